Source: an optimization exercise on an open RTL-to-GDS flow (aim: small area). Production flows keep margins and buffers that such runs may drop. Where RTL was checked, it was by simulation tests only, not by an equivalence proof against the original. Order is by start time. A run may have started before the one above it ended, and the first run may already hold edits. The series may have gaps, and a smaller design here may also do less where the tests do not look. Only the layout flow was run in runs 1, 2 and 4 to 8; the RTL was not checked for function there. Power is estimated from default activity; no workload was simulated.

## design/flow/run.sh

```bash
#!/bin/bash
# synth_recipe.tcl (not shown) runs the flow's synth.tcl, then flattens the netlist and writes it again
# the make line also repeats each setting of config.mk as NAME=value (left out here)
make -C /OpenROAD-flow-scripts/flow DESIGN_CONFIG=/design/flow/config.mk WORK_HOME=/design/flow/orfs CLKGATE_MAP_FILE= SYNTH_SCRIPT=/design/flow/synth_recipe.tcl finish
```

## design/flow/constraint.sdc

```tcl
create_clock -name core_clock -period 6.734 [get_ports {clk}]
set_input_delay 1.3468 -clock core_clock [delete_from_list [all_inputs] [get_ports {clk}]]
set_output_delay 1.3468 -clock core_clock [all_outputs]
set_load 0.01 [all_outputs]
```

## design/flow/design.v

```verilog
module dark_channel(
	input	clk,
	input	nrst,
	input	[7:0]	r,
	input	[7:0]	g,
	input	[7:0]	b,
	input	hsync,
	input	vsync,
	input	en,
	input frame_done_flag,
	output	[7:0]	dark,
	output	o_hsync,
	output	o_vsync,
	output	o_en,
	output reg[7:0] max_of_dark
);
reg	[7:0]	r_r,g_r,b_r;
always@(posedge clk or negedge nrst)begin
	if(!nrst)begin
		r_r	<=	8'd0;
		g_r	<=	8'd0;
		b_r	<=	8'd0;
	end
	else begin
		r_r	<=	r;
		g_r	<=	g;
		b_r	<=	b;
	end
end
reg	[7:0]	min_rg;
always@(posedge clk or negedge nrst)begin
	if(!nrst)
		min_rg	<=	8'd0;
	else begin
		min_rg	<=	(r <= g)	?	r:g;
	end
end
reg [7:0]	min_rgb;
always@(posedge clk or negedge nrst)begin
	if(!nrst)
		min_rgb	<=	8'd0;
	else
		min_rgb	<=	(min_rg	<=	b_r)	?	min_rg: b_r;
end
assign dark = min_rgb;
reg hsync_r,vsync_r,en_r,hsync_rr,vsync_rr,en_rr;
always@(posedge clk or negedge nrst)begin
	if(!nrst)begin
		hsync_r	<=	1'b0;
		vsync_r	<=	1'b0;
		en_r	<=	1'b0;
		hsync_rr	<=	1'b0;
		vsync_rr	<=	1'b0;
		en_rr	<=	1'b0;
	end
	else begin
		hsync_r	<=	hsync;
		vsync_r	<=	vsync;
		en_r	<=	en;
		hsync_rr	<=	hsync_r;
		vsync_rr	<=	vsync_r;
		en_rr	<=	en_r;
	end
end
assign o_hsync	=	hsync_rr;
assign o_vsync	=	vsync_rr;
assign o_en	=	en_rr;
always@(posedge clk or negedge nrst)begin
  if(!nrst)
    max_of_dark <=  8'd0;
  else if(frame_done_flag == 1'b1)
    max_of_dark <=  8'd0;
  else if(max_of_dark < min_rgb)
    max_of_dark <=  min_rgb;
  else
    max_of_dark <=  max_of_dark;
end
endmodule
module image_absorbance(
	input	clk,
	input	nrst,
	input	hsync,
	input	vsync,
	input	en,
	input	[7:0]	in_data,
	output	o_hsync,
	output	o_vsync,
	output	o_en,
	output	[7:0]	out_data
);
localparam [15:0]	defog_factor = 16'd167;    
localparam [15:0]	global_average_factor = 16'd26;
reg	[15:0]	t1,t2;
always@(posedge clk or negedge nrst)begin
	if(!nrst)begin
		t1	<=	16'd0;
		t2	<=	16'd0;
	end
	else begin
		t1	<=	16'd255 - ((defog_factor * in_data )>> 8);
		t2	<=	global_average_factor; 
	end
end
assign out_data	=	(t1 >= t2)	?	t1[7:0]:t2[7:0] ;
reg hsync_r,vsync_r,en_r;
always@(posedge clk or negedge nrst)begin
	if(!nrst)begin
		hsync_r	<=	1'b0;
		vsync_r	<=	1'b0;
		en_r	<=	1'b0;
	end
	else begin
		hsync_r	<=	hsync;
		vsync_r	<=	vsync;
		en_r	<=	en;
	end
end
assign o_hsync	=	hsync_r;
assign o_vsync	=	vsync_r;
assign o_en		=	en_r;
endmodule
module divider_for_defog(
	input	[7:0]	t2,
	input	[11:0]	dividend,
	input	clk,
	input	nrst,
	output	[7:0]	quotient
);
reg	[8:0]	step1,step2,step3,step4,step5,step6,step7,step8;
reg	[7:0]	results1,results2,results3,results4,results5,results6,results7,results8;
reg	[7:0]	t2_r1,t2_r2,t2_r3,t2_r4,t2_r5,t2_r6,t2_r7,t2_r8;
always@(posedge clk or negedge nrst)begin
	if(!nrst)	begin
		step1	<=	8'd0;
		results1	<=	8'd0;
		t2_r1	<=	8'd0;
	end
	else if(t2	>=	8'd128)begin
		step1	<=	(dividend[11:4]	>=	t2)	?	(dividend[11:4]	-	t2)	:	dividend[11:4];
		results1	<=	(dividend[11:4]	>=	t2)	?	1'b1	:	1'b0;
		t2_r1	<=	t2;
	end
	else if(t2	>=	8'd64)begin
		step1	<=	(dividend[11:5]	>=	t2)	?	(dividend[11:5]	-	t2)	:	dividend[11:5];
		results1	<=	(dividend[11:5]	>=	t2)	?	1'b1	:	1'b0;
		t2_r1	<=	t2;
	end
	else if(t2	>=	8'd32)begin
		step1	<=	(dividend[11:6]	>=	t2)	?	(dividend[11:6]	-	t2)	:	dividend[11:6];
		results1	<=	(dividend[11:6]	>=	t2)	?	1'b1	:	1'b0;
		t2_r1	<=	t2;		
	end
	else begin
		step1	<=	(dividend[11:7]	>=	t2)	?	(dividend[11:7]	-	t2)	:	dividend[11:7];
		results1	<=	(dividend[11:7]	>=	t2)	?	1'b1	:	1'b0;
		t2_r1	<=	t2;		
	end
end
always@(posedge clk or negedge nrst)begin
	if(!nrst)	begin
		step2	<=	8'd0;
		results2	<=	8'd0;
		t2_r2	<=	8'd0;
	end
	else if(t2_r1	>=	8'd128)begin
		step2	<=	({step1,dividend[3]}	>=	t2_r1)	?	({step1,dividend[3]}	-	t2_r1)	:	{step1,dividend[3]};
		results2	<=	({step1,dividend[3]}	>=	t2_r1)	?	(results1 << 1)+1'b1	:	(results1 << 1)+1'b0;
		t2_r2	<=	t2_r1;
	end
	else if(t2_r1	>=	8'd64)begin
		step2	<=	({step1,dividend[4]}	>=	t2_r1)	?	({step1,dividend[4]}	-	t2_r1)	:	{step1,dividend[4]};
		results2	<=	({step1,dividend[4]}	>=	t2_r1)	?	(results1 << 1)+1'b1	:	(results1 << 1)+1'b0;
		t2_r2	<=	t2_r1;
	end
	else if(t2_r1	>=	8'd32)begin
		step2	<=	({step1,dividend[5]}	>=	t2_r1)	?	({step1,dividend[5]}	-	t2_r1)	:	{step1,dividend[5]};
		results2	<=	({step1,dividend[5]}	>=	t2_r1)	?	(results1 << 1)+1'b1	:	(results1 << 1)+1'b0;
		t2_r2	<=	t2_r1;	
	end
	else begin
		step2	<=	({step1,dividend[6]}	>=	t2_r1)	?	({step1,dividend[6]}	-	t2_r1)	:	{step1,dividend[6]};
		results2	<=	({step1,dividend[6]}	>=	t2_r1)	?	(results1 << 1)+1'b1	:	(results1 << 1)+1'b0;
		t2_r2	<=	t2_r1;	
	end
end
always@(posedge clk or negedge nrst)begin
	if(!nrst)	begin
		step3	<=	8'd0;
		results3	<=	8'd0;
		t2_r3	<=	8'd0;
	end
	else if(t2_r2	>=	8'd128)begin
		step3	<=	({step2,dividend[2]}	>=	t2_r2)	?	({step2,dividend[2]}	-	t2_r2)	:	{step2,dividend[2]};
		results3	<=	({step2,dividend[2]}	>=	t2_r2)	?	(results2 << 1)+1'b1	:	(results2 << 1)+1'b0;
		t2_r3	<=	t2_r2;
	end
	else if(t2_r2	>=	8'd64)begin
		step3	<=	({step2,dividend[3]}	>=	t2_r2)	?	({step2,dividend[3]}	-	t2_r2)	:	{step2,dividend[3]};
		results3	<=	({step2,dividend[3]}	>=	t2_r2)	?	(results2 << 1)+1'b1	:	(results2 << 1)+1'b0;
		t2_r3	<=	t2_r2;
	end
	else if(t2_r2	>=	8'd32)begin
		step3	<=	({step2,dividend[4]}	>=	t2_r2)	?	({step2,dividend[4]}	-	t2_r2)	:	{step2,dividend[4]};
		results3	<=	({step2,dividend[4]}	>=	t2_r2)	?	(results2 << 1)+1'b1	:	(results2 << 1)+1'b0;
		t2_r3	<=	t2_r2;
	end
	else begin
		step3	<=	({step2,dividend[5]}	>=	t2_r2)	?	({step2,dividend[5]}	-	t2_r2)	:	{step2,dividend[5]};
		results3	<=	({step2,dividend[5]}	>=	t2_r2)	?	(results2 << 1)+1'b1	:	(results2 << 1)+1'b0;
		t2_r3	<=	t2_r2;
	end
end
always@(posedge clk or negedge nrst)begin
	if(!nrst)	begin
		step4	<=	8'd0;
		results4	<=	8'd0;
		t2_r4	<=	8'd0;
	end
	else if(t2_r3	>=	8'd128)begin
		step4	<=	({step3,dividend[1]}	>=	t2_r3)	?	({step3,dividend[1]}	-	t2_r3)	:	{step3,dividend[1]};
		results4	<=	({step3,dividend[1]}	>=	t2_r3)	?	(results3 << 1)+1'b1	:	(results3 << 1)+1'b0;
		t2_r4	<=	t2_r3;
	end
	else if(t2_r3	>=	8'd64)begin
		step4	<=	({step3,dividend[2]}	>=	t2_r3)	?	({step3,dividend[2]}	-	t2_r3)	:	{step3,dividend[2]};
		results4	<=	({step3,dividend[2]}	>=	t2_r3)	?	(results3 << 1)+1'b1	:	(results3 << 1)+1'b0;
		t2_r4	<=	t2_r3;
	end
	else if(t2_r3	>=	8'd32)begin
		step4	<=	({step3,dividend[3]}	>=	t2_r3)	?	({step3,dividend[3]}	-	t2_r3)	:	{step3,dividend[3]};
		results4	<=	({step3,dividend[3]}	>=	t2_r3)	?	(results3 << 1)+1'b1	:	(results3 << 1)+1'b0;
		t2_r4	<=	t2_r3;
	end
	else begin
		step4	<=	({step3,dividend[4]}	>=	t2_r3)	?	({step3,dividend[4]}	-	t2_r3)	:	{step3,dividend[4]};
		results4	<=	({step3,dividend[4]}	>=	t2_r3)	?	(results3 << 1)+1'b1	:	(results3 << 1)+1'b0;
		t2_r4	<=	t2_r3;
	end
end
always@(posedge clk or negedge nrst)begin
	if(!nrst)	begin
		step5	<=	8'd0;
		results5	<=	8'd0;
		t2_r5	<=	8'd0;
	end
	else if(t2_r4	>=	8'd128)begin
		step5	<=	({step4,dividend[0]}	>=	t2_r4)	?	({step4,dividend[0]}	-	t2_r4)	:	{step4,dividend[0]};
		results5	<=	({step4,dividend[0]}	>=	t2_r4)	?	(results4 << 1)+1'b1	:	(results4 << 1)+1'b0;
		t2_r5	<=	t2_r4;
	end
	else if(t2_r4	>=	8'd64)begin
		step5	<=	({step4,dividend[1]}	>=	t2_r4)	?	({step4,dividend[1]}	-	t2_r4)	:	{step4,dividend[1]};
		results5	<=	({step4,dividend[1]}	>=	t2_r4)	?	(results4 << 1)+1'b1	:	(results4 << 1)+1'b0;
		t2_r5	<=	t2_r4;
	end
	else if(t2_r4	>=	8'd32)begin
		step5	<=	({step4,dividend[2]}	>=	t2_r4)	?	({step4,dividend[2]}	-	t2_r4)	:	{step4,dividend[2]};
		results5	<=	({step4,dividend[2]}	>=	t2_r4)	?	(results4 << 1)+1'b1	:	(results4 << 1)+1'b0;
		t2_r5	<=	t2_r4;
	end
	else begin
		step5	<=	({step4,dividend[3]}	>=	t2_r4)	?	({step4,dividend[3]}	-	t2_r4)	:	{step4,dividend[3]};
		results5	<=	({step4,dividend[3]}	>=	t2_r4)	?	(results4 << 1)+1'b1	:	(results4 << 1)+1'b0;
		t2_r5	<=	t2_r4;
	end
end
always@(posedge clk or negedge nrst)begin
	if(!nrst)	begin
		step6	<=	8'd0;
		results6	<=	8'd0;
		t2_r6	<=	8'd0;
	end
	else if(t2_r5	>=	8'd128)begin
		step6	<=	9'd0;
		results6	<=	results5;
		t2_r6	<=	t2_r5;
	end
	else if(t2_r5	>=	8'd64)begin
		step6	<=	({step5,dividend[0]}	>=	t2_r5)	?	({step5,dividend[0]}	-	t2_r5)	:	{step5,dividend[0]};
		results6	<=	({step5,dividend[0]}	>=	t2_r5)	?	(results5 << 1)+1'b1	:	(results5 << 1)+1'b0;
		t2_r6	<=	t2_r5;
	end
	else if(t2_r5	>=	8'd32)begin
		step6	<=	({step5,dividend[1]}	>=	t2_r5)	?	({step5,dividend[1]}	-	t2_r5)	:	{step5,dividend[1]};
		results6	<=	({step5,dividend[1]}	>=	t2_r5)	?	(results5 << 1)+1'b1	:	(results5 << 1)+1'b0;
		t2_r6	<=	t2_r5;
	end
	else begin
		step6	<=	({step5,dividend[2]}	>=	t2_r5)	?	({step5,dividend[2]}	-	t2_r5)	:	{step5,dividend[2]};
		results6	<=	({step5,dividend[2]}	>=	t2_r5)	?	(results5 << 1)+1'b1	:	(results5 << 1)+1'b0;
		t2_r6	<=	t2_r5;
	end
end
always@(posedge clk or negedge nrst)begin
	if(!nrst)	begin
		step7	<=	8'd0;
		results7	<=	8'd0;
		t2_r7	<=	8'd0;
	end
	else if(t2_r6	>=	8'd128)begin
		step7	<=	9'd0;
		results7	<=	results6;
		t2_r7	<=	t2_r6;
	end
	else if(t2_r6	>=	8'd64)begin
		step7	<=	9'd0;
		results7	<=	results6;
		t2_r7	<=	t2_r6;
	end
	else if(t2_r6	>=	8'd32)begin
		step7	<=	({step6,dividend[0]}	>=	t2_r6)	?	({step6,dividend[0]}	-	t2_r6)	:	{step6,dividend[0]};
		results7	<=	({step6,dividend[0]}	>=	t2_r6)	?	(results6 << 1)+1'b1	:	(results6 << 1)+1'b0;
		t2_r7	<=	t2_r6;
	end
	else begin
		step7	<=	({step6,dividend[1]}	>=	t2_r6)	?	({step6,dividend[1]}	-	t2_r6)	:	{step6,dividend[1]};
		results7	<=	({step6,dividend[1]}	>=	t2_r6)	?	(results6 << 1)+1'b1	:	(results6 << 1)+1'b0;
		t2_r7	<=	t2_r6;
	end
end
always@(posedge clk or negedge nrst)begin
	if(!nrst)	begin
		step8	<=	8'd0;
		results8	<=	8'd0;
		t2_r8	<=	8'd0;
	end
	else if(t2_r7	>=	8'd128)begin
		step8	<=	9'd0;
		results8	<=	results7;
		t2_r8	<=	t2_r7;
	end
	else if(t2_r7	>=	8'd64)begin
		step8	<=	9'd0;
		results8	<=	results7;
		t2_r8	<=	t2_r7;
	end
	else if(t2_r7	>=	8'd32)begin
		step8	<=	9'd0;
		results8	<=	results7;
		t2_r8	<=	t2_r7;
	end
	else begin
		step8	<=	({step7,dividend[0]}	>=	t2_r7)	?	({step7,dividend[0]}	-	t2_r7)	:	{step7,dividend[0]};
		results8	<=	({step7,dividend[0]}	>=	t2_r7)	?	(results7 << 1)+1'b1	:	(results7 << 1)+1'b0;
		t2_r8	<=	t2_r7;
	end
end
assign	quotient	=	results8;
endmodule
module	defogged_image(
	input	clk,
	input	nrst,
	input	hsync,
	input	vsync,
	input	en,
	input	[7:0]	r,
	input	[7:0]	g,	
	input	[7:0]	b,
	input	[7:0]	t2,
	input	[7:0]	max_of_dark,
	output	[7:0]	defogged_r,
	output	[7:0]	defogged_g,
	output	[7:0]	defogged_b,
	output	o_hsync,
	output	o_vsync,
	output	o_en
);
wire [7:0]  quotient;
divider_for_defog u4(
	.t2(t2),
	.dividend(12'd4080),
	.clk(clk),
	.nrst(nrst),
	.quotient(quotient)
);
reg [7:0] r_r1,r_r2,r_r3,r_r4,r_r5,r_r6,r_r7,r_r8;
reg [7:0] g_r1,g_r2,g_r3,g_r4,g_r5,g_r6,g_r7,g_r8;
reg [7:0] b_r1,b_r2,b_r3,b_r4,b_r5,b_r6,b_r7,b_r8;
always@(posedge clk or negedge nrst)begin
  if(!nrst)begin
    r_r1  <=  8'd0;
    r_r2  <=  8'd0;
    r_r3  <=  8'd0;
    r_r4  <=  8'd0;
    r_r5  <=  8'd0;
    r_r6  <=  8'd0;
    r_r7  <=  8'd0;
    r_r8  <=  8'd0;
    g_r1  <=  8'd0;
    g_r2  <=  8'd0;
    g_r3  <=  8'd0;
    g_r4  <=  8'd0;
    g_r5  <=  8'd0;
    g_r6  <=  8'd0;
    g_r7  <=  8'd0;
    g_r8  <=  8'd0;
    b_r1  <=  8'd0;
    b_r2  <=  8'd0;
    b_r3  <=  8'd0;
    b_r4  <=  8'd0;
    b_r5  <=  8'd0;
    b_r6  <=  8'd0;
    b_r7  <=  8'd0;
    b_r8  <=  8'd0;
  end
  else begin
    r_r1  <=  r;
    r_r2  <=  r_r1;
    r_r3  <=  r_r2;
    r_r4  <=  r_r3;
    r_r5  <=  r_r4;
    r_r6  <=  r_r5;
    r_r7  <=  r_r6;
    r_r8  <=  r_r7;
    g_r1  <=  g;
    g_r2  <=  g_r1;
    g_r3  <=  g_r2;
    g_r4  <=  g_r3;
    g_r5  <=  g_r4;
    g_r6  <=  g_r5;
    g_r7  <=  g_r6;
    g_r8  <=  g_r7;   
    b_r1  <=  b;
    b_r2  <=  b_r1;
    b_r3  <=  b_r2;
    b_r4  <=  b_r3;
    b_r5  <=  b_r4;
    b_r6  <=  b_r5;
    b_r7  <=  b_r6;
    b_r8  <=  b_r7;
  end
end       
reg	[15:0]	out_r,out_g,out_b;
always@(posedge clk or negedge nrst)begin     
	if(!nrst)begin
		out_r	<=	16'd0;
		out_g	<=	16'd0;
		out_b	<=	16'd0;
	end
	else begin
		out_r	<=	((max_of_dark - r_r8) * quotient);
		out_g	<=	((max_of_dark - g_r8) * quotient);
		out_b	<=	((max_of_dark - b_r8) * quotient);
	end
end
assign defogged_r	=	({4'h0,max_of_dark} >= out_r[15:4]) ? (max_of_dark - out_r[11:4]) : 8'd0;
assign defogged_g	=	({4'h0,max_of_dark} >= out_g[15:4]) ? (max_of_dark - out_g[11:4]) : 8'd0;
assign defogged_b	=	({4'h0,max_of_dark} >= out_b[15:4]) ? (max_of_dark - out_b[11:4]) : 8'd0;
reg hsync_r0,vsync_r0,en_r0,hsync_r1,vsync_r1,en_r1,hsync_r2,vsync_r2,en_r2,hsync_r3,vsync_r3,en_r3;
reg hsync_r4,vsync_r4,en_r4,hsync_r5,vsync_r5,en_r5,hsync_r6,vsync_r6,en_r6,hsync_r7,vsync_r7,en_r7;
reg hsync_r8,vsync_r8,en_r8;
always@(posedge clk or negedge nrst)begin
	if(!nrst)begin
		hsync_r0	<=	1'b0;
		vsync_r0	<=	1'b0;
		en_r0	<=	1'b0;
		hsync_r1	<=	1'b0;
		vsync_r1	<=	1'b0;
		en_r1	<=	1'b0;
		hsync_r2	<=	1'b0;
		vsync_r2	<=	1'b0;
		en_r2	<=	1'b0;
		hsync_r3	<=	1'b0;
		vsync_r3	<=	1'b0;
		en_r3	<=	1'b0;
		hsync_r4	<=	1'b0;
		vsync_r4	<=	1'b0;
		en_r4	<=	1'b0;
		hsync_r5	<=	1'b0;
		vsync_r5	<=	1'b0;
		en_r5	<=	1'b0;
		hsync_r6	<=	1'b0;
		vsync_r6	<=	1'b0;
		en_r6	<=	1'b0;
		hsync_r7	<=	1'b0;
		vsync_r7	<=	1'b0;
		en_r7	<=	1'b0;
		hsync_r8	<=	1'b0;
		vsync_r8	<=	1'b0;
		en_r8	<=	1'b0;		
	end
	else begin
		hsync_r0	<=	hsync;
		vsync_r0	<=	vsync;
		en_r0	<=	en;
		hsync_r1	<=	hsync_r0;
		vsync_r1	<=	vsync_r0;
		en_r1	<=	en_r0;
		hsync_r2	<=	hsync_r1;
		vsync_r2	<=	vsync_r1;
		en_r2	<=	en_r1;
		hsync_r3	<=	hsync_r2;
		vsync_r3	<=	vsync_r2;
		en_r3	<=	en_r2;
		hsync_r4	<=	hsync_r3;
		vsync_r4	<=	vsync_r3;
		en_r4	<=	en_r3;
		hsync_r5	<=	hsync_r4;
		vsync_r5	<=	vsync_r4;
		en_r5	<=	en_r4;
		hsync_r6	<=	hsync_r5;
		vsync_r6	<=	vsync_r5;
		en_r6	<=	en_r5;
		hsync_r7	<=	hsync_r6;
		vsync_r7	<=	vsync_r6;
		en_r7	<=	en_r6;
		hsync_r8	<=	hsync_r7;
		vsync_r8	<=	vsync_r7;
		en_r8	<=	en_r7;				
	end
end
assign	o_hsync	=	hsync_r8;
assign	o_vsync	=	vsync_r8;
assign	o_en	=	en_r8;
endmodule
module rgb_buffer(
	input	clk,
	input	nrst,
	input	[7:0]	r,
	input	[7:0]	g,
	input	[7:0]	b,
	output	[7:0]	r_out,
	output	[7:0]	g_out,
	output	[7:0]	b_out
);
reg [7:0] r_d1,r_d2,r_d3;
reg [7:0] g_d1,g_d2,g_d3;
reg [7:0] b_d1,b_d2,b_d3;
always@(posedge clk or negedge nrst)begin
	if(!nrst)begin
		r_d1 <= 8'd0; r_d2 <= 8'd0; r_d3 <= 8'd0;
		g_d1 <= 8'd0; g_d2 <= 8'd0; g_d3 <= 8'd0;
		b_d1 <= 8'd0; b_d2 <= 8'd0; b_d3 <= 8'd0;
	end
	else begin
		r_d1 <= r; r_d2 <= r_d1; r_d3 <= r_d2;
		g_d1 <= g; g_d2 <= g_d1; g_d3 <= g_d2;
		b_d1 <= b; b_d2 <= b_d1; b_d3 <= b_d2;
	end
end
assign r_out = r_d3;
assign g_out = g_d3;
assign b_out = b_d3;
endmodule
module defog_top(
	input	clk,
	input	nrst,
	input	[7:0]	r,
	input	[7:0]	g,
	input	[7:0]	b,
	input	hsync,
	input	vsync,
	input	en,
	input	frame_done_flag,
	input	[7:0]	atmos,
	output	[7:0]	defogged_r,
	output	[7:0]	defogged_g,
	output	[7:0]	defogged_b,
	output	o_hsync,
	output	o_vsync,
	output	o_en,
	output	[7:0]	max_of_dark
);
wire [7:0] dark_value;
wire d_hsync,d_vsync,d_en;
dark_channel u0(
	.clk(clk),
	.nrst(nrst),
	.r(r),
	.g(g),
	.b(b),
	.hsync(hsync),
	.vsync(vsync),
	.en(en),
	.frame_done_flag(frame_done_flag),
	.dark(dark_value),
	.o_hsync(d_hsync),
	.o_vsync(d_vsync),
	.o_en(d_en),
	.max_of_dark(max_of_dark)
);
wire a_hsync,a_vsync,a_en;
wire [7:0] aimg;
image_absorbance u1(
	.clk(clk),
	.nrst(nrst),
	.hsync(d_hsync),
	.vsync(d_vsync),
	.en(d_en),
	.in_data(dark_value),
	.o_hsync(a_hsync),
	.o_vsync(a_vsync),
	.o_en(a_en),
	.out_data(aimg)
);
wire [7:0] r_delayed,g_delayed,b_delayed;
rgb_buffer u2(
	.clk(clk),
	.nrst(nrst),
	.r(r),
	.g(g),
	.b(b),
	.r_out(r_delayed),
	.g_out(g_delayed),
	.b_out(b_delayed)
);
defogged_image u3(
	.clk(clk),
	.nrst(nrst),
	.hsync(a_hsync),
	.vsync(a_vsync),
	.en(a_en),
	.r(r_delayed),
	.g(g_delayed),
	.b(b_delayed),
	.t2(aimg),
	.max_of_dark(atmos),
	.defogged_r(defogged_r),
	.defogged_g(defogged_g),
	.defogged_b(defogged_b),
	.o_hsync(o_hsync),
	.o_vsync(o_vsync),
	.o_en(o_en)
);
endmodule
```

## design/flow/config.mk

```make
export PLATFORM = sky130hd
export DESIGN_NAME = defog_top
export DESIGN_NICKNAME = defog_top
export VERILOG_FILES = /design/flow/design.v
export SDC_FILE = /design/flow/constraint.sdc
export NUM_CORES = 4
export LEC_CHECK = 0
export CAP_MARGIN = 20
export CORE_MARGIN = 2
export CORE_UTILIZATION = 40
export PLACE_DENSITY = 0.6
export SLEW_MARGIN = 20
```

==> results of run 1 <==
final timing paths:
check	to	cells after the start	slack, ns
max	u3.out_g[15]	20	0.34
max reg2reg	u3.out_r[12]	21	0.88
min in group asynchronous	u0.min_rg[1]	1	0.78
min	u3.r_r7[1]	0	0.34
min reg2reg	u3.r_r7[1]	0	0.34
max in group asynchronous	u3.u4.step7[2]	2	4.36
Yosys cell counts, types with 43 or more instances:
master	count	area [sq um]
clkbuf_1	44	165
dfrtp_1	524	13100
ha_1	243	3040
a21oi_1	106	531
inv_1	427	1600
nor2b_1	70	438
nor3_1	43	215
xnor2_1	85	744
fa_1	197	3940
nand2b_1	67	419
nor2_1	90	338
nand2_1	147	552
o21ai_0	94	470
and2_1	97	607
timing repair:
item | in CTS | in global routing
setup buffers | 0 | 5
resized for setup | 2 | 44
endpoints found under the setup margin | 5 | 17
pin swaps | 0 | 11
layout make-up:
cell class	count	area share
multi-input cells	1693	0.429
flip-flops and latches	524	0.370
repair buffers	274	0.0644
inverters	427	0.0453
clock buffers	77	0.0446
well taps	969	0.0342
clock inverters	28	0.0124
metal layers:
layer	share of wire	GRT usage	vias to the layer above	wire, um
met5	0	0	-	0
met4	0.023	0.0424	0	1360
met1	0.45	0.208	9611	27000
li1	-	-	9367	-
met2	0.50	0.283	298	30000
met3	0.032	0.0240	97	1950
stage by stage:
step / area (sq um) / worst slack (ns)
3_3_place_gp: 33200 / -0.595
5_1_grt: 35500 / 0.112
2_1_floorplan: 30000 / -0.0380
3_5_place_dp: 33300 / -0.747
6_report: 35500 / 0.339
4_1_cts: 35300 / 0.0136
worst register-to-register path, cell delays in order (launching register included):
cell,delay [ns]
dfrtp_1,0.38
inv_1,0.06
ha_1,0.26
nor2b_1,0.13
o21ai_1,0.15
a21boi_1,0.11
o21a_1,0.19
buf_4,0.15
o41ai_4,0.40
buf_4,0.18
mux2_2,0.35
fa_1,0.51
fa_1,0.44
fa_1,0.51
fa_1,0.55
inv_1,0.04
ha_1,0.28
and3_1,0.19
a221oi_4,0.07
buf_4,0.15
and4b_1,0.18
or4b_1,0.47
cells by family after synthesis:
logic type      synth area share
compound gates            0.0918
mux                       0.0262
xor+xnor                  0.0360
fa+ha+maj                  0.233
buf+inv                   0.0598
other cells             0.000125
flops                      0.438
simple gates               0.115
==> flow_summary.toml, run 1 <==
[outcome]
status = "no timing/DRC/antenna violations"

[logic_synthesis]
ys_ff_latch = 524
avgSynthCellArea_sq_um = 11.1
synthCells = 2692
synth-edff-count = 0
synth-main-ff-cell = "dfrtp_1"
syn_nets = 3170
syn-cell-area_sq_mm = 0.0299
synth.distinct_cells = 78
synth-seq-area-share = 0.438
ys_warn_count = 5
synthArstFlopShare = 1.00

[timing]
period_share = 0.950
final-hold-violation-count = 0
tightest_slew_ns = 1.05
rsz0062_at_grt = "no"
slew_violations = 0
skew_ns = 0.0767
max_slew_margin = 0.300
holdWs_ns = 0.340
max_clock_freq_mhz = 156
tns_ns = 0
report.final.setup_viol = 0
post-route-min-period_ns = 6.40

[drt]
drt-vias-per-instance = 4.85
drt_iter0_markers = 937
drc = 0
drt_pre_antenna_iters = 6
totalWireLength_um = 60300
wl_per_cell_um = 15.1
vias = 19373
ant_nets = 0

[die]
dieArea_sq_mm = 0.0771
num_rows = 100
io_pins = 73
dieWidth_um = 278
die_h_um = 278
core_area_sq_mm = 0.0743
start_util = 0.403

[critical_path]
path_delay_family = "adder cells"
cp_slowest_cell = "fa_1"
required_ns = 7.21
critPathMaxFanout = 6
worst-path-buf-inv = 7
cp-startpoint = "atmos[1]"
cp.arrival_ns = 6.87
crit_chain = "clkbuf_2 > buf_6 > buf_4 > fa_2 > a21o_1 > a221o_1 > o41ai_4 > buf_4 > buf_4 > and2_1 > inv_1 > fa_1 > fa_1 > fa_1 > fa_1 > inv_1 > ha_1 > or4_1 > o22ai_1 > xnor2_1"
cpMostUsedCell = "fa_1"
max_stage_delay_ns = 0.58
r2r_start = "u3.r_r8[1]"
crit_type = "primary input to flop"
cp-start-kind = "primary input"
end_kind = "flop"

[clock_network]
cts_tree = "built"
clock_sinks = 524
postCtsHoldBufs = 0
cts_buffer_depth = 3
cts_root_buffer = "clkbuf_16"
cts_buffers = 56
clk_latency_ns = 0.63
cts.clk_slew.worst_paths_ns = 0.07
htreeDepth = 2

[global_route]
grt_pass1_wl_um = 103000
grt_pass1_vias = 20805
grt_overflow = 0
grt_max_degree = 184
antenna_found_initial = 0
grt_usage = 0.161

[job]
cap_viol_max_count = 0

[layout]
layout_common_cells = "dfrtp_1 (524), inv_1 (425), ha_1 (239)"
layout_commonest_cell = "dfrtp_1"
seq_area_sq_mm = 0.0131
drive_gt1_frac = 0.131
nFillCells = 6696
syn2layout_area_growth_pct = 18.4
multi_input_area_sq_mm = 0.0152
post-route-util = 0.477
antenna_cells = 0
reg_top3 = "u3.out_b: 12 flops, u3.out_g: 12 flops, u3.out_r: 12 flops"
final_nets = 3454
stdcell_count = 3992

[placement]
port-buffer-count = 72
hpwl_um = 45500
place.gp.congestion = 0.876
placed_cells = 3882

[min_path]
hold_path.class = "flop to flop"
min_from = "u3.r_r6[1]"
Power of run 1 is left out: the tool's default activity adds up to more than one toggle a clock period on the data nets, which glitch-free logic cannot reach.
==> inputs of run 2 (changes only) <==
==> design/flow/design.v (replaced) <==
module defog_channel(
	input	[7:0]	c,
	input	[7:0]	a,
	input	[4:0]	qd,
	output	[7:0]	out
);
wire [8:0] e = {1'b0, a} - {1'b0, c};
wire [12:0] prod = e[7:0] * qd;
wire [9:0] v = {2'b00, c} - {1'b0, prod[12:4]};
assign out = (e[8] | v[9]) ? 8'd0 : v[7:0];
endmodule
module defog_top(
	input	clk,
	input	nrst,
	input	[7:0]	r,
	input	[7:0]	g,
	input	[7:0]	b,
	input	hsync,
	input	vsync,
	input	en,
	input	frame_done_flag,
	input	[7:0]	atmos,
	output	[7:0]	defogged_r,
	output	[7:0]	defogged_g,
	output	[7:0]	defogged_b,
	output	o_hsync,
	output	o_vsync,
	output	o_en,
	output	reg [7:0]	max_of_dark
);
reg [3:0] cnt;
wire cnt_done = cnt[3] & cnt[2];
always @(posedge clk or negedge nrst) begin
	if (!nrst)
		cnt <= 4'd0;
	else if (!cnt_done)
		cnt <= cnt + 4'd1;
end
wire p2_valid = cnt[3] | cnt[2] | cnt[1];
reg [23:0] p1, p2;
always @(posedge clk) begin
	p1 <= {r, g, b};
	p2 <= p1;
end
wire [7:0] r2 = p2[23:16];
wire [7:0] g2 = p2[15:8];
wire [7:0] b2 = p2[7:0];
wire [7:0] min_rg = (r2 <= g2) ? r2 : g2;
wire [7:0] dark = (min_rg <= b2) ? min_rg : b2;
always @(posedge clk or negedge nrst) begin
	if (!nrst)
		max_of_dark <= 8'd0;
	else if (frame_done_flag)
		max_of_dark <= 8'd0;
	else if (p2_valid && dark > max_of_dark)
		max_of_dark <= dark;
end
reg [4:0] qd;
always @(*) begin
	case (dark)
		8'd0: qd = 5'd0;
		8'd1: qd = 5'd0;
		8'd2: qd = 5'd0;
		8'd3: qd = 5'd0;
		8'd4: qd = 5'd0;
		8'd5: qd = 5'd0;
		8'd6: qd = 5'd0;
		8'd7: qd = 5'd0;
		8'd8: qd = 5'd0;
		8'd9: qd = 5'd0;
		8'd10: qd = 5'd0;
		8'd11: qd = 5'd0;
		8'd12: qd = 5'd0;
		8'd13: qd = 5'd0;
		8'd14: qd = 5'd0;
		8'd15: qd = 5'd0;
		8'd16: qd = 5'd0;
		8'd17: qd = 5'd0;
		8'd18: qd = 5'd0;
		8'd19: qd = 5'd0;
		8'd20: qd = 5'd0;
		8'd21: qd = 5'd0;
		8'd22: qd = 5'd0;
		8'd23: qd = 5'd1;
		8'd24: qd = 5'd1;
		8'd25: qd = 5'd1;
		8'd26: qd = 5'd1;
		8'd27: qd = 5'd1;
		8'd28: qd = 5'd1;
		8'd29: qd = 5'd1;
		8'd30: qd = 5'd1;
		8'd31: qd = 5'd1;
		8'd32: qd = 5'd1;
		8'd33: qd = 5'd1;
		8'd34: qd = 5'd1;
		8'd35: qd = 5'd1;
		8'd36: qd = 5'd1;
		8'd37: qd = 5'd1;
		8'd38: qd = 5'd1;
		8'd39: qd = 5'd1;
		8'd40: qd = 5'd1;
		8'd41: qd = 5'd1;
		8'd42: qd = 5'd1;
		8'd43: qd = 5'd1;
		8'd44: qd = 5'd1;
		8'd45: qd = 5'd2;
		8'd46: qd = 5'd2;
		8'd47: qd = 5'd2;
		8'd48: qd = 5'd2;
		8'd49: qd = 5'd2;
		8'd50: qd = 5'd2;
		8'd51: qd = 5'd2;
		8'd52: qd = 5'd2;
		8'd53: qd = 5'd2;
		8'd54: qd = 5'd2;
		8'd55: qd = 5'd2;
		8'd56: qd = 5'd2;
		8'd57: qd = 5'd2;
		8'd58: qd = 5'd2;
		8'd59: qd = 5'd2;
		8'd60: qd = 5'd2;
		8'd61: qd = 5'd2;
		8'd62: qd = 5'd2;
		8'd63: qd = 5'd3;
		8'd64: qd = 5'd3;
		8'd65: qd = 5'd3;
		8'd66: qd = 5'd3;
		8'd67: qd = 5'd3;
		8'd68: qd = 5'd3;
		8'd69: qd = 5'd3;
		8'd70: qd = 5'd3;
		8'd71: qd = 5'd3;
		8'd72: qd = 5'd3;
		8'd73: qd = 5'd3;
		8'd74: qd = 5'd3;
		8'd75: qd = 5'd3;
		8'd76: qd = 5'd3;
		8'd77: qd = 5'd3;
		8'd78: qd = 5'd3;
		8'd79: qd = 5'd4;
		8'd80: qd = 5'd4;
		8'd81: qd = 5'd4;
		8'd82: qd = 5'd4;
		8'd83: qd = 5'd4;
		8'd84: qd = 5'd4;
		8'd85: qd = 5'd4;
		8'd86: qd = 5'd4;
		8'd87: qd = 5'd4;
		8'd88: qd = 5'd4;
		8'd89: qd = 5'd4;
		8'd90: qd = 5'd4;
		8'd91: qd = 5'd4;
		8'd92: qd = 5'd4;
		8'd93: qd = 5'd4;
		8'd94: qd = 5'd5;
		8'd95: qd = 5'd5;
		8'd96: qd = 5'd5;
		8'd97: qd = 5'd5;
		8'd98: qd = 5'd5;
		8'd99: qd = 5'd5;
		8'd100: qd = 5'd5;
		8'd101: qd = 5'd5;
		8'd102: qd = 5'd5;
		8'd103: qd = 5'd5;
		8'd104: qd = 5'd5;
		8'd105: qd = 5'd5;
		8'd106: qd = 5'd5;
		8'd107: qd = 5'd5;
		8'd108: qd = 5'd6;
		8'd109: qd = 5'd6;
		8'd110: qd = 5'd6;
		8'd111: qd = 5'd6;
		8'd112: qd = 5'd6;
		8'd113: qd = 5'd6;
		8'd114: qd = 5'd6;
		8'd115: qd = 5'd6;
		8'd116: qd = 5'd6;
		8'd117: qd = 5'd6;
		8'd118: qd = 5'd6;
		8'd119: qd = 5'd6;
		8'd120: qd = 5'd7;
		8'd121: qd = 5'd7;
		8'd122: qd = 5'd7;
		8'd123: qd = 5'd7;
		8'd124: qd = 5'd7;
		8'd125: qd = 5'd7;
		8'd126: qd = 5'd7;
		8'd127: qd = 5'd7;
		8'd128: qd = 5'd7;
		8'd129: qd = 5'd7;
		8'd130: qd = 5'd7;
		8'd131: qd = 5'd8;
		8'd132: qd = 5'd8;
		8'd133: qd = 5'd8;
		8'd134: qd = 5'd8;
		8'd135: qd = 5'd8;
		8'd136: qd = 5'd8;
		8'd137: qd = 5'd8;
		8'd138: qd = 5'd8;
		8'd139: qd = 5'd8;
		8'd140: qd = 5'd8;
		8'd141: qd = 5'd8;
		8'd142: qd = 5'd9;
		8'd143: qd = 5'd9;
		8'd144: qd = 5'd9;
		8'd145: qd = 5'd9;
		8'd146: qd = 5'd9;
		8'd147: qd = 5'd9;
		8'd148: qd = 5'd9;
		8'd149: qd = 5'd9;
		8'd150: qd = 5'd9;
		8'd151: qd = 5'd9;
		8'd152: qd = 5'd10;
		8'd153: qd = 5'd10;
		8'd154: qd = 5'd10;
		8'd155: qd = 5'd10;
		8'd156: qd = 5'd10;
		8'd157: qd = 5'd10;
		8'd158: qd = 5'd10;
		8'd159: qd = 5'd10;
		8'd160: qd = 5'd11;
		8'd161: qd = 5'd11;
		8'd162: qd = 5'd11;
		8'd163: qd = 5'd11;
		8'd164: qd = 5'd11;
		8'd165: qd = 5'd11;
		8'd166: qd = 5'd11;
		8'd167: qd = 5'd11;
		8'd168: qd = 5'd11;
		8'd169: qd = 5'd12;
		8'd170: qd = 5'd12;
		8'd171: qd = 5'd12;
		8'd172: qd = 5'd12;
		8'd173: qd = 5'd12;
		8'd174: qd = 5'd12;
		8'd175: qd = 5'd12;
		8'd176: qd = 5'd12;
		8'd177: qd = 5'd13;
		8'd178: qd = 5'd13;
		8'd179: qd = 5'd13;
		8'd180: qd = 5'd13;
		8'd181: qd = 5'd13;
		8'd182: qd = 5'd13;
		8'd183: qd = 5'd14;
		8'd184: qd = 5'd14;
		8'd185: qd = 5'd14;
		8'd186: qd = 5'd14;
		8'd187: qd = 5'd14;
		8'd188: qd = 5'd14;
		8'd189: qd = 5'd14;
		8'd190: qd = 5'd14;
		8'd191: qd = 5'd15;
		8'd192: qd = 5'd15;
		8'd193: qd = 5'd15;
		8'd194: qd = 5'd15;
		8'd195: qd = 5'd15;
		8'd196: qd = 5'd15;
		8'd197: qd = 5'd16;
		8'd198: qd = 5'd16;
		8'd199: qd = 5'd16;
		8'd200: qd = 5'd16;
		8'd201: qd = 5'd16;
		8'd202: qd = 5'd16;
		8'd203: qd = 5'd17;
		8'd204: qd = 5'd17;
		8'd205: qd = 5'd17;
		8'd206: qd = 5'd17;
		8'd207: qd = 5'd18;
		8'd208: qd = 5'd18;
		8'd209: qd = 5'd18;
		8'd210: qd = 5'd18;
		8'd211: qd = 5'd18;
		8'd212: qd = 5'd18;
		8'd213: qd = 5'd18;
		8'd214: qd = 5'd19;
		8'd215: qd = 5'd19;
		8'd216: qd = 5'd19;
		8'd217: qd = 5'd19;
		8'd218: qd = 5'd20;
		8'd219: qd = 5'd20;
		8'd220: qd = 5'd20;
		8'd221: qd = 5'd20;
		8'd222: qd = 5'd20;
		8'd223: qd = 5'd21;
		8'd224: qd = 5'd21;
		8'd225: qd = 5'd21;
		8'd226: qd = 5'd21;
		8'd227: qd = 5'd22;
		8'd228: qd = 5'd22;
		8'd229: qd = 5'd22;
		8'd230: qd = 5'd22;
		8'd231: qd = 5'd22;
		8'd232: qd = 5'd23;
		8'd233: qd = 5'd23;
		8'd234: qd = 5'd23;
		8'd235: qd = 5'd24;
		8'd236: qd = 5'd24;
		8'd237: qd = 5'd24;
		8'd238: qd = 5'd24;
		8'd239: qd = 5'd24;
		8'd240: qd = 5'd25;
		8'd241: qd = 5'd25;
		8'd242: qd = 5'd25;
		8'd243: qd = 5'd26;
		8'd244: qd = 5'd26;
		8'd245: qd = 5'd26;
		8'd246: qd = 5'd26;
		8'd247: qd = 5'd27;
		8'd248: qd = 5'd27;
		8'd249: qd = 5'd27;
		8'd250: qd = 5'd28;
		8'd251: qd = 5'd28;
		8'd252: qd = 5'd28;
		8'd253: qd = 5'd29;
		8'd254: qd = 5'd29;
		8'd255: qd = 5'd29;
		default: qd = 5'd0;
	endcase
end
wire [23:0] res;
defog_channel ur(.c(r2), .a(atmos), .qd(qd), .out(res[23:16]));
defog_channel ug(.c(g2), .a(atmos), .qd(qd), .out(res[15:8]));
defog_channel ub(.c(b2), .a(atmos), .qd(qd), .out(res[7:0]));
reg [23:0] d3, d4, d5, d6, d7, d8, d9, d10, d11, d12;
always @(posedge clk) begin
	d3 <= res;
	d4 <= d3;
	d5 <= d4;
	d6 <= d5;
	d7 <= d6;
	d8 <= d7;
	d9 <= d8;
	d10 <= d9;
	d11 <= d10;
	d12 <= d11;
end
assign defogged_r = d12[23:16];
assign defogged_g = d12[15:8];
assign defogged_b = d12[7:0];
reg [2:0] s1, s2, s3, s4, s5, s6, s7, s8, s9, s10, s11, s12;
always @(posedge clk) begin
	s1 <= {hsync, vsync, en};
	s2 <= s1;
	s3 <= s2;
	s4 <= s3;
	s5 <= s4;
	s6 <= s5;
	s7 <= s6;
	s8 <= s7;
	s9 <= s8;
	s10 <= s9;
	s11 <= s10;
	s12 <= s11;
end
assign {o_hsync, o_vsync, o_en} = s12 & {3{cnt_done}};
endmodule
==> flow_summary.toml, run 2 <==
[clock_network]
cts_buffer_depth = 3
htreeDepth = 2
clk_latency_ns = 0.53
cts_buffers = 34
clock_sinks = 336
cts_tree = "built"
postCtsHoldBufs = 0
cts_root_buffer = "clkbuf_16"
cts.clk_slew.worst_paths_ns = 0.06

[critical_path]
path_depth = 45
cp_slowest_cell = "fa_1"
cp-start-kind = "flop"
r2r_end = "d3[19]"
max_stage_delay_ns = 0.55
cp.arrival_ns = 9.02
r2r_cells = 45
required_ns = 7.14
crit_type = "flop to flop"
worst-path-buf-inv = 9
cp-startpoint = "p2[9]"
end_kind = "flop"
rrSetupSlack_ns = -1.88
r2r_start = "p2[9]"
critPathMaxFanout = 8
crit_end = "d3[19]"
path_delay_family = "compound AO/OA/AOI/OAI gates"

[layout]
antenna_cells = 0
multi_input_area_sq_mm = 0.00696
postLayoutCellArea_sq_mm = 0.0188
seq_area_sq_mm = 0.00679
final_nets = 1820
stdcell_count = 2065
layout_commonest_cell = "dfxtp_1"
syn2layout_area_growth_pct = 36.9
layout_common_cells = "dfxtp_1 (318), buf_4 (257), ha_1 (117)"
drive_gt1_frac = 0.305
nFillCells = 2932

[global_route]
grt_overflow = 0
grt_pass1_wl_um = 48900
antenna_found_initial = 2
grt_max_degree = 17
grt_usage = 0.171
grt_pass1_vias = 9901

[timing]
period_share = 1.28
holdWs_ns = 0.316
max_slew_margin = 0.458
max_clock_freq_mhz = 116
skew_ns = 0.0292
final-hold-violation-count = 0
worst_slack_ns = -1.88
slew_violations = 0
report.final.setup_viol = 24
rsz0062_at_grt = "yes"
tightest_slew_ns = 0.814
post-route-min-period_ns = 8.62

[logic_synthesis]
synth-seq-area-share = 0.494
synth-main-ff-cell = "dfxtp_1"
avgSynthCellArea_sq_um = 11.1
synth-edff-count = 0
syn-cell-area_sq_mm = 0.0137
ys_warn_count = 1
ys_top_cells_by_area = "dfxtp_1 (47%), ha_1 (12%), fa_1 (8.3%)"
ys_ff_latch = 336
yosysMostFrequentCell = "dfxtp_1"
yosysTopAreaCellShare = 0.472
synthArstFlopShare = 0.0357
synth.distinct_cells = 80
syn_nets = 1461
synth_largest_area_cell = "dfxtp_1"
synthCells = 1234
synth_commonest_cells = "dfxtp_1 (324), ha_1 (132), inv_1 (126)"

[drt]
drc = 0
totalWireLength_um = 29400
wl_per_cell_um = 14.3
drt_iter0_markers = 450
vias = 9610
drt-vias-per-instance = 4.65
drt_pre_antenna_iters = 5
ant_nets = 0

[placement]
place.gp.congestion = 0.886
place_ws_ns = -2.33
hpwl_um = 22600
port-buffer-count = 72
place_area_sq_mm = 0.0169
placed_cells = 1968

[job]
cap_viol_max_count = 0

[die]
dieArea_sq_mm = 0.0358
num_rows = 67
core_area_sq_mm = 0.0337
dieWidth_um = 189
die_h_um = 189
io_pins = 73
start_util = 0.408

[outcome]
status = "complete, but fails checks"
violations = "setup timing"

[min_path]
hold_path.class = "flop to flop"
run 2: cell types whose count changed in the layout (fill, tap and decap cells not counted), sizes merged, moves of 53 or more:
cell   previous run  this run
inv             429       135
nand2           147        42
dfxtp             0       324
fa              197        57
dfrtp           524        12
buf             203       273
nor2b            70        17
and2             97         5
a21oi           106        49
ha              243       132
o21ai           102        36
run 2: worst min path at each step:
stage / start / end / slack [ns] / depth (start not counted)
after floorplan: p1[17] / p2[17] / 0.31 / 0
after global placement: d11[2] / d12[2] / 0.31 / 0
after detailed placement: d11[12] / d12[12] / 0.31 / 0
after CTS: s8[0] / s9[0] / 0.32 / 0
after global routing: d11[5] / d12[5] / 0.32 / 0
final: s8[0] / s9[0] / 0.32 / 0
run 2: cells by family (layout without fill, tap and decap cells):
kind of cell	Yosys count	after routing	synth area share
compound gates	213	213	0.112
xor+xnor	55	55	0.0351
fa+ha+maj	190	190	0.204
buf+inv	152	535	0.0446
flops	336	336	0.494
mux	10	10	0.00811
simple gates	278	278	0.102
run 2: per-layer routing:
layer | vias up | GRT usage | part of all wire
li1 | 4844 | - | -
met1 | 4537 | 0.228 | 0.47
met2 | 171 | 0.281 | 0.46
met3 | 56 | 0.0280 | 0.039
met4 | 2 | 0.0608 | 0.027
met5 | - | 0 | 0.00044
run 2: layout make-up:
cell class,instances,share of cell area
Multi-Input combinational cell,746,0.370
Sequential cell,336,0.361
Timing Repair Buffer,345,0.152
Clock buffer,44,0.0505
Tap cell,448,0.0298
Inverter,130,0.0261
Clock inverter,16,0.00958
run 2: through the flow:
stage	setup TNS (ns)	util
4_1_cts	-43.43	0.553
5_1_grt	-52.57	0.558
3_3_place_gp	-48.33	0.502
2_1_floorplan	-35.69	-
3_5_place_dp	-50.45	0.502
6_report	-43.13	0.558
run 2: timing repair:
action                     CTS  global route
setup endpoints to repair   24            24
cloned                       1             0
pin swaps                   67            29
gates resized for setup     80            27
setup buffers               29             7
Power of run 2 is not shown: the default activity estimate is doubtful for this run.
==> inputs of run 3 (changes only) <==
--- a/design/flow/design.v
+++ b/design/flow/design.v
@@ -1,13 +1,13 @@
 module defog_channel(
-	input	[7:0]	c,
+	input	[7:0]	e,
 	input	[7:0]	a,
 	input	[4:0]	qd,
 	output	[7:0]	out
 );
-wire [8:0] e = {1'b0, a} - {1'b0, c};
-wire [12:0] prod = e[7:0] * qd;
-wire [9:0] v = {2'b00, c} - {1'b0, prod[12:4]};
-assign out = (e[8] | v[9]) ? 8'd0 : v[7:0];
+wire [12:0] prod = e * qd;
+wire [9:0] y = {2'b00, e} + {1'b0, prod[12:4]};
+wire [10:0] v = {3'b000, a} - {1'b0, y};
+assign out = v[10] ? 8'd0 : v[7:0];
 endmodule
 module defog_top(
 	input	clk,
@@ -55,6 +55,13 @@
 	else if (p2_valid && dark > max_of_dark)
 		max_of_dark <= dark;
 end
+function [7:0] defog_diff(input [7:0] a, input [7:0] c);
+	reg [8:0] d;
+	begin
+		d = {1'b0, a} - {1'b0, c};
+		defog_diff = d[7:0] | {8{d[8]}};
+	end
+endfunction
 reg [4:0] qd;
 always @(*) begin
 	case (dark)
@@ -317,14 +324,19 @@
 		default: qd = 5'd0;
 	endcase
 end
+reg [4:0] qd3;
+reg [23:0] e3;
+always @(posedge clk) begin
+	qd3 <= qd;
+	e3 <= {defog_diff(atmos, r2), defog_diff(atmos, g2), defog_diff(atmos, b2)};
+end
 wire [23:0] res;
-defog_channel ur(.c(r2), .a(atmos), .qd(qd), .out(res[23:16]));
-defog_channel ug(.c(g2), .a(atmos), .qd(qd), .out(res[15:8]));
-defog_channel ub(.c(b2), .a(atmos), .qd(qd), .out(res[7:0]));
-reg [23:0] d3, d4, d5, d6, d7, d8, d9, d10, d11, d12;
+defog_channel ur(.e(e3[23:16]), .a(atmos), .qd(qd3), .out(res[23:16]));
+defog_channel ug(.e(e3[15:8]), .a(atmos), .qd(qd3), .out(res[15:8]));
+defog_channel ub(.e(e3[7:0]), .a(atmos), .qd(qd3), .out(res[7:0]));
+reg [23:0] d4, d5, d6, d7, d8, d9, d10, d11, d12;
 always @(posedge clk) begin
-	d3 <= res;
-	d4 <= d3;
+	d4 <= res;
 	d5 <= d4;
 	d6 <= d5;
 	d7 <= d6;
==> flow_summary.toml, run 3 <==
[global_route]
grt_pass1_vias = 8782
grt_overflow = 0
grt_usage = 0.150
grt_pass1_wl_um = 43400
antenna_found_initial = 0
grt_max_degree = 20

[clock_network]
cts.clk_slew.worst_paths_ns = 0.06
cts_tree = "built"
cts_buffer_depth = 3
clock_sinks = 341
postCtsHoldBufs = 0
clk_latency_ns = 0.52
cts_setup_buffers = 0
cts_root_buffer = "clkbuf_16"
htreeDepth = 2
cts_buffers = 35
post_cts_resized = 0

[timing]
rsz0062_at_grt = "no"
post-route-min-period_ns = 5.96
final-hold-violation-count = 0
tightest_slew_ns = 0.726
skew_ns = 0.0150
max_slew_margin = 0.502
max_clock_freq_mhz = 168
slew_violations = 0
report.final.setup_viol = 0
tns_ns = 0
period_share = 0.885

[die]
num_rows = 69
dieArea_sq_mm = 0.0370
die_h_um = 192
core_area_sq_mm = 0.0353
dieWidth_um = 192
io_pins = 73
start_util = 0.402

[logic_synthesis]
synth-main-ff-cell = "dfxtp_1"
ys_warn_count = 1
yosysMostFrequentCell = "dfxtp_1"
ys_top_cells_by_area = "dfxtp_1 (46%), ha_1 (12%), fa_1 (11%)"
ys_ff_latch = 341
synthCells = 1296
syn-cell-area_sq_mm = 0.0142
synth-edff-count = 0
syn_nets = 1544
synth.distinct_cells = 66
synth-seq-area-share = 0.485
synth_largest_area_cell = "dfxtp_1"
synth_commonest_cells = "dfxtp_1 (329), inv_1 (180), ha_1 (132)"
avgSynthCellArea_sq_um = 11.0
yosysTopAreaCellShare = 0.464
synthArstFlopShare = 0.0352

[critical_path]
cp-start-kind = "flop"
r2r_start = "p2[9]"
required_ns = 7.13
end_kind = "flop"
crit_type = "flop to flop"
r2r_end = "max_of_dark[2]"
r2r_cells = 19
critPathMaxFanout = 15
cp.arrival_ns = 6.35
rrSetupSlack_ns = 0.78

[drt]
drt_pre_antenna_iters = 4
totalWireLength_um = 26200
drt-vias-per-instance = 4.61
vias = 8675
drt_iter0_markers = 307
ant_nets = 0
drc = 0
wl_per_cell_um = 13.9

[layout]
antenna_cells = 0
seq_area_sq_mm = 0.00689
multi_input_area_sq_mm = 0.00653
layout_commonest_cell = "dfxtp_1"
final_nets = 1643
nFillCells = 3296
syn2layout_area_growth_pct = 17.1
layout_common_cells = "dfxtp_1 (329), inv_1 (180), ha_1 (132)"
drive_gt1_frac = 0.0627

[min_path]
hold_path.class = "flop to flop"
min_from = "d10[23]"
hold_end = "d11[23]"
holdPathStages = 0

[placement]
hpwl_um = 19900
place.gp.congestion = 0.803
port-buffer-count = 72

[outcome]
status = "no timing/DRC/antenna violations"

[job]
cap_viol_max_count = 0
-- run 3: changes by cell type in the layout (fill, tap and decap cells not counted), sizes merged, moves of 13 or more --
cell and delta:
mux2i +13, inv +51, nand2 +46, fa +21
buf -262, a211oi -15, nor3 +13, and2 +59
or2 -14, a21o -18, nor2 -87
-- run 3: critical path: stages (launching register included) --
cell and delay [ns]:
dfxtp_1 0.44, inv_1 0.09, ha_1 0.29, nor2b_1 0.13, o211a_1 0.22, o31ai_2 0.46
o21ai_0 0.22, nand2_1 0.11, ha_1 0.24, and3_4 0.19, a221o_1 0.38, a22oi_4 0.40
mux2i_1 0.69, inv_1 0.29, ha_1 0.36, o21ai_0 0.08, nand2b_1 0.14, o41ai_4 0.75
mux2i_1 0.27, nor2_1 0.05
-- run 3: metal layers --
metal | share of wire | vias to the layer above | track usage
met1 | 0.44 | 4050 | 0.177
met5 | 0 | - | 0
met2 | 0.48 | 172 | 0.265
met4 | 0.037 | 0 | 0.0658
met3 | 0.040 | 58 | 0.0302
li1 | - | 4395 | -
-- run 3: cell families after synthesis --
logic type | after synthesis | share of synthesized area
XOR/XNOR | 53 | 0.0327
flip-flops | 341 | 0.485
multiplexers | 15 | 0.0109
AND/OR/NAND/NOR | 286 | 0.103
adder cells (fa/ha/maj) | 212 | 0.228
buffers and inverters | 205 | 0.0554
AO/OA/AOI/OAI | 184 | 0.0852
-- run 3: stage by stage --
step	util	std cells	hold slack, ns	area (sq um)	worst slack, ns
after floorplan	-	1296	0.310	14200	1.16
after global placement	0.439	1819	0.310	15500	0.848
after detailed placement	0.439	1819	0.312	15500	0.795
after CTS	0.471	1881	0.321	16600	0.774
after global routing	0.471	1881	0.327	16600	0.391
final	0.471	1881	0.323	16600	0.778
-- run 3: cell type report --
cell class              count  share of cell area
clock inverters            10             0.00677
clock buffers              52              0.0625
inverters                 184              0.0415
repair buffers             83              0.0483
multi-input cells         750               0.393
well taps                 461              0.0347
flip-flops and latches    341               0.414
-- run 3: worst max path at each step --
| stage | startpoint | end | slack [ns] |
|---|---|---|---|
| 2_1_floorplan | qd3[4] | d4[2] | 1.16 |
| 3_3_place_gp | p2[9] | max_of_dark[7] | 0.85 |
| 3_5_place_dp | p2[9] | max_of_dark[2] | 0.80 |
| 4_1_cts | p2[9] | max_of_dark[2] | 0.77 |
| 5_1_grt | p2[9] | max_of_dark[6] | 0.39 |
| 6_report | p2[9] | max_of_dark[2] | 0.78 |
Power of run 3 is left out: the tool's default activity adds up to more than one toggle a clock period on the data nets, which glitch-free logic cannot reach.
==> inputs of run 4 (changes only) <==
--- a/design/flow/design.v
+++ b/design/flow/design.v
@@ -1,13 +1,123 @@
 module defog_channel(
-	input	[7:0]	e,
-	input	[7:0]	a,
-	input	[4:0]	qd,
+	input	[7:0]	f,
+	input	[4:0]	qdn,
+	input	[7:0]	an,
+	input	z,
 	output	[7:0]	out
 );
-wire [12:0] prod = e * qd;
-wire [9:0] y = {2'b00, e} + {1'b0, prod[12:4]};
-wire [10:0] v = {3'b000, a} - {1'b0, y};
-assign out = v[10] ? 8'd0 : v[7:0];
+wire [7:0] e = ~f;
+wire [7:0] pp0 = ~(f | {8{qdn[0]}});
+wire [7:0] pp1 = ~(f | {8{qdn[1]}});
+wire [7:0] pp2 = ~(f | {8{qdn[2]}});
+wire [7:0] pp3 = ~(f | {8{qdn[3]}});
+wire [7:0] pp4 = ~(f | {8{qdn[4]}});
+wire t_1, t_2;
+defog_fa t_fa2(.a(pp0[2]), .b(pp1[1]), .ci(pp2[0]), .s(t_1), .co(t_2));
+wire t_3, t_4;
+defog_fa t_fa4(.a(pp0[3]), .b(pp1[2]), .ci(pp2[1]), .s(t_3), .co(t_4));
+wire t_5, t_6;
+defog_fa t_fa6(.a(pp3[0]), .b(t_2), .ci(t_3), .s(t_5), .co(t_6));
+wire t_7, t_8;
+defog_fa t_fa8(.a(e[0]), .b(pp0[4]), .ci(pp1[3]), .s(t_7), .co(t_8));
+wire t_9, t_10;
+defog_fa t_fa10(.a(pp2[2]), .b(pp3[1]), .ci(pp4[0]), .s(t_9), .co(t_10));
+wire t_11, t_12;
+defog_fa t_fa12(.a(an[0]), .b(t_4), .ci(t_7), .s(t_11), .co(t_12));
+wire t_13, t_14;
+defog_fa t_fa14(.a(t_9), .b(t_11), .ci(t_6), .s(t_13), .co(t_14));
+wire t_15, t_16;
+defog_fa t_fa16(.a(e[1]), .b(pp0[5]), .ci(pp1[4]), .s(t_15), .co(t_16));
+wire t_17, t_18;
+defog_fa t_fa18(.a(pp2[3]), .b(pp3[2]), .ci(pp4[1]), .s(t_17), .co(t_18));
+wire t_19, t_20;
+defog_fa t_fa20(.a(an[1]), .b(t_10), .ci(t_15), .s(t_19), .co(t_20));
+wire t_21, t_22;
+defog_fa t_fa22(.a(t_17), .b(t_8), .ci(t_12), .s(t_21), .co(t_22));
+wire t_23, t_24;
+defog_fa t_fa24(.a(t_19), .b(t_14), .ci(t_21), .s(t_23), .co(t_24));
+wire t_25, t_26;
+defog_fa t_fa26(.a(e[2]), .b(pp0[6]), .ci(pp1[5]), .s(t_25), .co(t_26));
+wire t_27, t_28;
+defog_fa t_fa28(.a(pp2[4]), .b(pp3[3]), .ci(pp4[2]), .s(t_27), .co(t_28));
+wire t_29, t_30;
+defog_fa t_fa30(.a(an[2]), .b(t_16), .ci(t_18), .s(t_29), .co(t_30));
+wire t_31, t_32;
+defog_fa t_fa32(.a(t_25), .b(t_27), .ci(t_20), .s(t_31), .co(t_32));
+wire t_33, t_34;
+defog_fa t_fa34(.a(t_29), .b(t_22), .ci(t_31), .s(t_33), .co(t_34));
+wire t_35, t_36;
+defog_fa t_fa36(.a(e[3]), .b(pp0[7]), .ci(pp1[6]), .s(t_35), .co(t_36));
+wire t_37, t_38;
+defog_fa t_fa38(.a(pp2[5]), .b(pp3[4]), .ci(pp4[3]), .s(t_37), .co(t_38));
+wire t_39, t_40;
+defog_fa t_fa40(.a(an[3]), .b(t_26), .ci(t_28), .s(t_39), .co(t_40));
+wire t_41, t_42;
+defog_fa t_fa42(.a(t_35), .b(t_37), .ci(t_30), .s(t_41), .co(t_42));
+wire t_43, t_44;
+defog_fa t_fa44(.a(t_39), .b(t_32), .ci(t_41), .s(t_43), .co(t_44));
+wire t_45, t_46;
+defog_fa t_fa46(.a(e[4]), .b(pp1[7]), .ci(pp2[6]), .s(t_45), .co(t_46));
+wire t_47, t_48;
+defog_fa t_fa48(.a(pp3[5]), .b(pp4[4]), .ci(an[4]), .s(t_47), .co(t_48));
+wire t_49, t_50;
+defog_fa t_fa50(.a(t_36), .b(t_38), .ci(t_45), .s(t_49), .co(t_50));
+wire t_51, t_52;
+defog_fa t_fa52(.a(t_40), .b(t_47), .ci(t_49), .s(t_51), .co(t_52));
+wire t_53, t_54;
+defog_fa t_fa54(.a(t_42), .b(t_51), .ci(t_44), .s(t_53), .co(t_54));
+wire t_55, t_56;
+defog_fa t_fa56(.a(e[5]), .b(pp2[7]), .ci(pp3[6]), .s(t_55), .co(t_56));
+wire t_57, t_58;
+defog_fa t_fa58(.a(pp4[5]), .b(an[5]), .ci(t_46), .s(t_57), .co(t_58));
+wire t_59, t_60;
+defog_fa t_fa60(.a(t_55), .b(t_48), .ci(t_50), .s(t_59), .co(t_60));
+wire t_61, t_62;
+defog_fa t_fa62(.a(t_57), .b(t_52), .ci(t_59), .s(t_61), .co(t_62));
+wire t_63, t_64;
+defog_fa t_fa64(.a(e[6]), .b(pp3[7]), .ci(pp4[6]), .s(t_63), .co(t_64));
+wire t_65, t_66;
+defog_fa t_fa66(.a(an[6]), .b(t_56), .ci(t_63), .s(t_65), .co(t_66));
+wire t_67, t_68;
+defog_fa t_fa68(.a(t_58), .b(t_65), .ci(t_60), .s(t_67), .co(t_68));
+wire t_69, t_70;
+defog_fa t_fa70(.a(e[7]), .b(pp4[7]), .ci(an[7]), .s(t_69), .co(t_70));
+wire t_71, t_72;
+defog_fa t_fa72(.a(t_64), .b(t_66), .ci(t_69), .s(t_71), .co(t_72));
+wire t_73, t_74;
+defog_ha t_ha74(.a(pp0[1]), .b(pp1[0]), .s(t_73), .co(t_74));
+wire t_75, t_76;
+defog_ha t_ha76(.a(t_1), .b(t_74), .s(t_75), .co(t_76));
+wire t_77, t_78;
+defog_ha t_ha78(.a(t_5), .b(t_76), .s(t_77), .co(t_78));
+wire t_79, t_80;
+defog_ha t_ha80(.a(t_13), .b(t_78), .s(t_79), .co(t_80));
+wire t_81, t_82;
+defog_ha t_ha82(.a(t_23), .b(t_80), .s(t_81), .co(t_82));
+wire t_83, t_84;
+defog_fa t_fa84(.a(t_24), .b(t_33), .ci(t_82), .s(t_83), .co(t_84));
+wire t_85, t_86;
+defog_fa t_fa86(.a(t_34), .b(t_43), .ci(t_84), .s(t_85), .co(t_86));
+wire t_87, t_88;
+defog_ha t_ha88(.a(t_53), .b(t_86), .s(t_87), .co(t_88));
+wire t_89, t_90;
+defog_fa t_fa90(.a(t_61), .b(t_54), .ci(t_88), .s(t_89), .co(t_90));
+wire t_91, t_92;
+defog_fa t_fa92(.a(t_62), .b(t_67), .ci(t_90), .s(t_91), .co(t_92));
+wire t_93, t_94;
+defog_fa t_fa94(.a(t_71), .b(t_68), .ci(t_92), .s(t_93), .co(t_94));
+wire t_95, t_96;
+defog_fa t_fa96(.a(t_70), .b(t_72), .ci(t_94), .s(t_95), .co(t_96));
+wire [9:0] w = {t_96, t_95, t_93, t_91, t_89, t_87, t_85, t_83, t_81, t_79};
+wire zero = w[9] | w[8] | z;
+assign out = ~(w[7:0] | {8{zero}});
+endmodule
+module defog_fa(input a, input b, input ci, output s, output co);
+assign s = a ^ b ^ ci;
+assign co = (a & b) | (a & ci) | (b & ci);
+endmodule
+module defog_ha(input a, input b, output s, output co);
+assign s = a ^ b;
+assign co = a & b;
 endmodule
 module defog_top(
 	input	clk,
@@ -55,13 +165,6 @@
 	else if (p2_valid && dark > max_of_dark)
 		max_of_dark <= dark;
 end
-function [7:0] defog_diff(input [7:0] a, input [7:0] c);
-	reg [8:0] d;
-	begin
-		d = {1'b0, a} - {1'b0, c};
-		defog_diff = d[7:0] | {8{d[8]}};
-	end
-endfunction
 reg [4:0] qd;
 always @(*) begin
 	case (dark)
@@ -324,16 +427,24 @@
 		default: qd = 5'd0;
 	endcase
 end
-reg [4:0] qd3;
-reg [23:0] e3;
+wire [7:0] an = ~atmos;
+wire [7:0] fr, fg, fb;
+wire zr, zg, zb;
+defog_sub sr(.an(an), .c(r2), .f(fr), .z(zr));
+defog_sub sg(.an(an), .c(g2), .f(fg), .z(zg));
+defog_sub sb(.an(an), .c(b2), .f(fb), .z(zb));
+reg [4:0] qdn3;
+reg [23:0] f3;
+reg [2:0] z3;
 always @(posedge clk) begin
-	qd3 <= qd;
-	e3 <= {defog_diff(atmos, r2), defog_diff(atmos, g2), defog_diff(atmos, b2)};
+	qdn3 <= ~qd;
+	f3 <= {fr, fg, fb};
+	z3 <= {zr, zg, zb};
 end
 wire [23:0] res;
-defog_channel ur(.e(e3[23:16]), .a(atmos), .qd(qd3), .out(res[23:16]));
-defog_channel ug(.e(e3[15:8]), .a(atmos), .qd(qd3), .out(res[15:8]));
-defog_channel ub(.e(e3[7:0]), .a(atmos), .qd(qd3), .out(res[7:0]));
+defog_channel ur(.f(f3[23:16]), .qdn(qdn3), .an(an), .z(z3[2]), .out(res[23:16]));
+defog_channel ug(.f(f3[15:8]), .qdn(qdn3), .an(an), .z(z3[1]), .out(res[15:8]));
+defog_channel ub(.f(f3[7:0]), .qdn(qdn3), .an(an), .z(z3[0]), .out(res[7:0]));
 reg [23:0] d4, d5, d6, d7, d8, d9, d10, d11, d12;
 always @(posedge clk) begin
 	d4 <= res;
@@ -366,3 +477,17 @@
 end
 assign {o_hsync, o_vsync, o_en} = s12 & {3{cnt_done}};
 endmodule
+module defog_sub(
+	input	[7:0]	an,
+	input	[7:0]	c,
+	output	[7:0]	f,
+	output	z
+);
+wire [8:0] cy;
+defog_ha h0(.a(an[0]), .b(c[0]), .s(f[0]), .co(cy[1]));
+genvar i;
+generate for (i = 1; i < 8; i = i + 1) begin : gsub
+	defog_fa fa(.a(an[i]), .b(c[i]), .ci(cy[i]), .s(f[i]), .co(cy[i+1]));
+end endgenerate
+assign z = cy[8];
+endmodule
--- a/design/flow/config.mk
+++ b/design/flow/config.mk
@@ -5,6 +5,7 @@
 export SDC_FILE = /design/flow/constraint.sdc
 export NUM_CORES = 4
 export LEC_CHECK = 0
+export ABC_AREA = 1
 export CAP_MARGIN = 20
 export CORE_MARGIN = 2
 export CORE_UTILIZATION = 40
==> flow_summary.toml, run 4 <==
[outcome]
status = "no timing/DRC/antenna violations"

[logic_synthesis]
synth_largest_area_cell = "dfxtp_1"
synthCells = 1147
synth-edff-count = 0
synth_commonest_cells = "dfxtp_1 (332), inv_1 (221), fa_1 (141)"
synth.distinct_cells = 42
ys_ff_latch = 344
ys_top_cells_by_area = "dfxtp_1 (51%), fa_1 (22%), inv_1 (6.4%)"
syn-cell-area_sq_mm = 0.0130
synth_mux_area_frac = 0.000868
synth-seq-area-share = 0.535
synth-main-ff-cell = "dfxtp_1"
synth_xor_area_frac = 0.00338
synthAdderAreaFrac = 0.256
synth-compound-area-share = 0.0254
synth-simple-area-share = 0.106
yosysTopAreaCellShare = 0.512
synth_top_family_by_area = "adder cells"
synthArstFlopShare = 0.0349
syn_nets = 1366
yosysMostFrequentCell = "dfxtp_1"
ys_warn_count = 1
avgSynthCellArea_sq_um = 11.3

[clock_network]
htreeDepth = 2
cts.clk_slew.worst_paths_ns = 0.06
cts_buffer_depth = 3
cts_tree = "built"
clk_latency_ns = 0.51
clock_sinks = 344
cts_root_buffer = "clkbuf_16"
cts_buffers = 36

[die]
dieArea_sq_mm = 0.0339
io_pins = 73
num_rows = 65
die_h_um = 184
core_area_sq_mm = 0.0317
start_util = 0.409
dieWidth_um = 184

[placement]
place.gp.congestion = 0.854
port-buffer-count = 72
hpwl_um = 16100
placed_cells = 1619

[job]
cap_viol_max_count = 0

[drt]
ant_nets = 0
vias = 7282
drt_iter0_markers = 272
drt-vias-per-instance = 4.32
wl_per_cell_um = 12.5
drt_pre_antenna_iters = 4
drc = 0
totalWireLength_um = 21100

[critical_path]
critPathMaxFanout = 8
crit_type = "primary input to flop"
cp_slowest_cell = "clkdlybuf4s50_1"
path_delay_family = "adder cells"
cpMostUsedCell = "fa_1"
crit_chain = "clkdlybuf4s50_1 > fa_1 > fa_1 > fa_1 > inv_1 > ha_1 > fa_1 > inv_1 > fa_1 > inv_1 > ha_1 > inv_1 > fa_1 > fa_1 > fa_1 > inv_1 > fa_1 > or3_1 > nor2_1"
end_kind = "flop"
max_stage_delay_ns = 0.54
cp-start-kind = "primary input"
worst-path-buf-inv = 6
cp.arrival_ns = 6.88
required_ns = 7.18

[layout]
post-route-util = 0.489
drive_gt1_frac = 0.0966
layout_commonest_cell = "dfxtp_1"
stdcell_count = 1685
antenna_cells = 0
nFillCells = 2829
layout_common_cells = "dfxtp_1 (331), inv_1 (221), fa_1 (141)"
final_nets = 1474
syn2layout_area_growth_pct = 19.7

[timing]
post-route-min-period_ns = 6.44
final-hold-violation-count = 0
skew_ns = 0.0145
slew_violations = 0
period_share = 0.956
report.final.setup_viol = 0
max_clock_freq_mhz = 155
tightest_slew_ns = 0.770
holdWs_ns = 0.317
max_slew_margin = 0.486
rsz0062_at_grt = "no"

[global_route]
grt_pass1_wl_um = 35500
grt_usage = 0.133
grt_max_degree = 19
grt_overflow = 0
antenna_found_initial = 0
grt_pass1_vias = 7383

[min_path]
hold_path.class = "flop to flop"
run 4: cell types whose count changed in the layout (fill, tap and decap cells not counted), moves of 27 or more:
cell | previous run | this run
a21oi_1 | 52 | 18
and2_1 | 64 | 0
fa_1 | 78 | 141
ha_1 | 132 | 40
inv_1 | 180 | 221
nand2_1 | 88 | 121
nor2_1 | 30 | 118
o21ai_0 | 41 | 13
xnor2_1 | 31 | 4
run 4: what timing repair did:
action / in CTS / in global routing
setup buffers: 0 / 0
endpoints found under the setup margin: 0 / 2
gates resized for setup: 0 / 1
hold buffers: 0 / 0
run 4: final cells by class:
class | count | area, sq um | area share
Inverter | 228 | 858 | 0.0553
Clock buffer | 48 | 1020 | 0.0655
Timing Repair Buffer | 88 | 841 | 0.0542
Sequential cell | 344 | 6950 | 0.448
Multi-Input combinational cell | 557 | 5090 | 0.328
Clock inverter | 18 | 269 | 0.0173
Tap cell | 402 | 503 | 0.0324
run 4: per-stage QoR:
step / cell area (sq um) / TNS, ns / setup WS, ns
2_1_floorplan: 13000 / 0 / 0.458
5_1_grt: 15500 / 0 / 0.00133
3_5_place_dp: 14200 / -5.02 / -0.281
3_3_place_gp: 14200 / -2.35 / -0.186
6_report: 15500 / 0 / 0.299
4_1_cts: 15500 / 0 / 0.265
run 4: cells by family after synthesis:
logic type / after synthesis
flip-flops: 344
XOR/XNOR: 5
buffers and inverters: 246
AO/OA/AOI/OAI: 55
AND/OR/NAND/NOR: 315
multiplexers: 1
adder cells (fa/ha/maj): 181
run 4: worst paths after layout:
kind,from,end,slack (ns),cells past startpoint
worst max register to register,qdn3[0],d4[15],0.40,21
max in group asynchronous,nrst,max_of_dark[6],5.17,1
worst min-delay path,d6[1],d7[1],0.32,0
min in group asynchronous,nrst,cnt[0],1.19,1
worst max-delay path,atmos[0],d4[15],0.30,19
worst min register to register,d6[1],d7[1],0.32,0
run 4: routing by layer:
layer | routed length [um] | up-vias | global-route usage
met3 | 1060 | 52 | 0.0291
li1 | - | 3621 | -
met1 | 9520 | 3453 | 0.169
met2 | 9930 | 156 | 0.222
met5 | 0 | - | 0
met4 | 642 | 0 | 0.0547
Power of run 4 is not shown: the default activity estimate is doubtful for this run.
==> inputs of run 5 (changes only) <==
--- a/design/flow/config.mk
+++ b/design/flow/config.mk
@@ -5,7 +5,6 @@
 export SDC_FILE = /design/flow/constraint.sdc
 export NUM_CORES = 4
 export LEC_CHECK = 0
-export ABC_AREA = 1
 export CAP_MARGIN = 20
 export CORE_MARGIN = 2
 export CORE_UTILIZATION = 40
==> flow_summary.toml, run 5 <==
[outcome]
status = "no timing/DRC/antenna violations"

[logic_synthesis]
synth-edff-count = 0
avgSynthCellArea_sq_um = 12.1
syn_nets = 1301
synth-main-ff-cell = "dfxtp_1"
synthCells = 1082
ys_warn_count = 1
yosysMostFrequentCell = "dfxtp_1"
synth_commonest_cells = "dfxtp_1 (332), inv_1 (186), fa_1 (141)"
synth.distinct_cells = 70
ys_top_cells_by_area = "dfxtp_1 (51%), fa_1 (21%), inv_1 (5.3%)"
ys_ff_latch = 344
syn-cell-area_sq_mm = 0.0131
synth_largest_area_cell = "dfxtp_1"
synth-seq-area-share = 0.529
yosysTopAreaCellShare = 0.506
synthArstFlopShare = 0.0349

[placement]
placed_cells = 1590
place_area_sq_mm = 0.0144
hpwl_um = 15800
place.gp.congestion = 0.838
port-buffer-count = 72

[critical_path]
cpMostUsedCell = "fa_1"
r2r_cells = 22
cp-start-kind = "primary input"
end_kind = "flop"
critPathMaxFanout = 4
worst-path-buf-inv = 6
cp_slowest_cell = "fa_1"
max_stage_delay_ns = 0.54
cp-startpoint = "atmos[0]"
crit_chain = "clkdlybuf4s50_1 > fa_1 > fa_1 > fa_1 > inv_1 > ha_1 > fa_1 > inv_1 > fa_1 > inv_1 > ha_1 > inv_1 > fa_1 > fa_1 > fa_1 > inv_1 > fa_1 > or3_1 > nor2_1"
rrSetupSlack_ns = 0.48
required_ns = 7.17
r2r_start = "qdn3[1]"
path_depth = 19
crit_end = "d4[12]"
r2r_end = "d4[12]"
crit_type = "primary input to flop"
cp.arrival_ns = 6.81
path_delay_family = "adder cells"

[clock_network]
cts_buffers = 36
cts.clk_slew.worst_paths_ns = 0.06
cts_setup_buffers = 0
post_cts_resized = 0
cts_root_buffer = "clkbuf_16"
cts_tree = "built"
postCtsHoldBufs = 0
htreeDepth = 2
clk_latency_ns = 0.52
cts_buffer_depth = 3
clock_sinks = 344

[drt]
totalWireLength_um = 21400
drt-vias-per-instance = 4.40
drt_pre_antenna_iters = 5
drt_iter0_markers = 332
vias = 7294
drc = 0
wl_per_cell_um = 12.9
ant_nets = 0

[power_and_ir_drop]
leakage_uw = 0.00701
powerDensity_mw_per_mm2 = 514
ir_worst_vdd_mv = 0.237

[die]
start_util = 0.405
core_area_sq_mm = 0.0325
io_pins = 73
num_rows = 66
dieWidth_um = 185
die_h_um = 185
dieArea_sq_mm = 0.0343

[timing]
final-hold-violation-count = 0
report.final.setup_viol = 0
tightest_slew_ns = 0.618
slew_violations = 0
period_share = 0.947
skew_ns = 0.0180
rsz0062_at_grt = "no"
post-route-min-period_ns = 6.37
max_clock_freq_mhz = 157
max_slew_margin = 0.587
holdWs_ns = 0.317

[layout]
final_nets = 1405
postLayoutCellArea_sq_mm = 0.0157
antenna_cells = 0
multi_input_area_sq_mm = 0.00538
seq_area_sq_mm = 0.00695
layout_common_cells = "dfxtp_1 (332), inv_1 (186), fa_1 (141)"
layout_commonest_cell = "dfxtp_1"
drive_gt1_frac = 0.114
nFillCells = 2925
stdcell_count = 1656
syn2layout_area_growth_pct = 19.2
post-route-util = 0.483

[global_route]
grt_pass1_wl_um = 36400
grt_pass1_vias = 7496
grt_max_degree = 25
grt_overflow = 0
grt_usage = 0.134
antenna_found_initial = 0

[min_path]
hold_path.class = "flop to flop"
min_from = "d5[10]"

[job]
cap_viol_max_count = 0
run 5: changes by cell type after synthesis, sizes merged, moves of 8 or more:
cell	before	now
nor2	121	108
or2	12	40
nand2	137	21
a21o	1	9
mux2i	0	10
inv	227	191
nand3	32	13
and2	0	15
run 5: worst min path at each step:
| stage | slack [ns] | cells after the start | end |
|---|---|---|---|
| after global placement | 0.31 | 0 | d11[23] |
| final | 0.32 | 0 | d6[10] |
| after detailed placement | 0.31 | 0 | d10[11] |
| after global routing | 0.32 | 0 | d6[10] |
| after CTS | 0.32 | 0 | d6[10] |
| after floorplan | 0.31 | 0 | d10[0] |
run 5: logic make-up after synthesis:
logic type / share of synthesized area
adders and majority gates: 0.253
buffers and inverters: 0.0618
AOI/OAI and AO/OA: 0.0539
and+or+nand+nor: 0.0880
xor gates and xnor gates: 0.00467
muxes: 0.0102
DFF: 0.529
run 5: cell type report:
cell class                 count  area share
inverter                     191      0.0458
sequential                   344       0.443
clock inverter                15      0.0117
tap                          442      0.0353
clock buffer                  51      0.0676
timing repair buffer          86      0.0527
multi-input combinational    527       0.344
run 5: per-layer routing:
metal / global-route usage / share of wire / vias to the layer above / routed length, um
li1: - / - / 3548 / -
met1: 0.172 / 0.45 / 3510 / 9620
met2: 0.223 / 0.47 / 185 / 10100
met3: 0.0271 / 0.055 / 51 / 1180
met4: 0.0486 / 0.025 / 0 / 530
met5: 0 / 0 / - / 0
run 5: metrics by stage:
stage               setup TNS [ns]  total power (uW)  worst slack, ns
global placement            -0.420              6110          -0.0668
floorplan                        0              5260            0.537
CTS                              0              8250            0.328
global route                     0              9020           0.0729
finish                           0              8060            0.360
detailed placement           -2.05              6210           -0.185
run 5: where the power goes:
group | total, uW | switching, uW | internal, uW
sequential | 2600 | 169 | 2430
combinational | 3470 | 1900 | 1570
clock | 1990 | 765 | 1220
total | 8060 | 2840 | 5220
run 5: worst register-to-register path: stages, from the launching register on:
cell     delay [ns]
dfxtp_1        0.43
buf_4          0.25
or2_2          0.32
fa_1           0.46
inv_1          0.09
fa_1           0.16
inv_1          0.05
fa_1           0.52
inv_1          0.05
fa_1           0.57
fa_1           0.18
inv_1          0.06
fa_1           0.42
inv_1          0.07
ha_1           0.13
inv_1          0.05
fa_1           0.44
fa_1           0.46
fa_1           0.43
inv_1          0.09
fa_1           0.40
or3_1          0.44
nor2_1         0.11
==> inputs of run 6 (changes only) <==
==> design/flow/config.mk (replaced) <==
export PLATFORM = sky130hd
export DESIGN_NAME = defog_top
export DESIGN_NICKNAME = defog_top
export VERILOG_FILES = /design/flow/design.v
export SDC_FILE = /design/flow/constraint.sdc
export NUM_CORES = 4
export LEC_CHECK = 0
export ABC_AREA = 1
export CAP_MARGIN = 20
export CORE_MARGIN = 2
export CORE_UTILIZATION = 70
export PLACE_DENSITY = 0.8
export SLEW_MARGIN = 20
==> flow_summary.toml, run 6 <==
[outcome]
status = "no timing/DRC/antenna violations"

[global_route]
use_met2 = 0.484
grt_overflow = 0
grt_busiest_layer = "met2"
grt_usage = 0.273
grt_max_degree = 19
use_met3 = 0.0609
gr-usage-met1 = 0.308
antenna_found_initial = 0
grt_pass1_vias = 8809
grt_pass1_wl_um = 41700

[drt]
totalWireLength_um = 25300
vias = 7915
ant_nets = 0
drt_pre_antenna_iters = 19
wl_per_cell_um = 16.8
drt_iter0_markers = 594
drt-vias-per-instance = 5.26
drc = 0

[placement]
place.gp.congestion = 0.947
port-buffer-count = 72
hpwl_um = 16500
place_area_sq_mm = 0.0140
place_ws_ns = -0.272

[timing]
report.final.setup_viol = 0
final-hold-violation-count = 0
rsz0062_at_grt = "no"
tightest_slew_ns = 0.690
max_slew_margin = 0.534
skew_ns = 0.0145
post-route-min-period_ns = 6.44
slew_violations = 0
worst_slack_ns = 0.295
holdWs_ns = 0.320
max_clock_freq_mhz = 155
period_share = 0.956

[layout]
drive_gt1_frac = 0.0940
nFillCells = 906
antenna_cells = 0
syn2layout_area_growth_pct = 17.1
seq_area_sq_mm = 0.00695
post-route-util = 0.840
postLayoutCellArea_sq_mm = 0.0152
multi_input_area_sq_mm = 0.00510
layout_commonest_cell = "dfxtp_1"
final_nets = 1470
layout_common_cells = "dfxtp_1 (330), inv_1 (221), fa_1 (141)"

[logic_synthesis]
avgSynthCellArea_sq_um = 11.3
yosysTopAreaCellShare = 0.512
ys_top_cells_by_area = "dfxtp_1 (51%), fa_1 (22%), inv_1 (6.4%)"
synthCells = 1147
synth-seq-area-share = 0.535
ys_warn_count = 1
synth.distinct_cells = 42
ys_ff_latch = 344
synth_largest_area_cell = "dfxtp_1"
synthArstFlopShare = 0.0349
syn-cell-area_sq_mm = 0.0130
yosysMostFrequentCell = "dfxtp_1"
synth-main-ff-cell = "dfxtp_1"
synth_commonest_cells = "dfxtp_1 (332), inv_1 (221), fa_1 (141)"
synth-edff-count = 0
syn_nets = 1366

[clock_network]
clock_sinks = 344
cts_buffers = 34
cts_buffer_depth = 3
cts_setup_buffers = 0
cts.clk_slew.worst_paths_ns = 0.07
cts_root_buffer = "clkbuf_16"
clk_latency_ns = 0.51
cts_tree = "built"
htreeDepth = 2

[die]
start_util = 0.717
die_h_um = 140
io_pins = 73
dieArea_sq_mm = 0.0196
num_rows = 49
dieWidth_um = 140
core_area_sq_mm = 0.0181

[critical_path]
required_ns = 7.17
crit_type = "flop to flop"
cp-start-kind = "flop"
end_kind = "flop"
critPathMaxFanout = 9
cp.arrival_ns = 6.87

[min_path]
hold_path.class = "flop to flop"

[job]
cap_viol_max_count = 0
[run 6: cell types whose count changed in the layout (fill, tap and decap cells not counted), moves of 8 or more]
cell | previous run | this run
inv_1 | 186 | 221
or2_2 | 40 | 11
nand2_1 | 19 | 121
a21o_1 | 9 | 1
and2_1 | 15 | 0
mux2i_1 | 10 | 0
nand2_2 | 2 | 13
nor2_1 | 106 | 118
nand3_1 | 13 | 29
[run 6: kinds of logic (layout without fill, tap and decap cells)]
family          after synthesis  in the layout  synth area share
buf+inv                     246            375            0.0724
mux                           1              1          0.000868
xor+xnor                      5              5           0.00338
fa+ha+maj                   181            181             0.256
flops                       344            344             0.535
compound gates               55             55            0.0254
simple gates                315            315             0.106
[run 6: routing by layer]
layer / share of wire / wire, um / vias up
li1: - / - / 3614
met1: 0.36 / 9190 / 3789
met2: 0.51 / 13000 / 389
met3: 0.069 / 1740 / 123
met4: 0.054 / 1360 / 0
met5: 0 / 0 / -
[run 6: path summary, 6_finish.rpt]
check	from	cells past startpoint	slack, ns	end
max	qdn3[1]	22	0.30	d4[3]
min in group asynchronous	nrst	1	1.22	cnt[1]
min	d7[23]	0	0.32	d8[23]
max in group asynchronous	nrst	1	5.12	max_of_dark[2]
max reg2reg	qdn3[1]	22	0.30	d4[3]
min reg2reg	d7[23]	0	0.32	d8[23]
[run 6: worst max-delay path, stage by stage, from the launching register on]
cell,delay [ns]
dfxtp_2,0.48
buf_4,0.25
nor2_1,0.09
fa_1,0.41
inv_1,0.09
fa_1,0.44
fa_1,0.44
fa_1,0.46
inv_1,0.07
ha_1,0.18
fa_1,0.18
inv_1,0.05
fa_1,0.43
inv_1,0.10
ha_1,0.18
inv_1,0.07
fa_1,0.46
fa_1,0.46
fa_1,0.43
inv_1,0.09
fa_1,0.39
or3_4,0.43
nor2_1,0.17
[run 6: final cells by class]
class | instances | area share
Tap cell | 229 | 0.0189
Sequential cell | 344 | 0.457
Inverter | 228 | 0.0565
Clock inverter | 18 | 0.0166
Multi-Input combinational cell | 557 | 0.335
Timing Repair Buffer | 86 | 0.0545
Clock buffer | 43 | 0.0609
[run 6: timing repair]
action | in CTS | in global routing
hold buffers | 0 | 0
resized for setup | 0 | 5
endpoints found under the setup margin | 0 | 24
[run 6: metrics by stage]
stage	TNS, ns	instances
2_1_floorplan	0	1147
3_3_place_gp	-2.39	1444
3_5_place_dp	-5.06	1444
4_1_cts	0	1505
5_1_grt	0	1505
6_report	0	1505
Power of run 6 is not shown: the default activity estimate is doubtful for this run.
==> inputs of run 7 (changes only) <==
--- a/design/flow/config.mk
+++ b/design/flow/config.mk
@@ -9,5 +9,8 @@
 export CAP_MARGIN = 20
 export CORE_MARGIN = 2
 export CORE_UTILIZATION = 70
+export CTS_BUF_LIST = sky130_fd_sc_hd__clkbuf_8
+export CTS_CLUSTER_DIAMETER = 60
+export CTS_CLUSTER_SIZE = 20
 export PLACE_DENSITY = 0.8
 export SLEW_MARGIN = 20
==> flow_summary.toml, run 7 <==
[outcome]
status = "no timing/DRC/antenna violations"

[logic_synthesis]
ys_ff_latch = 344
ys_top_cells_by_area = "dfxtp_1 (51%), fa_1 (22%), inv_1 (6.4%)"
synth-seq-area-share = 0.535
avgSynthCellArea_sq_um = 11.3
syn_nets = 1366
synth_largest_area_cell = "dfxtp_1"
synth-edff-count = 0
yosysMostFrequentCell = "dfxtp_1"
syn-cell-area_sq_mm = 0.0130
synth.distinct_cells = 42
ys_warn_count = 1
synth_commonest_cells = "dfxtp_1 (332), inv_1 (221), fa_1 (141)"
synth-main-ff-cell = "dfxtp_1"
yosysTopAreaCellShare = 0.512
synthCells = 1147
synthArstFlopShare = 0.0349

[drt]
wl_per_cell_um = 14.6
vias = 7427
drt_iter0_markers = 488
ant_nets = 0
drt-vias-per-instance = 5.03
drt_pre_antenna_iters = 20
totalWireLength_um = 21600
drc = 0

[timing]
final-hold-violation-count = 0
period_share = 0.959
post-route-min-period_ns = 6.46
slew_violations = 0
tightest_slew_ns = 0.699
report.final.setup_viol = 0
rsz0062_at_grt = "no"
worst_slack_ns = 0.275
skew_ns = 0.0204
max_clock_freq_mhz = 155
max_slew_margin = 0.528

[critical_path]
cp_slowest_cell = "fa_1"
required_ns = 7.21
crit_chain = "clkdlybuf4s50_1 > fa_1 > fa_1 > fa_1 > inv_1 > ha_1 > fa_1 > inv_1 > fa_1 > inv_1 > ha_1 > inv_1 > fa_1 > fa_1 > fa_1 > inv_1 > fa_1 > or3_1 > nor2_1"
end_kind = "flop"
max_stage_delay_ns = 0.56
path_delay_family = "adder cells"
cp.arrival_ns = 6.94
worst-path-buf-inv = 6
critPathMaxFanout = 8
cpMostUsedCell = "fa_1"
rrSetupSlack_ns = 0.42
r2r_cells = 21
path_depth = 19
cp-start-kind = "primary input"
crit_type = "primary input to flop"

[die]
io_pins = 73
die_h_um = 140
start_util = 0.717
num_rows = 49
dieWidth_um = 140
dieArea_sq_mm = 0.0196
core_area_sq_mm = 0.0181

[clock_network]
clk_latency_ns = 0.56
cts_buffer_depth = 3
cts.clk_slew.worst_paths_ns = 0.12
cts_root_buffer = "clkbuf_8"
cts_buffers = 22
cts_tree = "built"
clock_sinks = 344
htreeDepth = 1
cts_setup_buffers = 0

[placement]
hpwl_um = 16500
place_ws_ns = -0.272
port-buffer-count = 72
place_area_sq_mm = 0.0140
place.gp.congestion = 0.947
placed_cells = 1444

[global_route]
grt_pass1_vias = 8081
antenna_found_initial = 0
grt_max_degree = 22
grt_pass1_wl_um = 36800
grt_overflow = 0
grt_usage = 0.236

[min_path]
hold_path.class = "flop to flop"
holdPathStages = 0

[layout]
drive_gt1_frac = 0.0730
layout_common_cells = "dfxtp_1 (331), inv_1 (224), fa_1 (141)"
layout_commonest_cell = "dfxtp_1"
post-route-util = 0.797
syn2layout_area_growth_pct = 11.2
antenna_cells = 0
postLayoutCellArea_sq_mm = 0.0144
stdcell_count = 1476
final_nets = 1458

[job]
cap_viol_max_count = 0
-- run 7: cell count changes in the layout (fill, tap and decap cells not counted), sizes merged --
cell,before,now
clkbuf,43,22
clkinv,10,4
inv,227,232
clkinvlp,4,0
bufinv,5,2
clkdlybuf4s50,71,72
dlymetal6s2s,1,0
-- run 7: worst paths after layout --
check / startpoint / end
max reg2reg: qdn3[0] / d4[3]
max: atmos[0] / d4[3]
min reg2reg: s6[0] / s7[0]
min in group asynchronous: nrst / cnt[3]
min: s6[0] / s7[0]
max in group asynchronous: nrst / max_of_dark[2]
-- run 7: metal layers --
| metal | global-route usage | wire [um] |
|---|---|---|
| met1 | 0.280 | 8570 |
| met2 | 0.427 | 11100 |
| met3 | 0.0451 | 1270 |
| met4 | 0.0957 | 731 |
| met5 | 0 | 0 |
-- run 7: through the flow --
step	setup TNS, ns	hold WS, ns
2_1_floorplan	0	0.310
3_3_place_gp	-2.39	0.309
3_5_place_dp	-5.06	0.312
4_1_cts	0	0.329
5_1_grt	0	0.327
6_report	0	0.330
-- run 7: kinds of logic (layout without fill, tap and decap cells) --
group                    count (synthesis)  count (layout)  share of synthesized area
multiplexers                             1               1                   0.000868
buffers and inverters                  246             346                     0.0724
flip-flops                             344             344                      0.535
XOR/XNOR                                 5               5                    0.00338
AO/OA/AOI/OAI                           55              55                     0.0254
AND/OR/NAND/NOR                        315             315                      0.106
adder cells (fa/ha/maj)                181             181                      0.256
-- run 7: repair_timing --
item	CTS	global route
hold buffers	0	0
resized for setup	0	1
endpoints found under the setup margin	0	2
-- run 7: layout make-up --
type	count	area [sq um]
fill	1063	3660
timing repair buffer	86	826
clock inverter	10	115
sequential	344	6950
multi-input combinational	557	5090
clock buffer	22	303
inverter	228	858
tap	229	287
Power of run 7 is not shown: the default activity estimate is doubtful for this run.
==> inputs of run 8 (changes only) <==
--- a/design/flow/config.mk
+++ b/design/flow/config.mk
@@ -9,8 +9,8 @@
 export CAP_MARGIN = 20
 export CORE_MARGIN = 2
 export CORE_UTILIZATION = 70
-export CTS_BUF_LIST = sky130_fd_sc_hd__clkbuf_8
-export CTS_CLUSTER_DIAMETER = 60
-export CTS_CLUSTER_SIZE = 20
+export CTS_BUF_LIST = sky130_fd_sc_hd__clkbuf_16
+export CTS_CLUSTER_DIAMETER = 80
+export CTS_CLUSTER_SIZE = 30
 export PLACE_DENSITY = 0.8
 export SLEW_MARGIN = 20
==> flow_summary.toml, run 8 <==
[layout]
post-route-util = 0.798
layout_commonest_cell = "dfxtp_1"
stdcell_count = 1464
syn2layout_area_growth_pct = 11.2
final_nets = 1451
antenna_cells = 0
nFillCells = 1059
layout_common_cells = "dfxtp_1 (331), inv_1 (223), fa_1 (141)"
drive_gt1_frac = 0.0664

[global_route]
grt_usage = 0.242
grt_pass1_wl_um = 37500
grt_max_degree = 32
antenna_found_initial = 0
grt_overflow = 0
grt_pass1_vias = 8114

[clock_network]
cts_tree = "built"
cts_root_buffer = "clkbuf_16"
clock_sinks = 344
cts_buffers = 15
clk_latency_ns = 0.51
postCtsHoldBufs = 0
cts_buffer_depth = 3
cts.clk_slew.worst_paths_ns = 0.10
htreeDepth = 1

[die]
die_h_um = 140
core_area_sq_mm = 0.0181
io_pins = 73
num_rows = 49
start_util = 0.717
dieArea_sq_mm = 0.0196
dieWidth_um = 140

[placement]
place.gp.congestion = 0.947
hpwl_um = 16500
place_ws_ns = -0.272
port-buffer-count = 72
placed_cells = 1444

[min_path]
hold_path.class = "flop to flop"
hold_end = "d8[16]"
min_from = "d7[16]"
holdPathStages = 0

[drt]
ant_nets = 0
vias = 7495
drt_iter0_markers = 441
drt-vias-per-instance = 5.12
totalWireLength_um = 22000
drc = 0
wl_per_cell_um = 15.0
drt_pre_antenna_iters = 20

[logic_synthesis]
syn-cell-area_sq_mm = 0.0130
avgSynthCellArea_sq_um = 11.3
syn_nets = 1366
synth-main-ff-cell = "dfxtp_1"
yosysMostFrequentCell = "dfxtp_1"
yosysTopAreaCellShare = 0.512
synth.distinct_cells = 42
synth-edff-count = 0
synth_commonest_cells = "dfxtp_1 (332), inv_1 (221), fa_1 (141)"
ys_ff_latch = 344
synthCells = 1147
synthArstFlopShare = 0.0349
ys_warn_count = 1
ys_top_cells_by_area = "dfxtp_1 (51%), fa_1 (22%), inv_1 (6.4%)"
synth_largest_area_cell = "dfxtp_1"
synth-seq-area-share = 0.535

[timing]
rsz0062_at_grt = "no"
skew_ns = 0.0109
worst_slack_ns = 0.216
slew_violations = 0
post-route-min-period_ns = 6.52
final-hold-violation-count = 0
period_share = 0.968
report.final.setup_viol = 0
max_slew_margin = 0.552
tns_ns = 0
max_clock_freq_mhz = 153
tightest_slew_ns = 0.664

[critical_path]
critPathMaxFanout = 8
r2r_end = "d4[6]"
r2r_cells = 21
cp.arrival_ns = 6.96
required_ns = 7.17
rrSetupSlack_ns = 0.40
crit_type = "primary input to flop"
end_kind = "flop"
cp-start-kind = "primary input"
r2r_start = "qdn3[0]"

[job]
cap_viol_max_count = 0

[outcome]
status = "no timing/DRC/antenna violations"
run 8: cells by family after synthesis:
family,Yosys count,share of synthesized area
compound gates,55,0.0254
xor+xnor,5,0.00338
simple gates,315,0.106
mux,1,0.000868
fa+ha+maj,181,0.256
flops,344,0.535
buf+inv,246,0.0724
run 8: per-layer routing:
metal / vias up / part of all wire / GRT usage
met1: 3616 / 0.39 / 0.285
met2: 253 / 0.51 / 0.434
met5: - / 0 / 0
met4: 0 / 0.045 / 0.112
met3: 73 / 0.058 / 0.0427
li1: 3553 / - / -
run 8: cell type report:
| cell class | instances | area (sq um) | share of cell area |
|---|---|---|---|
| Clock buffer | 15 | 375 | 0.0260 |
| Clock inverter | 5 | 36.3 | 0.00252 |
| Inverter | 228 | 858 | 0.0595 |
| Multi-Input combinational cell | 557 | 5100 | 0.353 |
| Sequential cell | 344 | 6950 | 0.482 |
| Tap cell | 229 | 287 | 0.0199 |
| Timing Repair Buffer | 86 | 826 | 0.0572 |
run 8: worst max path at each step:
stage	from	cells past startpoint	endpoint	slack, ns
after floorplan	atmos[1]	20	d4[10]	0.46
after global routing	atmos[0]	21	d4[14]	0.05
final	atmos[0]	19	d4[6]	0.22
after global placement	atmos[0]	19	d4[10]	-0.18
after detailed placement	atmos[0]	19	d4[2]	-0.27
after CTS	atmos[0]	19	d4[6]	0.16
run 8: repair_timing:
action / CTS / global route
gates resized for setup: 0 / 3
setup buffers: 0 / 0
setup endpoints to repair: 0 / 15
run 8: worst max-delay path, stage by stage:
cell and delay (ns):
clkdlybuf4s50_1 0.53, fa_1 0.56, fa_1 0.44, fa_1 0.46, inv_1 0.07, ha_1 0.18, fa_1 0.18, inv_1 0.06
fa_1 0.43, inv_1 0.09, ha_1 0.15, inv_1 0.06, fa_1 0.46, fa_1 0.46, fa_1 0.43, inv_1 0.09
fa_1 0.40, or3_4 0.43, nor2_1 0.14
run 8: stage by stage:
step                      hold WS, ns  instance area (sq um)
final                           0.332                  14400
after global routing            0.340                  14400
after CTS                       0.335                  14400
after detailed placement        0.312                  14000
after global placement          0.309                  14000
after floorplan                 0.310                  13000
Power of run 8 is not shown: the default activity estimate is doubtful for this run.
==> inputs of run 9 (changes only) <==
--- a/design/flow/design.v
+++ b/design/flow/design.v
@@ -155,14 +155,30 @@
 wire [7:0] r2 = p2[23:16];
 wire [7:0] g2 = p2[15:8];
 wire [7:0] b2 = p2[7:0];
-wire [7:0] min_rg = (r2 <= g2) ? r2 : g2;
-wire [7:0] dark = (min_rg <= b2) ? min_rg : b2;
+wire [8:0] ar, ag, ab;
+wire [7:0] dark;
+assign ar[8] = 1'b1;
+assign ag[8] = 1'b1;
+assign ab[8] = 1'b1;
+genvar k;
+generate for (k = 7; k >= 0; k = k - 1) begin : gmin
+	assign dark[k] = ~((ar[k+1] & ~r2[k]) | (ag[k+1] & ~g2[k]) | (ab[k+1] & ~b2[k]));
+	assign ar[k] = ar[k+1] & ~(r2[k] & ~dark[k]);
+	assign ag[k] = ag[k+1] & ~(g2[k] & ~dark[k]);
+	assign ab[k] = ab[k+1] & ~(b2[k] & ~dark[k]);
+end endgenerate
+wire [8:0] gt;
+assign gt[0] = 1'b0;
+generate for (k = 0; k < 8; k = k + 1) begin : ggt
+	assign gt[k+1] = (dark[k] & ~max_of_dark[k]) | (dark[k] & gt[k]) | (~max_of_dark[k] & gt[k]);
+end endgenerate
+wire dark_gt = gt[8];
 always @(posedge clk or negedge nrst) begin
 	if (!nrst)
 		max_of_dark <= 8'd0;
 	else if (frame_done_flag)
 		max_of_dark <= 8'd0;
-	else if (p2_valid && dark > max_of_dark)
+	else if (p2_valid && dark_gt)
 		max_of_dark <= dark;
 end
 reg [4:0] qd;
==> flow_summary.toml, run 9 <==
[outcome]
status = "no timing/DRC/antenna violations"

[timing]
post-route-min-period_ns = 6.18
final-hold-violation-count = 0
tightest_slew_ns = 0.589
rsz0062_at_grt = "no"
period_share = 0.918
worst_slack_ns = 0.552
max_clock_freq_mhz = 162
max_slew_margin = 0.606
slew_violations = 0
tns_ns = 0
skew_ns = 0.0229
report.final.setup_viol = 0

[logic_synthesis]
synth-edff-count = 0
ys_ff_latch = 344
ys_top_cells_by_area = "dfxtp_1 (53%), fa_1 (23%), inv_1 (5.6%)"
synth.distinct_cells = 45
ys_warn_count = 1
avgSynthCellArea_sq_um = 11.7
yosysMostFrequentCell = "dfxtp_1"
synth-main-ff-cell = "dfxtp_1"
yosysTopAreaCellShare = 0.532
synth_largest_area_cell = "dfxtp_1"
syn_nets = 1261
synthArstFlopShare = 0.0349
synth_commonest_cells = "dfxtp_1 (332), inv_1 (188), fa_1 (141)"
syn-cell-area_sq_mm = 0.0125
synthCells = 1066
synth-seq-area-share = 0.556

[power_and_ir_drop]
combPwrFrac = 0.350
pwr-share-seq = 0.458
power.net_switching_uw = 1910
pwr-share-clk = 0.193
netSwitchingFraction = 0.336
ir_worst_vdd_mv = 0.367
p_int_uw = 3760
leakage_uw = 0.00651
powerDensity_mw_per_mm2 = 405

[critical_path]
crit_chain = "inv_1 > buf_4 > nand2_1 > fa_1 > fa_1 > inv_1 > fa_1 > fa_1 > ha_1 > fa_1 > fa_1 > ha_1 > inv_1 > fa_1 > fa_1 > fa_1 > inv_1 > fa_1 > or3_1 > nor2_1"
cp_slowest_cell = "dfxtp_1"
r2r_start = "qdn3[0]"
path_depth = 20
cpMostUsedCell = "fa_1"
critPathMaxFanout = 11
rrSetupSlack_ns = 0.55
max_stage_delay_ns = 0.66
cp.arrival_ns = 6.62
path_delay_family = "adder cells"
crit_end = "d4[17]"
cp-start-kind = "flop"
end_kind = "flop"
required_ns = 7.17
r2r_cells = 20
crit_type = "flop to flop"
worst-path-buf-inv = 5
cp-startpoint = "qdn3[0]"
r2r_end = "d4[17]"

[drt]
drc = 0
vias = 7047
drt_iter0_markers = 491
ant_nets = 0
wl_per_cell_um = 16.1
totalWireLength_um = 22200
drt-vias-per-instance = 5.10
drt_pre_antenna_iters = 7

[layout]
antenna_cells = 0
nFillCells = 995
drive_gt1_frac = 0.0691
post-route-util = 0.807
layout_common_cells = "dfxtp_1 (332), inv_1 (190), fa_1 (141)"
stdcell_count = 1383
postLayoutCellArea_sq_mm = 0.0140
final_nets = 1346
syn2layout_area_growth_pct = 12.0
layout_commonest_cell = "dfxtp_1"

[job]
cap_viol_max_count = 0

[clock_network]
cts_buffer_depth = 3
post_cts_resized = 0
postCtsHoldBufs = 0
clk_latency_ns = 0.51
cts_root_buffer = "clkbuf_16"
clock_sinks = 344
cts_setup_buffers = 0
cts.clk_slew.worst_paths_ns = 0.11
htreeDepth = 1
cts_buffers = 16
cts_tree = "built"

[die]
core_area_sq_mm = 0.0174
num_rows = 48
dieWidth_um = 138
io_pins = 73
dieArea_sq_mm = 0.0189
die_h_um = 138
start_util = 0.720

[global_route]
grt_overflow = 0
antenna_found_initial = 0
grt_max_degree = 32
grt_usage = 0.252
grt_pass1_wl_um = 36600
grt_pass1_vias = 7423

[placement]
place.gp.congestion = 0.869
hpwl_um = 16100
place_area_sq_mm = 0.0135
place_ws_ns = 0.0408
port-buffer-count = 72
placed_cells = 1358

[min_path]
hold_path.class = "flop to flop"
==> run 9: power groups by stage <==
| stage | registers [uW] | logic (uW) | clock network, uW |
|---|---|---|---|
| detailed placement | 2640 | 1910 | 0 |
| global route | 2630 | 2310 | 1190 |
| floorplan | 2590 | 1370 | 0 |
| global placement | 2610 | 1780 | 0 |
| finish | 2600 | 1980 | 1090 |
| CTS | 2600 | 2000 | 1120 |
==> run 9: through the flow <==
stage                     power [uW]  hold WS [ns]
after CTS                       5720         0.320
after global routing            6130         0.323
after floorplan                 3960         0.310
final                           5670         0.318
after global placement          4390         0.309
after detailed placement        4550         0.312
==> run 9: how the worst min path moves through the flow <==
stage / endpoint / startpoint / slack [ns] / cells after the start
after global routing: d9[6] / d8[6] / 0.32 / 0
after floorplan: d10[0] / d9[0] / 0.31 / 0
final: d8[7] / d7[7] / 0.32 / 0
after global placement: s5[1] / s4[1] / 0.31 / 0
after detailed placement: d11[16] / d10[16] / 0.31 / 0
after CTS: d8[7] / d7[7] / 0.32 / 0
==> run 9: layout make-up <==
class	count	area (sq um)	area share
repair buffers	84	811	0.0579
clock inverters	8	66.3	0.00473
clock buffers	17	425	0.0304
inverters	192	721	0.0514
well taps	225	282	0.0201
flip-flops and latches	344	6950	0.496
multi-input cells	513	4760	0.340
==> run 9: metal layers <==
metal  wire length, um  vias to the layer above  share of wire  track usage
li1                  -                     3331              -            -
met1              8990                     3437           0.40        0.323
met2             11600                      231           0.52        0.458
met3              1140                       48          0.051       0.0313
met4               514                        0          0.023       0.0619
met5                 0                        -              0            0
==> run 9: kinds of logic after synthesis <==
family | after synthesis | share of synthesized area
flops | 344 | 0.556
simple gates | 306 | 0.111
buf+inv | 209 | 0.0639
fa+ha+maj | 157 | 0.242
compound gates | 45 | 0.0242
xor+xnor | 5 | 0.00350
==> inputs of run 10 (changes only) <==
==> design/flow/flow/run.sh (new file) <==
#!/bin/bash
# The standard layout (standard.sh, unchanged synthesis), with two settings:
# - port buffers: every input and output port still gets its own buffer,
#   but the small sky130_fd_sc_hd__buf_1 instead of the default choice;
# - clock tree: sink clustering into fewer, larger clusters, no dummy loads.
set -euo pipefail
export BUFFER_PORTS_ARGS="-buffer_cell sky130_fd_sc_hd__buf_1"
export CTS_ARGS="-sink_clustering_enable -repair_clock_nets -sink_clustering_size 30 -sink_clustering_max_diameter 80 -buf_list sky130_fd_sc_hd__clkbuf_16 -dont_use_dummy_load"
bash standard.sh > standard.log 2>&1
==> design/flow/standard.sh (new file) <==
#!/bin/bash
# synth_recipe.tcl (not shown) runs the flow's synth.tcl, then flattens the netlist and writes it again
# the make line also repeats each setting of config.mk as NAME=value (left out here)
make -C /OpenROAD-flow-scripts/flow DESIGN_CONFIG=/design/flow/config.mk WORK_HOME=/design/flow/orfs CLKGATE_MAP_FILE= SYNTH_SCRIPT=/design/flow/synth_recipe.tcl "${@:-finish}"
--- a/design/flow/config.mk
+++ b/design/flow/config.mk
@@ -9,8 +9,5 @@
 export CAP_MARGIN = 20
 export CORE_MARGIN = 2
 export CORE_UTILIZATION = 70
-export CTS_BUF_LIST = sky130_fd_sc_hd__clkbuf_16
-export CTS_CLUSTER_DIAMETER = 80
-export CTS_CLUSTER_SIZE = 30
 export PLACE_DENSITY = 0.8
 export SLEW_MARGIN = 20
removed: design/flow/run.sh
==> flow_summary.toml, run 10 <==
[layout]
syn2layout_area_growth_pct = 7.40
drive_gt1_frac = 0.0603
antenna_cells = 0
layout_common_cells = "dfxtp_1 (332), inv_1 (188), fa_1 (141)"
multi_input_area_sq_mm = 0.00476
layout_commonest_cell = "dfxtp_1"
seq_area_sq_mm = 0.00695
post-route-util = 0.774
nFillCells = 1102
final_nets = 1341

[logic_synthesis]
syn_nets = 1261
synthAdderAreaFrac = 0.242
synth_xor_area_frac = 0.00350
ys_top_cells_by_area = "dfxtp_1 (53%), fa_1 (23%), inv_1 (5.6%)"
synth_largest_area_cell = "dfxtp_1"
synth-seq-area-share = 0.556
yosysTopAreaCellShare = 0.532
ys_ff_latch = 344
yosysMostFrequentCell = "dfxtp_1"
synthArstFlopShare = 0.0349
avgSynthCellArea_sq_um = 11.7
ys_warn_count = 1
synth_commonest_cells = "dfxtp_1 (332), inv_1 (188), fa_1 (141)"
synth_top_family_by_area = "adder cells"
synth-edff-count = 0
synth.distinct_cells = 45
syn-cell-area_sq_mm = 0.0125
synthCells = 1066
synth-main-ff-cell = "dfxtp_1"
synth_mux_area_frac = 0
synth-simple-area-share = 0.111
synth-compound-area-share = 0.0242

[clock_network]
cts_setup_buffers = 0
cts_buffer_depth = 3
clock_sinks = 344
cts_tree = "built"
cts_root_buffer = "clkbuf_16"
cts.clk_slew.worst_paths_ns = 0.11
clk_latency_ns = 0.50
postCtsHoldBufs = 0
cts_buffers = 16
post_cts_resized = 0
htreeDepth = 1

[drt]
routed.top_layer = "met4"
totalWireLength_um = 20100
drt_pre_antenna_iters = 5
ant_nets = 0
drt-vias-per-instance = 5.08
drt_iter0_markers = 354
drc = 0
vias = 6958
wl_met1_um = 8280
wl_met2_um = 10200
wl_met3_um = 1090
wl_per_cell_um = 14.7

[die]
dieWidth_um = 138
die_h_um = 138
start_util = 0.720
core_area_sq_mm = 0.0174
io_pins = 73
dieArea_sq_mm = 0.0189
num_rows = 48

[timing]
tightest_slew_ns = 0.738
max_slew_margin = 0.508
skew_ns = 0.0338
holdWs_ns = 0.308
rsz0062_at_grt = "no"
slew_violations = 0
period_share = 0.923
tns_ns = 0
final-hold-violation-count = 0
max_clock_freq_mhz = 161
report.final.setup_viol = 0
post-route-min-period_ns = 6.22

[global_route]
antenna_found_initial = 0
grt_overflow = 0
grt_pass1_wl_um = 33200
grt_pass1_vias = 7069
grt_max_degree = 31
grt_usage = 0.227

[critical_path]
path_delay_family = "adder cells"
required_ns = 7.14
cp-start-kind = "flop"
critPathMaxFanout = 11
worst-path-buf-inv = 5
crit_type = "flop to flop"
crit_chain = "inv_1 > buf_4 > nand2_1 > fa_1 > fa_1 > inv_1 > fa_1 > fa_1 > ha_1 > fa_1 > fa_1 > ha_1 > inv_1 > fa_1 > fa_1 > fa_1 > inv_1 > fa_1 > or3_1 > nor2_1"
cp.arrival_ns = 6.62
cpMostUsedCell = "fa_1"
cp_slowest_cell = "dfxtp_1"
end_kind = "flop"
max_stage_delay_ns = 0.63
r2r_cells = 20
path_depth = 20

[min_path]
hold_path.class = "flop to flop"
holdPathStages = 0

[outcome]
status = "no timing/DRC/antenna violations"

[placement]
hpwl_um = 15300
port-buffer-count = 72
place.gp.congestion = 0.894

[job]
cap_viol_max_count = 0

[power_and_ir_drop]
ir_worst_vdd_mv = 0.297
powerDensity_mw_per_mm2 = 407
leakage_uw = 0.00625
run 10: cells by family (layout without fill, tap and decap cells):
kind of cell,after synthesis,count (layout)
flip-flops,344,344
AND/OR/NAND/NOR,306,306
buffers and inverters,209,287
adder cells (fa/ha/maj),157,157
AO/OA/AOI/OAI,45,45
XOR/XNOR,5,5
run 10: final timing paths:
check,slack (ns),startpoint,to
max in group asynchronous,5.37,nrst,max_of_dark[7]
min in group asynchronous,0.87,nrst,cnt[0]
max reg2reg,0.52,qdn3[0],d4[18]
min reg2reg,0.31,p1[13],p2[13]
max,0.52,qdn3[0],d4[18]
min,0.31,p1[13],p2[13]
run 10: layout make-up:
cell class              count  share of cell area
flip-flops and latches    344               0.517
clock buffers              16              0.0298
multi-input cells         513               0.354
inverters                 192              0.0537
repair buffers             79              0.0240
well taps                 225              0.0210
run 10: per-layer routing:
layer  global-route usage  vias up
met5                    0        -
met4               0.0785        0
met3               0.0313       41
met2                0.397      222
met1                0.293     3389
li1                     -     3306
run 10: per-stage QoR:
| stage | power, uW | cell area (sq um) | setup slack [ns] | std cells |
|---|---|---|---|---|
| 2_1_floorplan | 3960 | 12500 | 0.771 | 1066 |
| 6_report | 5460 | 13400 | 0.517 | 1369 |
| 3_3_place_gp | 4370 | 13000 | 0.412 | 1353 |
| 3_5_place_dp | 4520 | 13000 | 0.232 | 1353 |
| 4_1_cts | 5520 | 13400 | 0.531 | 1369 |
| 5_1_grt | 5950 | 13400 | 0.274 | 1369 |
run 10: where the power goes:
part           internal [uW]  switching [uW]
Sequential              2430             152
Combinational            783            1110
Clock                    429             563
Total                   3640            1820
==> inputs of run 11 (changes only) <==
==> design/flow/flow/run.sh (replaced) <==
#!/bin/bash
# The standard layout (standard.sh, with its synthesis unchanged), with:
# - full-adder polarity: after synthesis, flow/fapol.py flips full-adder
#   cells (FA is self-dual) to need fewer inverters; registers untouched;
# - port buffers: every input and output port still gets its own buffer,
#   the small sky130_fd_sc_hd__buf_1 instead of the default choice;
# - clock tree: sinks clustered into fewer, larger clusters, no dummy loads.
set -euo pipefail
export BUFFER_PORTS_ARGS="-buffer_cell sky130_fd_sc_hd__buf_1"
export CTS_ARGS="-sink_clustering_enable -repair_clock_nets -sink_clustering_size 30 -sink_clustering_max_diameter 80 -buf_list sky130_fd_sc_hd__clkbuf_16 -dont_use_dummy_load"
bash standard.sh synth > synth.log 2>&1
R=orfs/results/${FLOW_PLATFORM}/defog_top/base
cp $R/1_2_yosys.v yosys_netlist.v
if python3 flow/fapol.py yosys_netlist.v fapol_netlist.v > fapol.log 2>&1; then
  cp fapol_netlist.v $R/1_2_yosys.v
  touch $R/1_2_yosys.v
fi
bash standard.sh > layout.log 2>&1
==> design/flow/flow/fapol.py (new file) <==
#!/usr/bin/env python3
"""Re-assigns the polarity of full-adder cells in a flat gate-level netlist
(written by Yosys) to cut inverters.  A full adder is self-dual:
FA(~a, ~b, ~c) = (~sum, ~cout), so each FA may be "flipped" (all inputs and
both outputs complemented) without changing the function.  All inverter
cells are taken out, the flips are chosen greedily to need the fewest
inverters, and one inverter is put back for each signal that is needed in
the polarity its driver does not give.

usage: fapol.py IN.v OUT.v
"""
import re, sys
from collections import defaultdict

src = open(sys.argv[1]).read()
m = re.search(r"^module\s+(\w+)", src, re.M)
# split into header (module ... up to first cell), cells, footer
cell_re = re.compile(r"^(\s*)(sky130_fd_sc_hd__\w+)\s+(\S+)\s*\((.*?)\);\s*$", re.S | re.M)
pin_re = re.compile(r"\.(\w+)\(([^()]*)\)")
OUT = {"X", "Y", "Q", "Q_N", "SUM", "COUT", "HI", "LO"}

cells = []  # [type, name, {pin: net}, span]
for mm in cell_re.finditer(src):
    pins = {p: n.strip() for p, n in pin_re.findall(mm.group(4))}
    cells.append([mm.group(2), mm.group(3), pins, mm.span()])

def is_inv(t):
    return re.fullmatch(r"sky130_fd_sc_hd__(inv|clkinv)_\d+", t) is not None

def is_fa(t):
    return re.fullmatch(r"sky130_fd_sc_hd__fa_\d+", t) is not None

# inverter graph: net -> (root, pol)
inv_of = {}  # output net -> input net
for t, n, p, _ in cells:
    if is_inv(t):
        inv_of[p["Y"]] = p["A"]

def root(net):
    pol = 0
    seen = 0
    while net in inv_of:
        net = inv_of[net]
        pol ^= 1
        seen += 1
        if seen > 100:
            raise SystemExit("inverter loop")
    return net, pol

# nets that must stay as they are: ports (outputs) and anything named like a clock
port_nets = set()
for mm in re.finditer(r"^\s*(input|output|inout)\s+(\[[^\]]*\]\s*)?([^;]+);", src, re.M):
    for nm in mm.group(3).split(","):
        port_nets.add(nm.strip())
outputs = set()
for mm in re.finditer(r"^\s*output\s+(\[[^\]]*\]\s*)?([^;]+);", src, re.M):
    for nm in mm.group(2).split(","):
        outputs.add(nm.strip())

# consumers: list of (cellidx, pin, root, pol)
cons = []
fa_idx = []
for i, (t, n, p, _) in enumerate(cells):
    if is_inv(t):
        continue
    if is_fa(t):
        fa_idx.append(i)
    for pin, net in p.items():
        if pin in OUT:
            continue
        r, pol = root(net)
        cons.append((i, pin, r, pol))
# output ports that are driven through inverters count as consumers too
assigns = re.findall(r"^\s*assign\s+(.+?)\s*=\s*(.+?)\s*;", src, re.M)
if any(re.search(r"\S", a[1]) for a in assigns):
    pass
port_cons = []
for net in outputs:
    if net in inv_of:
        r, pol = root(net)
        port_cons.append((net, r, pol))

# which cell drives each root net, and via which pin
drv = {}
for i, (t, n, p, _) in enumerate(cells):
    if is_inv(t):
        continue
    for pin, net in p.items():
        if pin in OUT:
            drv[net] = (i, pin)

flip = defaultdict(int)  # cell index -> 0/1

def need_sets():
    need = defaultdict(set)  # root -> set of physical polarities needed
    for i, pin, r, pol in cons:
        need[r].add(pol ^ flip[i] if is_fa(cells[i][0]) else pol)
    for net, r, pol in port_cons:
        need[r].add(pol)
    return need

def produced(r):
    d = drv.get(r)
    if d is None:
        return 0
    return flip[d[0]]

def cost():
    need = need_sets()
    c = 0
    for r, s in need.items():
        pr = produced(r)
        if (pr ^ 1) in s:
            c += 1
    return c

fa_roots = {}
root_users = defaultdict(list)
for k, (i, pin, r, pol) in enumerate(cons):
    root_users[r].append(k)
for i in fa_idx:
    rs = set()
    for pin, net in cells[i][2].items():
        if pin in OUT:
            rs.add(net)
        else:
            rs.add(root(net)[0])
    fa_roots[i] = rs

port_by_root = defaultdict(list)
for net, r, pol in port_cons:
    port_by_root[r].append(pol)

def root_cost(r):
    s = set()
    for k in root_users[r]:
        i, pin, _, pol = cons[k]
        s.add(pol ^ flip[i] if is_fa(cells[i][0]) else pol)
    for pol in port_by_root[r]:
        s.add(pol)
    return 1 if (produced(r) ^ 1) in s else 0

def local(i):
    return sum(root_cost(r) for r in fa_roots[i])

for i in list(fa_idx):
    if any(net in port_nets for pin, net in cells[i][2].items() if pin in OUT):
        fa_idx.remove(i)
before = cost()
changed = True
it = 0
while changed and it < 50:
    changed = False
    it += 1
    for i in fa_idx:
        c0 = local(i)
        flip[i] ^= 1
        c1 = local(i)
        if c1 < c0:
            changed = True
        else:
            flip[i] ^= 1
import random
random.seed(1)
best = cost(); bestflip = dict(flip)
T = 1.0
for step in range(20000):
    i = random.choice(fa_idx)
    c0 = local(i)
    flip[i] ^= 1
    c1 = local(i)
    d = c1 - c0
    if d <= 0 or random.random() < pow(2.718, -d / T):
        pass
    else:
        flip[i] ^= 1
    T = max(0.05, T * 0.9997)
    if step % 500 == 0:
        c = cost()
        if c < best:
            best = c; bestflip = dict(flip)
c = cost()
if c < best:
    best = c; bestflip = dict(flip)
flip.clear(); flip.update(bestflip)
changed = True
while changed:
    changed = False
    for i in fa_idx:
        c0 = local(i)
        flip[i] ^= 1
        c1 = local(i)
        if c1 < c0:
            changed = True
        else:
            flip[i] ^= 1
after = cost()
n_inv_before = sum(1 for c in cells if is_inv(c[0]))
sys.stderr.write("fapol: %d inverters in; polarity cost %d -> %d; %d of %d full adders flipped\n"
                 % (n_inv_before, before, after, sum(flip[i] for i in fa_idx), len(fa_idx)))

# rebuild: every root r gets net r with produced polarity; if the other polarity
# is needed, one inverter drives net "r_fapoln" (or reuse an existing output port name)
need = need_sets()
newname = {}
extra = []
k = 0
def esc(net):
    return net
def inv_net(r):
    return newname[r]
for r, s in need.items():
    pr = produced(r)
    if (pr ^ 1) in s:
        k += 1
        nn = "fapol_n%d" % k
        newname[r] = nn
        extra.append((r, nn))

# physical net for (root, wanted polarity)
def phys(r, want):
    return r if produced(r) == want else newname[r]

# output ports driven through inverters: keep the port name as the net of the
# wanted polarity, via a buffer-free route: we drive the port with an inverter
# or assign statement
out_lines = []
pieces = []
last = 0
for i, (t, n, p, span) in enumerate(cells):
    pieces.append(src[last:span[0]])
    last = span[1]
    if is_inv(t):
        continue
    newp = {}
    for pin, net in p.items():
        if pin in OUT:
            newp[pin] = net
        else:
            r, pol = root(net)
            want = pol ^ flip[i] if is_fa(t) else pol
            newp[pin] = phys(r, want)
    indent = re.match(r"\s*", src[span[0]:span[1]]).group(0)
    pins = ",\n".join("%s    .%s(%s)" % (indent, pin, net + (" " if net.startswith("\\") else "")) for pin, net in newp.items())
    pieces.append("%s%s %s (\n%s);" % (indent, t, n, pins))
pieces.append(src[last:])
body = "".join(pieces)
# declarations and new inverters before endmodule
add = []
for r, nn in extra:
    add.append("  wire %s;" % nn)
for j, (r, nn) in enumerate(extra):
    if produced(r) == 0:
        add.append("  sky130_fd_sc_hd__inv_1 fapol_inv%d (\n    .A(%s),\n    .Y(%s));" % (j, r + (" " if r.startswith("\\") else ""), nn))
    else:
        add.append("  sky130_fd_sc_hd__inv_1 fapol_inv%d (\n    .A(%s),\n    .Y(%s));" % (j, r + (" " if r.startswith("\\") else ""), nn))
# output ports that were driven by inverters: now drive them from the right polarity
for net, r, pol in port_cons:
    pn = phys(r, pol)
    add.append("  assign %s = %s;" % (net, pn + (" " if pn.startswith("\\") else "")))
idx = body.rindex("endmodule")
body = body[:idx] + "\n".join(add) + "\n" + body[idx:]
open(sys.argv[2], "w").write(body)
==> flow_summary.toml, run 11 <==
[outcome]
status = "no timing/DRC/antenna violations"

[job]
cap_viol_max_count = 0

[timing]
slew_violations = 0
skew_ns = 0.0537
max_slew_margin = 0.535
final-hold-violation-count = 0
post-route-min-period_ns = 6.49
report.final.setup_viol = 0
max_clock_freq_mhz = 154
tightest_slew_ns = 0.698
worst_slack_ns = 0.240
rsz0062_at_grt = "no"
period_share = 0.964

[placement]
place.gp.congestion = 0.877
placed_cells = 1280
place_area_sq_mm = 0.0128
port-buffer-count = 72
place_ws_ns = -0.335
hpwl_um = 15600

[die]
die_h_um = 136
start_util = 0.711
dieArea_sq_mm = 0.0185
num_rows = 48
io_pins = 73
core_area_sq_mm = 0.0172
dieWidth_um = 136

[critical_path]
rrSetupSlack_ns = 0.24
r2r_start = "qdn3[1]"
max_stage_delay_ns = 0.54
required_ns = 7.17
r2r_cells = 16
cp-start-kind = "flop"
critPathMaxFanout = 8
cp_slowest_cell = "fa_1"
crit_chain = "or2_2 > fa_1 > inv_1 > fa_1 > fa_1 > fa_1 > ha_1 > fa_1 > fa_1 > ha_1 > fa_2 > fa_2 > fa_1 > fa_1 > or3_4 > nor2_1"
cp-startpoint = "qdn3[1]"
crit_type = "flop to flop"
end_kind = "flop"
worst-path-buf-inv = 1
cp.arrival_ns = 6.93
r2r_end = "d4[4]"
cpMostUsedCell = "fa_1"
path_delay_family = "adder cells"

[clock_network]
cts_setup_buffers = 0
clk_latency_ns = 0.52
cts_tree = "built"
cts_buffer_depth = 3
cts_buffers = 16
post_cts_resized = 0
htreeDepth = 1
clock_sinks = 344
cts.clk_slew.worst_paths_ns = 0.11
cts_root_buffer = "clkbuf_16"
postCtsHoldBufs = 0

[power_and_ir_drop]
ir_worst_vdd_mv = 0.245
leakage_uw = 0.00608
total_power_uw = 5590
powerDensity_mw_per_mm2 = 424

[drt]
drc = 0
totalWireLength_um = 23900
drt_pre_antenna_iters = 7
vias = 6992
drt-vias-per-instance = 5.40
wl_per_cell_um = 18.4
ant_nets = 0
drt_iter0_markers = 506

[global_route]
antenna_found_initial = 0
grt_max_degree = 31
grt_overflow = 0
grt_pass1_vias = 7453
grt_pass1_wl_um = 37900
grt_usage = 0.272

[min_path]
hold_end = "d7[14]"
min_from = "d6[14]"
hold_path.class = "flop to flop"
holdPathStages = 0

[logic_synthesis]
synthCells = 987
avgSynthCellArea_sq_um = 12.4
syn_nets = 1182
ys_warn_count = 1
syn-cell-area_sq_mm = 0.0122

[layout]
layout_common_cells = "dfxtp_1 (332), fa_1 (139), nor2_1 (114)"
syn2layout_area_growth_pct = 8.04
drive_gt1_frac = 0.0691
post-route-util = 0.768
antenna_cells = 0
layout_commonest_cell = "dfxtp_1"
final_nets = 1268
postLayoutCellArea_sq_mm = 0.0132
stdcell_count = 1296
nFillCells = 1002
[run 11: cell count changes in the layout (fill, tap and decap cells not counted), sizes merged]
cell / change
buf: +6
inv: -79
[run 11: worst max path at each step]
stage / depth (start not counted) / endpoint / slack, ns
finish: 16 / d4[4] / 0.24
global placement: 15 / d4[0] / -0.17
global route: 16 / d4[4] / 0.04
CTS: 16 / d4[4] / 0.03
floorplan: 15 / d4[0] / 0.06
detailed placement: 15 / d4[0] / -0.33
[run 11: area by class of cell]
class                   count  area [sq um]  area share
multi-input cells         513          4770       0.362
repair buffers             85           368      0.0279
flip-flops and latches    344          6950       0.527
clock buffers              16           400      0.0304
inverters                 113           424      0.0322
well taps                 225           282      0.0213
[run 11: metrics by stage]
| stage | TNS [ns] | hold WS, ns |
|---|---|---|
| 3_3_place_gp | -1.32 | 0.310 |
| 2_1_floorplan | 0 | 0.310 |
| 3_5_place_dp | -2.70 | 0.312 |
| 4_1_cts | 0 | 0.313 |
| 6_report | 0 | 0.314 |
| 5_1_grt | 0 | 0.321 |
[run 11: worst register-to-register path: stages (launching register included)]
cell,delay (ns)
dfxtp_1,0.32
or2_2,0.32
fa_1,0.54
inv_1,0.09
fa_1,0.43
fa_1,0.53
fa_1,0.50
ha_1,0.22
fa_1,0.46
fa_1,0.44
ha_1,0.25
fa_2,0.43
fa_2,0.41
fa_1,0.47
fa_1,0.48
or3_4,0.43
nor2_1,0.12
[run 11: metal layers]
metal  GRT usage  share of wire  vias up
met2       0.478           0.51      306
met4       0.135          0.054        0
met1       0.325           0.37     3416
met5           0              0        -
met3      0.0451          0.061      108
li1            -              -     3162
[run 11: power by group]
part	total, uW	switching (uW)	internal, uW
logic	1980	1140	833
registers	2600	164	2430
clock network	1020	587	429
total	5590	1890	3700
==> inputs of run 12 (changes only) <==
==> design/flow/flow/run.sh (replaced) <==
#!/bin/bash
# The standard layout (standard.sh, with its synthesis unchanged), with:
# - after synthesis, the netlist between the registers is improved for area;
#   registers keep their instances, names and cell types:
#   1. flow/fapol.py flips full-adder cells (FA is self-dual) to need fewer
#      inverters,
#   2. flow/resyn.sh re-maps the gates between registers and adders with ABC
#      for area;
# - port buffers: every input and output port still gets its own buffer,
#   the small sky130_fd_sc_hd__buf_1 instead of the default choice;
# - clock tree: sinks clustered into fewer, larger clusters, no dummy loads.
# Each tool's output goes to a log of its own in this folder.
set -euo pipefail
export BUFFER_PORTS_ARGS="-buffer_cell sky130_fd_sc_hd__buf_1"
export CTS_ARGS="-sink_clustering_enable -repair_clock_nets -sink_clustering_size 30 -sink_clustering_max_diameter 80 -buf_list sky130_fd_sc_hd__clkbuf_16 -dont_use_dummy_load"
bash standard.sh synth > synth.log 2>&1
R=orfs/results/${FLOW_PLATFORM}/defog_top/base
cp $R/1_2_yosys.v yosys_netlist.v
cp yosys_netlist.v net_in.v
if python3 flow/fapol.py net_in.v fapol_netlist.v > fapol.log 2>&1; then
  cp fapol_netlist.v net_in.v
fi
if bash flow/resyn.sh net_in.v resyn_netlist.v > resyn.log 2>&1; then
  cp resyn_netlist.v net_in.v
fi
cp net_in.v $R/1_2_yosys.v
touch $R/1_2_yosys.v
bash standard.sh > layout.log 2>&1
==> design/flow/flow/resyn.abc (new file) <==
strash
dch -f
map -a
mfs2
strash
dch -f
map -a
topo
==> design/flow/flow/resyn.sh (new file) <==
#!/bin/bash
# Re-maps the combinational logic of a synthesized netlist for area with ABC.
# Flip-flops, full/half adders and tie cells are kept as they are (same
# instances, same names); only the gates between them are re-mapped.
# usage: resyn.sh IN.v OUT.v
set -euo pipefail
IN=$1; OUT=$2
HERE=$(cd "$(dirname "$0")" && pwd)
LIB=$FLOW_HOME/platforms/$FLOW_PLATFORM/lib/sky130_fd_sc_hd__tt_025C_1v80.lib
YOSYS=$FLOW_HOME/../tools/install/yosys/bin/yosys
DU=""
for c in $(sed -n '/DONT_USE_CELLS += /,/^$/p' $FLOW_HOME/platforms/$FLOW_PLATFORM/config.mk | tr -d '\\' | tr ' ' '\n' | grep sky130); do
  DU="$DU -dont_use $c"
done
cat > resyn.ys <<EOY
read_liberty -ignore_miss_func $LIB
read_verilog $IN
hierarchy -top $FLOW_TOP
setattr -mod -set keep_hierarchy 1 sky130_fd_sc_hd__fa_* sky130_fd_sc_hd__ha_* sky130_fd_sc_hd__df* sky130_fd_sc_hd__conb*
flatten
opt_clean -purge
select -module $FLOW_TOP
abc -liberty $LIB -script $HERE/resyn.abc $DU -dont_use sky130_fd_sc_hd__clk* -dont_use sky130_fd_sc_hd__dly*
select -clear
opt_clean -purge
rename -hide w:*.*
splitnets
opt_clean -purge
tee -o resyn_stat.txt stat -liberty $LIB $FLOW_TOP
select $FLOW_TOP
write_verilog -noattr -selected $OUT
EOY
$YOSYS -q -l resyn_yosys.log resyn.ys
==> flow_summary.toml, run 12 <==
[outcome]
status = "no timing/DRC/antenna violations"

[timing]
max_slew_margin = 0.588
max_clock_freq_mhz = 155
slew_violations = 0
report.final.setup_viol = 0
final-hold-violation-count = 0
post-route-min-period_ns = 6.45
rsz0062_at_grt = "no"
worst_slack_ns = 0.288
tightest_slew_ns = 0.617
period_share = 0.957
holdWs_ns = 0.291
skew_ns = 0.0353

[logic_synthesis]
syn_nets = 1115
synthCells = 920
ys_warn_count = 1
avgSynthCellArea_sq_um = 12.8
syn-cell-area_sq_mm = 0.0118

[min_path]
hold_end = "d6[12]"
min_from = "d5[12]"
holdPathStages = 0
hold_path.class = "flop to flop"

[drt]
drt_pre_antenna_iters = 5
ant_nets = 0
drt_iter0_markers = 455
wl_per_cell_um = 16.2
totalWireLength_um = 20200
drt-vias-per-instance = 5.24
drc = 0
vias = 6521

[critical_path]
required_ns = 7.13
crit_chain = "or2_2 > fa_1 > inv_1 > fa_1 > fa_1 > fa_1 > ha_1 > fa_1 > fa_1 > ha_1 > fa_1 > fa_1 > fa_1 > fa_1 > or3_4 > nor2_1"
cpMostUsedCell = "fa_1"
cp_slowest_cell = "fa_1"
max_stage_delay_ns = 0.52
path_delay_family = "adder cells"
r2r_cells = 16
r2r_end = "d4[5]"
crit_type = "flop to flop"
r2r_start = "f3[3]"
end_kind = "flop"
critPathMaxFanout = 8
cp.arrival_ns = 6.85
worst-path-buf-inv = 1
cp-start-kind = "flop"
rrSetupSlack_ns = 0.29

[placement]
place_ws_ns = -0.247
hpwl_um = 14600
place.gp.congestion = 0.916
port-buffer-count = 72

[clock_network]
cts_tree = "built"
cts_setup_buffers = 0
htreeDepth = 1
cts_root_buffer = "clkbuf_16"
clk_latency_ns = 0.49
cts_buffer_depth = 3
post_cts_resized = 0
cts_buffers = 15
clock_sinks = 344
postCtsHoldBufs = 0
cts.clk_slew.worst_paths_ns = 0.11

[global_route]
grt_pass1_vias = 6771
grt_max_degree = 31
grt_pass1_wl_um = 32900
grt_overflow = 0
antenna_found_initial = 0
grt_usage = 0.239

[power_and_ir_drop]
powerDensity_mw_per_mm2 = 407
leakage_uw = 0.00576
ir_worst_vdd_mv = 0.255

[layout]
final_nets = 1221
layout_commonest_cell = "dfxtp_1"
drive_gt1_frac = 0.0420
syn2layout_area_growth_pct = 8.94
layout_common_cells = "dfxtp_1 (332), nor2_1 (147), fa_1 (141)"
antenna_cells = 0

[die]
die_h_um = 134
io_pins = 73
dieWidth_um = 134
core_area_sq_mm = 0.0165
start_util = 0.714
num_rows = 47
dieArea_sq_mm = 0.0179

[job]
cap_viol_max_count = 0
[run 12: how the worst max path moves through the flow]
| stage | startpoint | end | slack (ns) | depth (start not counted) |
|---|---|---|---|---|
| 2_1_floorplan | atmos[0] | d4[0] | 0.07 | 14 |
| 3_3_place_gp | atmos[0] | d4[7] | -0.16 | 15 |
| 3_5_place_dp | atmos[0] | d4[7] | -0.25 | 15 |
| 4_1_cts | f3[3] | d4[5] | 0.09 | 16 |
| 5_1_grt | p2[23] | max_of_dark[5] | 0.04 | 37 |
| 6_report | f3[3] | d4[5] | 0.29 | 16 |
[run 12: layout make-up]
type / count / area [sq um]
Inverter: 115 / 432
Tap cell: 220 / 275
Clock buffer: 15 / 375
Multi-Input combinational cell: 461 / 4420
Sequential cell: 344 / 6950
Timing Repair Buffer: 89 / 398
Fill cell: 1015 / 3670
[run 12: power by group]
part           total [uW]  switching (uW)  internal (uW)
clock                 960             557            403
combinational        1690             955            730
sequential           2580             148           2430
[run 12: worst register-to-register path, cell delays in order, from the launching register on]
cell and delay (ns):
dfxtp_1 0.33, or2_2 0.31, fa_1 0.51, inv_1 0.06, fa_1 0.42, fa_1 0.52
fa_1 0.48, ha_1 0.22, fa_1 0.48, fa_1 0.44, ha_1 0.23, fa_1 0.46
fa_1 0.46, fa_1 0.46, fa_1 0.43, or3_4 0.44, nor2_1 0.11
[run 12: stage by stage]
| step | instance area, sq um | total power, uW | setup TNS [ns] | util | cells |
|---|---|---|---|---|---|
| global placement | 12500 | 4160 | -1.21 | 0.755 | 1229 |
| global route | 12800 | 5640 | 0 | 0.778 | 1244 |
| detailed placement | 12500 | 4300 | -2.05 | 0.755 | 1229 |
| CTS | 12800 | 5280 | 0 | 0.777 | 1244 |
| finish | 12800 | 5230 | 0 | 0.778 | 1244 |
| floorplan | 11800 | 3820 | 0 | - | 920 |
[run 12: per-layer routing]
layer / part of all wire / track usage / vias up
met1: 0.39 / 0.304 / 3174
met3: 0.059 / 0.0401 / 72
li1: - / - / 3025
met5: 0 / 0 / -
met4: 0.039 / 0.0916 / 0
met2: 0.51 / 0.415 / 250
==> inputs of run 13 (changes only) <==
--- a/design/flow/flow/run.sh
+++ b/design/flow/flow/run.sh
@@ -12,7 +12,7 @@
 # Each tool's output goes to a log of its own in this folder.
 set -euo pipefail
 export BUFFER_PORTS_ARGS="-buffer_cell sky130_fd_sc_hd__buf_1"
-export CTS_ARGS="-sink_clustering_enable -repair_clock_nets -sink_clustering_size 30 -sink_clustering_max_diameter 80 -buf_list sky130_fd_sc_hd__clkbuf_16 -dont_use_dummy_load"
+export CTS_ARGS="-sink_clustering_enable -repair_clock_nets -sink_clustering_size 20 -sink_clustering_max_diameter 60 -buf_list sky130_fd_sc_hd__clkbuf_8 -dont_use_dummy_load"
 bash standard.sh synth > synth.log 2>&1
 R=orfs/results/${FLOW_PLATFORM}/defog_top/base
 cp $R/1_2_yosys.v yosys_netlist.v
==> flow_summary.toml, run 13 <==
[critical_path]
critPathMaxFanout = 8
path_delay_family = "adder cells"
crit_type = "flop to flop"
cpMostUsedCell = "fa_1"
cp_slowest_cell = "fa_1"
worst-path-buf-inv = 1
required_ns = 7.19
max_stage_delay_ns = 0.52
cp-start-kind = "flop"
cp.arrival_ns = 6.85
crit_chain = "or2_2 > fa_1 > inv_1 > fa_1 > fa_1 > fa_1 > ha_1 > fa_1 > fa_1 > ha_1 > fa_1 > fa_1 > fa_1 > fa_1 > or3_4 > nor2_1"
end_kind = "flop"

[clock_network]
postCtsHoldBufs = 0
cts_root_buffer = "clkbuf_8"
cts_buffer_depth = 3
cts_buffers = 22
cts.clk_slew.worst_paths_ns = 0.11
cts_tree = "built"
clk_latency_ns = 0.55
htreeDepth = 1
clock_sinks = 344

[drt]
vias = 6494
drc = 0
drt_pre_antenna_iters = 5
totalWireLength_um = 19300
drt_iter0_markers = 347
drt-vias-per-instance = 5.19
ant_nets = 0
wl_per_cell_um = 15.4

[job]
cap_viol_max_count = 0

[placement]
place.gp.congestion = 0.916
hpwl_um = 14600
port-buffer-count = 72
placed_cells = 1229
place_area_sq_mm = 0.0125

[power_and_ir_drop]
powerDensity_mw_per_mm2 = 398
leakage_uw = 0.00573
combPwrFrac = 0.329
netSwitchingFraction = 0.320
pwr-share-seq = 0.506
power.net_switching_uw = 1630
p_int_uw = 3460
pwr-share-clk = 0.165
ir_worst_vdd_mv = 0.228

[timing]
tightest_slew_ns = 0.626
report.final.setup_viol = 0
rsz0062_at_grt = "no"
max_clock_freq_mhz = 156
post-route-min-period_ns = 6.39
period_share = 0.949
final-hold-violation-count = 0
skew_ns = 0.0477
slew_violations = 0
max_slew_margin = 0.583

[min_path]
hold_path.class = "flop to flop"

[die]
start_util = 0.714
die_h_um = 134
dieWidth_um = 134
io_pins = 73
core_area_sq_mm = 0.0165
num_rows = 47
dieArea_sq_mm = 0.0179

[layout]
layout_common_cells = "dfxtp_1 (332), nor2_1 (147), fa_1 (141)"
antenna_cells = 0
nFillCells = 1052
final_nets = 1228
syn2layout_area_growth_pct = 8.33
drive_gt1_frac = 0.0485
postLayoutCellArea_sq_mm = 0.0128
layout_commonest_cell = "dfxtp_1"
stdcell_count = 1251

[logic_synthesis]
synthCells = 920
avgSynthCellArea_sq_um = 12.8
syn_nets = 1115
ys_warn_count = 1
syn-cell-area_sq_mm = 0.0118

[global_route]
grt_max_degree = 21
grt_usage = 0.229
antenna_found_initial = 0
grt_pass1_wl_um = 31900
grt_overflow = 0
grt_pass1_vias = 6763

[outcome]
status = "no timing/DRC/antenna violations"
-- run 13: changes by cell type in the layout (fill, tap and decap cells not counted), sizes merged --
| cell | before | now |
|---|---|---|
| clkbuf | 15 | 22 |
-- run 13: per-stage QoR --
step / setup WS [ns] / total power (uW) / utilization / setup TNS, ns / hold slack [ns]
detailed placement: -0.247 / 4300 / 0.755 / -2.05 / 0.312
global route: 0.0698 / 5510 / 0.773 / 0 / 0.298
CTS: 0.150 / 5150 / 0.773 / 0 / 0.301
finish: 0.342 / 5080 / 0.773 / 0 / 0.289
floorplan: 0.0664 / 3820 / - / 0 / 0.310
global placement: -0.156 / 4160 / 0.755 / -1.21 / 0.309
-- run 13: power groups by stage --
stage / Sequential, uW / Clock [uW] / Combinational, uW
after floorplan: 2600 / 0 / 1210
after global placement: 2600 / 0 / 1560
after detailed placement: 2630 / 0 / 1680
after CTS: 2580 / 873 / 1700
after global routing: 2610 / 948 / 1950
final: 2570 / 838 / 1670
-- run 13: worst paths after layout --
check | slack [ns] | cells after the start | to | from
max | 0.34 | 16 | d4[1] | f3[3]
min | 0.29 | 0 | p2[22] | p1[22]
max reg2reg | 0.34 | 16 | d4[1] | f3[3]
min reg2reg | 0.29 | 0 | p2[22] | p1[22]
max in group asynchronous | 5.56 | 1 | max_of_dark[3] | nrst
min in group asynchronous | 0.77 | 1 | cnt[0] | nrst
-- run 13: timing repair --
action,4_1_cts,5_1_grt
endpoints found under the setup margin,0,12
setup buffers,0,0
resized for setup,0,3
-- run 13: final cells by class --
type | count | area (sq um) | share of cell area
clock buffers | 22 | 303 | 0.0237
inverters | 115 | 432 | 0.0338
multi-input cells | 461 | 4420 | 0.346
flip-flops and latches | 344 | 6950 | 0.544
well taps | 220 | 275 | 0.0215
repair buffers | 89 | 398 | 0.0311
-- run 13: metal layers --
metal  wire (um)  track usage  vias up
li1            -            -     3039
met1        7610        0.283     3162
met2        9830        0.398      234
met3        1180       0.0420       59
met4         702       0.0975        0
met5           0            0        -
==> inputs of run 14 (changes only) <==
--- a/design/flow/config.mk
+++ b/design/flow/config.mk
@@ -9,5 +9,6 @@
 export CAP_MARGIN = 20
 export CORE_MARGIN = 2
 export CORE_UTILIZATION = 70
+export GPL_TIMING_DRIVEN = 0
 export PLACE_DENSITY = 0.8
 export SLEW_MARGIN = 20
==> flow_summary.toml, run 14 <==
[critical_path]
critPathMaxFanout = 12
cp_slowest_cell = "or3_2"
max_stage_delay_ns = 0.58
end_kind = "flop"
r2r_start = "qdn3[0]"
r2r_cells = 18
cp.arrival_ns = 6.90
crit_type = "flop to flop"
cpMostUsedCell = "fa_1"
rrSetupSlack_ns = 0.29
required_ns = 7.19
cp-start-kind = "flop"
r2r_end = "d4[15]"
crit_chain = "clkinvlp_4 > buf_4 > nand2_1 > fa_1 > inv_1 > fa_1 > fa_1 > fa_1 > ha_1 > fa_1 > fa_1 > ha_1 > fa_1 > fa_1 > fa_1 > fa_1 > or3_2 > nor2_1"

[power_and_ir_drop]
powerDensity_mw_per_mm2 = 400
pwr-share-seq = 0.509
leakage_uw = 0.00566
p_int_uw = 3450
power.net_switching_uw = 1640
ir_worst_vdd_mv = 0.298
combPwrFrac = 0.328
netSwitchingFraction = 0.322
pwr-share-clk = 0.163

[drt]
totalWireLength_um = 18100
drt_iter0_markers = 323
drt-vias-per-instance = 5.16
drt_pre_antenna_iters = 5
drc = 0
vias = 6380
wl_per_cell_um = 14.6
ant_nets = 0

[placement]
place.gp.congestion = 0.852
hpwl_um = 13300
port-buffer-count = 72
place_ws_ns = -0.396

[timing]
tightest_slew_ns = 0.654
max_clock_freq_mhz = 155
worst_slack_ns = 0.295
max_slew_margin = 0.564
tns_ns = 0
final-hold-violation-count = 0
post-route-min-period_ns = 6.44
report.final.setup_viol = 0
period_share = 0.956
slew_violations = 0
skew_ns = 0.0308

[die]
io_pins = 73
core_area_sq_mm = 0.0165
num_rows = 47
dieWidth_um = 134
dieArea_sq_mm = 0.0179
start_util = 0.714
die_h_um = 134

[clock_network]
postCtsHoldBufs = 0
cts_root_buffer = "clkbuf_8"
clock_sinks = 344
clk_latency_ns = 0.55
cts_buffers = 21
htreeDepth = 1
cts_tree = "built"
cts.clk_slew.worst_paths_ns = 0.11
cts_buffer_depth = 3

[min_path]
hold_end = "d11[6]"
min_from = "d10[6]"
holdPathStages = 0
hold_path.class = "flop to flop"

[logic_synthesis]
syn-cell-area_sq_mm = 0.0118
syn_nets = 1115
avgSynthCellArea_sq_um = 12.8
synthCells = 920
ys_warn_count = 1

[job]
cap_viol_max_count = 0

[layout]
final_nets = 1214
layout_common_cells = "dfxtp_1 (326), nor2_1 (147), fa_1 (139)"
drive_gt1_frac = 0.0462
layout_commonest_cell = "dfxtp_1"
syn2layout_area_growth_pct = 7.75
nFillCells = 1061
antenna_cells = 0

[global_route]
antenna_found_initial = 0
grt_pass1_wl_um = 30000
grt_usage = 0.212
grt_pass1_vias = 6459
grt_overflow = 0
grt_max_degree = 28

[outcome]
status = "no timing/DRC/antenna violations"
[run 14: timing repair]
action,in CTS,in global routing
setup endpoints to repair,18,35
setup buffers,1,3
resized for setup,6,11
pin swaps,0,2
[run 14: metrics by stage]
step | cell area [sq um] | instances | utilization | total power, uW | hold WS, ns
4_1_cts | 12700 | 1234 | 0.766 | 5110 | 0.320
6_report | 12700 | 1237 | 0.769 | 5090 | 0.322
3_5_place_dp | 12300 | 1212 | 0.747 | 4260 | 0.312
2_1_floorplan | 11800 | 920 | - | 3820 | 0.310
3_3_place_gp | 12300 | 1212 | 0.747 | 4160 | 0.310
5_1_grt | 12700 | 1237 | 0.769 | 5510 | 0.334
[run 14: critical path: cells and delay by family (launching register included)]
family / cells / cell delay, ns
adders and majority gates: 12 / 4.56
and+or+nand+nor: 3 / 0.88
DFF: 1 / 0.47
buffers and inverters: 3 / 0.42
[run 14: worst max-delay path by stage]
stage	from	end	slack [ns]	cells after the start
floorplan	atmos[0]	d4[0]	0.07	14
global placement	atmos[0]	d4[7]	-0.36	15
detailed placement	atmos[0]	d4[1]	-0.40	15
CTS	p2[23]	max_of_dark[5]	0.04	39
global route	p2[15]	max_of_dark[0]	-0.01	39
finish	qdn3[0]	d4[15]	0.29	18
[run 14: power groups by stage]
stage	Sequential (uW)	Combinational, uW	Clock, uW
global placement	2620	1550	0
global route	2630	1950	931
floorplan	2600	1210	0
finish	2590	1670	830
detailed placement	2640	1620	0
CTS	2590	1650	862
[run 14: routing by layer]
metal / part of all wire / up-vias / GRT usage
li1: - / 3005 / -
met1: 0.40 / 3129 / 0.273
met2: 0.51 / 201 / 0.363
met3: 0.055 / 45 / 0.0336
met4: 0.034 / 0 / 0.0881
met5: 0 / - / 0
[run 14: cell type report]
type                    instances  area (sq um)  share of cell area
clock buffers                  21           289              0.0227
multi-input cells             461          4450               0.350
flip-flops and latches        344          6960               0.548
well taps                     220           275              0.0217
repair buffers                 76           300              0.0236
inverters                     115           435              0.0343
==> inputs of run 15 (changes only) <==
--- a/design/flow/design.v
+++ b/design/flow/design.v
@@ -5,12 +5,12 @@
 	input	z,
 	output	[7:0]	out
 );
-wire [7:0] e = ~f;
-wire [7:0] pp0 = ~(f | {8{qdn[0]}});
-wire [7:0] pp1 = ~(f | {8{qdn[1]}});
-wire [7:0] pp2 = ~(f | {8{qdn[2]}});
-wire [7:0] pp3 = ~(f | {8{qdn[3]}});
-wire [7:0] pp4 = ~(f | {8{qdn[4]}});
+wire [7:0] e = f;
+wire [7:0] pp0 = e & {8{~qdn[0]}};
+wire [7:0] pp1 = e & {8{~qdn[1]}};
+wire [7:0] pp2 = e & {8{~qdn[2]}};
+wire [7:0] pp3 = e & {8{~qdn[3]}};
+wire [7:0] pp4 = e & {8{~qdn[4]}};
 wire t_1, t_2;
 defog_fa t_fa2(.a(pp0[2]), .b(pp1[1]), .ci(pp2[0]), .s(t_1), .co(t_2));
 wire t_3, t_4;
@@ -105,10 +105,8 @@
 defog_fa t_fa92(.a(t_62), .b(t_67), .ci(t_90), .s(t_91), .co(t_92));
 wire t_93, t_94;
 defog_fa t_fa94(.a(t_71), .b(t_68), .ci(t_92), .s(t_93), .co(t_94));
-wire t_95, t_96;
-defog_fa t_fa96(.a(t_70), .b(t_72), .ci(t_94), .s(t_95), .co(t_96));
-wire [9:0] w = {t_96, t_95, t_93, t_91, t_89, t_87, t_85, t_83, t_81, t_79};
-wire zero = w[9] | w[8] | z;
+wire [7:0] w = {t_93, t_91, t_89, t_87, t_85, t_83, t_81, t_79};
+wire zero = t_70 | t_72 | t_94 | z;
 assign out = ~(w[7:0] | {8{zero}});
 endmodule
 module defog_fa(input a, input b, input ci, output s, output co);
@@ -454,7 +452,7 @@
 reg [2:0] z3;
 always @(posedge clk) begin
 	qdn3 <= ~qd;
-	f3 <= {fr, fg, fb};
+	f3 <= ~{fr, fg, fb};
 	z3 <= {zr, zg, zb};
 end
 wire [23:0] res;
--- a/design/flow/flow/run.sh
+++ b/design/flow/flow/run.sh
@@ -12,7 +12,7 @@
 # Each tool's output goes to a log of its own in this folder.
 set -euo pipefail
 export BUFFER_PORTS_ARGS="-buffer_cell sky130_fd_sc_hd__buf_1"
-export CTS_ARGS="-sink_clustering_enable -repair_clock_nets -sink_clustering_size 20 -sink_clustering_max_diameter 60 -buf_list sky130_fd_sc_hd__clkbuf_8 -dont_use_dummy_load"
+export CTS_ARGS="-sink_clustering_enable -repair_clock_nets -sink_clustering_size 18 -sink_clustering_max_diameter 50 -buf_list sky130_fd_sc_hd__clkbuf_8 -dont_use_dummy_load"
 bash standard.sh synth > synth.log 2>&1
 R=orfs/results/${FLOW_PLATFORM}/defog_top/base
 cp $R/1_2_yosys.v yosys_netlist.v
--- a/design/flow/flow/fapol.py
+++ b/design/flow/flow/fapol.py
@@ -29,6 +29,13 @@
 
 def is_fa(t):
     return re.fullmatch(r"sky130_fd_sc_hd__fa_\d+", t) is not None
+
+def is_fixed(t):
+    # cells whose pins have a fixed polarity: registers, half adders, tie cells
+    return re.fullmatch(r"sky130_fd_sc_hd__(df\w*|ha_\d+|conb_\d+|s?dl\w*)", t) is not None
+
+def is_logic(t):
+    return not (is_fa(t) or is_fixed(t) or is_inv(t))
 
 # inverter graph: net -> (root, pol)
 inv_of = {}  # output net -> input net
@@ -106,13 +113,7 @@
     return flip[d[0]]
 
 def cost():
-    need = need_sets()
-    c = 0
-    for r, s in need.items():
-        pr = produced(r)
-        if (pr ^ 1) in s:
-            c += 1
-    return c
+    return sum(root_cost(r) for r in set(root_users) | set(port_by_root))
 
 fa_roots = {}
 root_users = defaultdict(list)
@@ -135,9 +136,14 @@
     s = set()
     for k in root_users[r]:
         i, pin, _, pol = cons[k]
+        if is_logic(cells[i][0]):
+            continue
         s.add(pol ^ flip[i] if is_fa(cells[i][0]) else pol)
     for pol in port_by_root[r]:
         s.add(pol)
+    d = drv.get(r)
+    if d is not None and is_logic(cells[d[0]][0]):
+        return 1 if len(s) == 2 else 0
     return 1 if (produced(r) ^ 1) in s else 0
 
 def local(i):
==> flow_summary.toml, run 15 <==
[power_and_ir_drop]
powerDensity_mw_per_mm2 = 403
leakage_uw = 0.00564
total_power_uw = 5110
ir_worst_vdd_mv = 0.323

[drt]
vias = 6397
drt-vias-per-instance = 5.18
drt_iter0_markers = 368
totalWireLength_um = 18200
ant_nets = 0
drc = 0
wl_per_cell_um = 14.7
drt_pre_antenna_iters = 5

[placement]
port-buffer-count = 72
place.gp.congestion = 0.839
place_area_sq_mm = 0.0123
hpwl_um = 13000

[clock_network]
clk_latency_ns = 0.57
cts_buffer_depth = 3
clock_sinks = 344
postCtsHoldBufs = 0
htreeDepth = 1
cts_root_buffer = "clkbuf_8"
cts.clk_slew.worst_paths_ns = 0.10
cts_buffers = 27
cts_tree = "built"

[logic_synthesis]
ys_warn_count = 1
syn-cell-area_sq_mm = 0.0117
avgSynthCellArea_sq_um = 12.8
syn_nets = 1108
synthCells = 916

[timing]
tightest_slew_ns = 0.768
skew_ns = 0.0661
report.final.setup_viol = 0
holdWs_ns = 0.283
max_clock_freq_mhz = 156
final-hold-violation-count = 0
slew_violations = 0
rsz0062_at_grt = "no"
max_slew_margin = 0.486
post-route-min-period_ns = 6.43
period_share = 0.955

[global_route]
grt_usage = 0.220
antenna_found_initial = 0
grt_pass1_wl_um = 31100
grt_pass1_vias = 6852
grt_overflow = 0
grt_max_degree = 25

[die]
io_pins = 73
num_rows = 47
start_util = 0.712
dieWidth_um = 133
dieArea_sq_mm = 0.0178
core_area_sq_mm = 0.0165
die_h_um = 133

[critical_path]
critPathMaxFanout = 19
rrSetupSlack_ns = 0.30
cp-start-kind = "flop"
required_ns = 7.20
r2r_end = "d4[7]"
cp.arrival_ns = 6.89
r2r_start = "qdn3[0]"
end_kind = "flop"
crit_type = "flop to flop"
r2r_cells = 14

[min_path]
hold_end = "d5[0]"
min_from = "d4[0]"
holdPathStages = 0
hold_path.class = "flop to flop"

[layout]
final_nets = 1209
layout_commonest_cell = "dfxtp_1"
layout_common_cells = "dfxtp_1 (327), nor2_1 (181), fa_1 (138)"
syn2layout_area_growth_pct = 8.02
postLayoutCellArea_sq_mm = 0.0127
nFillCells = 1046
drive_gt1_frac = 0.0404
antenna_cells = 0

[job]
cap_viol_max_count = 0

[outcome]
status = "no timing/DRC/antenna violations"
run 15: worst max-delay path by stage:
stage	from	slack (ns)	to	cells past startpoint
3_5_place_dp	atmos[0]	-0.18	d4[0]	14
6_report	qdn3[0]	0.30	d4[7]	14
5_1_grt	qdn3[0]	0.04	d4[7]	14
2_1_floorplan	atmos[0]	0.31	d4[0]	13
4_1_cts	qdn3[0]	0.01	d4[7]	14
3_3_place_gp	atmos[0]	-0.14	d4[7]	14
run 15: what timing repair did:
item	in CTS	in global routing
setup endpoints to repair	8	16
gates resized for setup	2	6
setup buffers	0	0
run 15: stage by stage:
stage	setup slack (ns)	instances	utilization	TNS, ns
finish	0.304	1235	0.769	0
global route	0.0385	1235	0.769	0
CTS	0.0103	1235	0.768	0
detailed placement	-0.183	1208	0.745	-1.26
global placement	-0.136	1208	0.745	-0.675
floorplan	0.310	916	-	0
run 15: area by class of cell:
class / instances / area (sq um) / area share
repair buffers: 72 / 270 / 0.0213
multi-input cells: 463 / 4380 / 0.346
well taps: 220 / 275 / 0.0217
clock buffers: 27 / 372 / 0.0294
flip-flops and latches: 344 / 6960 / 0.550
inverters: 109 / 409 / 0.0323
run 15: worst max-delay path: stages, from the launching register on:
cell,delay [ns]
dfxtp_2,0.62
nor2_1,0.14
fa_1,0.48
fa_1,0.43
fa_1,0.52
fa_1,0.51
ha_1,0.23
fa_1,0.45
fa_1,0.43
ha_1,0.23
fa_1,0.45
fa_1,0.46
fa_1,0.43
or4_2,0.81
nor2_1,0.16
run 15: report_power, final:
part           switching [uW]  internal, uW
clock                     563           357
sequential                151          2460
combinational             878           695
run 15: routing by layer:
layer / up-vias / global-route usage / share of wire
met2: 207 / 0.395 / 0.52
met3: 55 / 0.0369 / 0.053
met4: 0 / 0.0898 / 0.037
met5: - / 0 / 0
li1: 3006 / - / -
met1: 3129 / 0.267 / 0.39
==> inputs of run 16 (changes only) <==
--- a/design/flow/config.mk
+++ b/design/flow/config.mk
@@ -8,7 +8,7 @@
 export ABC_AREA = 1
 export CAP_MARGIN = 20
 export CORE_MARGIN = 2
-export CORE_UTILIZATION = 70
+export CORE_UTILIZATION = 80
 export GPL_TIMING_DRIVEN = 0
-export PLACE_DENSITY = 0.8
+export PLACE_DENSITY = 0.85
 export SLEW_MARGIN = 20
==> flow_summary.toml, run 16 <==
[global_route]
grt_busiest_layer = "met2"
grt_pass1_vias = 7346
antenna_found_initial = 0
use_met2 = 0.497
grt_pass1_wl_um = 34400
gr-usage-met1 = 0.322
use_met3 = 0.0458
grt_max_degree = 25
grt_overflow = 0
grt_usage = 0.277

[logic_synthesis]
syn_nets = 1108
synthCells = 916
avgSynthCellArea_sq_um = 12.8
syn-cell-area_sq_mm = 0.0117
ys_warn_count = 1

[clock_network]
postCtsHoldBufs = 0
cts_root_buffer = "clkbuf_8"
clk_latency_ns = 0.56
cts_buffers = 26
cts_tree = "built"
htreeDepth = 1
cts_buffer_depth = 3
clock_sinks = 344
cts.clk_slew.worst_paths_ns = 0.10

[min_path]
hold_path.class = "flop to flop"
min_from = "d4[12]"
holdPathStages = 0
hold_end = "d5[12]"

[critical_path]
end_kind = "flop"
cp.arrival_ns = 6.94
r2r_cells = 15
path_delay_family = "adder cells"
worst-path-buf-inv = 2
crit_chain = "buf_1 > inv_1 > fa_1 > fa_1 > fa_1 > ha_1 > fa_1 > fa_1 > ha_1 > fa_1 > fa_1 > fa_1 > or4_2 > nor2_1"
cpMostUsedCell = "fa_1"
required_ns = 7.20
crit_type = "primary input to flop"
max_stage_delay_ns = 0.83
rrSetupSlack_ns = 0.27
r2r_start = "f3[3]"
critPathMaxFanout = 8
r2r_end = "d4[7]"
cp_slowest_cell = "or4_2"
cp-start-kind = "primary input"

[layout]
antenna_cells = 0
drive_gt1_frac = 0.0413
layout_common_cells = "dfxtp_1 (327), nor2_1 (181), fa_1 (138)"
final_nets = 1210
nFillCells = 651
layout_commonest_cell = "dfxtp_1"
syn2layout_area_growth_pct = 7.70

[power_and_ir_drop]
ir_worst_vdd_mv = 0.293
power.net_switching_uw = 1670
pwr-share-seq = 0.505
leakage_uw = 0.00565
combPwrFrac = 0.320
p_int_uw = 3530
pwr-share-clk = 0.175
netSwitchingFraction = 0.322
powerDensity_mw_per_mm2 = 412

[drt]
wl_per_cell_um = 17.1
drc = 0
drt-vias-per-instance = 5.51
drt_iter0_markers = 309
drt_pre_antenna_iters = 7
vias = 6612
totalWireLength_um = 20500
ant_nets = 0

[placement]
port-buffer-count = 72
hpwl_um = 14700
place.gp.congestion = 0.860

[timing]
slew_violations = 0
final-hold-violation-count = 0
period_share = 0.962
report.final.setup_viol = 0
tightest_slew_ns = 0.800
skew_ns = 0.0489
tns_ns = 0
holdWs_ns = 0.280
post-route-min-period_ns = 6.48
max_slew_margin = 0.465
max_clock_freq_mhz = 154

[die]
core_area_sq_mm = 0.0144
num_rows = 44
io_pins = 73
start_util = 0.813
dieWidth_um = 125
die_h_um = 125
dieArea_sq_mm = 0.0156

[outcome]
status = "no timing/DRC/antenna violations"

[job]
cap_viol_max_count = 0
## run 16: per-layer routing
| layer | share of wire | vias up | wire length [um] |
|---|---|---|---|
| li1 | - | 3006 | - |
| met1 | 0.36 | 3217 | 7490 |
| met2 | 0.52 | 295 | 10700 |
| met3 | 0.064 | 94 | 1310 |
| met4 | 0.051 | 0 | 1040 |
| met5 | 0 | - | 0 |
## run 16: worst max-delay path by stage
stage | startpoint | end | slack, ns | depth (start not counted)
global placement | atmos[0] | d4[7] | -0.13 | 14
global route | p2[7] | max_of_dark[3] | -0.03 | 34
floorplan | atmos[0] | d4[0] | 0.31 | 13
finish | atmos[0] | d4[7] | 0.26 | 14
detailed placement | atmos[0] | d4[7] | -0.32 | 14
CTS | qdn3[1] | d4[7] | 0.03 | 14
## run 16: timing repair
item                                    in CTS  in global routing
pin swaps                                    0                  1
gates resized for setup                      3                  6
endpoints found under the setup margin       8                 17
buffers inserted                             0                  2
## run 16: cell type report
type                            instances  area, sq um  share of cell area
Sequential cell                       344         6960               0.551
Clock buffer                           26          358              0.0284
Inverter                              109          409              0.0324
Timing Repair Buffer                   74          289              0.0229
Tap cell                              184          230              0.0182
Multi-Input combinational cell        463         4380               0.347
## run 16: power groups by stage
stage	Sequential (uW)	Combinational [uW]	Clock (uW)
floorplan	2630	1170	0
global placement	2630	1450	0
detailed placement	2670	1630	0
CTS	2630	1660	931
global route	2660	1900	996
finish	2630	1670	912
## run 16: per-stage QoR
step | power (uW) | utilization | cells | setup WS (ns) | cell area (sq um)
final | 5200 | 0.875 | 1200 | 0.257 | 12600
after detailed placement | 4300 | 0.848 | 1172 | -0.320 | 12200
after floorplan | 3800 | - | 916 | 0.310 | 11700
after global placement | 4080 | 0.847 | 1172 | -0.126 | 12200
after CTS | 5230 | 0.873 | 1198 | 0.0300 | 12600
after global routing | 5560 | 0.875 | 1200 | -0.0308 | 12600
==> inputs of run 17 (changes only) <==
--- a/design/flow/flow/run.sh
+++ b/design/flow/flow/run.sh
@@ -12,7 +12,7 @@
 # Each tool's output goes to a log of its own in this folder.
 set -euo pipefail
 export BUFFER_PORTS_ARGS="-buffer_cell sky130_fd_sc_hd__buf_1"
-export CTS_ARGS="-sink_clustering_enable -repair_clock_nets -sink_clustering_size 18 -sink_clustering_max_diameter 50 -buf_list sky130_fd_sc_hd__clkbuf_8 -dont_use_dummy_load"
+export CTS_ARGS="-sink_clustering_enable -repair_clock_nets -sink_clustering_size 20 -sink_clustering_max_diameter 50 -buf_list sky130_fd_sc_hd__clkbuf_8 -dont_use_dummy_load"
 bash standard.sh synth > synth.log 2>&1
 R=orfs/results/${FLOW_PLATFORM}/defog_top/base
 cp $R/1_2_yosys.v yosys_netlist.v
--- a/design/flow/config.mk
+++ b/design/flow/config.mk
@@ -8,7 +8,7 @@
 export ABC_AREA = 1
 export CAP_MARGIN = 20
 export CORE_MARGIN = 2
-export CORE_UTILIZATION = 80
+export CORE_UTILIZATION = 70
 export GPL_TIMING_DRIVEN = 0
-export PLACE_DENSITY = 0.85
+export PLACE_DENSITY = 0.8
 export SLEW_MARGIN = 20
==> flow_summary.toml, run 17 <==
[outcome]
status = "no timing/DRC/antenna violations"

[layout]
antenna_cells = 0
syn2layout_area_growth_pct = 7.90
layout_commonest_cell = "dfxtp_1"
final_nets = 1208
layout_common_cells = "dfxtp_1 (327), nor2_1 (181), fa_1 (138)"
nFillCells = 1042
drive_gt1_frac = 0.0394

[timing]
tightest_slew_ns = 0.811
rsz0062_at_grt = "no"
period_share = 0.954
max_slew_margin = 0.457
skew_ns = 0.0553
slew_violations = 0
final-hold-violation-count = 0
max_clock_freq_mhz = 156
worst_slack_ns = 0.311
post-route-min-period_ns = 6.42
report.final.setup_viol = 0

[global_route]
grt_max_degree = 25
grt_pass1_vias = 6795
grt_pass1_wl_um = 31100
grt_overflow = 0
antenna_found_initial = 0
grt_usage = 0.221

[drt]
drt-vias-per-instance = 5.22
totalWireLength_um = 18200
ant_nets = 0
drt_pre_antenna_iters = 7
drc = 0
drt_iter0_markers = 365
vias = 6444
wl_per_cell_um = 14.7

[critical_path]
critPathMaxFanout = 19
cp-startpoint = "qdn3[0]"
path_delay_family = "adder cells"
worst-path-buf-inv = 0
max_stage_delay_ns = 0.80
end_kind = "flop"
cp-start-kind = "flop"
r2r_start = "qdn3[0]"
crit_chain = "nor2_1 > fa_1 > fa_1 > fa_1 > fa_1 > ha_1 > fa_1 > fa_1 > ha_1 > fa_1 > fa_1 > fa_1 > or4_2 > nor2_1"
crit_end = "d4[0]"
r2r_end = "d4[0]"
required_ns = 7.20
cp_slowest_cell = "or4_2"
r2r_cells = 14
path_depth = 14
rrSetupSlack_ns = 0.31
cp.arrival_ns = 6.89
crit_type = "flop to flop"
cpMostUsedCell = "fa_1"

[power_and_ir_drop]
powerDensity_mw_per_mm2 = 402
total_power_uw = 5090
ir_worst_vdd_mv = 0.330
leakage_uw = 0.00564

[placement]
hpwl_um = 13000
port-buffer-count = 72
place.gp.congestion = 0.839
place_ws_ns = -0.183

[clock_network]
cts_buffers = 26
cts_tree = "built"
clock_sinks = 344
postCtsHoldBufs = 0
cts_root_buffer = "clkbuf_8"
cts.clk_slew.worst_paths_ns = 0.10
clk_latency_ns = 0.57
cts_buffer_depth = 3
htreeDepth = 1

[logic_synthesis]
synthCells = 916
syn_nets = 1108
ys_warn_count = 1
avgSynthCellArea_sq_um = 12.8
syn-cell-area_sq_mm = 0.0117

[die]
io_pins = 73
dieWidth_um = 133
core_area_sq_mm = 0.0165
die_h_um = 133
num_rows = 47
start_util = 0.712
dieArea_sq_mm = 0.0178

[job]
cap_viol_max_count = 0

[min_path]
hold_path.class = "flop to flop"
## run 17: area by class of cell
type / count / area, sq um / area share
Inverter: 109 / 409 / 0.0324
Tap cell: 220 / 275 / 0.0218
Multi-Input combinational cell: 463 / 4380 / 0.346
Clock buffer: 26 / 358 / 0.0283
Timing Repair Buffer: 72 / 270 / 0.0214
Sequential cell: 344 / 6960 / 0.550
## run 17: where the power goes
part	internal [uW]	leakage [uW]	switching (uW)
sequential	2460	0.00290	150
combinational	691	0.00255	878
clock	345	0.000187	561
## run 17: worst min-delay path by stage
stage,to,from,depth (start not counted),slack (ns)
final,d5[0],d4[0],0,0.28
after detailed placement,d12[13],d11[13],0,0.31
after floorplan,d10[0],d9[0],0,0.31
after global placement,s7[2],s6[2],0,0.31
after global routing,d5[0],d4[0],0,0.28
after CTS,d6[21],d5[21],0,0.28
## run 17: per-stage QoR
| step | cells | TNS (ns) | util | hold slack, ns | cell area, sq um |
|---|---|---|---|---|---|
| after floorplan | 916 | 0 | - | 0.310 | 11700 |
| after global placement | 1208 | -0.675 | 0.745 | 0.310 | 12300 |
| after detailed placement | 1208 | -1.26 | 0.745 | 0.312 | 12300 |
| after CTS | 1234 | 0 | 0.767 | 0.278 | 12600 |
| after global routing | 1234 | 0 | 0.768 | 0.277 | 12600 |
| final | 1234 | 0 | 0.768 | 0.281 | 12600 |
## run 17: repair_timing
action | CTS | global route
resized for setup | 2 | 6
gates cloned | 0 | 0
setup buffers | 0 | 0
endpoints found under the setup margin | 8 | 16
hold endpoints to repair | 0 | 0
## run 17: layer usage
metal	track usage	share of wire	wire, um	up-vias
li1	-	-	-	3007
met2	0.396	0.52	9380	256
met1	0.267	0.38	6980	3123
met4	0.0928	0.038	696	0
met5	0	0	0	-
met3	0.0365	0.062	1120	58
==> inputs of run 18 (changes only) <==
--- a/design/flow/flow/run.sh
+++ b/design/flow/flow/run.sh
@@ -12,7 +12,7 @@
 # Each tool's output goes to a log of its own in this folder.
 set -euo pipefail
 export BUFFER_PORTS_ARGS="-buffer_cell sky130_fd_sc_hd__buf_1"
-export CTS_ARGS="-sink_clustering_enable -repair_clock_nets -sink_clustering_size 20 -sink_clustering_max_diameter 50 -buf_list sky130_fd_sc_hd__clkbuf_8 -dont_use_dummy_load"
+export CTS_ARGS="-sink_clustering_enable -repair_clock_nets -sink_clustering_size 12 -sink_clustering_max_diameter 40 -buf_list sky130_fd_sc_hd__clkbuf_4 -dont_use_dummy_load"
 bash standard.sh synth > synth.log 2>&1
 R=orfs/results/${FLOW_PLATFORM}/defog_top/base
 cp $R/1_2_yosys.v yosys_netlist.v
==> flow_summary.toml, run 18 <==
[layout]
layout_commonest_cell = "dfxtp_1"
post-route-util = 0.765
drive_gt1_frac = 0.0525
postLayoutCellArea_sq_mm = 0.0126
layout_common_cells = "dfxtp_1 (327), nor2_1 (181), fa_1 (138)"
final_nets = 1222
syn2layout_area_growth_pct = 7.45

[power_and_ir_drop]
leakage_uw = 0.00563
powerDensity_mw_per_mm2 = 398
ir_worst_vdd_mv = 0.253

[job]
cap_viol_max_count = 0

[clock_network]
clock_sinks = 344
htreeDepth = 2
cts.clk_slew.worst_paths_ns = 0.11
cts_buffers = 40
cts_tree = "built"
postCtsHoldBufs = 0
cts_setup_buffers = 0
cts_buffer_depth = 3
clk_latency_ns = 0.65
cts_root_buffer = "clkbuf_4"

[timing]
report.final.setup_viol = 0
post-route-min-period_ns = 6.38
tightest_slew_ns = 0.801
slew_violations = 0
final-hold-violation-count = 0
period_share = 0.948
rsz0062_at_grt = "no"
skew_ns = 0.0599
max_clock_freq_mhz = 157
max_slew_margin = 0.464

[die]
num_rows = 47
start_util = 0.712
dieArea_sq_mm = 0.0178
die_h_um = 133
io_pins = 73
dieWidth_um = 133
core_area_sq_mm = 0.0165

[global_route]
grt_usage = 0.223
antenna_found_initial = 1
grt_pass1_vias = 6837
grt_overflow = 0
grt_pass1_wl_um = 31000
grt_max_degree = 25

[placement]
port-buffer-count = 72
place_area_sq_mm = 0.0123
place.gp.congestion = 0.839
hpwl_um = 13000

[critical_path]
cp-startpoint = "qdn3[1]"
critPathMaxFanout = 24
required_ns = 7.28
cp.arrival_ns = 6.92
cp-start-kind = "flop"
crit_type = "flop to flop"
end_kind = "flop"
r2r_start = "qdn3[1]"

[min_path]
min_from = "d6[13]"
hold_path.class = "flop to flop"

[drt]
drt-vias-per-instance = 5.15
drt_iter0_markers = 321
drt_pre_antenna_iters = 5
totalWireLength_um = 18100
wl_per_cell_um = 14.5
ant_nets = 0
drc = 0
vias = 6436

[logic_synthesis]
syn_nets = 1108
avgSynthCellArea_sq_um = 12.8
synthCells = 916
syn-cell-area_sq_mm = 0.0117
ys_warn_count = 1

[outcome]
status = "no timing/DRC/antenna violations"
==> run 18: path summary, 6_finish.rpt <==
check	end	slack, ns	cells after the start
max reg2reg	d4[0]	0.35	14
max in group asynchronous	max_of_dark[6]	5.60	1
min reg2reg	d7[13]	0.27	0
max	d4[0]	0.35	14
min	d7[13]	0.27	0
min in group asynchronous	cnt[0]	0.70	1
==> run 18: report_power, final <==
part / switching (uW) / leakage, uW / internal [uW]
registers: 148 / 0.00290 / 2460
clock network: 560 / 0.000184 / 275
logic: 879 / 0.00255 / 692
==> run 18: final cells by class <==
| type | count | area [sq um] |
|---|---|---|
| Antenna cell | 2 | 5.00 |
| Clock buffer | 40 | 300 |
| Fill cell | 1071 | 3870 |
| Inverter | 109 | 409 |
| Multi-Input combinational cell | 463 | 4380 |
| Sequential cell | 344 | 6960 |
| Tap cell | 220 | 275 |
| Timing Repair Buffer | 72 | 270 |
==> run 18: routing by layer <==
layer  up-vias  routed length, um  track usage
met2       262               9470        0.397
met5         -                  0            0
met4         0                527       0.0975
met3        51               1190       0.0430
li1       3054                  -            -
met1      3069               6890        0.265
==> run 18: worst max-delay path, stage by stage (launching register included) <==
cell and delay (ns):
dfxtp_4 0.56, nor2_1 0.12, fa_1 0.49, fa_1 0.43, fa_1 0.52, fa_1 0.50
ha_1 0.22, fa_1 0.45, fa_1 0.45, ha_1 0.24, fa_1 0.45, fa_1 0.46
fa_1 0.41, or4_2 0.79, nor2_1 0.15
==> run 18: through the flow <==
| step | setup TNS, ns | total power, uW | hold WS (ns) | worst slack (ns) | instances |
|---|---|---|---|---|---|
| floorplan | 0 | 3800 | 0.310 | 0.310 | 916 |
| global placement | -0.675 | 4080 | 0.310 | -0.136 | 1208 |
| detailed placement | -1.26 | 4210 | 0.312 | -0.183 | 1208 |
| CTS | 0 | 5080 | 0.270 | 0.101 | 1248 |
| global route | 0 | 5430 | 0.260 | 0.0592 | 1250 |
| finish | 0 | 5010 | 0.271 | 0.352 | 1250 |
==> run 18: what timing repair did <==
| action | in CTS | in global routing |
|---|---|---|
| setup endpoints to repair | 8 | 16 |
| endpoints found under the hold margin | 0 | 0 |
| gates resized for setup | 2 | 6 |
==> inputs of run 19 (changes only) <==
--- a/design/flow/design.v
+++ b/design/flow/design.v
@@ -5,12 +5,12 @@
 	input	z,
 	output	[7:0]	out
 );
-wire [7:0] e = f;
-wire [7:0] pp0 = e & {8{~qdn[0]}};
-wire [7:0] pp1 = e & {8{~qdn[1]}};
-wire [7:0] pp2 = e & {8{~qdn[2]}};
-wire [7:0] pp3 = e & {8{~qdn[3]}};
-wire [7:0] pp4 = e & {8{~qdn[4]}};
+wire [7:0] e = ~f;
+wire [7:0] pp0 = ~(f | {8{qdn[0]}});
+wire [7:0] pp1 = ~(f | {8{qdn[1]}});
+wire [7:0] pp2 = ~(f | {8{qdn[2]}});
+wire [7:0] pp3 = ~(f | {8{qdn[3]}});
+wire [7:0] pp4 = ~(f | {8{qdn[4]}});
 wire t_1, t_2;
 defog_fa t_fa2(.a(pp0[2]), .b(pp1[1]), .ci(pp2[0]), .s(t_1), .co(t_2));
 wire t_3, t_4;
@@ -83,30 +83,30 @@
 defog_fa t_fa70(.a(e[7]), .b(pp4[7]), .ci(an[7]), .s(t_69), .co(t_70));
 wire t_71, t_72;
 defog_fa t_fa72(.a(t_64), .b(t_66), .ci(t_69), .s(t_71), .co(t_72));
-wire t_73, t_74;
-defog_ha t_ha74(.a(pp0[1]), .b(pp1[0]), .s(t_73), .co(t_74));
-wire t_75, t_76;
-defog_ha t_ha76(.a(t_1), .b(t_74), .s(t_75), .co(t_76));
-wire t_77, t_78;
-defog_ha t_ha78(.a(t_5), .b(t_76), .s(t_77), .co(t_78));
-wire t_79, t_80;
-defog_ha t_ha80(.a(t_13), .b(t_78), .s(t_79), .co(t_80));
-wire t_81, t_82;
-defog_ha t_ha82(.a(t_23), .b(t_80), .s(t_81), .co(t_82));
-wire t_83, t_84;
-defog_fa t_fa84(.a(t_24), .b(t_33), .ci(t_82), .s(t_83), .co(t_84));
-wire t_85, t_86;
-defog_fa t_fa86(.a(t_34), .b(t_43), .ci(t_84), .s(t_85), .co(t_86));
-wire t_87, t_88;
-defog_ha t_ha88(.a(t_53), .b(t_86), .s(t_87), .co(t_88));
-wire t_89, t_90;
-defog_fa t_fa90(.a(t_61), .b(t_54), .ci(t_88), .s(t_89), .co(t_90));
-wire t_91, t_92;
-defog_fa t_fa92(.a(t_62), .b(t_67), .ci(t_90), .s(t_91), .co(t_92));
-wire t_93, t_94;
-defog_fa t_fa94(.a(t_71), .b(t_68), .ci(t_92), .s(t_93), .co(t_94));
-wire [7:0] w = {t_93, t_91, t_89, t_87, t_85, t_83, t_81, t_79};
-wire zero = t_70 | t_72 | t_94 | z;
+wire t_73;
+assign t_73 = pp0[1] & pp1[0];
+wire t_74;
+assign t_74 = t_1 & t_73;
+wire t_75;
+assign t_75 = t_5 & t_74;
+wire t_76, t_77;
+defog_ha t_ha77(.a(t_13), .b(t_75), .s(t_76), .co(t_77));
+wire t_78, t_79;
+defog_ha t_ha79(.a(t_23), .b(t_77), .s(t_78), .co(t_79));
+wire t_80, t_81;
+defog_fa t_fa81(.a(t_24), .b(t_33), .ci(t_79), .s(t_80), .co(t_81));
+wire t_82, t_83;
+defog_fa t_fa83(.a(t_34), .b(t_43), .ci(t_81), .s(t_82), .co(t_83));
+wire t_84, t_85;
+defog_ha t_ha85(.a(t_53), .b(t_83), .s(t_84), .co(t_85));
+wire t_86, t_87;
+defog_fa t_fa87(.a(t_61), .b(t_54), .ci(t_85), .s(t_86), .co(t_87));
+wire t_88, t_89;
+defog_fa t_fa89(.a(t_62), .b(t_67), .ci(t_87), .s(t_88), .co(t_89));
+wire t_90, t_91;
+defog_fa t_fa91(.a(t_71), .b(t_68), .ci(t_89), .s(t_90), .co(t_91));
+wire [7:0] w = {t_90, t_88, t_86, t_84, t_82, t_80, t_78, t_76};
+wire zero = t_70 | t_72 | t_91 | z;
 assign out = ~(w[7:0] | {8{zero}});
 endmodule
 module defog_fa(input a, input b, input ci, output s, output co);
@@ -452,7 +452,7 @@
 reg [2:0] z3;
 always @(posedge clk) begin
 	qdn3 <= ~qd;
-	f3 <= ~{fr, fg, fb};
+	f3 <= {fr, fg, fb};
 	z3 <= {zr, zg, zb};
 end
 wire [23:0] res;
--- a/design/flow/flow/run.sh
+++ b/design/flow/flow/run.sh
@@ -12,7 +12,7 @@
 # Each tool's output goes to a log of its own in this folder.
 set -euo pipefail
 export BUFFER_PORTS_ARGS="-buffer_cell sky130_fd_sc_hd__buf_1"
-export CTS_ARGS="-sink_clustering_enable -repair_clock_nets -sink_clustering_size 12 -sink_clustering_max_diameter 40 -buf_list sky130_fd_sc_hd__clkbuf_4 -dont_use_dummy_load"
+export CTS_ARGS="-sink_clustering_enable -repair_clock_nets -sink_clustering_size 13 -sink_clustering_max_diameter 35 -buf_list sky130_fd_sc_hd__clkbuf_4 -dont_use_dummy_load"
 bash standard.sh synth > synth.log 2>&1
 R=orfs/results/${FLOW_PLATFORM}/defog_top/base
 cp $R/1_2_yosys.v yosys_netlist.v
--- a/design/flow/flow/fapol.py
+++ b/design/flow/flow/fapol.py
@@ -167,10 +167,32 @@
         else:
             flip[i] ^= 1
 import random
+def descend():
+    changed = True
+    while changed:
+        changed = False
+        for i in fa_idx:
+            c0 = local(i)
+            flip[i] ^= 1
+            c1 = local(i)
+            if c1 < c0:
+                changed = True
+            else:
+                flip[i] ^= 1
+# try starting from all adders flipped as well
+for i in fa_idx:
+    flip[i] = 1
+descend()
+c_all = cost(); flip_all = dict(flip)
+for i in fa_idx:
+    flip[i] = 0
+descend()
+if c_all < cost():
+    flip.clear(); flip.update(flip_all)
 random.seed(1)
 best = cost(); bestflip = dict(flip)
 T = 1.0
-for step in range(20000):
+for step in range(20000 if fa_idx else 0):
     i = random.choice(fa_idx)
     c0 = local(i)
     flip[i] ^= 1
==> flow_summary.toml, run 19 <==
[power_and_ir_drop]
ir_worst_vdd_mv = 0.222
leakage_uw = 0.00531
powerDensity_mw_per_mm2 = 408
total_power_uw = 5130

[timing]
report.final.setup_viol = 0
slew_violations = 0
tightest_slew_ns = 1.15
max_clock_freq_mhz = 163
final-hold-violation-count = 0
tns_ns = 0
period_share = 0.913
max_slew_margin = 0.230
skew_ns = 0.0974
rsz0062_at_grt = "no"
post-route-min-period_ns = 6.15

[die]
start_util = 0.713
die_h_um = 133
core_area_sq_mm = 0.0165
dieWidth_um = 133
dieArea_sq_mm = 0.0178
io_pins = 73
num_rows = 47

[logic_synthesis]
avgSynthCellArea_sq_um = 12.8
ys_warn_count = 1
syn_nets = 1111
syn-cell-area_sq_mm = 0.0117
synthCells = 919

[global_route]
antenna_found_initial = 1
grt_usage = 0.221
grt_pass1_vias = 6791
grt_max_degree = 16
grt_pass1_wl_um = 30800
grt_overflow = 0

[outcome]
status = "no timing/DRC/antenna violations"

[clock_network]
postCtsHoldBufs = 0
cts_buffers = 40
clk_latency_ns = 0.67
htreeDepth = 2
cts.clk_slew.worst_paths_ns = 0.10
cts_buffer_depth = 3
cts_tree = "built"
clock_sinks = 344
cts_root_buffer = "clkbuf_4"

[drt]
drc = 0
drt-vias-per-instance = 5.11
totalWireLength_um = 18200
ant_nets = 0
wl_per_cell_um = 14.5
drt_iter0_markers = 360
drt_pre_antenna_iters = 5
vias = 6408

[critical_path]
rrSetupSlack_ns = 0.59
end_kind = "flop"
cp_slowest_cell = "dfxtp_1"
cp.arrival_ns = 6.59
r2r_end = "d4[22]"
r2r_start = "qdn3[0]"
path_delay_family = "adder cells"
critPathMaxFanout = 12
path_depth = 19
max_stage_delay_ns = 0.66
cp-start-kind = "flop"
crit_chain = "inv_1 > nand2_1 > fa_1 > fa_1 > fa_1 > fa_1 > inv_1 > ha_1 > inv_1 > fa_1 > fa_1 > inv_1 > ha_1 > inv_1 > fa_1 > fa_1 > fa_1 > nand3_1 > nor2_1"
required_ns = 7.18
cp-startpoint = "qdn3[0]"
crit_end = "d4[22]"
r2r_cells = 19
crit_type = "flop to flop"
worst-path-buf-inv = 5
cpMostUsedCell = "fa_1"

[job]
cap_viol_max_count = 0

[min_path]
hold_path.class = "flop to flop"

[placement]
place.gp.congestion = 0.871
place_area_sq_mm = 0.0123
hpwl_um = 13600
port-buffer-count = 72

[layout]
postLayoutCellArea_sq_mm = 0.0126
drive_gt1_frac = 0.0456
syn2layout_area_growth_pct = 7.29
nFillCells = 1080
layout_common_cells = "dfxtp_1 (332), fa_1 (138), nor2_1 (114), inv_1 (114), nand2_1 (84)"
layout_commonest_cell = "dfxtp_1"
final_nets = 1225
==> run 19: layout make-up <==
class	count	area (sq um)	area share
sequential	344	6950	0.552
multi-input combinational	461	4360	0.347
tap	220	275	0.0219
timing repair buffer	72	270	0.0215
inverter	114	428	0.0340
antenna	2	5.00	0.000398
clock buffer	40	300	0.0239
==> run 19: what timing repair did <==
action,CTS,global route
buffers inserted,0,0
gates resized for setup,0,1
setup endpoints to repair,0,10
==> run 19: worst min-delay path by stage <==
| stage | startpoint | endpoint | slack, ns | cells after the start |
|---|---|---|---|---|
| floorplan | d9[0] | d10[0] | 0.31 | 0 |
| global placement | d7[23] | d8[23] | 0.31 | 0 |
| detailed placement | d9[2] | d10[2] | 0.31 | 0 |
| CTS | d5[22] | d6[22] | 0.27 | 0 |
| global route | d7[2] | d8[2] | 0.26 | 0 |
| finish | d5[22] | d6[22] | 0.27 | 0 |
==> run 19: routing by layer <==
metal	routed length [um]	global-route usage	vias up
met4	532	0.0887	0
met5	0	0	-
met3	1210	0.0506	54
met1	7350	0.276	3057
li1	-	-	3059
met2	9100	0.379	238
==> run 19: through the flow <==
step | cells | setup WS [ns] | util | hold slack [ns]
final | 1253 | 0.588 | 0.765 | 0.267
after CTS | 1251 | 0.522 | 0.764 | 0.269
after detailed placement | 1211 | 0.619 | 0.746 | 0.312
after floorplan | 919 | 1.37 | - | 0.310
after global placement | 1211 | 0.732 | 0.746 | 0.310
after global routing | 1253 | 0.0349 | 0.765 | 0.258
==> run 19: worst reg2reg max path, delay by kind of cell, from the launching register on <==
kind	cells	cell delay [ns]
adder cells (fa/ha/maj)	11	4.06
flip-flops	1	0.66
AND/OR/NAND/NOR	3	0.66
buffers and inverters	5	0.62
==> run 19: where the power goes <==
group | leakage [uW] | switching (uW) | internal (uW)
Combinational | 0.00222 | 1010 | 752
Sequential | 0.00290 | 133 | 2410
Clock | 0.000184 | 555 | 274
==> inputs of run 20 (changes only) <==
--- a/design/flow/flow/run.sh
+++ b/design/flow/flow/run.sh
@@ -12,7 +12,7 @@
 # Each tool's output goes to a log of its own in this folder.
 set -euo pipefail
 export BUFFER_PORTS_ARGS="-buffer_cell sky130_fd_sc_hd__buf_1"
-export CTS_ARGS="-sink_clustering_enable -repair_clock_nets -sink_clustering_size 13 -sink_clustering_max_diameter 35 -buf_list sky130_fd_sc_hd__clkbuf_4 -dont_use_dummy_load"
+export CTS_ARGS="-sink_clustering_enable -repair_clock_nets -sink_clustering_size 12 -sink_clustering_max_diameter 40 -buf_list sky130_fd_sc_hd__clkbuf_4 -dont_use_dummy_load"
 bash standard.sh synth > synth.log 2>&1
 R=orfs/results/${FLOW_PLATFORM}/defog_top/base
 cp $R/1_2_yosys.v yosys_netlist.v
==> flow_summary.toml, run 20 <==
[global_route]
grt_max_degree = 16
grt_pass1_vias = 6834
grt_pass1_wl_um = 31200
antenna_found_initial = 1
grt_usage = 0.223
grt_overflow = 0

[critical_path]
crit_type = "flop to flop"
cp.arrival_ns = 6.60
required_ns = 7.23
cp-start-kind = "flop"
end_kind = "flop"
rrSetupSlack_ns = 0.62
critPathMaxFanout = 12
r2r_cells = 19
r2r_start = "qdn3[0]"
r2r_end = "d4[22]"

[drt]
wl_per_cell_um = 14.6
ant_nets = 0
drc = 0
drt_pre_antenna_iters = 5
drt-vias-per-instance = 5.17
vias = 6471
totalWireLength_um = 18300
drt_iter0_markers = 402

[clock_network]
htreeDepth = 2
cts_root_buffer = "clkbuf_4"
clock_sinks = 344
cts_tree = "built"
cts_buffers = 40
cts_buffer_depth = 3
clk_latency_ns = 0.65
cts.clk_slew.worst_paths_ns = 0.10

[timing]
tightest_slew_ns = 1.14
tns_ns = 0
report.final.setup_viol = 0
period_share = 0.907
post-route-min-period_ns = 6.11
slew_violations = 0
final-hold-violation-count = 0
skew_ns = 0.0675
rsz0062_at_grt = "no"
max_slew_margin = 0.234
max_clock_freq_mhz = 164

[layout]
nFillCells = 1080
drive_gt1_frac = 0.0456
post-route-util = 0.764
stdcell_count = 1252
seq_area_sq_mm = 0.00695
syn2layout_area_growth_pct = 7.27
layout_commonest_cell = "dfxtp_1"
multi_input_area_sq_mm = 0.00436
final_nets = 1225
postLayoutCellArea_sq_mm = 0.0126
layout_common_cells = "dfxtp_1 (332), fa_1 (138), nor2_1 (114), inv_1 (114), nand2_1 (84)"

[placement]
placed_cells = 1211
port-buffer-count = 72
hpwl_um = 13600
place_area_sq_mm = 0.0123
place.gp.congestion = 0.871

[die]
num_rows = 47
dieArea_sq_mm = 0.0178
dieWidth_um = 133
start_util = 0.713
die_h_um = 133
core_area_sq_mm = 0.0165
io_pins = 73

[logic_synthesis]
syn_nets = 1111
synthCells = 919
syn-cell-area_sq_mm = 0.0117
avgSynthCellArea_sq_um = 12.8
ys_warn_count = 1

[min_path]
holdPathStages = 0
hold_end = "d5[1]"
min_from = "d4[1]"
hold_path.class = "flop to flop"

[power_and_ir_drop]
ir_worst_vdd_mv = 0.225
powerDensity_mw_per_mm2 = 408
leakage_uw = 0.00531

[outcome]
status = "no timing/DRC/antenna violations"

[job]
cap_viol_max_count = 0
run 20: worst max-delay path by stage:
stage                     cells after the start        endpoint      from
after floorplan                              14           d4[0]  atmos[0]
after global placement                       19          d4[23]   qdn3[0]
after detailed placement                     31  max_of_dark[0]    p2[23]
after CTS                                    31  max_of_dark[7]    p2[23]
after global routing                         31  max_of_dark[5]    p2[23]
final                                        19          d4[22]   qdn3[0]
run 20: power by group:
| group | internal, uW | switching, uW | total, uW |
|---|---|---|---|
| logic | 752 | 1010 | 1760 |
| registers | 2410 | 132 | 2540 |
| clock network | 274 | 560 | 834 |
| total | 3440 | 1700 | 5140 |
run 20: metrics by stage:
stage | power (uW) | setup slack, ns | hold slack, ns
after global routing | 5600 | 0.0770 | 0.225
after CTS | 5210 | 0.572 | 0.231
after floorplan | 3870 | 1.37 | 0.310
after detailed placement | 4360 | 0.619 | 0.312
final | 5140 | 0.623 | 0.248
after global placement | 4230 | 0.732 | 0.310
run 20: layout make-up:
| cell class | instances | share of cell area |
|---|---|---|
| diodes | 1 | 0.000199 |
| clock buffers | 40 | 0.0239 |
| inverters | 114 | 0.0340 |
| multi-input cells | 461 | 0.347 |
| flip-flops and latches | 344 | 0.552 |
| well taps | 220 | 0.0219 |
| repair buffers | 72 | 0.0215 |
run 20: worst max-delay path, stage by stage, from the launching register on:
cell and delay [ns]:
dfxtp_1 0.66, inv_1 0.37, nand2_1 0.19, fa_1 0.45
fa_1 0.49, fa_1 0.43, fa_1 0.47, inv_1 0.08
ha_1 0.14, inv_1 0.05, fa_1 0.39, fa_1 0.38
inv_1 0.07, ha_1 0.13, inv_1 0.05, fa_1 0.37
fa_1 0.41, fa_1 0.39, nand3_1 0.38, nor2_1 0.08
run 20: timing repair:
action | 4_1_cts | 5_1_grt
setup buffers | 0 | 0
endpoints found under the setup margin | 0 | 10
resized for setup | 0 | 1
hold buffers | 0 | 0
hold endpoints to repair | 0 | 0
run 20: per-layer routing:
| metal | share of wire | global-route usage |
|---|---|---|
| met1 | 0.39 | 0.280 |
| met4 | 0.032 | 0.0975 |
| met2 | 0.50 | 0.379 |
| met5 | 0 | 0 |
| met3 | 0.074 | 0.0483 |
==> inputs of run 21 (changes only) <==
--- a/design/flow/design.v
+++ b/design/flow/design.v
@@ -2,7 +2,6 @@
 	input	[7:0]	f,
 	input	[4:0]	qdn,
 	input	[7:0]	an,
-	input	z,
 	output	[7:0]	out
 );
 wire [7:0] e = ~f;
@@ -106,7 +105,7 @@
 wire t_90, t_91;
 defog_fa t_fa91(.a(t_71), .b(t_68), .ci(t_89), .s(t_90), .co(t_91));
 wire [7:0] w = {t_90, t_88, t_86, t_84, t_82, t_80, t_78, t_76};
-wire zero = t_70 | t_72 | t_91 | z;
+wire zero = t_70 | t_72 | t_91;
 assign out = ~(w[7:0] | {8{zero}});
 endmodule
 module defog_fa(input a, input b, input ci, output s, output co);
@@ -443,22 +442,19 @@
 end
 wire [7:0] an = ~atmos;
 wire [7:0] fr, fg, fb;
-wire zr, zg, zb;
-defog_sub sr(.an(an), .c(r2), .f(fr), .z(zr));
-defog_sub sg(.an(an), .c(g2), .f(fg), .z(zg));
-defog_sub sb(.an(an), .c(b2), .f(fb), .z(zb));
+defog_sub sr(.an(an), .c(r2), .f(fr));
+defog_sub sg(.an(an), .c(g2), .f(fg));
+defog_sub sb(.an(an), .c(b2), .f(fb));
 reg [4:0] qdn3;
 reg [23:0] f3;
-reg [2:0] z3;
 always @(posedge clk) begin
 	qdn3 <= ~qd;
 	f3 <= {fr, fg, fb};
-	z3 <= {zr, zg, zb};
 end
 wire [23:0] res;
-defog_channel ur(.f(f3[23:16]), .qdn(qdn3), .an(an), .z(z3[2]), .out(res[23:16]));
-defog_channel ug(.f(f3[15:8]), .qdn(qdn3), .an(an), .z(z3[1]), .out(res[15:8]));
-defog_channel ub(.f(f3[7:0]), .qdn(qdn3), .an(an), .z(z3[0]), .out(res[7:0]));
+defog_channel ur(.f(f3[23:16]), .qdn(qdn3), .an(an), .out(res[23:16]));
+defog_channel ug(.f(f3[15:8]), .qdn(qdn3), .an(an), .out(res[15:8]));
+defog_channel ub(.f(f3[7:0]), .qdn(qdn3), .an(an), .out(res[7:0]));
 reg [23:0] d4, d5, d6, d7, d8, d9, d10, d11, d12;
 always @(posedge clk) begin
 	d4 <= res;
@@ -494,14 +490,13 @@
 module defog_sub(
 	input	[7:0]	an,
 	input	[7:0]	c,
-	output	[7:0]	f,
-	output	z
+	output	[7:0]	f
 );
-wire [8:0] cy;
+wire [7:0] cy;
 defog_ha h0(.a(an[0]), .b(c[0]), .s(f[0]), .co(cy[1]));
 genvar i;
-generate for (i = 1; i < 8; i = i + 1) begin : gsub
+generate for (i = 1; i < 7; i = i + 1) begin : gsub
 	defog_fa fa(.a(an[i]), .b(c[i]), .ci(cy[i]), .s(f[i]), .co(cy[i+1]));
 end endgenerate
-assign z = cy[8];
+assign f[7] = an[7] ^ c[7] ^ cy[7];
 endmodule
==> flow_summary.toml, run 21 <==
[critical_path]
crit_chain = "nor2_1 > fa_1 > fa_1 > fa_1 > fa_1 > ha_1 > fa_1 > fa_1 > ha_1 > fa_1 > fa_1 > fa_1 > or3_2 > nor2_1"
cp.arrival_ns = 6.57
max_stage_delay_ns = 0.94
cp-startpoint = "qdn3[2]"
cp_slowest_cell = "dfxtp_1"
cp-start-kind = "flop"
r2r_start = "qdn3[2]"
rrSetupSlack_ns = 0.66
required_ns = 7.22
end_kind = "flop"
cpMostUsedCell = "fa_1"
critPathMaxFanout = 21
crit_type = "flop to flop"
r2r_cells = 14

[power_and_ir_drop]
p_int_uw = 3650
powerDensity_mw_per_mm2 = 432
leakage_uw = 0.00549
combPwrFrac = 0.325
netSwitchingFraction = 0.324
total_power_uw = 5400
pwr-share-seq = 0.522
ir_worst_vdd_mv = 0.324
pwr-share-clk = 0.153
power.net_switching_uw = 1750

[logic_synthesis]
ys_warn_count = 1
syn-cell-area_sq_mm = 0.0116
avgSynthCellArea_sq_um = 12.7
syn_nets = 1101
synthCells = 912

[placement]
place_ws_ns = -0.0960
place.gp.congestion = 0.869
hpwl_um = 13400
port-buffer-count = 72

[global_route]
grt_pass1_vias = 6653
antenna_found_initial = 1
grt_overflow = 0
grt_pass1_wl_um = 31100
grt_usage = 0.225
grt_max_degree = 23

[die]
core_area_sq_mm = 0.0164
dieWidth_um = 133
die_h_um = 133
num_rows = 47
start_util = 0.709
dieArea_sq_mm = 0.0177
io_pins = 73

[job]
cap_viol_max_count = 0

[drt]
drt-vias-per-instance = 5.15
wl_per_cell_um = 14.7
drt_pre_antenna_iters = 5
drc = 0
vias = 6414
totalWireLength_um = 18300
drt_iter0_markers = 294
ant_nets = 0

[layout]
final_nets = 1216
layout_commonest_cell = "dfxtp_1"
post-route-util = 0.762
layout_common_cells = "dfxtp_1 (329), nor2_1 (163), fa_1 (135)"
drive_gt1_frac = 0.0507
syn2layout_area_growth_pct = 7.56

[timing]
max_slew_margin = 0.328
max_clock_freq_mhz = 165
tns_ns = 0
post-route-min-period_ns = 6.08
report.final.setup_viol = 0
slew_violations = 0
rsz0062_at_grt = "no"
final-hold-violation-count = 0
tightest_slew_ns = 1.01
skew_ns = 0.0760
period_share = 0.903
worst_slack_ns = 0.656

[clock_network]
clk_latency_ns = 0.64
postCtsHoldBufs = 0
cts_buffers = 40
cts_tree = "built"
cts.clk_slew.worst_paths_ns = 0.10
cts_root_buffer = "clkbuf_4"
clock_sinks = 341
cts_buffer_depth = 3
htreeDepth = 2

[min_path]
hold_path.class = "flop to flop"
min_from = "p1[16]"
holdPathStages = 0

[outcome]
status = "no timing/DRC/antenna violations"
==> run 21: power by group through the flow <==
stage / registers [uW] / clock network, uW / logic (uW)
after floorplan: 2830 / 0 / 1290
after global placement: 2840 / 0 / 1660
after detailed placement: 2880 / 0 / 1760
after CTS: 2830 / 866 / 1780
after global routing: 2890 / 938 / 2080
final: 2820 / 825 / 1760
==> run 21: worst paths after layout <==
check / endpoint
setup / recovery: d4[23]
hold reg to reg: p2[16]
setup reg to reg: d4[23]
hold / removal: p2[16]
max in group asynchronous: max_of_dark[6]
min in group asynchronous: cnt[0]
==> run 21: per-stage QoR <==
step	cells	hold slack, ns	cell area, sq um
global route	1246	0.258	12500
finish	1246	0.262	12500
CTS	1244	0.261	12500
detailed placement	1204	0.312	12200
floorplan	912	0.310	11600
global placement	1204	0.310	12200
==> run 21: worst max-delay path: cells and delay by family (launching register included) <==
kind | cells | cell delay [ns]
simple gates | 3 | 0.87
fa+ha+maj | 11 | 4.14
flops | 1 | 0.94
==> run 21: final cells by class <==
class,instances,area [sq um]
Inverter,103,387
Clock buffer,40,300
Tap cell,220,275
Antenna cell,1,2.50
Timing Repair Buffer,73,278
Fill cell,1052,3900
Sequential cell,341,6890
Multi-Input combinational cell,468,4370
==> run 21: per-layer routing <==
metal | up-vias | track usage | share of wire
met5 | - | 0 | 0
met4 | 0 | 0.0902 | 0.030
met3 | 46 | 0.0487 | 0.065
met2 | 242 | 0.373 | 0.49
met1 | 3102 | 0.294 | 0.41
li1 | 3024 | - | -
==> run 21: timing repair <==
item / 4_1_cts / 5_1_grt
endpoints found under the setup margin: 11 / 13
buffers inserted: 0 / 1
resized for setup: 1 / 6
pin swaps: 0 / 1
==> inputs of run 22 (changes only) <==
--- a/design/flow/design.v
+++ b/design/flow/design.v
@@ -4,12 +4,12 @@
 	input	[7:0]	an,
 	output	[7:0]	out
 );
-wire [7:0] e = ~f;
 wire [7:0] pp0 = ~(f | {8{qdn[0]}});
 wire [7:0] pp1 = ~(f | {8{qdn[1]}});
 wire [7:0] pp2 = ~(f | {8{qdn[2]}});
 wire [7:0] pp3 = ~(f | {8{qdn[3]}});
-wire [7:0] pp4 = ~(f | {8{qdn[4]}});
+wire [7:0] pq4 = ~(f | {8{~qdn[4]}});
+wire [7:0] pq5 = ~(f | {8{qdn[4]}});
 wire t_1, t_2;
 defog_fa t_fa2(.a(pp0[2]), .b(pp1[1]), .ci(pp2[0]), .s(t_1), .co(t_2));
 wire t_3, t_4;
@@ -17,95 +17,91 @@
 wire t_5, t_6;
 defog_fa t_fa6(.a(pp3[0]), .b(t_2), .ci(t_3), .s(t_5), .co(t_6));
 wire t_7, t_8;
-defog_fa t_fa8(.a(e[0]), .b(pp0[4]), .ci(pp1[3]), .s(t_7), .co(t_8));
+defog_fa t_fa8(.a(pp0[4]), .b(pp1[3]), .ci(pp2[2]), .s(t_7), .co(t_8));
 wire t_9, t_10;
-defog_fa t_fa10(.a(pp2[2]), .b(pp3[1]), .ci(pp4[0]), .s(t_9), .co(t_10));
+defog_fa t_fa10(.a(pp3[1]), .b(pq4[0]), .ci(an[0]), .s(t_9), .co(t_10));
 wire t_11, t_12;
-defog_fa t_fa12(.a(an[0]), .b(t_4), .ci(t_7), .s(t_11), .co(t_12));
+defog_fa t_fa12(.a(t_4), .b(t_7), .ci(t_6), .s(t_11), .co(t_12));
 wire t_13, t_14;
-defog_fa t_fa14(.a(t_9), .b(t_11), .ci(t_6), .s(t_13), .co(t_14));
+defog_fa t_fa14(.a(pp0[5]), .b(pp1[4]), .ci(pp2[3]), .s(t_13), .co(t_14));
 wire t_15, t_16;
-defog_fa t_fa16(.a(e[1]), .b(pp0[5]), .ci(pp1[4]), .s(t_15), .co(t_16));
+defog_fa t_fa16(.a(pp3[2]), .b(pq4[1]), .ci(pq5[0]), .s(t_15), .co(t_16));
 wire t_17, t_18;
-defog_fa t_fa18(.a(pp2[3]), .b(pp3[2]), .ci(pp4[1]), .s(t_17), .co(t_18));
+defog_fa t_fa18(.a(an[1]), .b(t_13), .ci(t_15), .s(t_17), .co(t_18));
 wire t_19, t_20;
-defog_fa t_fa20(.a(an[1]), .b(t_10), .ci(t_15), .s(t_19), .co(t_20));
+defog_fa t_fa20(.a(t_8), .b(t_10), .ci(t_17), .s(t_19), .co(t_20));
 wire t_21, t_22;
-defog_fa t_fa22(.a(t_17), .b(t_8), .ci(t_12), .s(t_21), .co(t_22));
+defog_fa t_fa22(.a(pp0[6]), .b(pp1[5]), .ci(pp2[4]), .s(t_21), .co(t_22));
 wire t_23, t_24;
-defog_fa t_fa24(.a(t_19), .b(t_14), .ci(t_21), .s(t_23), .co(t_24));
+defog_fa t_fa24(.a(pp3[3]), .b(pq4[2]), .ci(pq5[1]), .s(t_23), .co(t_24));
 wire t_25, t_26;
-defog_fa t_fa26(.a(e[2]), .b(pp0[6]), .ci(pp1[5]), .s(t_25), .co(t_26));
+defog_fa t_fa26(.a(an[2]), .b(t_14), .ci(t_16), .s(t_25), .co(t_26));
 wire t_27, t_28;
-defog_fa t_fa28(.a(pp2[4]), .b(pp3[3]), .ci(pp4[2]), .s(t_27), .co(t_28));
+defog_fa t_fa28(.a(t_21), .b(t_23), .ci(t_18), .s(t_27), .co(t_28));
 wire t_29, t_30;
-defog_fa t_fa30(.a(an[2]), .b(t_16), .ci(t_18), .s(t_29), .co(t_30));
+defog_fa t_fa30(.a(t_25), .b(t_20), .ci(t_27), .s(t_29), .co(t_30));
 wire t_31, t_32;
-defog_fa t_fa32(.a(t_25), .b(t_27), .ci(t_20), .s(t_31), .co(t_32));
+defog_fa t_fa32(.a(pp0[7]), .b(pp1[6]), .ci(pp2[5]), .s(t_31), .co(t_32));
 wire t_33, t_34;
-defog_fa t_fa34(.a(t_29), .b(t_22), .ci(t_31), .s(t_33), .co(t_34));
+defog_fa t_fa34(.a(pp3[4]), .b(pq4[3]), .ci(pq5[2]), .s(t_33), .co(t_34));
 wire t_35, t_36;
-defog_fa t_fa36(.a(e[3]), .b(pp0[7]), .ci(pp1[6]), .s(t_35), .co(t_36));
+defog_fa t_fa36(.a(an[3]), .b(t_22), .ci(t_24), .s(t_35), .co(t_36));
 wire t_37, t_38;
-defog_fa t_fa38(.a(pp2[5]), .b(pp3[4]), .ci(pp4[3]), .s(t_37), .co(t_38));
+defog_fa t_fa38(.a(t_31), .b(t_33), .ci(t_26), .s(t_37), .co(t_38));
 wire t_39, t_40;
-defog_fa t_fa40(.a(an[3]), .b(t_26), .ci(t_28), .s(t_39), .co(t_40));
+defog_fa t_fa40(.a(t_35), .b(t_28), .ci(t_37), .s(t_39), .co(t_40));
 wire t_41, t_42;
-defog_fa t_fa42(.a(t_35), .b(t_37), .ci(t_30), .s(t_41), .co(t_42));
+defog_fa t_fa42(.a(pp1[7]), .b(pp2[6]), .ci(pp3[5]), .s(t_41), .co(t_42));
 wire t_43, t_44;
-defog_fa t_fa44(.a(t_39), .b(t_32), .ci(t_41), .s(t_43), .co(t_44));
+defog_fa t_fa44(.a(pq4[4]), .b(pq5[3]), .ci(an[4]), .s(t_43), .co(t_44));
 wire t_45, t_46;
-defog_fa t_fa46(.a(e[4]), .b(pp1[7]), .ci(pp2[6]), .s(t_45), .co(t_46));
+defog_fa t_fa46(.a(t_32), .b(t_34), .ci(t_41), .s(t_45), .co(t_46));
 wire t_47, t_48;
-defog_fa t_fa48(.a(pp3[5]), .b(pp4[4]), .ci(an[4]), .s(t_47), .co(t_48));
+defog_fa t_fa48(.a(t_36), .b(t_43), .ci(t_45), .s(t_47), .co(t_48));
 wire t_49, t_50;
-defog_fa t_fa50(.a(t_36), .b(t_38), .ci(t_45), .s(t_49), .co(t_50));
+defog_fa t_fa50(.a(t_38), .b(t_47), .ci(t_40), .s(t_49), .co(t_50));
 wire t_51, t_52;
-defog_fa t_fa52(.a(t_40), .b(t_47), .ci(t_49), .s(t_51), .co(t_52));
+defog_fa t_fa52(.a(pp2[7]), .b(pp3[6]), .ci(pq4[5]), .s(t_51), .co(t_52));
 wire t_53, t_54;
-defog_fa t_fa54(.a(t_42), .b(t_51), .ci(t_44), .s(t_53), .co(t_54));
+defog_fa t_fa54(.a(pq5[4]), .b(an[5]), .ci(t_42), .s(t_53), .co(t_54));
 wire t_55, t_56;
-defog_fa t_fa56(.a(e[5]), .b(pp2[7]), .ci(pp3[6]), .s(t_55), .co(t_56));
+defog_fa t_fa56(.a(t_51), .b(t_44), .ci(t_46), .s(t_55), .co(t_56));
 wire t_57, t_58;
-defog_fa t_fa58(.a(pp4[5]), .b(an[5]), .ci(t_46), .s(t_57), .co(t_58));
+defog_fa t_fa58(.a(t_53), .b(t_48), .ci(t_55), .s(t_57), .co(t_58));
 wire t_59, t_60;
-defog_fa t_fa60(.a(t_55), .b(t_48), .ci(t_50), .s(t_59), .co(t_60));
+defog_fa t_fa60(.a(pp3[7]), .b(pq4[6]), .ci(pq5[5]), .s(t_59), .co(t_60));
 wire t_61, t_62;
-defog_fa t_fa62(.a(t_57), .b(t_52), .ci(t_59), .s(t_61), .co(t_62));
+defog_fa t_fa62(.a(an[6]), .b(t_52), .ci(t_59), .s(t_61), .co(t_62));
 wire t_63, t_64;
-defog_fa t_fa64(.a(e[6]), .b(pp3[7]), .ci(pp4[6]), .s(t_63), .co(t_64));
+defog_fa t_fa64(.a(t_54), .b(t_61), .ci(t_56), .s(t_63), .co(t_64));
 wire t_65, t_66;
-defog_fa t_fa66(.a(an[6]), .b(t_56), .ci(t_63), .s(t_65), .co(t_66));
+defog_fa t_fa66(.a(pq4[7]), .b(pq5[6]), .ci(an[7]), .s(t_65), .co(t_66));
 wire t_67, t_68;
-defog_fa t_fa68(.a(t_58), .b(t_65), .ci(t_60), .s(t_67), .co(t_68));
-wire t_69, t_70;
-defog_fa t_fa70(.a(e[7]), .b(pp4[7]), .ci(an[7]), .s(t_69), .co(t_70));
-wire t_71, t_72;
-defog_fa t_fa72(.a(t_64), .b(t_66), .ci(t_69), .s(t_71), .co(t_72));
-wire t_73;
-assign t_73 = pp0[1] & pp1[0];
-wire t_74;
-assign t_74 = t_1 & t_73;
-wire t_75;
-assign t_75 = t_5 & t_74;
+defog_fa t_fa68(.a(t_60), .b(t_62), .ci(t_65), .s(t_67), .co(t_68));
+wire t_69;
+assign t_69 = pp0[1] & pp1[0];
+wire t_70;
+assign t_70 = t_1 & t_69;
+wire t_71;
+assign t_71 = t_5 & t_70;
+wire t_72, t_73;
+defog_fa t_fa73(.a(t_9), .b(t_11), .ci(t_71), .s(t_72), .co(t_73));
+wire t_74, t_75;
+defog_fa t_fa75(.a(t_12), .b(t_19), .ci(t_73), .s(t_74), .co(t_75));
 wire t_76, t_77;
-defog_ha t_ha77(.a(t_13), .b(t_75), .s(t_76), .co(t_77));
+defog_ha t_ha77(.a(t_29), .b(t_75), .s(t_76), .co(t_77));
 wire t_78, t_79;
-defog_ha t_ha79(.a(t_23), .b(t_77), .s(t_78), .co(t_79));
+defog_fa t_fa79(.a(t_30), .b(t_39), .ci(t_77), .s(t_78), .co(t_79));
 wire t_80, t_81;
-defog_fa t_fa81(.a(t_24), .b(t_33), .ci(t_79), .s(t_80), .co(t_81));
+defog_ha t_ha81(.a(t_49), .b(t_79), .s(t_80), .co(t_81));
 wire t_82, t_83;
-defog_fa t_fa83(.a(t_34), .b(t_43), .ci(t_81), .s(t_82), .co(t_83));
+defog_fa t_fa83(.a(t_57), .b(t_50), .ci(t_81), .s(t_82), .co(t_83));
 wire t_84, t_85;
-defog_ha t_ha85(.a(t_53), .b(t_83), .s(t_84), .co(t_85));
+defog_fa t_fa85(.a(t_58), .b(t_63), .ci(t_83), .s(t_84), .co(t_85));
 wire t_86, t_87;
-defog_fa t_fa87(.a(t_61), .b(t_54), .ci(t_85), .s(t_86), .co(t_87));
-wire t_88, t_89;
-defog_fa t_fa89(.a(t_62), .b(t_67), .ci(t_87), .s(t_88), .co(t_89));
-wire t_90, t_91;
-defog_fa t_fa91(.a(t_71), .b(t_68), .ci(t_89), .s(t_90), .co(t_91));
-wire [7:0] w = {t_90, t_88, t_86, t_84, t_82, t_80, t_78, t_76};
-wire zero = t_70 | t_72 | t_91;
+defog_fa t_fa87(.a(t_67), .b(t_64), .ci(t_85), .s(t_86), .co(t_87));
+wire [7:0] w = {t_86, t_84, t_82, t_80, t_78, t_76, t_74, t_72};
+wire zero = pq5[7] | t_66 | t_68 | t_87;
 assign out = ~(w[7:0] | {8{zero}});
 endmodule
 module defog_fa(input a, input b, input ci, output s, output co);
==> flow_summary.toml, run 22 <==
[outcome]
status = "no timing/DRC/antenna violations"

[power_and_ir_drop]
leakage_uw = 0.00534
powerDensity_mw_per_mm2 = 432
ir_worst_vdd_mv = 0.238

[global_route]
grt_max_degree = 26
antenna_found_initial = 1
grt_overflow = 0
grt_pass1_wl_um = 30600
grt_usage = 0.220
grt_pass1_vias = 6801

[drt]
vias = 6508
drt_pre_antenna_iters = 6
drt-vias-per-instance = 5.34
routed.top_layer = "met4"
drc = 0
wl_met1_um = 6800
drt_iter0_markers = 490
wl_met2_um = 9170
totalWireLength_um = 18100
wl_met3_um = 1420
ant_nets = 0
wl_per_cell_um = 14.8

[die]
dieWidth_um = 132
die_h_um = 132
start_util = 0.717
core_area_sq_mm = 0.0159
num_rows = 46
dieArea_sq_mm = 0.0174
io_pins = 73

[layout]
layout_common_cells = "dfxtp_1 (325), nor2_1 (209), fa_1 (132)"
syn2layout_area_growth_pct = 7.55
drive_gt1_frac = 0.0500
post-route-util = 0.771
layout_commonest_cell = "dfxtp_1"
stdcell_count = 1218
final_nets = 1183
postLayoutCellArea_sq_mm = 0.0123

[timing]
holdWs_ns = 0.288
tightest_slew_ns = 1.00
report.final.setup_viol = 0
final-hold-violation-count = 0
worst_slack_ns = 0.323
rsz0062_at_grt = "no"
slew_violations = 0
skew_ns = 0.0552
period_share = 0.952
post-route-min-period_ns = 6.41
max_clock_freq_mhz = 156
max_slew_margin = 0.331

[clock_network]
clock_sinks = 341
cts_setup_buffers = 0
cts.clk_slew.worst_paths_ns = 0.11
cts_buffer_depth = 3
htreeDepth = 2
cts_tree = "built"
clk_latency_ns = 0.64
cts_buffers = 39
postCtsHoldBufs = 0
cts_root_buffer = "clkbuf_4"

[job]
cap_viol_max_count = 0

[placement]
placed_cells = 1177
place_ws_ns = -0.175
port-buffer-count = 72
place_area_sq_mm = 0.0120
hpwl_um = 12800
place.gp.congestion = 0.864

[logic_synthesis]
avgSynthCellArea_sq_um = 12.9
ys_warn_count = 1
syn_nets = 1069
synthCells = 889
syn-cell-area_sq_mm = 0.0114

[critical_path]
cp_slowest_cell = "dfxtp_2"
path_delay_family = "adder cells"
critPathMaxFanout = 26
cp.arrival_ns = 6.94
cpMostUsedCell = "fa_1"
max_stage_delay_ns = 0.74
required_ns = 7.26
crit_chain = "clkinvlp_4 > nor2_1 > fa_1 > fa_1 > fa_1 > fa_1 > ha_1 > fa_1 > ha_1 > fa_1 > fa_1 > fa_1 > nor2_1 > o221ai_1 > nor2_1"
end_kind = "flop"
crit_type = "flop to flop"
worst-path-buf-inv = 1
cp-start-kind = "flop"

[min_path]
hold_path.class = "flop to flop"
[run 22: area by class of cell]
cell class	count	area, sq um
antenna	1	2.50
clock buffer	39	293
fill	1001	3640
inverter	51	195
multi-input combinational	497	4370
sequential	341	6890
tap	216	270
timing repair buffer	72	270
timing repair inverter	1	5.00
[run 22: worst paths after layout]
check | from | end | slack, ns | cells after the start
max in group asynchronous | nrst | max_of_dark[0] | 5.57 | 1
worst min register to register | d5[15] | d6[15] | 0.29 | 0
min in group asynchronous | nrst | cnt[1] | 0.69 | 1
worst max register to register | qdn3[4] | d4[7] | 0.32 | 15
worst min-delay path | d5[15] | d6[15] | 0.29 | 0
worst max-delay path | qdn3[4] | d4[7] | 0.32 | 15
[run 22: through the flow]
step / total power (uW) / setup TNS (ns)
after CTS: 5380 / 0
after global placement: 4360 / -0.169
final: 5310 / 0
after global routing: 5780 / 0
after detailed placement: 4520 / -1.09
after floorplan: 4040 / 0
[run 22: timing repair]
action / in CTS / in global routing
resized for setup: 1 / 7
gates cloned: 0 / 1
hold endpoints to repair: 0 / 0
endpoints found under the setup margin: 8 / 16
[run 22: power breakdown]
part / internal, uW / leakage, uW / switching, uW
sequential: 2630 / 0.00290 / 218
combinational: 727 / 0.00226 / 916
clock: 269 / 0.000179 / 558
[run 22: metal layers]
metal | vias to the layer above | global-route usage
met5 | - | 0
met4 | 0 | 0.103
met3 | 64 | 0.0550
met2 | 342 | 0.372
met1 | 3085 | 0.269
li1 | 3017 | -
==> inputs of run 23 (changes only) <==
--- a/design/flow/design.v
+++ b/design/flow/design.v
@@ -8,8 +8,7 @@
 wire [7:0] pp1 = ~(f | {8{qdn[1]}});
 wire [7:0] pp2 = ~(f | {8{qdn[2]}});
 wire [7:0] pp3 = ~(f | {8{qdn[3]}});
-wire [7:0] pq4 = ~(f | {8{~qdn[4]}});
-wire [7:0] pq5 = ~(f | {8{qdn[4]}});
+wire [8:0] pm = qdn[4] ? {1'b0, ~f} : {~f, 1'b0};
 wire t_1, t_2;
 defog_fa t_fa2(.a(pp0[2]), .b(pp1[1]), .ci(pp2[0]), .s(t_1), .co(t_2));
 wire t_3, t_4;
@@ -17,91 +16,79 @@
 wire t_5, t_6;
 defog_fa t_fa6(.a(pp3[0]), .b(t_2), .ci(t_3), .s(t_5), .co(t_6));
 wire t_7, t_8;
-defog_fa t_fa8(.a(pp0[4]), .b(pp1[3]), .ci(pp2[2]), .s(t_7), .co(t_8));
+defog_fa t_fa8(.a(pm[0]), .b(pp0[4]), .ci(pp1[3]), .s(t_7), .co(t_8));
 wire t_9, t_10;
-defog_fa t_fa10(.a(pp3[1]), .b(pq4[0]), .ci(an[0]), .s(t_9), .co(t_10));
+defog_fa t_fa10(.a(pp2[2]), .b(pp3[1]), .ci(an[0]), .s(t_9), .co(t_10));
 wire t_11, t_12;
 defog_fa t_fa12(.a(t_4), .b(t_7), .ci(t_6), .s(t_11), .co(t_12));
 wire t_13, t_14;
-defog_fa t_fa14(.a(pp0[5]), .b(pp1[4]), .ci(pp2[3]), .s(t_13), .co(t_14));
+defog_fa t_fa14(.a(pm[1]), .b(pp0[5]), .ci(pp1[4]), .s(t_13), .co(t_14));
 wire t_15, t_16;
-defog_fa t_fa16(.a(pp3[2]), .b(pq4[1]), .ci(pq5[0]), .s(t_15), .co(t_16));
+defog_fa t_fa16(.a(pp2[3]), .b(pp3[2]), .ci(an[1]), .s(t_15), .co(t_16));
 wire t_17, t_18;
-defog_fa t_fa18(.a(an[1]), .b(t_13), .ci(t_15), .s(t_17), .co(t_18));
+defog_fa t_fa18(.a(t_13), .b(t_8), .ci(t_10), .s(t_17), .co(t_18));
 wire t_19, t_20;
-defog_fa t_fa20(.a(t_8), .b(t_10), .ci(t_17), .s(t_19), .co(t_20));
+defog_fa t_fa20(.a(t_15), .b(t_12), .ci(t_17), .s(t_19), .co(t_20));
 wire t_21, t_22;
-defog_fa t_fa22(.a(pp0[6]), .b(pp1[5]), .ci(pp2[4]), .s(t_21), .co(t_22));
+defog_fa t_fa22(.a(pm[2]), .b(pp0[6]), .ci(pp1[5]), .s(t_21), .co(t_22));
 wire t_23, t_24;
-defog_fa t_fa24(.a(pp3[3]), .b(pq4[2]), .ci(pq5[1]), .s(t_23), .co(t_24));
+defog_fa t_fa24(.a(pp2[4]), .b(pp3[3]), .ci(an[2]), .s(t_23), .co(t_24));
 wire t_25, t_26;
-defog_fa t_fa26(.a(an[2]), .b(t_14), .ci(t_16), .s(t_25), .co(t_26));
+defog_fa t_fa26(.a(t_14), .b(t_21), .ci(t_16), .s(t_25), .co(t_26));
 wire t_27, t_28;
-defog_fa t_fa28(.a(t_21), .b(t_23), .ci(t_18), .s(t_27), .co(t_28));
+defog_fa t_fa28(.a(t_23), .b(t_18), .ci(t_25), .s(t_27), .co(t_28));
 wire t_29, t_30;
-defog_fa t_fa30(.a(t_25), .b(t_20), .ci(t_27), .s(t_29), .co(t_30));
+defog_fa t_fa30(.a(pm[3]), .b(pp0[7]), .ci(pp1[6]), .s(t_29), .co(t_30));
 wire t_31, t_32;
-defog_fa t_fa32(.a(pp0[7]), .b(pp1[6]), .ci(pp2[5]), .s(t_31), .co(t_32));
+defog_fa t_fa32(.a(pp2[5]), .b(pp3[4]), .ci(an[3]), .s(t_31), .co(t_32));
 wire t_33, t_34;
-defog_fa t_fa34(.a(pp3[4]), .b(pq4[3]), .ci(pq5[2]), .s(t_33), .co(t_34));
+defog_fa t_fa34(.a(t_22), .b(t_29), .ci(t_24), .s(t_33), .co(t_34));
 wire t_35, t_36;
-defog_fa t_fa36(.a(an[3]), .b(t_22), .ci(t_24), .s(t_35), .co(t_36));
+defog_fa t_fa36(.a(t_31), .b(t_26), .ci(t_33), .s(t_35), .co(t_36));
 wire t_37, t_38;
-defog_fa t_fa38(.a(t_31), .b(t_33), .ci(t_26), .s(t_37), .co(t_38));
+defog_fa t_fa38(.a(pm[4]), .b(pp1[7]), .ci(pp2[6]), .s(t_37), .co(t_38));
 wire t_39, t_40;
-defog_fa t_fa40(.a(t_35), .b(t_28), .ci(t_37), .s(t_39), .co(t_40));
+defog_fa t_fa40(.a(pp3[5]), .b(an[4]), .ci(t_30), .s(t_39), .co(t_40));
 wire t_41, t_42;
-defog_fa t_fa42(.a(pp1[7]), .b(pp2[6]), .ci(pp3[5]), .s(t_41), .co(t_42));
+defog_fa t_fa42(.a(t_37), .b(t_32), .ci(t_39), .s(t_41), .co(t_42));
 wire t_43, t_44;
-defog_fa t_fa44(.a(pq4[4]), .b(pq5[3]), .ci(an[4]), .s(t_43), .co(t_44));
+defog_fa t_fa44(.a(t_34), .b(t_41), .ci(t_36), .s(t_43), .co(t_44));
 wire t_45, t_46;
-defog_fa t_fa46(.a(t_32), .b(t_34), .ci(t_41), .s(t_45), .co(t_46));
+defog_fa t_fa46(.a(pm[5]), .b(pp2[7]), .ci(pp3[6]), .s(t_45), .co(t_46));
 wire t_47, t_48;
-defog_fa t_fa48(.a(t_36), .b(t_43), .ci(t_45), .s(t_47), .co(t_48));
+defog_fa t_fa48(.a(an[5]), .b(t_38), .ci(t_45), .s(t_47), .co(t_48));
 wire t_49, t_50;
-defog_fa t_fa50(.a(t_38), .b(t_47), .ci(t_40), .s(t_49), .co(t_50));
+defog_fa t_fa50(.a(t_40), .b(t_47), .ci(t_42), .s(t_49), .co(t_50));
 wire t_51, t_52;
-defog_fa t_fa52(.a(pp2[7]), .b(pp3[6]), .ci(pq4[5]), .s(t_51), .co(t_52));
+defog_fa t_fa52(.a(pm[6]), .b(pp3[7]), .ci(an[6]), .s(t_51), .co(t_52));
 wire t_53, t_54;
-defog_fa t_fa54(.a(pq5[4]), .b(an[5]), .ci(t_42), .s(t_53), .co(t_54));
+defog_fa t_fa54(.a(t_46), .b(t_48), .ci(t_51), .s(t_53), .co(t_54));
 wire t_55, t_56;
-defog_fa t_fa56(.a(t_51), .b(t_44), .ci(t_46), .s(t_55), .co(t_56));
-wire t_57, t_58;
-defog_fa t_fa58(.a(t_53), .b(t_48), .ci(t_55), .s(t_57), .co(t_58));
-wire t_59, t_60;
-defog_fa t_fa60(.a(pp3[7]), .b(pq4[6]), .ci(pq5[5]), .s(t_59), .co(t_60));
-wire t_61, t_62;
-defog_fa t_fa62(.a(an[6]), .b(t_52), .ci(t_59), .s(t_61), .co(t_62));
-wire t_63, t_64;
-defog_fa t_fa64(.a(t_54), .b(t_61), .ci(t_56), .s(t_63), .co(t_64));
-wire t_65, t_66;
-defog_fa t_fa66(.a(pq4[7]), .b(pq5[6]), .ci(an[7]), .s(t_65), .co(t_66));
-wire t_67, t_68;
-defog_fa t_fa68(.a(t_60), .b(t_62), .ci(t_65), .s(t_67), .co(t_68));
-wire t_69;
-assign t_69 = pp0[1] & pp1[0];
-wire t_70;
-assign t_70 = t_1 & t_69;
-wire t_71;
-assign t_71 = t_5 & t_70;
+defog_fa t_fa56(.a(pm[7]), .b(an[7]), .ci(t_52), .s(t_55), .co(t_56));
+wire t_57;
+assign t_57 = pp0[1] & pp1[0];
+wire t_58;
+assign t_58 = t_1 & t_57;
+wire t_59;
+assign t_59 = t_5 & t_58;
+wire t_60, t_61;
+defog_fa t_fa61(.a(t_9), .b(t_11), .ci(t_59), .s(t_60), .co(t_61));
+wire t_62, t_63;
+defog_ha t_ha63(.a(t_19), .b(t_61), .s(t_62), .co(t_63));
+wire t_64, t_65;
+defog_fa t_fa65(.a(t_20), .b(t_27), .ci(t_63), .s(t_64), .co(t_65));
+wire t_66, t_67;
+defog_fa t_fa67(.a(t_28), .b(t_35), .ci(t_65), .s(t_66), .co(t_67));
+wire t_68, t_69;
+defog_ha t_ha69(.a(t_43), .b(t_67), .s(t_68), .co(t_69));
+wire t_70, t_71;
+defog_fa t_fa71(.a(t_49), .b(t_44), .ci(t_69), .s(t_70), .co(t_71));
 wire t_72, t_73;
-defog_fa t_fa73(.a(t_9), .b(t_11), .ci(t_71), .s(t_72), .co(t_73));
+defog_fa t_fa73(.a(t_53), .b(t_50), .ci(t_71), .s(t_72), .co(t_73));
 wire t_74, t_75;
-defog_fa t_fa75(.a(t_12), .b(t_19), .ci(t_73), .s(t_74), .co(t_75));
-wire t_76, t_77;
-defog_ha t_ha77(.a(t_29), .b(t_75), .s(t_76), .co(t_77));
-wire t_78, t_79;
-defog_fa t_fa79(.a(t_30), .b(t_39), .ci(t_77), .s(t_78), .co(t_79));
-wire t_80, t_81;
-defog_ha t_ha81(.a(t_49), .b(t_79), .s(t_80), .co(t_81));
-wire t_82, t_83;
-defog_fa t_fa83(.a(t_57), .b(t_50), .ci(t_81), .s(t_82), .co(t_83));
-wire t_84, t_85;
-defog_fa t_fa85(.a(t_58), .b(t_63), .ci(t_83), .s(t_84), .co(t_85));
-wire t_86, t_87;
-defog_fa t_fa87(.a(t_67), .b(t_64), .ci(t_85), .s(t_86), .co(t_87));
-wire [7:0] w = {t_86, t_84, t_82, t_80, t_78, t_76, t_74, t_72};
-wire zero = pq5[7] | t_66 | t_68 | t_87;
+defog_fa t_fa75(.a(t_54), .b(t_55), .ci(t_73), .s(t_74), .co(t_75));
+wire [7:0] w = {t_74, t_72, t_70, t_68, t_66, t_64, t_62, t_60};
+wire zero = pm[8] | t_56 | t_75;
 assign out = ~(w[7:0] | {8{zero}});
 endmodule
 module defog_fa(input a, input b, input ci, output s, output co);
==> flow_summary.toml, run 23 <==
[critical_path]
crit_chain = "nor2_1 > fa_1 > fa_1 > fa_1 > fa_1 > ha_1 > fa_1 > fa_1 > ha_1 > fa_1 > fa_1 > fa_1 > nor2_1 > o21ai_0 > nor2_1"
critPathMaxFanout = 24
crit_type = "flop to flop"
cp_slowest_cell = "dfxtp_2"
max_stage_delay_ns = 0.70
required_ns = 7.26
end_kind = "flop"
cp-start-kind = "flop"
rrSetupSlack_ns = 0.47
cp.arrival_ns = 6.79
cpMostUsedCell = "fa_1"

[logic_synthesis]
ys_warn_count = 1
syn_nets = 1035
avgSynthCellArea_sq_um = 12.9
synthCells = 867
syn-cell-area_sq_mm = 0.0112

[drt]
ant_nets = 0
drt_iter0_markers = 407
drt_pre_antenna_iters = 5
wl_met2_um = 8480
totalWireLength_um = 16800
wl_met1_um = 6620
drt-vias-per-instance = 5.22
drc = 0
vias = 6249
wl_per_cell_um = 14.0
routed.top_layer = "met4"
wl_met3_um = 1070

[global_route]
grt_overflow = 0
grt_usage = 0.216
antenna_found_initial = 1
grt_max_degree = 26
grt_pass1_wl_um = 28400
grt_pass1_vias = 6355

[power_and_ir_drop]
netSwitchingFraction = 0.315
combPwrFrac = 0.305
leakage_uw = 0.00527
powerDensity_mw_per_mm2 = 436
pwr-share-seq = 0.537
pwr-share-clk = 0.158
ir_worst_vdd_mv = 0.280
power.net_switching_uw = 1660
p_int_uw = 3600

[clock_network]
htreeDepth = 2
cts_tree = "built"
cts.clk_slew.worst_paths_ns = 0.11
postCtsHoldBufs = 0
cts_buffer_depth = 3
cts_buffers = 40
cts_root_buffer = "clkbuf_4"
clock_sinks = 341
clk_latency_ns = 0.64

[timing]
skew_ns = 0.0593
report.final.setup_viol = 0
period_share = 0.930
holdWs_ns = 0.290
max_slew_margin = 0.301
max_clock_freq_mhz = 160
final-hold-violation-count = 0
tightest_slew_ns = 1.04
post-route-min-period_ns = 6.26
tns_ns = 0
rsz0062_at_grt = "no"
slew_violations = 0

[placement]
hpwl_um = 12200
port-buffer-count = 72
place.gp.congestion = 0.878

[outcome]
status = "no timing/DRC/antenna violations"

[layout]
syn2layout_area_growth_pct = 7.75
drive_gt1_frac = 0.0510
layout_commonest_cell = "dfxtp_1"
layout_common_cells = "dfxtp_1 (325), nor2_1 (180), fa_1 (120)"
final_nets = 1150

[die]
dieWidth_um = 130
num_rows = 46
dieArea_sq_mm = 0.0170
core_area_sq_mm = 0.0158
io_pins = 73
start_util = 0.709
die_h_um = 130

[min_path]
hold_path.class = "flop to flop"

[job]
cap_viol_max_count = 0
## run 23: worst paths after layout
path / start / to / depth (start not counted)
worst max-delay path: qdn3[2] / d4[7] / 15
worst min-delay path: d10[23] / d11[23] / 0
worst max register to register: qdn3[2] / d4[7] / 15
worst min register to register: d10[23] / d11[23] / 0
max in group asynchronous: nrst / max_of_dark[6] / 1
min in group asynchronous: nrst / cnt[3] / 1
## run 23: repair_timing
item	4_1_cts	5_1_grt
gates resized for setup	0	6
setup buffers	0	1
endpoints found under the setup margin	0	20
## run 23: worst max-delay path: cells and delay by family (launching register included)
kind                       cells  cell delay, ns
adders and majority gates     11            4.60
DFF                            1            0.70
and+or+nand+nor                3            0.48
AOI/OAI and AO/OA              1            0.35
## run 23: final cells by class
type / instances / area, sq um
antenna: 1 / 2.50
inverter: 68 / 255
fill: 1038 / 3720
multi-input combinational: 458 / 4050
tap: 216 / 270
sequential: 341 / 6890
timing repair buffer: 73 / 278
clock buffer: 40 / 300
## run 23: through the flow
step	util	setup WS [ns]	cell area (sq um)	instances	total power [uW]
2_1_floorplan	-	0.710	11200	867	4020
3_3_place_gp	0.743	0.111	11700	1155	4340
3_5_place_dp	0.743	0.0956	11700	1155	4490
4_1_cts	0.762	0.0942	12000	1195	5320
5_1_grt	0.764	0.136	12100	1197	5710
6_report	0.764	0.472	12100	1197	5260
## run 23: per-layer routing
layer,up-vias,GRT usage
met5,-,0
met4,0,0.102
met3,66,0.0513
met2,257,0.371
met1,2975,0.260
li1,2951,-
## run 23: power by group through the flow
stage | registers [uW] | clock network, uW | logic [uW]
detailed placement | 2880 | 0 | 1610
CTS | 2830 | 867 | 1630
floorplan | 2820 | 0 | 1200
finish | 2820 | 832 | 1600
global route | 2880 | 946 | 1880
global placement | 2830 | 0 | 1510

## static timing again, ports no longer ideal
The results above use ideal ports. As a check the final layouts listed here were re-extracted and re-timed, cells and wires unchanged. Step 1 sets driving cells, clkbuf_16 on the clock port and buf_2 on the other inputs (assumed; they add their load-dependent delay and slew). Step 2 adds t to the input delays and takes it off the output delays; t is the mean of the earliest and latest rising clock arrival at the registers after step 1. Input paths then give back, and output paths get back, about the clock's delay inside the block. a / b / c = ideal ports / drivers / drivers and shift; a / b = the first two.
run | t (ns) | setup slack, ns | worst setup path at the end | worst slew at a driven data input, ns
run 1 | 0.654 | 0.339 / 0.370 / -0.285 | input to register | 0.06
run 2 | 0.557 | -1.885 / -1.885 / -1.885 | register to register | 0.07
run 3 | 0.569 | 0.778 / 0.778 / 0.778 | register to register | 0.04
run 4 | 0.554 | 0.299 / 0.283 / -0.271 | input to register | 0.07
run 5 | 0.556 | 0.360 / 0.362 / -0.195 | input to register | 0.06
run 6 | 0.547 | 0.295 / 0.295 / -0.160 | input to register | 0.05
run 7 | 0.594 | 0.275 / 0.290 / -0.304 | input to register | 0.04
run 8 | 0.543 | 0.216 / 0.229 / -0.314 | input to register | 0.04
run 9 | 0.538 | 0.552 / 0.552 / 0.049 | input to register | 0.04
run 10 | 0.530 | 0.517 / 0.517 / 0.285 | input to register | 0.05
run 11 | 0.536 | 0.240 / 0.240 / -0.111 | input to register | 0.04
run 12 | 0.524 | 0.288 / 0.288 / -0.110 | input to register | 0.04
run 13 | 0.572 | 0.342 / 0.342 / -0.096 | input to register | 0.04
run 14 | 0.579 | 0.295 / 0.295 / -0.117 | input to register | 0.04
run 15 | 0.571 | 0.304 / 0.304 / -0.202 | input to register | 0.03
run 16 | 0.573 | 0.257 / 0.272 / -0.295 | input to register | 0.04
run 17 | 0.583 | 0.311 / 0.311 / -0.189 | input to register | 0.03
run 18 | 0.655 | 0.352 / 0.352 / -0.189 | input to register | 0.03
run 19 | 0.658 | 0.588 / 0.588 / 0.588 | register to register | 0.05
run 20 | 0.651 | 0.623 / 0.623 / 0.623 | register to register | 0.06
run 21 | 0.635 | 0.656 / 0.656 / 0.420 | input to register | 0.04
run 22 | 0.651 | 0.323 / 0.323 / 0.323 | register to register | 0.04
run 23 | 0.649 | 0.472 / 0.472 / 0.116 | input to register | 0.03
With both steps, setup timing fails in 14 of these runs, where it was met with ideal ports. For run 1, which loses most, drivers alone change the setup slack by +0.031 ns; drivers and shift together by -0.624 ns.
